Context: an optimization exercise on an open-source flow, tuned for small area. The choices shown serve that exercise and are no tape-out recipe. At most, simulation tests tie the RTL to the original design; equivalence was not proved. Runs are listed by start time; runs that overlapped did not see each other's results, and the first one shown may already differ from the original design. Not every run is shown, and edits may drop behaviour that the tests do not exercise. The RTL of run 5 was laid out without a check of its function. In runs 7 to 17 the design's own scripts or RTL, not TritonCTS, make the clock network. The flow treats the clock pin as an ideal source. Dropping or thinning the clock tree relies on that and would not hold on a real chip. Power figures rest on the tool's default switching activity, not on a simulated workload.

==> flow/run.sh <==
#!/bin/bash
# synth_recipe.tcl (not shown) runs the flow's synth.tcl, then flattens the netlist and writes it again
# the make line also repeats each setting of config.mk as NAME=value (left out here)
make -C /OpenROAD-flow-scripts/flow DESIGN_CONFIG=/design/flow/config.mk WORK_HOME=/design/flow/orfs CLKGATE_MAP_FILE= SYNTH_SCRIPT=/design/flow/synth_recipe.tcl finish
==> flow/config.mk <==
export PLATFORM = sky130hd
export DESIGN_NAME = Soft_Processor
export DESIGN_NICKNAME = Soft_Processor
export VERILOG_FILES = /design/flow/design.v
export SDC_FILE = /design/flow/constraint.sdc
export NUM_CORES = 4
export LEC_CHECK = 0
export CAP_MARGIN = 20
export CORE_MARGIN = 2
export CORE_UTILIZATION = 40
export SLEW_MARGIN = 20
==> flow/constraint.sdc <==
create_clock -name core_clock -period 10.0 [get_ports {SYSCLK}]
set_input_delay 2.0000 -clock core_clock [delete_from_list [all_inputs] [get_ports {SYSCLK}]]
set_output_delay 2.0000 -clock core_clock [all_outputs]
set_load 0.01 [all_outputs]
==> flow/design.v <==
`timescale 1ns / 1ps
module Soft_Processor(
    output [7:0] LED,
    output [6:0] SEGMENT,
    output reg CTRL,
    input [7:0] SWITCH,
    input [2:0] BUTTON,
    input SYSCLK,
    input RST
);
    wire step, step_next;
    wire reset_all, reset_all_next;
    wire pc_acc_reset, pc_acc_reset_next;
    debounce STEP ( .clk(SYSCLK), .reset(RST), .button_in(BUTTON[0]), .button_out(step), .button_next(step_next));
    debounce RESET (.clk(SYSCLK), .reset(RST), .button_in(BUTTON[1]), .button_out(reset_all), .button_next(reset_all_next));
    debounce RESET_PC_ACC (.clk(SYSCLK), .reset(RST), .button_in(BUTTON[2]), .button_out(pc_acc_reset), .button_next(pc_acc_reset_next));
    reg [3:0] ACC;
    reg [3:0] PC;
    reg [3:0] R [0:15];
    reg carry;
    wire [7:0] rom_instr;
    Instruction_ROM ROM (.pc(PC), .instr(rom_instr));
    wire use_rom = (SWITCH[7:4] == 4'h0);
    wire [7:0] current_instr = use_rom ? rom_instr : SWITCH;
    wire [3:0] opcode = current_instr[7:4];
    wire [3:0] operand = current_instr[3:0];
    reg [2:0] count;
    localparam [2:0] desired = 3'd5;  
    always @(posedge SYSCLK) begin
        if (RST) begin
            CTRL <= 1'b0;
            count <= 3'd0;
        end else if (count == desired) begin
            CTRL <= ~CTRL;
            count <= 3'd0;
        end else begin
            count <= count + 3'd1;
        end
    end
    wire step_edge = step_next & ~step;
    integer i;
    always @ (posedge SYSCLK) begin
       if (RST || reset_all_next) begin
            ACC <= 0;
            PC <= 0;
            carry <= 0;
            for (i = 0; i < 16; i = i + 1) begin
                R[i] <= 4'b0;
            end
       end else if (pc_acc_reset_next) begin
            ACC <= 0;
            PC  <= 0;
       end else if (step_edge) begin
            case(opcode)
                4'h0: ;
                4'h1: ACC <= R[operand];
                4'h2: R[operand] <= ACC;
                4'h3: {carry, ACC} <= ACC + R[operand];
                4'h4: {carry, ACC} <= ACC - R[operand];
                4'h5: ACC <= ACC & R[operand];
                4'h6: ACC <= ACC | R[operand];
                4'h7: ACC <= operand;
                4'h8: {carry, ACC} <= ACC + operand;
                4'h9: {carry, ACC} <= ACC - operand;
                4'hA: PC <= operand;
                4'hB: if (!(ACC == 4'h0)) PC <= operand;
                4'hC: if (ACC == 4'h0) PC <= operand;
                4'hD: if (!carry) PC <= operand;
                4'hE: if (carry) PC <= operand;
                4'hF: ;  
                default: ;
            endcase
            if (!(opcode == 4'hA || (opcode == 4'hB && !(ACC == 4'h0)) || (opcode == 4'hC && (ACC == 4'h0))
            || (opcode == 4'hD && !carry) || (opcode == 4'hE && carry) || opcode == 4'hF)) begin
                PC <= PC + 1;
            end
        end
    end
    wire [6:0] left;
    wire [6:0] right;
    SevenSegDisp LeftDisp (.segment(left), .value(operand));
    SevenSegDisp RightDisp (.segment(right), .value(R[operand]));
    wire [6:0] L_zero;
    wire [6:0] R_zero;
    SevenSegDisp Zero (.segment(L_zero), .value(4'd0));
    SevenSegDisp R_Zero (.segment(R_zero), .value(R[0]));
    wire [6:0] left_seg = use_rom ? L_zero : left;
    wire [6:0] right_seg = use_rom ? R_zero : right;
    assign LED[7:4] = PC;
    assign LED[3:0] = ACC;
    assign SEGMENT = CTRL ? left_seg : right_seg;
endmodule
module Instruction_ROM (
    input [3:0] pc,
    output reg [7:0] instr
);
    always @(*) begin
        case (pc)
            4'b0000: instr = 8'b0001_0000;  
            4'b0001: instr = 8'b1000_0001;  
            4'b0010: instr = 8'b0010_0000;  
            4'b0011: instr = 8'b1011_0000;  
            default: instr = 8'b1111_1111;  
        endcase
    end
endmodule
module SevenSegDisp(
    output reg [6:0] segment,
    input [3:0] value
);
    always @(*) begin
        case(value)
            4'b0000: segment = 7'b1111110;
            4'b0001: segment = 7'b0110000;
            4'b0010: segment = 7'b1101101;
            4'b0011: segment = 7'b1111001;
            4'b0100: segment = 7'b0110011;
            4'b0101: segment = 7'b1011011;
            4'b0110: segment = 7'b1011111;
            4'b0111: segment = 7'b1110000;
            4'b1000: segment = 7'b1111111;
            4'b1001: segment = 7'b1110011;
            4'b1010: segment = 7'b1110111;
            4'b1011: segment = 7'b0011111;
            4'b1100: segment = 7'b0001101;
            4'b1101: segment = 7'b0111101;
            4'b1110: segment = 7'b1001111;
            4'b1111: segment = 7'b1000111;
            default: segment = 7'b0000000;
        endcase
    end
endmodule
module debounce(
    input clk,
    input reset,         
    input button_in,
    output button_out,
    output button_next   
);
    wire slow_clk_en;
    wire Q1, Q2, Q2_bar, Q0;
    clock_enable u1(
        .Clk_100M(clk),
        .reset(reset),
        .slow_clk_en(slow_clk_en)
    );
    my_dff_en d0(
        .DFF_CLOCK(clk),
        .reset(reset),
        .clock_enable(slow_clk_en),
        .D(button_in),
        .Q(Q0)
    );
    my_dff_en d1(
        .DFF_CLOCK(clk),
        .reset(reset),
        .clock_enable(slow_clk_en),
        .D(Q0),
        .Q(Q1)
    );
    my_dff_en d2(
        .DFF_CLOCK(clk),
        .reset(reset),
        .clock_enable(slow_clk_en),
        .D(Q1),
        .Q(Q2)
    );
    assign Q2_bar = ~Q2;
    assign button_out = Q1 & Q2_bar;
    assign button_next = reset ? 1'b0 : (slow_clk_en ? (Q0 & ~Q1) : button_out);
endmodule
module clock_enable(
    input Clk_100M,
    input reset,         
    output slow_clk_en
);
    reg [2:0] counter;
    localparam [2:0] desired = 3'd5;  
    always @(posedge Clk_100M) begin
        if (reset) begin
            counter <= 3'd0;
        end else begin
            counter <= (counter >= desired) ? 3'd0 : counter + 3'd1;
        end
    end
    assign slow_clk_en = (counter == desired) ? 1'b1 : 1'b0;
endmodule
module my_dff_en(
    input DFF_CLOCK,
    input reset,         
    input clock_enable,
    input D,
    output reg Q
);
    always @(posedge DFF_CLOCK) begin
        if (reset) begin
            Q <= 1'b0;
        end else if (clock_enable) begin
            Q <= D;
        end
    end
endmodule
==> flow_summary.ini, run 1 <==
[status]
status = timing/DRC/antenna clean

[place]
io_buffers = 28
gp_congestion = 0.9505
dp_hpwl_mm = 13.35

[worst_setup_path]
arrival_ns = 7.01
critical_path_class = input port to primary output
start_kind = input port
cpLargestDelayFamily = simple AND/OR/NAND/NOR gates
crit_required_ns = 8.00
crit_buf_inv = 5
cpPeakStageDelay_ns = 0.68
end_kind = primary output
crit_path_max_fanout = 18
path_cells = clkdlybuf4s50_1 > nor4_4 > nor2_1 > nor2_2 > inv_2 > a211oi_1 > a31o_2 > o32ai_1 > nor2_1 > inv_1 > ha_1 > inv_1 > mux2i_1 > o22ai_1 > a221oi_1 > clkdlybuf4s50_1
cp_slowest_cell = nor2_2

[synth]
synth_top_family_by_area = simple AND/OR/NAND/NOR gates
synth_compound_area_frac = 0.2006
synth.distinct_cells = 72
synth.top_cell.area_share = 0.2929
synth_nets = 801
synth_area_leaders = edfxtp_1 (29%), ha_1 (9.9%), dfxtp_1 (9.2%), nor3_1 (6.8%), nand2_1 (3.3%)
synth-main-ff-cell = edfxtp_1
async_reset_ff_frac = 0
synthCells = 733
synth_fa_ha_area_frac = 0.1083
synthSimpleGateAreaFrac = 0.2201
synth_top_cell_by_area = edfxtp_1
synth.area.mux_share = 0.02479
yosys_warnings = 5
synthXorXnorAreaFrac = 0.006674
synth-edff-count = 64
yosysSeqAreaShare = 0.3844
syn_area_per_cell_um2 = 8.951
yosys_register_bits = 94
synth_area_mm2 = 0.006561

[sta]
fin_setup_tns_ns = 0
hold_viol_final = 0
fin_crit_ns = 9.006
drv_slew = 0
fmax_mhz = 111.0
finClkSkew_ns = 0.01733
rsz0062_at_grt = false
finalSetupViolCount = 0
worstMarginPinSlew_ns = 0.9124
slew_headroom = 0.3880
fin_hold_ws_ns = 0.4591
post-route-period-util = 0.9006

[clocking]
cts_resized = 0
cts-root-buf = clkbuf_16
cts_tree = yes
clock_sinks = 94
clockBufferDepth = 2
post_cts_buffers = 0
insertion_delay_ns = 0.36
postCtsHoldBufs = 0
htree_levels = 3
clk_pin_slew_worst_paths_ns = 0.07
cts_made_buffers = 9

[routing]
antenna_left = 0
routed_via_density = 5.987
first_pass_iters = 6
drc = 0
wl_per_cell_um = 19.33
vias = 5688
routed_wl_mm = 18.37
drtIter0Drc = 494

[floorplan]
num_rows = 46
dieHeight_um = 132.1
io_pins = 29
dieArea_mm2 = 0.01744
start_util = 0.4116
core_mm2 = 0.01594
die_w_um = 132.1

[power]
power_leakage_nw = 2.558
power.total_mw = 0.9643
ir_drop_mv = 0.09662
p_per_area_mw_per_mm2 = 133.2

[global_route]
grt_pass1_wl_mm = 29.06
grt_pass1_vias = 5490
gr-total-overflow = 0
grt_max_degree = 24
antenna_found_initial = 0
grt_util_all_layers = 0.2105

[layout]
area_growth_pct = 10.34
register_area_mm2 = 0.002522
fin_util = 0.4541
multi_input_area_mm2 = 0.003690
antenna_cells = 0
nFillCells = 1549
drive_gt1_frac = 0.06267
fin_nets = 797

[min_path]
min_path_type = flop to flop

[flow_run]
maxCapViolations = 0
-- sequential cells by signal (all words and copies together) (netlist names), 3 cells and up --
register / flops
R: 64
ACC: 4
PC: 4
RESET.u1.counter: 3
RESET_PC_ACC.u1.counter: 3
STEP.u1.counter: 3
count: 3
-- final timing paths --
kind	from	cells past startpoint	endpoint	slack [ns]
worst max register to register	PC[0]	18	ACC[1]	4.75
worst min register to register	count[0]	1	count[0]	0.46
worst max-delay path	SWITCH[4]	16	SEGMENT[3]	0.99
worst min-delay path	count[0]	1	count[0]	0.46
-- report_power, final --
part | internal, mW | total (mW) | switching, mW
clock network | 0.173 | 0.332 | 0.159
logic | 0.0750 | 0.195 | 0.120
registers | 0.427 | 0.437 | 0.00944
total | 0.675 | 0.964 | 0.289
-- metal layers --
layer | GRT usage | up-vias | wire length (um)
met5 | 0 | - | 0
met4 | 0.08213 | 0 | 440
met3 | 0.03230 | 34 | 1018
met2 | 0.3472 | 208 | 8641
met1 | 0.2780 | 2713 | 8264
li1 | - | 2733 | -
-- synth_stat cells (5+ instances only) --
cell and n:
dfxtp_1 30, and2_1 5, nor2b_1 7, o21a_1 6, nor3_1 89, nand3_1 18
nand2_1 57, nand2b_1 9, a21boi_0 9, clkbuf_1 42, a21oi_1 41, o21ai_0 40
o31ai_1 9, and3_1 16, mux2i_1 14, o211ai_1 6, nor4_1 5, nor2_1 36
inv_2 5, ha_1 52, edfxtp_1 64, inv_1 30, a31oi_1 8, or3_1 5
a211oi_1 28
-- layout by cell type (no fill, tap or decap), types with 14 or more instances in the layout --
master           instances
nor3_1                  89
edfxtp_1                64
nand2_1                 57
ha_1                    52
a21oi_1                 41
o21ai_0                 40
nor2_1                  36
dfxtp_1                 30
inv_1                   30
clkdlybuf4s50_1         28
a211oi_1                27
nand3_1                 18
and3_1                  16
mux2i_1                 14
-- cell type report --
cell class,count,share of cell area
Clock buffer,10,0.03163
Multi-Input combinational cell,550,0.5097
Sequential cell,94,0.3484
Tap cell,216,0.03733
Inverter,39,0.02022
Timing Repair Buffer,35,0.04597
Clock inverter,6,0.006740
-- cells by family after synthesis --
group	Yosys count
adders and majority gates	55
xor gates and xnor gates	5
DFF	94
AOI/OAI and AO/OA	197
buffers and inverters	89
and+or+nand+nor	278
muxes	15
-- through the flow --
step / cells / worst slack [ns] / cell area, um2
after global placement: 934 / 1.243 / 6962
after detailed placement: 934 / 1.034 / 6962
final: 950 / 0.9937 / 7239
after global routing: 950 / 0.6256 / 7239
after floorplan: 733 / 2.799 / 6561
after CTS: 950 / 1.015 / 7239
-- worst reg2reg max path, stage by stage, from the launching register on --
cell and delay (ns):
dfxtp_1 0.45, inv_1 0.10, ha_1 0.27, nor3_1 0.53, nor3_4 0.10, nor2_2 0.69
a211oi_1 0.25, a311o_1 0.40, o32ai_1 0.35, nor2_1 0.22, inv_1 0.21, ha_1 0.23
inv_1 0.06, fa_1 0.47, inv_1 0.04, a222oi_1 0.42, nand2_1 0.10, a21oi_1 0.17
a211oi_1 0.07
==> inputs of run 2 (changes only) <==
==> flow/design.v (replaced) <==
`timescale 1ns / 1ps
module Soft_Processor(
    output [7:0] LED,
    output [6:0] SEGMENT,
    output reg CTRL,
    input [7:0] SWITCH,
    input [2:0] BUTTON,
    input SYSCLK,
    input RST
);
    reg [2:0] cnt;
    wire tick = cnt[2] & ~cnt[1];
    always @(posedge SYSCLK) begin
        if (RST) cnt <= 3'b000;
        else     cnt <= {cnt[1:0], ~cnt[2]};
    end
    always @(posedge SYSCLK) begin
        if (RST) CTRL <= 1'b0;
        else if (tick) CTRL <= ~CTRL;
    end
    reg [2:0] q0, q1, db;
    always @(posedge SYSCLK) begin
        if (RST) q0 <= 3'b000;
        else if (tick) q0 <= BUTTON;
    end
    always @(posedge SYSCLK) begin
        if (tick) q1 <= q0;
    end
    always @(posedge SYSCLK) begin
        if (RST) db <= 3'b000;
        else if (tick) db <= q0 & ~q1;
    end
    wire step_edge = tick & q0[0] & ~q1[0] & ~db[0];
    wire ra_next   = tick ? (q0[1] & ~q1[1]) : db[1];
    wire pa_next   = tick ? (q0[2] & ~q1[2]) : db[2];
    reg [3:0] ACC;
    reg [3:0] PC;
    reg carry;
    reg [3:0] R [0:15];
    wire use_rom = (SWITCH[7:4] == 4'h0);
    wire pc_lo = (PC[3:2] == 2'b00);
    reg [3:0] rom_op;
    always @(*) begin
        case (PC[1:0])
            2'd0: rom_op = 4'h1;
            2'd1: rom_op = 4'h8;
            2'd2: rom_op = 4'h2;
            default: rom_op = 4'hB;
        endcase
        if (!pc_lo) rom_op = 4'hF;
    end
    wire [3:0] rom_arg = pc_lo ? {3'b000, (PC[1:0] == 2'd1)} : 4'hF;
    wire [3:0] opcode  = use_rom ? rom_op  : SWITCH[7:4];
    wire [3:0] operand = use_rom ? rom_arg : SWITCH[3:0];
    wire [3:0] raddr = use_rom ? 4'h0 : SWITCH[3:0];
    wire [3:0] rval = R[raddr];
    wire use_reg = (opcode == 4'h1) | (opcode == 4'h3) | (opcode == 4'h4) |
                   (opcode == 4'h5) | (opcode == 4'h6);
    wire [3:0] b = use_reg ? rval : operand;
    wire is_sub = (opcode == 4'h4) | (opcode == 4'h9);
    wire [4:0] sum = {1'b0, ACC} + {1'b0, b ^ {4{is_sub}}} + {4'b0, is_sub};
    wire cout = sum[4] ^ is_sub;
    reg [3:0] alu;
    always @(*) begin
        case (opcode)
            4'h3, 4'h4, 4'h8, 4'h9: alu = sum[3:0];
            4'h5: alu = ACC & b;
            4'h6: alu = ACC | b;
            default: alu = b;  
        endcase
    end
    wire acc_wr   = (opcode == 4'h1) | (opcode == 4'h3) | (opcode == 4'h4) |
                    (opcode == 4'h5) | (opcode == 4'h6) | (opcode == 4'h7) |
                    (opcode == 4'h8) | (opcode == 4'h9);
    wire carry_wr = (opcode == 4'h3) | (opcode == 4'h4) | (opcode == 4'h8) | (opcode == 4'h9);
    wire acc_zero = (ACC == 4'h0);
    wire taken = (opcode == 4'hA) | ((opcode == 4'hB) & ~acc_zero) |
                 ((opcode == 4'hC) & acc_zero) | ((opcode == 4'hD) & ~carry) |
                 ((opcode == 4'hE) & carry);
    wire halt = (opcode == 4'hF);
    wire clr_all = RST | ra_next;
    wire clr_pa  = clr_all | pa_next;
    wire exec    = step_edge & ~pa_next;    
    always @(posedge SYSCLK) begin
        if (clr_pa) ACC <= 4'h0;
        else if (exec & acc_wr) ACC <= alu;
    end
    always @(posedge SYSCLK) begin
        if (clr_pa) PC <= 4'h0;
        else if (exec & ~halt) PC <= taken ? operand : PC + 4'h1;
    end
    always @(posedge SYSCLK) begin
        if (clr_all) carry <= 1'b0;
        else if (exec & carry_wr) carry <= cout;
    end
    wire [3:0] wdata = ACC & {4{~clr_all}};
    wire wr = exec & (opcode == 4'h2);
    genvar g;
    generate
        for (g = 0; g < 16; g = g + 1) begin : regs
            always @(posedge SYSCLK) begin
                if (clr_all | (wr & (raddr == g))) R[g] <= wdata;
            end
        end
    endgenerate
    wire [3:0] dval = CTRL ? raddr : rval;
    reg [6:0] seg;
    always @(*) begin
        case (dval)
            4'h0: seg = 7'h7E;
            4'h1: seg = 7'h30;
            4'h2: seg = 7'h6D;
            4'h3: seg = 7'h79;
            4'h4: seg = 7'h33;
            4'h5: seg = 7'h5B;
            4'h6: seg = 7'h5F;
            4'h7: seg = 7'h70;
            4'h8: seg = 7'h7F;
            4'h9: seg = 7'h73;
            4'hA: seg = 7'h77;
            4'hB: seg = 7'h1F;
            4'hC: seg = 7'h0D;
            4'hD: seg = 7'h3D;
            4'hE: seg = 7'h4F;
            default: seg = 7'h47;
        endcase
    end
    assign SEGMENT = seg;
    assign LED = {PC, ACC};
endmodule
--- a/flow/config.mk
+++ b/flow/config.mk
@@ -5,6 +5,7 @@
 export SDC_FILE = /design/flow/constraint.sdc
 export NUM_CORES = 4
 export LEC_CHECK = 0
+export ABC_AREA = 1
 export CAP_MARGIN = 20
 export CORE_MARGIN = 2
 export CORE_UTILIZATION = 40
==> flow_summary.ini, run 2 <==
[status]
status = timing/DRC/antenna clean

[power]
p_per_area_mw_per_mm2 = 159.3
power_leakage_nw = 2.354
switching_share = 0.2575
p_switching_mw = 0.2219
pwr-share-comb = 0.153
power.total_mw = 0.8619
clockPowerShare = 0.383
ir_drop_mv = 0.08347
intPower_mw = 0.6400
p_seq_frac = 0.464

[clocking]
htree_levels = 3
post_cts_buffers = 0
cts-root-buf = clkbuf_16
cts_made_buffers = 9
insertion_delay_ns = 0.33
cts_tree = yes
clockBufferDepth = 2
clock_sinks = 86
clk_pin_slew_worst_paths_ns = 0.06
cts_resized = 0
postCtsHoldBufs = 0

[place]
io_buffers = 28
gp_congestion = 0.8978
dp.cells = 700
dp_hpwl_mm = 7.902
place_area_mm2 = 0.005107

[sta]
drv_slew = 0
worstMarginPinSlew_ns = 1.101
fmax_mhz = 128.5
slew_headroom = 0.2634
finClkSkew_ns = 0.007821
rsz0062_at_grt = false
fin_crit_ns = 7.780
hold_viol_final = 0
finalSetupViolCount = 0
post-route-period-util = 0.7780
fin_setup_tns_ns = 0

[routing]
antenna_left = 0
wl_per_cell_um = 15.00
routed_via_density = 5.113
drtIter0Drc = 311
drc = 0
routed_wl_mm = 10.74
vias = 3661
first_pass_iters = 5

[layout]
nFillCells = 1087
layout.cells.non_filler = 716
fin_nets = 596
largestRegisters = R (64), ACC (4), PC (4)
largest-register = R
final_area_mm2 = 0.005409
fin_util = 0.4737
drive_gt1_frac = 0.09424
antenna_cells = 0
register_area_mm2 = 0.002392
multi_input_area_mm2 = 0.001966
area_growth_pct = 15.96
final_cell_mix = nand2_1 (154), edfxtp_1 (67), inv_1 (67)
layout_commonest_cell = nand2_1
largest_reg_flops = 64

[floorplan]
io_pins = 29
start_util = 0.4085
die_w_um = 112.0
num_rows = 39
dieArea_mm2 = 0.01254
core_mm2 = 0.01142
dieHeight_um = 112.0

[global_route]
gr-total-overflow = 0
grt_max_degree = 18
antenna_found_initial = 0
grt_pass1_wl_mm = 17.71
grt_pass1_vias = 3522
grt_util_all_layers = 0.1767

[synth]
yosys_register_bits = 86
synth_top_cell_by_area = edfxtp_1
yosysSeqAreaShare = 0.5129
synth-main-ff-cell = edfxtp_1
synth_area_mm2 = 0.004664
synth-edff-count = 67
syn_area_per_cell_um2 = 8.768
synthCells = 532
synth.distinct_cells = 39
synth.top_cell.area_share = 0.4313
synth_area_leaders = edfxtp_1 (43%), nand2_1 (12%), dfxtp_1 (8.2%), inv_1 (5.4%), nor2_1 (4.0%)
synth_nets = 560
synth_common_cells = nand2_1 (154), edfxtp_1 (67), inv_1 (67)
synth.most_common_cell = nand2_1
yosys_warnings = 2
async_reset_ff_frac = 0

[worst_setup_path]
arrival_ns = 5.78
crit_required_ns = 8.00
cpPeakStageDelay_ns = 0.55
end_kind = primary output
timing.rr.start = PC[0]
r2r_cells = 18
critical_path_class = input port to primary output
path_cells = clkdlybuf4s50_1 > nor2_1 > nand2_2 > o21ai_0 > nand2_1 > nand2_1 > nor2_1 > nand2_1 > o21ai_0 > o21ai_0 > inv_1 > ha_1 > nand2_1 > nand2_1 > o21ai_0 > clkdlybuf4s50_1
cpLargestDelayFamily = simple AND/OR/NAND/NOR gates
crit_buf_inv = 3
start_kind = input port
cpMostUsedCell = nand2_1
regToRegEndpoint = ACC[2]
cp_slowest_cell = clkdlybuf4s50_1
r2r_slack_ns = 6.45
crit_path_max_fanout = 17

[min_path]
hold_path_depth = 1
min_path_type = flop to flop
hold_start = cnt[2]
whs_endpoint = cnt[0]

[flow_run]
maxCapViolations = 0
-- run 2: changes by cell type after synthesis, moves of 10 or more --
cell and change:
and3_1 -16, nand2_1 +97, o21ai_0 -17, mux2i_1 -14, a211oi_1 -25, nor3_1 -86
dfxtp_1 -11, nand3_1 +10, clkbuf_1 -37, a21oi_1 -24, ha_1 -38, nor2_1 +14
inv_1 +37
-- run 2: worst max-delay path by stage --
stage                     startpoint    endpoint  slack, ns  cells after the start
final                      SWITCH[7]  SEGMENT[6]       2.22                     16
after global placement     SWITCH[4]  SEGMENT[6]       2.34                     16
after CTS                  SWITCH[4]  SEGMENT[6]       2.21                     16
after floorplan            SWITCH[4]  SEGMENT[6]       3.94                     14
after detailed placement   SWITCH[4]  SEGMENT[6]       2.25                     16
after global routing       SWITCH[4]  SEGMENT[1]       1.90                     17
-- run 2: cell type report --
class,count,area share
Multi-Input combinational cell,368,0.3634
Sequential cell,86,0.4423
Timing Repair Buffer,31,0.05598
Clock inverter,7,0.01365
Tap cell,143,0.03308
Inverter,72,0.04997
Clock buffer,9,0.04164
-- run 2: metal layers --
| metal | track usage | part of all wire | wire [um] |
|---|---|---|---|
| met4 | 0.05528 | 0.018 | 189 |
| met2 | 0.2614 | 0.43 | 4617 |
| met5 | 0 | 0 | 0 |
| met1 | 0.2581 | 0.49 | 5236 |
| met3 | 0.04192 | 0.065 | 698 |
-- run 2: power by group through the flow --
stage	combinational (mW)	sequential, mW	clock, mW
final	0.132	0.400	0.330
after global routing	0.149	0.401	0.352
after CTS	0.132	0.400	0.336
after detailed placement	0.131	0.408	0
after global placement	0.129	0.408	0
after floorplan	0.0858	0.406	0
-- run 2: metrics by stage --
stage	setup WS (ns)	hold slack, ns
floorplan	3.942	0.3883
global placement	2.339	0.3947
detailed placement	2.245	0.4057
CTS	2.214	0.4144
global route	1.904	0.4257
finish	2.220	0.4113
-- run 2: cells by family (layout without fill, tap and decap cells) --
group	Yosys count	in the layout	share of synthesized area
buf+inv	78	119	0.06626
xor+xnor	6	6	0.01127
flops	86	86	0.5129
fa+ha+maj	15	15	0.04185
simple gates	268	268	0.2559
compound gates	79	79	0.1119
==> inputs of run 3 (changes only) <==
==> flow/flow/run.sh (new file) <==
#!/bin/bash
# Own layout flow: the standard flow, except
#  - synthesis maps logic with an area-oriented ABC script (flow/area.abc);
#    everything else in synthesis (registers included) is the standard synthesis;
#  - port buffers use the smallest buffer cell;
#  - clock tree built from small clock buffers, without dummy loads.
set -euo pipefail
W=$(pwd)
F=$W/flow

# synthesis script: ORFS synth.tcl with only the abc script replaced
sed "s|^  log_cmd abc {\*}\$abc_args|  log_cmd abc {*}[lreplace \$abc_args 1 1 $F/area.abc]|" \
    "$FLOW_HOME/scripts/synth.tcl" > "$W/orfs_synth_area.tcl"
grep -q "$F/area.abc" "$W/orfs_synth_area.tcl"
sed "s|source \$::env(SCRIPTS_DIR)/synth.tcl|source $W/orfs_synth_area.tcl|" \
    "$W/synth_recipe.tcl" > "$W/area_synth.tcl"
grep -q orfs_synth_area "$W/area_synth.tcl"
sed "s|$W/synth_recipe.tcl|$W/area_synth.tcl|g" "$W/standard.sh" > "$W/area_synth.sh"
grep -q area_synth.tcl "$W/area_synth.sh"

bash "$W/area_synth.sh" synth > "$W/synth.log" 2>&1

export BUFFER_PORTS_ARGS="-buffer_cell sky130_fd_sc_hd__buf_1"
export CTS_ARGS="-sink_clustering_enable -repair_clock_nets -dont_use_dummy_load -buf_list ${CTS_BUFS:-sky130_fd_sc_hd__clkbuf_8} -sink_clustering_size ${CTS_SIZE:-30}"
bash "$W/standard.sh" finish > "$W/layout.log" 2>&1
==> flow/flow/area.abc (new file) <==
strash
&get -n
&st
&dch
&nf -R 1000
&put
topo
stime -c
==> flow/standard.sh (new file) <==
#!/bin/bash
# synth_recipe.tcl (not shown) runs the flow's synth.tcl, then flattens the netlist and writes it again
# the make line also repeats each setting of config.mk as NAME=value (left out here)
make -C /OpenROAD-flow-scripts/flow DESIGN_CONFIG=/design/flow/config.mk WORK_HOME=/design/flow/orfs CLKGATE_MAP_FILE= SYNTH_SCRIPT=/design/flow/synth_recipe.tcl "${@:-finish}"
--- a/flow/config.mk
+++ b/flow/config.mk
@@ -5,7 +5,6 @@
 export SDC_FILE = /design/flow/constraint.sdc
 export NUM_CORES = 4
 export LEC_CHECK = 0
-export ABC_AREA = 1
 export CAP_MARGIN = 20
 export CORE_MARGIN = 2
 export CORE_UTILIZATION = 40
removed: flow/run.sh
==> flow_summary.ini, run 3 <==
[clocking]
cts_made_buffers = 9
clockBufferDepth = 2
htree_levels = 3
cts_resized = 0
cts_tree = yes
clock_sinks = 86
postCtsHoldBufs = 0
cts-root-buf = clkbuf_8
insertion_delay_ns = 0.35
clk_pin_slew_worst_paths_ns = 0.09
post_cts_buffers = 0

[sta]
slew_headroom = 0.2986
drv_slew = 0
hold_viol_final = 0
fin_setup_tns_ns = 0
fin_crit_ns = 8.209
worstMarginPinSlew_ns = 1.052
setup_slack_ns = 1.791
rsz0062_at_grt = false
finalSetupViolCount = 0
fmax_mhz = 121.8
post-route-period-util = 0.8209
finClkSkew_ns = 0.03019

[worst_setup_path]
crit_path_max_fanout = 16
startpoint = SWITCH[4]
end_kind = primary output
regToRegEndpoint = carry
r2r_slack_ns = 6.15
r2r_cells = 13
start_kind = input port
crit_end = SEGMENT[1]
arrival_ns = 6.21
crit_required_ns = 8.00
critical_path_class = input port to primary output
timing.rr.start = PC[0]

[floorplan]
num_rows = 37
io_pins = 29
start_util = 0.4057
dieArea_mm2 = 0.01116
core_mm2 = 0.01018
die_w_um = 105.6
dieHeight_um = 105.6

[synth]
synth.distinct_cells = 39
synth_common_cells = edfxtp_1 (67), nor2_1 (54), nand2_1 (33), o21ai_0 (33), a21oi_1 (25)
syn_area_per_cell_um2 = 10.84
yosys_register_bits = 86
synthCells = 381
synth-main-ff-cell = edfxtp_1
synth_area_mm2 = 0.004131
synth_top_cell_by_area = edfxtp_1
synth.most_common_cell = edfxtp_1
synth_nets = 409
yosys_warnings = 2
synth.top_cell.area_share = 0.4870
async_reset_ff_frac = 0
synth-edff-count = 67
synth_area_leaders = edfxtp_1 (49%), dfxtp_1 (9.2%), nor2_1 (4.9%), ha_1 (4.2%), o21ai_0 (4.0%)
yosysSeqAreaShare = 0.5790

[global_route]
grt_pass1_wl_mm = 15.25
grt_pass1_vias = 3018
grt_util_all_layers = 0.1766
gr-total-overflow = 0
antenna_found_initial = 0
grt_max_degree = 24

[routing]
drtIter0Drc = 235
first_pass_iters = 5
routed_wl_mm = 9.674
routed_via_density = 5.676
antenna_left = 0
wl_per_cell_um = 17.43
vias = 3150
drc = 0

[place]
io_buffers = 28
gp_congestion = 0.9106
pre_cts_ws_ns = 1.933
dp_hpwl_mm = 6.964

[layout]
largest_reg_flops = 64
layout_commonest_cell = edfxtp_1
area_growth_pct = 9.842
largest-register = R
drive_gt1_frac = 0.02387
fin_nets = 449
final_cell_mix = edfxtp_1 (67), nor2_1 (54), nand2_1 (33), o21ai_0 (33), buf_1 (28)
antenna_cells = 0
largestRegisters = R (64), ACC (4), PC (4)

[power]
p_per_area_mw_per_mm2 = 152.0
ir_drop_mv = 0.06589
power.total_mw = 0.6899
power_leakage_nw = 1.571

[status]
status = timing/DRC/antenna clean

[min_path]
min_path_type = flop to flop

[flow_run]
maxCapViolations = 0
[run 3: worst min path at each step]
stage | startpoint | end | depth (start not counted)
finish | cnt[2] | cnt[0] | 1
global route | cnt[2] | cnt[0] | 1
CTS | cnt[2] | cnt[0] | 1
detailed placement | cnt[2] | cnt[0] | 1
global placement | cnt[2] | cnt[0] | 1
floorplan | cnt[2] | cnt[0] | 1
[run 3: metal layers]
layer	up-vias	track usage	share of wire
li1	1521	-	-
met3	13	0.04020	0.058
met1	1515	0.2431	0.47
met2	101	0.2793	0.46
met4	0	0.05451	0.014
met5	-	0	0
[run 3: area by class of cell]
type / instances / area, um2
fillers: 981 / 5647
flip-flops and latches: 86 / 2392
multi-input cells: 282 / 1690
well taps: 136 / 170.2
clock buffers: 9 / 123.9
repair buffers: 29 / 112.6
inverters: 13 / 48.80
[run 3: logic make-up (layout without fill, tap and decap cells)]
| family | count (synthesis) | in the layout | share of synthesized area |
|---|---|---|---|
| compound gates | 118 | 118 | 0.1823 |
| xor+xnor | 8 | 8 | 0.01696 |
| fa+ha+maj | 15 | 15 | 0.04724 |
| buf+inv | 13 | 51 | 0.01181 |
| flops | 86 | 86 | 0.5790 |
| mux | 7 | 7 | 0.01696 |
| simple gates | 134 | 134 | 0.1457 |
[run 3: worst max-delay path: stages]
cell and delay [ns]:
buf_1 0.11, or4_1 0.78, and2_0 0.35, nand2_1 0.24, nor2_1 0.16, a222oi_1 0.42
nand3_1 0.15, nor2_1 0.14, a21oi_1 0.10, o21ai_0 0.51, clkinv_1 0.31, ha_1 0.27
nor2_1 0.19, a21oi_1 0.07, o21ai_0 0.22, buf_1 0.17
[run 3: stage by stage]
| step | instance area (um2) | std cells | hold WS, ns | utilization |
|---|---|---|---|---|
| global placement | 4414 | 546 | 0.4108 | 0.4334 |
| global route | 4538 | 555 | 0.4419 | 0.4456 |
| floorplan | 4131 | 381 | 0.3894 | - |
| detailed placement | 4414 | 546 | 0.4098 | 0.4334 |
| finish | 4538 | 555 | 0.4266 | 0.4456 |
| CTS | 4538 | 555 | 0.4240 | 0.4456 |
[run 3: report_power, final]
part           leakage [nW]  switching [mW]  internal (mW)  total, mW
sequential            0.843         0.00480          0.396      0.400
clock                0.0647           0.106         0.0806      0.187
combinational         0.663          0.0691         0.0336      0.103
==> inputs of run 4 (changes only) <==
--- a/flow/flow/run.sh
+++ b/flow/flow/run.sh
@@ -1,6 +1,7 @@
 #!/bin/bash
 # Own layout flow: the standard flow, except
-#  - synthesis maps logic with an area-oriented ABC script (flow/area.abc);
+#  - synthesis maps logic with an area-oriented ABC script (flow/area.abc)
+#    and leaves adders to ABC (no full/half-adder cell extraction);
 #    everything else in synthesis (registers included) is the standard synthesis;
 #  - port buffers use the smallest buffer cell;
 #  - clock tree built from small clock buffers, without dummy loads.
@@ -12,7 +13,7 @@
 sed "s|^  log_cmd abc {\*}\$abc_args|  log_cmd abc {*}[lreplace \$abc_args 1 1 $F/area.abc]|" \
     "$FLOW_HOME/scripts/synth.tcl" > "$W/orfs_synth_area.tcl"
 grep -q "$F/area.abc" "$W/orfs_synth_area.tcl"
-sed "s|source \$::env(SCRIPTS_DIR)/synth.tcl|source $W/orfs_synth_area.tcl|" \
+sed "s|source \$::env(SCRIPTS_DIR)/synth.tcl|set ::env(ADDER_MAP_FILE) {}; source $W/orfs_synth_area.tcl|" \
     "$W/synth_recipe.tcl" > "$W/area_synth.tcl"
 grep -q orfs_synth_area "$W/area_synth.tcl"
 sed "s|$W/synth_recipe.tcl|$W/area_synth.tcl|g" "$W/standard.sh" > "$W/area_synth.sh"
==> flow_summary.ini, run 4 <==
[status]
status = timing/DRC/antenna clean

[place]
gp_congestion = 0.8820
dp_hpwl_mm = 6.696
io_buffers = 28

[sta]
post-route-period-util = 0.7706
slew_headroom = 0.3213
fin_setup_tns_ns = 0
fmax_mhz = 129.8
hold_viol_final = 0
drv_slew = 0
finalSetupViolCount = 0
fin_crit_ns = 7.706
worstMarginPinSlew_ns = 1.018
finClkSkew_ns = 0.01930
rsz0062_at_grt = false

[worst_setup_path]
crit_cells = 14
crit_buf_inv = 2
r2r_cells = 18
cpLargestDelayFamily = simple AND/OR/NAND/NOR gates
timing.rr.start = PC[0]
path_cells = buf_1 > or4_1 > nand2_1 > nand2_1 > nor3_1 > a222oi_1 > nand3_1 > or3_1 > o21ai_0 > o21ai_0 > nor2b_1 > o21ai_0 > o22ai_1 > buf_1
cp_slowest_cell = or4_1
arrival_ns = 5.71
regToRegEndpoint = ACC[3]
crit_path_max_fanout = 10
start_kind = input port
cpMostUsedCell = o21ai_0
critical_path_class = input port to primary output
crit_required_ns = 8.00
end_kind = primary output
r2r_slack_ns = 6.14
cpPeakStageDelay_ns = 0.70

[layout]
antenna_cells = 0
multi_input_area_mm2 = 0.001559
largest_reg_flops = 64
nFillCells = 946
final_cell_mix = edfxtp_1 (67), nor2_1 (57), nand2_1 (39)
area_growth_pct = 10.08
largestRegisters = R (64), ACC (4), PC (4)
register_area_mm2 = 0.002392
fin_nets = 435
largest-register = R
layout_commonest_cell = edfxtp_1
drive_gt1_frac = 0.02381

[synth]
synth_area_leaders = edfxtp_1 (50%), dfxtp_1 (9.5%), nor2_1 (5.4%), a22oi_1 (4.3%), nand2_1 (3.7%)
synth_area_mm2 = 0.003996
synthCells = 382
synth.top_cell.area_share = 0.5034
yosys_register_bits = 86
async_reset_ff_frac = 0
yosysSeqAreaShare = 0.5986
synth.distinct_cells = 35
synth_top_cell_by_area = edfxtp_1
syn_area_per_cell_um2 = 10.46
synth-edff-count = 67
synth_common_cells = edfxtp_1 (67), nor2_1 (57), nand2_1 (39)
yosys_warnings = 2
synth-main-ff-cell = edfxtp_1
synth_nets = 395
synth.most_common_cell = edfxtp_1

[min_path]
hold_path_depth = 1
min_path_type = flop to flop
hold_start = cnt[2]
whs_endpoint = cnt[0]

[global_route]
grt_util_all_layers = 0.1767
grt_max_degree = 23
gr-total-overflow = 0
grt_pass1_vias = 2915
grt_pass1_wl_mm = 15.01
antenna_found_initial = 0

[power]
pwr-share-comb = 0.137
intPower_mw = 0.5056
p_per_area_mw_per_mm2 = 153.9
power.total_mw = 0.6771
p_switching_mw = 0.1716
p_seq_frac = 0.591
clockPowerShare = 0.272
ir_drop_mv = 0.04589
switching_share = 0.2534
power_leakage_nw = 1.476

[routing]
wl_per_cell_um = 16.74
antenna_left = 0
vias = 3117
routed_via_density = 5.637
routed_wl_mm = 9.259
drc = 0
first_pass_iters = 5
drtIter0Drc = 238

[clocking]
insertion_delay_ns = 0.35
cts-root-buf = clkbuf_8
clockBufferDepth = 2
cts_resized = 0
post_cts_buffers = 0
cts_tree = yes
postCtsHoldBufs = 0
clock_sinks = 86
cts_made_buffers = 9
htree_levels = 3
clk_pin_slew_worst_paths_ns = 0.08

[floorplan]
io_pins = 29
start_util = 0.4108
dieHeight_um = 104.0
die_w_um = 104.0
core_mm2 = 0.009729
dieArea_mm2 = 0.01081
num_rows = 36

[flow_run]
maxCapViolations = 0
==> run 4: cell types whose count changed after synthesis, moves of 4 or more <==
cell / delta
mux2i_1: -5
xnor2_1: +5
and2_0: +4
ha_1: -14
o21ai_0: -7
nand2_1: +6
nor3_1: +7
==> run 4: logic make-up after synthesis <==
logic type,share of synthesized area
AO/OA/AOI/OAI,0.1647
XOR/XNOR,0.02849
adder cells (fa/ha/maj),0.002505
buffers and inverters,0.01127
flip-flops,0.5986
multiplexers,0.007827
AND/OR/NAND/NOR,0.1866
==> run 4: power by group through the flow <==
stage          Combinational [mW]  Clock [mW]  Sequential, mW
2_1_floorplan              0.0657           0           0.406
3_3_place_gp               0.0913           0           0.408
3_5_place_dp               0.0922           0           0.408
4_1_cts                    0.0925       0.189           0.400
5_1_grt                     0.104       0.205           0.401
6_report                   0.0928       0.184           0.400
==> run 4: worst max-delay path by stage <==
| stage | end | start | slack (ns) |
|---|---|---|---|
| after floorplan | SEGMENT[5] | SWITCH[4] | 3.23 |
| after global placement | SEGMENT[5] | SWITCH[4] | 2.42 |
| after detailed placement | SEGMENT[5] | SWITCH[4] | 2.35 |
| after CTS | SEGMENT[5] | SWITCH[4] | 2.34 |
| after global routing | SEGMENT[5] | SWITCH[4] | 1.85 |
| final | SEGMENT[5] | SWITCH[4] | 2.29 |
==> run 4: metrics by stage <==
stage / setup slack, ns / utilization / instance area (um2) / hold WS (ns) / instances
2_1_floorplan: 3.234 / - / 3996 / 0.3894 / 382
3_3_place_gp: 2.417 / 0.4394 / 4275 / 0.4089 / 544
3_5_place_dp: 2.354 / 0.4394 / 4275 / 0.4073 / 544
4_1_cts: 2.341 / 0.4522 / 4399 / 0.4220 / 553
5_1_grt: 1.845 / 0.4522 / 4399 / 0.4559 / 553
6_report: 2.294 / 0.4522 / 4399 / 0.4225 / 553
==> run 4: area by class of cell <==
cell class,instances,share of cell area
tap,133,0.03783
multi-input combinational,284,0.3544
timing repair buffer,29,0.02560
clock buffer,9,0.02816
inverter,12,0.01024
sequential,86,0.5438
==> run 4: layer usage <==
metal / GRT usage / vias up / part of all wire
li1: - / 1520 / -
met1: 0.2410 / 1462 / 0.46
met2: 0.2768 / 117 / 0.46
met3: 0.04261 / 18 / 0.063
met4: 0.06081 / 0 / 0.021
met5: 0 / - / 0
==> inputs of run 5 (changes only) <==
--- a/flow/design.v
+++ b/flow/design.v
@@ -81,10 +81,8 @@
     wire clr_all = RST | ra_next;
     wire clr_pa  = clr_all | pa_next;
     wire exec    = step_edge & ~pa_next;    
-    always @(posedge SYSCLK) begin
-        if (clr_pa) ACC <= 4'h0;
-        else if (exec & acc_wr) ACC <= alu;
-    end
+    wire [3:0] acc_next = clr_pa ? 4'h0 : (exec & acc_wr) ? alu : ACC;
+    always @(posedge SYSCLK) ACC <= acc_next;
     always @(posedge SYSCLK) begin
         if (clr_pa) PC <= 4'h0;
         else if (exec & ~halt) PC <= taken ? operand : PC + 4'h1;
@@ -93,7 +91,7 @@
         if (clr_all) carry <= 1'b0;
         else if (exec & carry_wr) carry <= cout;
     end
-    wire [3:0] wdata = ACC & {4{~clr_all}};
+    wire [3:0] wdata = acc_next;
     wire wr = exec & (opcode == 4'h2);
     genvar g;
     generate
==> flow/flow/run.sh (replaced) <==
#!/bin/bash
# Own layout flow: the standard flow (standard.sh), except
#  - synthesis maps logic with an area-oriented ABC script (flow/area.abc)
#    and leaves adders to ABC (no full/half-adder cell extraction); the rest
#    of synthesis, registers included, is the standard synthesis;
#  - port buffers use a small buffer cell (flow/params.sh);
#  - the clock tree uses small clock buffers and no dummy loads.
set -euo pipefail
W=$(pwd)
F=$W/flow
source "$F/params.sh"

# synthesis script: ORFS synth.tcl with only the abc script replaced
sed "s|^  log_cmd abc {\*}\$abc_args|  log_cmd abc {*}[lreplace \$abc_args 1 1 $F/area.abc]|" \
    "$FLOW_HOME/scripts/synth.tcl" > "$W/orfs_synth_area.tcl"
grep -q "$F/area.abc" "$W/orfs_synth_area.tcl"
sed "s|source \$::env(SCRIPTS_DIR)/synth.tcl|set ::env(ADDER_MAP_FILE) {}; source $W/orfs_synth_area.tcl|" \
    "$W/synth_recipe.tcl" > "$W/area_synth.tcl"
grep -q orfs_synth_area "$W/area_synth.tcl"
sed "s|$W/synth_recipe.tcl|$W/area_synth.tcl|g" "$W/standard.sh" > "$W/area_synth.sh"
grep -q area_synth.tcl "$W/area_synth.sh"

bash "$W/area_synth.sh" synth > "$W/synth.log" 2>&1

export BUFFER_PORTS_ARGS="-buffer_cell $PORT_BUF"
export CTS_ARGS="-sink_clustering_enable -repair_clock_nets -dont_use_dummy_load -buf_list {$CTS_BUFS} $CTS_EXTRA"
bash "$W/standard.sh" finish > "$W/layout.log" 2>&1
==> flow/flow/area.abc (replaced) <==
strash
&get -n
&deepsyn -T 120
&st
&dch
&nf -R 1000
&put
==> flow/flow/params.sh (new file) <==
# layout choices read by run.sh
CTS_BUFS="sky130_fd_sc_hd__clkbuf_8"
CTS_EXTRA=""
PORT_BUF="sky130_fd_sc_hd__buf_1"
--- a/flow/config.mk
+++ b/flow/config.mk
@@ -7,5 +7,5 @@
 export LEC_CHECK = 0
 export CAP_MARGIN = 20
 export CORE_MARGIN = 2
-export CORE_UTILIZATION = 40
+export CORE_UTILIZATION = 65
 export SLEW_MARGIN = 20
==> flow_summary.ini, run 5 <==
[status]
status = timing/DRC/antenna clean

[floorplan]
core_mm2 = 0.005574
die_w_um = 80.35
start_util = 0.6797
dieArea_mm2 = 0.006455
dieHeight_um = 80.35
io_pins = 29
num_rows = 27

[flow_run]
maxCapViolations = 0

[worst_setup_path]
timing.rr.start = R[12][0]
crit_buf_inv = 3
crit_required_ns = 8.00
start_kind = input port
critical_path_class = input port to primary output
r2r_cells = 14
end_kind = primary output
path_cells = buf_1 > clkinv_1 > nor2_1 > o21ai_0 > o22ai_1 > o21ai_0 > a31oi_1 > mux2i_1 > or2_0 > and3_1 > nand2_1 > o21ai_0 > xor2_1 > nand2_1 > buf_1
cpMostUsedCell = o21ai_0
r2r_slack_ns = 6.39
cpPeakStageDelay_ns = 0.48
cpLargestDelayFamily = simple AND/OR/NAND/NOR gates
regToRegEndpoint = R[6][3]
arrival_ns = 5.45
crit_path_max_fanout = 12
cp_slowest_cell = buf_1

[synth]
syn_area_per_cell_um2 = 11.31
async_reset_ff_frac = 0
yosys_register_bits = 86
synth.top_cell.area_share = 0.5310
synth_nets = 348
yosysSeqAreaShare = 0.6314
synth-edff-count = 67
synth.most_common_cell = edfxtp_1
yosys_warnings = 2
synth_common_cells = edfxtp_1 (67), nand2_1 (39), o21ai_0 (37)
synth.distinct_cells = 46
synth-main-ff-cell = edfxtp_1
synthCells = 335
synth_top_cell_by_area = edfxtp_1
synth_area_mm2 = 0.003789
synth_area_leaders = edfxtp_1 (53%), dfxtp_1 (10%), o21ai_0 (4.9%), nand2_1 (3.9%), nor2_1 (3.4%)

[routing]
vias = 3014
antenna_left = 0
wl_per_cell_um = 20.39
drc = 0
routed_wl_mm = 9.174
routed_via_density = 6.698
drtIter0Drc = 364
first_pass_iters = 6

[clocking]
htree_levels = 3
cts_resized = 0
cts_tree = yes
post_cts_buffers = 0
cts_made_buffers = 9
clk_pin_slew_worst_paths_ns = 0.06
cts-root-buf = clkbuf_8
clockBufferDepth = 2
postCtsHoldBufs = 0
clock_sinks = 86
insertion_delay_ns = 0.36

[layout]
drive_gt1_frac = 0.04762
largestRegisters = R (64), ACC (4), PC (4)
layout_commonest_cell = edfxtp_1
area_growth_pct = 10.11
largest-register = R
largest_reg_flops = 64
antenna_cells = 0
final_cell_mix = edfxtp_1 (67), nand2_1 (39), o21ai_0 (37)
fin_nets = 393
fin_util = 0.7484

[sta]
fmax_mhz = 134.2
post-route-period-util = 0.7450
finClkSkew_ns = 0.02134
hold_viol_final = 0
fin_setup_tns_ns = 0
fin_crit_ns = 7.450
slew_headroom = 0.2880
worstMarginPinSlew_ns = 1.053
finalSetupViolCount = 0
rsz0062_at_grt = false
drv_slew = 0

[min_path]
hold_path_depth = 1
min_path_type = flop to flop
hold_start = cnt[2]
whs_endpoint = cnt[0]

[global_route]
use_met3 = 0.09663
grt_util_all_layers = 0.3128
grt_pass1_wl_mm = 14.61
grt_use_met2 = 0.4550
use_met1 = 0.4444
grt_max_degree = 19
antenna_found_initial = 0
top_usage_layer = met2
gr-total-overflow = 0
grt_pass1_vias = 2814

[power]
ir_drop_mv = 0.1605
power_leakage_nw = 1.425
p_per_area_mw_per_mm2 = 184.5

[place]
io_buffers = 28
gp_congestion = 0.9496
dp_hpwl_mm = 6.478
-- run 5: cell types whose count changed in the layout (fill, tap and decap cells not counted), sizes merged, moves of 4 or more --
cell	delta
and2	-7
a21oi	-4
nor3	-16
a22oi	-11
a22o	+6
nand4	-8
nor2b	+6
a211oi	-5
o21ai	+11
a221oi	+4
o31ai	-6
xnor2	-5
nor2	-23
buf	+5
-- run 5: layout make-up --
class                      count  area [um2]
tap                           72       90.09
sequential                    86        2392
timing repair buffer          34       150.1
clock buffer                   9       123.9
inverter                      12       45.04
fill                         407        1403
multi-input combinational    237        1370
-- run 5: logic make-up after synthesis --
group                      count (synthesis)  share of synthesized area
AOI/OAI and AO/OA                        116                     0.1972
and+or+nand+nor                          112                     0.1377
DFF                                       86                     0.6314
buffers and inverters                     12                    0.01189
xor gates and xnor gates                   6                    0.01387
muxes                                      2                   0.005284
adders and majority gates                  1                   0.002642
-- run 5: stage by stage --
step | hold WS (ns) | instances | total power, mW | instance area (um2) | setup WS (ns)
after detailed placement | 0.4254 | 441 | 0.5908 | 4048 | 2.690
final | 0.4304 | 450 | 0.7698 | 4172 | 2.550
after global placement | 0.4096 | 441 | 0.5831 | 4048 | 2.897
after global routing | 0.4377 | 450 | 0.8012 | 4172 | 2.337
after CTS | 0.4305 | 450 | 0.7670 | 4172 | 2.701
after floorplan | 0.3894 | 335 | 0.5311 | 3789 | 3.887
-- run 5: worst max-delay path by stage --
stage / from / to / slack, ns / depth (start not counted)
final: SWITCH[1] / SEGMENT[6] / 2.55 / 15
after global routing: SWITCH[1] / SEGMENT[6] / 2.34 / 15
after CTS: SWITCH[1] / SEGMENT[6] / 2.70 / 15
after detailed placement: SWITCH[1] / SEGMENT[6] / 2.69 / 15
after global placement: SWITCH[1] / SEGMENT[6] / 2.90 / 15
after floorplan: SWITCH[4] / SEGMENT[2] / 3.89 / 10
-- run 5: report_power, final --
part | internal, mW | switching [mW] | total [mW]
sequential | 0.403 | 0.0111 | 0.414
combinational | 0.0566 | 0.114 | 0.171
clock | 0.0805 | 0.104 | 0.184
total | 0.540 | 0.229 | 0.770
-- run 5: worst register-to-register path, stage by stage, from the launching register on --
cell and delay, ns:
edfxtp_1 0.39, a221oi_1 0.29, a21oi_1 0.09, a221oi_1 0.33, a21oi_1 0.10, o32ai_1 0.41, a22oi_1 0.22, nand2_1 0.13
maj3_1 0.23, o221ai_1 0.19, and3_1 0.23, nor2_1 0.17, a21oi_1 0.10, a311oi_2 0.25, buf_4 0.28
-- run 5: per-layer routing --
layer | vias up | routed length [um]
met3 | 20 | 961
li1 | 1374 | -
met5 | - | 0
met4 | 0 | 187
met1 | 1442 | 3846
met2 | 178 | 4179
==> inputs of run 6 (changes only) <==
--- a/flow/design.v
+++ b/flow/design.v
@@ -18,7 +18,7 @@
         if (RST) CTRL <= 1'b0;
         else if (tick) CTRL <= ~CTRL;
     end
-    reg [2:0] q0, q1, db;
+    reg [2:0] q0, q1;
     always @(posedge SYSCLK) begin
         if (RST) q0 <= 3'b000;
         else if (tick) q0 <= BUTTON;
@@ -26,13 +26,10 @@
     always @(posedge SYSCLK) begin
         if (tick) q1 <= q0;
     end
-    always @(posedge SYSCLK) begin
-        if (RST) db <= 3'b000;
-        else if (tick) db <= q0 & ~q1;
-    end
-    wire step_edge = tick & q0[0] & ~q1[0] & ~db[0];
-    wire ra_next   = tick ? (q0[1] & ~q1[1]) : db[1];
-    wire pa_next   = tick ? (q0[2] & ~q1[2]) : db[2];
+    wire [2:0] rise = {3{tick}} & q0 & ~q1;
+    wire step_edge = rise[0];
+    wire ra_next   = rise[1];
+    wire pa_next   = rise[2];
     reg [3:0] ACC;
     reg [3:0] PC;
     reg carry;
==> flow/flow/area.abc (replaced) <==
strash
&get -n
&deepsyn -T 180
&st
&dch
&nf -R 1000
&put
==> flow_summary.ini, run 6 <==
[routing]
routed_via_density = 6.532
first_pass_iters = 5
routed_wl_mm = 8.685
wl_per_cell_um = 19.74
drtIter0Drc = 340
antenna_left = 0
vias = 2874
drc = 0

[global_route]
use_met3 = 0.06222
antenna_found_initial = 0
grt_util_all_layers = 0.2903
grt_pass1_wl_mm = 13.49
top_usage_layer = met2
grt_pass1_vias = 2616
use_met1 = 0.3927
grt_use_met2 = 0.4580
gr-total-overflow = 0
grt_max_degree = 19

[synth]
synth_nets = 339
synth_area_mm2 = 0.003732
synth-main-ff-cell = edfxtp_1
synth.most_common_cell = edfxtp_1
yosys_warnings = 2
synth_top_cell_by_area = edfxtp_1
syn_area_per_cell_um2 = 11.45
yosysSeqAreaShare = 0.6249
yosys_register_bits = 83
synth-edff-count = 67
synth_area_leaders = edfxtp_1 (54%), dfxtp_1 (8.6%), nand2_1 (3.6%), nor2_1 (3.4%), o21ai_0 (2.8%)
async_reset_ff_frac = 0
synth.top_cell.area_share = 0.5391
synthCells = 326
synth.distinct_cells = 36
synth_common_cells = edfxtp_1 (67), nand2_1 (36), nor2_1 (34)

[sta]
finClkSkew_ns = 0.01883
setup_slack_ns = 2.359
hold_viol_final = 0
drv_slew = 0
post-route-period-util = 0.7641
worstMarginPinSlew_ns = 0.9980
finalSetupViolCount = 0
fmax_mhz = 130.9
rsz0062_at_grt = false
fin_setup_tns_ns = 0
fin_crit_ns = 7.641
slew_headroom = 0.3286
fin_hold_ws_ns = 0.4191

[worst_setup_path]
start_kind = input port
arrival_ns = 5.64
cpLargestDelayFamily = simple AND/OR/NAND/NOR gates
regToRegEndpoint = R[12][2]
timing.rr.start = PC[0]
cpPeakStageDelay_ns = 0.89
end_kind = primary output
crit_buf_inv = 2
crit_required_ns = 8.00
crit_path_max_fanout = 8
r2r_slack_ns = 5.83
path_cells = buf_1 > nor4_1 > nor2_1 > nand2_1 > nor2_1 > a222oi_1 > nand4_1 > a21oi_1 > nor2_1 > o21ai_0 > o21ai_0 > nand2_1 > o21ai_0 > buf_1
critical_path_class = input port to primary output
startpoint = SWITCH[4]
cp_slowest_cell = nor4_1
r2r_cells = 10

[layout]
layout_commonest_cell = edfxtp_1
largest_reg_flops = 64
nFillCells = 432
largestRegisters = R (64), ACC (4), PC (4)
multi_input_area_mm2 = 0.001388
largest-register = R
fin_nets = 383
final_cell_mix = edfxtp_1 (67), nand2_1 (36), nor2_1 (34)
area_growth_pct = 9.923
register_area_mm2 = 0.002332
drive_gt1_frac = 0.04348
antenna_cells = 0

[place]
gp_congestion = 0.9133
pre_cts_ws_ns = 2.406
io_buffers = 28
dp_hpwl_mm = 6.103

[clocking]
insertion_delay_ns = 0.35
post_cts_buffers = 0
clock_sinks = 83
postCtsHoldBufs = 0
cts_resized = 0
htree_levels = 3
clk_pin_slew_worst_paths_ns = 0.07
cts_made_buffers = 9
cts-root-buf = clkbuf_8
cts_tree = yes
clockBufferDepth = 2

[min_path]
min_path_type = flop to flop
hold_path_depth = 1
whs_endpoint = cnt[0]
hold_start = cnt[2]

[floorplan]
dieHeight_um = 79.78
start_util = 0.6737
io_pins = 29
core_mm2 = 0.005540
dieArea_mm2 = 0.006364
die_w_um = 79.78
num_rows = 27

[status]
status = timing/DRC/antenna clean

[power]
power.total_mw = 0.6601
p_per_area_mw_per_mm2 = 160.9
ir_drop_mv = 0.1424
power_leakage_nw = 1.383

[flow_run]
maxCapViolations = 0
-- run 6: logic make-up after synthesis --
group,synth area share
compound gates,0.1787
mux,0.005699
buf+inv,0.007041
xor+xnor,0.02581
flops,0.6249
fa+ha+maj,0.005364
simple gates,0.1525
-- run 6: metrics by stage --
step / util / area [um2] / cells
final: 0.7405 / 4103 / 440
after global routing: 0.7405 / 4103 / 440
after detailed placement: 0.7168 / 3971 / 431
after global placement: 0.7168 / 3971 / 431
after floorplan: - / 3732 / 326
after CTS: 0.7392 / 4095 / 440
-- run 6: how the worst max path moves through the flow --
stage	endpoint	slack, ns	cells past startpoint
6_report	SEGMENT[2]	2.36	14
5_1_grt	SEGMENT[6]	2.02	14
4_1_cts	SEGMENT[2]	2.40	14
3_5_place_dp	SEGMENT[2]	2.41	14
3_3_place_gp	SEGMENT[6]	2.61	15
2_1_floorplan	SEGMENT[6]	3.31	13
-- run 6: power breakdown --
| part | leakage, nW | internal [mW] | total [mW] | switching (mW) |
|---|---|---|---|---|
| clock | 0.0647 | 0.0805 | 0.185 | 0.104 |
| sequential | 0.817 | 0.383 | 0.387 | 0.00455 |
| combinational | 0.502 | 0.0287 | 0.0880 | 0.0594 |
| total | 1.38 | 0.492 | 0.660 | 0.168 |
-- run 6: routing by layer --
layer | routed length [um] | part of all wire | vias up
li1 | - | - | 1357
met1 | 3807 | 0.44 | 1359
met2 | 4024 | 0.46 | 139
met3 | 662 | 0.076 | 19
met4 | 190 | 0.022 | 0
met5 | 0 | 0 | -
-- run 6: layout make-up --
class,instances,area share
Sequential cell,83,0.5685
Multi-Input combinational cell,236,0.3382
Timing Repair Buffer,33,0.03477
Clock buffer,9,0.03019
Tap cell,72,0.02196
Inverter,7,0.006404
==> inputs of run 7 (changes only) <==
==> flow/flow/run.sh (replaced) <==
#!/bin/bash
# Own layout flow: the standard flow (standard.sh), except
#  - synthesis maps logic with an area-oriented ABC script (deepsyn, then &nf),
#    tried with several seeds in parallel, keeping the smallest result; it leaves
#    adders to ABC (no full/half-adder cell extraction). The rest of synthesis,
#    registers included, is the standard synthesis;
#  - port buffers use a small buffer cell;
#  - the clock is buffered by flow/manual_cts.tcl (a few clock buffers driven
#    straight from the clock port, each driving a compact group of flip-flops)
#    instead of TritonCTS.
# Settings are in flow/params.sh. Each tool's output goes to a log file here.
set -euo pipefail
W=$(pwd)
F=$W/flow
source "$F/params.sh"

# synthesis script: ORFS synth.tcl with only the abc script replaced
sed "s|^  log_cmd abc {\*}\$abc_args|  log_cmd abc {*}[lreplace \$abc_args 1 1 \$::env(AREA_ABC)]|" \
    "$FLOW_HOME/scripts/synth.tcl" > "$W/orfs_synth_area.tcl"
grep -q 'AREA_ABC' "$W/orfs_synth_area.tcl"
sed "s|source \$::env(SCRIPTS_DIR)/synth.tcl|set ::env(ADDER_MAP_FILE) {}; source $W/orfs_synth_area.tcl|" \
    "$W/synth_recipe.tcl" > "$W/area_synth.tcl"
grep -q orfs_synth_area "$W/area_synth.tcl"

best=""; best_area=""
for s in $SEEDS; do
  printf 'strash\n&get -n\n&deepsyn -T %s -S %s\n&st\n&dch\n&nf -R 1000\n&put\n' "$DEEPSYN_T" "$s" > "$W/area_$s.abc"
  sed -e "s|$W/synth_recipe.tcl|$W/area_synth.tcl|g" -e "s|WORK_HOME=$W/orfs |WORK_HOME=$W/syn_$s |" \
      "$W/standard.sh" > "$W/synth_$s.sh"
  grep -q "WORK_HOME=$W/syn_$s " "$W/synth_$s.sh"
  (AREA_ABC="$W/area_$s.abc" bash "$W/synth_$s.sh" synth > "$W/synth_$s.log" 2>&1 || true) &
done
wait
for s in $SEEDS; do
  st="$W/syn_$s/reports/sky130hd/Soft_Processor/base/synth_stat.txt"
  [[ -f "$W/syn_$s/results/sky130hd/Soft_Processor/base/1_synth.odb" && -f "$st" ]] || continue
  a=$(awk '/Chip area for module/ {print $NF}' "$st" | tail -1)
  echo "seed $s: synthesis area $a" | tee -a "$W/synth_choice.log"
  if [[ -z "$best" ]] || awk -v a="$a" -v b="$best_area" 'BEGIN {exit !(a < b)}'; then best=$s; best_area=$a; fi
done
[[ -n "$best" ]]
echo "kept seed $best ($best_area)" | tee -a "$W/synth_choice.log"
mv "$W/syn_$best" "$W/orfs"

export BUFFER_PORTS_ARGS="-buffer_cell $PORT_BUF"
export MCTS_LIB="$F/manual_cts_lib.tcl" MCTS_BUFS MCTS_CAPS
export PRE_CTS_TCL="$F/manual_cts.tcl"
bash "$W/standard.sh" finish > "$W/layout.log" 2>&1
==> flow/flow/manual_cts.tcl (new file) <==
# PRE_CTS_TCL hook: buffer the clock by hand (flow/manual_cts_lib.tcl) and skip TritonCTS.
source $::env(MCTS_LIB)
manual_cts $::env(MCTS_BUFS) $::env(MCTS_CAPS)
set_propagated_clock [all_clocks]
rename clock_tree_synthesis orig_clock_tree_synthesis
proc clock_tree_synthesis {args} {
  puts "clock_tree_synthesis skipped: the clock buffers were placed by manual_cts"
}
==> flow/flow/manual_cts_lib.tcl (new file) <==
# Clock buffering without TritonCTS: the flip-flop clock pins are split by recursive
# bisection (alternating on the wider side) into equal groups, one clock buffer per group
# placed at the group's centre and driven straight from the clock port.
proc bisect {sinks caps} {
  if {[llength $caps] == 1} { return [list $sinks] }
  set hc [expr {[llength $caps] / 2}]
  set c1 [lrange $caps 0 [expr {$hc - 1}]]; set c2 [lrange $caps $hc end]
  set w1 0.0; foreach c $c1 { set w1 [expr {$w1 + $c}] }
  set w2 0.0; foreach c $c2 { set w2 [expr {$w2 + $c}] }
  set xs {}; set ys {}
  foreach s $sinks { lappend xs [lindex $s 1]; lappend ys [lindex $s 2] }
  set xs [lsort -real $xs]; set ys [lsort -real $ys]
  set idx [expr {([lindex $xs end] - [lindex $xs 0]) >= ([lindex $ys end] - [lindex $ys 0]) ? 1 : 2}]
  set sorted [lsort -real -index $idx $sinks]
  set h [expr {int(round([llength $sorted] * $w1 / ($w1 + $w2)))}]
  return [concat [bisect [lrange $sorted 0 [expr {$h - 1}]] $c1] \
                 [bisect [lrange $sorted $h end] $c2]]
}
# bufs: one clock buffer cell per group; caps: the relative share of clock pins of each
proc manual_cts {bufs caps} {
  set block [ord::get_db_block]
  set db [ord::get_db]
  set clknet [$block findNet SYSCLK]
  set sinks {}
  foreach it [$clknet getITerms] {
    set inst [$it getInst]
    set bb [$inst getBBox]
    lappend sinks [list $it [expr {([$bb xMin] + [$bb xMax]) / 2.0}] [expr {([$bb yMin] + [$bb yMax]) / 2.0}]]
  }
  set groups [bisect $sinks $caps]
  set k 0
  foreach g $groups {
    set sx 0.0; set sy 0.0
    foreach s $g { set sx [expr {$sx + [lindex $s 1]}]; set sy [expr {$sy + [lindex $s 2]}] }
    set n [llength $g]
    set master [$db findMaster [lindex $bufs $k]]
    set inst [odb::dbInst_create $block $master "clkbuf_m_$k"]
    set net [odb::dbNet_create $block "clknet_m_$k"]
    $net setSigType CLOCK
    [$inst findITerm A] connect $clknet
    [$inst findITerm X] connect $net
    $inst setLocation [expr {int($sx / $n - [$master getWidth] / 2)}] [expr {int($sy / $n - [$master getHeight] / 2)}]
    $inst setPlacementStatus PLACED
    foreach s $g {
      set it [lindex $s 0]
      $it disconnect
      $it connect $net
    }
    puts "manual_cts: buffer $k [$master getName] drives $n clock pins"
    incr k
  }
}
==> flow/flow/params.sh (replaced) <==
# layout choices read by run.sh
# deepsyn seeds tried in parallel; the smallest synthesis is kept
SEEDS="1 2 3 4"
DEEPSYN_T=150
PORT_BUF="sky130_fd_sc_hd__buf_1"
# clock buffers, one per group of clock pins, with each group's relative size
MCTS_BUFS="sky130_fd_sc_hd__clkbuf_16 sky130_fd_sc_hd__clkbuf_8 sky130_fd_sc_hd__clkbuf_16 sky130_fd_sc_hd__clkbuf_8"
MCTS_CAPS="1.6 1 1.6 1"
removed: flow/flow/area.abc
==> flow_summary.ini, run 7 <==
[global_route]
grt_max_degree = 27
grt_pass1_wl_mm = 13.08
grt_pass1_vias = 2571
gr-total-overflow = 0
grt_util_all_layers = 0.2692
antenna_found_initial = 0

[layout]
antenna_cells = 0
fin_nets = 380
largest_reg_flops = 64
final_cell_mix = edfxtp_1 (67), o21ai_0 (42), nor2_1 (39)
layout_commonest_cell = edfxtp_1
largest-register = R
largestRegisters = R (64), ACC (4), PC (4)
area_growth_pct = 9.221
fin_util = 0.7311
drive_gt1_frac = 0.02740
nFillCells = 399

[place]
dp_hpwl_mm = 5.814
io_buffers = 28
gp_congestion = 0.9533
pre_cts_ws_ns = 2.875

[clocking]
clk_pin_slew_worst_paths_ns = 0.08
cts_resized = 0
post_cts_buffers = 0
insertion_delay_ns = 0.16
postCtsHoldBufs = 0

[power]
p_per_area_mw_per_mm2 = 172.8
p_seq_frac = 0.578
pwr-share-comb = 0.228
power_leakage_nw = 1.343
switching_share = 0.2841
p_switching_mw = 0.1965
ir_drop_mv = 0.1883
clockPowerShare = 0.194
intPower_mw = 0.4951
power.total_mw = 0.6915

[sta]
slew_headroom = 0.4336
fin_crit_ns = 7.281
worstMarginPinSlew_ns = 0.8420
setup_slack_ns = 2.719
finalSetupViolCount = 0
fin_hold_ws_ns = 0.4074
fin_setup_tns_ns = 0
fmax_mhz = 137.3
finClkSkew_ns = 0.01475
post-route-period-util = 0.7281
rsz0062_at_grt = false
hold_viol_final = 0
drv_slew = 0

[synth]
yosys_register_bits = 83
yosys_warnings = 2
synth_area_mm2 = 0.003664
synth_top_cell_by_area = edfxtp_1
async_reset_ff_frac = 0
synth_nets = 342
synth-main-ff-cell = edfxtp_1
synth-edff-count = 67
yosysSeqAreaShare = 0.6366
synth.distinct_cells = 33
syn_area_per_cell_um2 = 11.14
synth.top_cell.area_share = 0.5492
synth_area_leaders = edfxtp_1 (55%), dfxtp_1 (8.7%), o21ai_0 (5.7%), nor2_1 (4.0%), nand2_1 (3.2%)
synth_common_cells = edfxtp_1 (67), o21ai_0 (42), nor2_1 (39)
synth.most_common_cell = edfxtp_1
synthCells = 329

[worst_setup_path]
start_kind = input port
crit_path_max_fanout = 17
critical_path_class = input port to primary output
arrival_ns = 5.28
end_kind = primary output
crit_required_ns = 8.00

[flow_run]
maxCapViolations = 0

[routing]
routed_via_density = 6.561
antenna_left = 0
drc = 0
drtIter0Drc = 371
vias = 2867
wl_per_cell_um = 18.84
routed_wl_mm = 8.233
first_pass_iters = 5

[floorplan]
dieHeight_um = 79.08
dieArea_mm2 = 0.006253
num_rows = 27
start_util = 0.6694
core_mm2 = 0.005473
io_pins = 29
die_w_um = 79.08

[min_path]
min_path_type = flop to flop

[status]
status = timing/DRC/antenna clean
==> run 7: cell types whose count changed after synthesis, moves of 5 or more <==
cell / change
a22oi_1: -5
nand2_1: -5
nand3_1: -5
nor2_1: +5
o21ai_0: +21
o22ai_1: +11
o31ai_1: -9
==> run 7: per-stage QoR <==
stage	area, um2	cells
detailed placement	3913	433
floorplan	3664	329
global placement	3901	433
global route	4001	437
CTS	3990	437
finish	4001	437
==> run 7: worst paths after layout <==
check / end / cells past startpoint / slack [ns] / start
setup reg to reg: R[11][3] / 12 / 6.21 / cnt[2]
setup / recovery: SEGMENT[0] / 15 / 2.72 / SWITCH[1]
hold / removal: cnt[0] / 1 / 0.41 / cnt[2]
hold reg to reg: cnt[0] / 1 / 0.41 / cnt[2]
==> run 7: critical path, stage by stage <==
cell and delay (ns):
buf_1 0.55, or2_0 0.52, o22ai_1 0.19, nor3_1 0.14, o21ai_0 0.14, o21ai_0 0.13
nor3_1 0.08, a21oi_1 0.19, clkinv_1 0.10, o21ai_0 0.48, o21ai_0 0.23, nand2_1 0.12
nand2_1 0.07, or2_0 0.21, buf_1 0.12
==> run 7: power groups by stage <==
| stage | sequential, mW | combinational [mW] | clock (mW) |
|---|---|---|---|
| after detailed placement | 0.407 | 0.154 | 0 |
| final | 0.400 | 0.157 | 0.134 |
| after global routing | 0.401 | 0.173 | 0.144 |
| after CTS | 0.400 | 0.155 | 0.133 |
| after floorplan | 0.406 | 0.103 | 0 |
| after global placement | 0.407 | 0.150 | 0 |
==> run 7: logic make-up (layout without fill, tap and decap cells) <==
| logic type | count (synthesis) | after routing | synth area share |
|---|---|---|---|
| compound gates | 108 | 108 | 0.1827 |
| xor+xnor | 8 | 8 | 0.01913 |
| buf+inv | 11 | 47 | 0.01127 |
| flops | 83 | 83 | 0.6366 |
| mux | 1 | 1 | 0.002732 |
| simple gates | 118 | 118 | 0.1475 |
==> run 7: layout make-up <==
class,count,area (um2),share of cell area
flip-flops and latches,83,2332,0.5829
multi-input cells,235,1325,0.3311
repair buffers,32,135.1,0.03377
well taps,72,90.09,0.02251
plain buffers,4,77.57,0.01939
inverters,11,41.29,0.01032
==> run 7: per-layer routing <==
layer	wire (um)	global-route usage	share of wire
met1	3588	0.4123	0.44
met2	3541	0.4110	0.43
met3	928	0.03977	0.11
met4	174	0.06724	0.021
met5	0	0	0
==> inputs of run 8 (changes only) <==
--- a/flow/config.mk
+++ b/flow/config.mk
@@ -7,5 +7,6 @@
 export LEC_CHECK = 0
 export CAP_MARGIN = 20
 export CORE_MARGIN = 2
-export CORE_UTILIZATION = 65
+export CORE_UTILIZATION = 80
+export GPL_TIMING_DRIVEN = 0
 export SLEW_MARGIN = 20
==> flow_summary.ini, run 8 <==
[synth]
yosysSeqAreaShare = 0.6366
synth_top_cell_by_area = edfxtp_1
synth.top_cell.area_share = 0.5492
async_reset_ff_frac = 0
synth_area_leaders = edfxtp_1 (55%), dfxtp_1 (8.7%), o21ai_0 (5.7%), nor2_1 (4.0%), nand2_1 (3.2%)
synthCells = 329
synth_common_cells = edfxtp_1 (67), o21ai_0 (42), nor2_1 (39)
synth.distinct_cells = 33
yosys_register_bits = 83
synth-edff-count = 67
synth-main-ff-cell = edfxtp_1
synth_area_mm2 = 0.003664
yosys_warnings = 2
synth.most_common_cell = edfxtp_1
synth_nets = 342
syn_area_per_cell_um2 = 11.14

[sta]
fin_setup_tns_ns = 0
finalSetupViolCount = 0
hold_viol_final = 0
fin_hold_ws_ns = 0.4354
post-route-period-util = 0.7665
slew_headroom = 0.3588
drv_slew = 0
fin_crit_ns = 7.665
fmax_mhz = 130.5
finClkSkew_ns = 0.01774
setup_slack_ns = 2.335
rsz0062_at_grt = false
worstMarginPinSlew_ns = 0.9533

[clocking]
cts_resized = 0
postCtsHoldBufs = 0
clk_pin_slew_worst_paths_ns = 0.09
insertion_delay_ns = 0.17
post_cts_buffers = 0

[place]
io_buffers = 28
place_area_mm2 = 0.003882
pre_cts_ws_ns = 2.617
dp_hpwl_mm = 6.593
gp_congestion = 0.9129
dp.cells = 413

[power]
power.total_mw = 0.7065
ir_drop_mv = 0.1700
power_leakage_nw = 1.344
p_per_area_mw_per_mm2 = 177.8

[worst_setup_path]
path_cells = buf_1 > or2_0 > o22ai_1 > nor3_1 > o21ai_0 > o21ai_0 > nor3_1 > a21oi_1 > clkinv_1 > o21ai_0 > o21ai_0 > nand2_1 > nand2_1 > or2_0 > buf_1
cpMostUsedCell = o21ai_0
cp_slowest_cell = or2_0
arrival_ns = 5.67
crit_required_ns = 8.00
start_kind = input port
crit_path_max_fanout = 17
cpPeakStageDelay_ns = 0.65
critical_path_class = input port to primary output
end_kind = primary output

[layout]
final_cell_mix = edfxtp_1 (67), o21ai_0 (42), nor2_1 (39)
layout.cells.non_filler = 417
final_area_mm2 = 0.003973
area_growth_pct = 8.436
nFillCells = 172
antenna_cells = 0
largestRegisters = R (64), ACC (4), PC (4)
layout_commonest_cell = edfxtp_1
drive_gt1_frac = 0.03562
largest_reg_flops = 64
largest-register = R
fin_util = 0.9061
fin_nets = 380

[global_route]
grt_max_degree = 27
gr-total-overflow = 0
grt_pass1_vias = 2869
grt_util_all_layers = 0.3824
antenna_found_initial = 0
grt_pass1_wl_mm = 14.65

[routing]
routed_wl_mm = 10.27
antenna_left = 0
routed_via_density = 7.573
vias = 3158
drc = 0
first_pass_iters = 7
wl_per_cell_um = 24.64
drtIter0Drc = 544

[floorplan]
die_w_um = 71.67
io_pins = 29
core_mm2 = 0.004384
dieHeight_um = 71.67
start_util = 0.8356
dieArea_mm2 = 0.005137
num_rows = 24

[min_path]
min_path_type = flop to flop

[flow_run]
maxCapViolations = 0

[status]
status = timing/DRC/antenna clean
==> run 8: per-layer routing <==
metal,global-route usage,routed length (um)
met5,0,0
met3,0.08017,1527
met4,0.1488,518
met2,0.6245,4822
met1,0.5115,3405
==> run 8: cells by family (layout without fill, tap and decap cells) <==
logic type | after synthesis | in the layout | share of synthesized area
compound gates | 108 | 108 | 0.1827
flops | 83 | 83 | 0.6366
buf+inv | 11 | 47 | 0.01127
mux | 1 | 1 | 0.002732
xor+xnor | 8 | 8 | 0.01913
simple gates | 118 | 118 | 0.1475
==> run 8: where the power goes <==
part / internal [mW] / total [mW] / switching [mW]
combinational: 0.0517 / 0.164 / 0.112
sequential: 0.388 / 0.401 / 0.0130
clock: 0.0555 / 0.141 / 0.0859
total: 0.495 / 0.706 / 0.211
==> run 8: worst max-delay path: cells and delay by family <==
kind	cells	cell delay, ns
simple gates	6	1.37
compound gates	6	1.49
buf+inv	3	0.81
==> run 8: final timing paths <==
kind	start	to	slack, ns	cells past startpoint
worst max-delay path	SWITCH[1]	SEGMENT[0]	2.33	15
worst min-delay path	cnt[2]	cnt[0]	0.44	1
worst max register to register	cnt[2]	R[14][3]	5.40	12
worst min register to register	cnt[2]	cnt[0]	0.44	1
==> run 8: area by class of cell <==
| type | instances | area [um2] | share of cell area |
|---|---|---|---|
| sequential | 83 | 2332 | 0.5871 |
| timing repair buffer | 32 | 135.1 | 0.03402 |
| buffer | 4 | 77.57 | 0.01953 |
| multi-input combinational | 235 | 1321 | 0.3326 |
| inverter | 11 | 41.29 | 0.01039 |
| tap | 52 | 65.06 | 0.01638 |
==> inputs of run 9 (changes only) <==
--- a/flow/config.mk
+++ b/flow/config.mk
@@ -7,6 +7,6 @@
 export LEC_CHECK = 0
 export CAP_MARGIN = 20
 export CORE_MARGIN = 2
-export CORE_UTILIZATION = 80
+export CORE_UTILIZATION = 65
 export GPL_TIMING_DRIVEN = 0
 export SLEW_MARGIN = 20
==> flow_summary.ini, run 9 <==
[status]
status = timing/DRC/antenna clean

[layout]
register_area_mm2 = 0.002332
nFillCells = 411
final_area_mm2 = 0.003994
drive_gt1_frac = 0.03571
largest_reg_flops = 64
antenna_cells = 0
multi_input_area_mm2 = 0.001325
final_cell_mix = edfxtp_1 (67), o21ai_0 (42), nor2_1 (39)
area_growth_pct = 9.016
layout_commonest_cell = edfxtp_1
largestRegisters = R (64), ACC (4), PC (4)
fin_nets = 379
fin_util = 0.7298
largest-register = R

[worst_setup_path]
cpPeakStageDelay_ns = 0.62
r2r_slack_ns = 5.89
crit_required_ns = 8.00
crit_path_max_fanout = 17
cpMostUsedCell = o21ai_0
r2r_cells = 12
arrival_ns = 5.53
cpLargestDelayFamily = compound AO/OA/AOI/OAI gates
cp_slowest_cell = or2_0
startpoint = SWITCH[2]
timing.rr.start = cnt[2]
crit_buf_inv = 3
start_kind = input port
path_cells = buf_1 > or2_0 > o22ai_1 > nor3_1 > o21ai_0 > o21ai_0 > nor3_1 > a21oi_1 > clkinv_1 > o21ai_0 > o21ai_0 > nand2_1 > nand2_1 > or2_0 > buf_1
critical_path_class = input port to primary output
regToRegEndpoint = R[10][3]
end_kind = primary output

[synth]
synth_area_mm2 = 0.003664
synth.most_common_cell = edfxtp_1
syn_area_per_cell_um2 = 11.14
synth_common_cells = edfxtp_1 (67), o21ai_0 (42), nor2_1 (39)
yosysSeqAreaShare = 0.6366
yosys_register_bits = 83
synth.distinct_cells = 33
async_reset_ff_frac = 0
synth_nets = 342
yosys_warnings = 2
synth-edff-count = 67
synth_top_cell_by_area = edfxtp_1
synthCells = 329
synth.top_cell.area_share = 0.5492
synth_area_leaders = edfxtp_1 (55%), dfxtp_1 (8.7%), o21ai_0 (5.7%), nor2_1 (4.0%), nand2_1 (3.2%)
synth-main-ff-cell = edfxtp_1

[routing]
wl_per_cell_um = 19.15
routed_via_density = 6.406
drc = 0
routed_wl_mm = 8.350
drtIter0Drc = 435
first_pass_iters = 5
vias = 2793
antenna_left = 0

[sta]
hold_viol_final = 0
worstMarginPinSlew_ns = 0.8399
fin_setup_tns_ns = 0
finClkSkew_ns = 0.01589
finalSetupViolCount = 0
fin_hold_ws_ns = 0.4161
fin_crit_ns = 7.532
rsz0062_at_grt = false
fmax_mhz = 132.8
slew_headroom = 0.4350
post-route-period-util = 0.7532
drv_slew = 0

[power]
ir_drop_mv = 0.1533
power.total_mw = 0.6935
p_per_area_mw_per_mm2 = 173.6
power_leakage_nw = 1.338

[floorplan]
dieArea_mm2 = 0.006253
start_util = 0.6694
die_w_um = 79.08
dieHeight_um = 79.08
num_rows = 27
core_mm2 = 0.005473
io_pins = 29

[flow_run]
maxCapViolations = 0

[clocking]
cts_resized = 0
clk_pin_slew_worst_paths_ns = 0.09
postCtsHoldBufs = 0
insertion_delay_ns = 0.16
post_cts_buffers = 0

[min_path]
min_path_type = flop to flop
hold_start = cnt[2]
whs_endpoint = cnt[0]
hold_path_depth = 1

[global_route]
grt_max_degree = 27
grt_util_all_layers = 0.2726
grt_pass1_wl_mm = 13.15
antenna_found_initial = 0
grt_pass1_vias = 2597
gr-total-overflow = 0

[place]
place_area_mm2 = 0.003910
dp_hpwl_mm = 5.994
gp_congestion = 0.8837
io_buffers = 28
## run 9: cell count changes in the layout (fill, tap and decap cells not counted), sizes merged
cell  delta
buf      -1
## run 9: final cells by class
| cell class | count | area share |
|---|---|---|
| Sequential cell | 83 | 0.5840 |
| Multi-Input combinational cell | 235 | 0.3318 |
| Timing Repair Buffer | 31 | 0.03195 |
| Tap cell | 72 | 0.02256 |
| Buffer | 4 | 0.01942 |
| Inverter | 11 | 0.01034 |
## run 9: kinds of logic after synthesis
| family | count (synthesis) | share of synthesized area |
|---|---|---|
| AND/OR/NAND/NOR | 118 | 0.1475 |
| AO/OA/AOI/OAI | 108 | 0.1827 |
| flip-flops | 83 | 0.6366 |
| buffers and inverters | 11 | 0.01127 |
| XOR/XNOR | 8 | 0.01913 |
| multiplexers | 1 | 0.002732 |
## run 9: worst max-delay path by stage
stage / end / slack (ns) / cells past startpoint
2_1_floorplan: SEGMENT[3] / 3.91 / 8
3_3_place_gp: R[7][3] / 2.45 / 17
3_5_place_dp: SEGMENT[0] / 2.66 / 15
4_1_cts: SEGMENT[0] / 2.64 / 15
5_1_grt: SEGMENT[0] / 2.25 / 15
6_report: SEGMENT[0] / 2.47 / 15
## run 9: worst register-to-register path, stage by stage, from the launching register on
cell      delay [ns]
dfxtp_1         0.33
nor2b_1         0.49
nand4_1         0.28
or3_1           0.43
a21oi_1         0.28
nand2_1         0.21
nor3_1          0.26
a31oi_1         0.12
o21ai_0         0.32
xor2_1          0.27
nand2_1         0.10
a221oi_2        0.59
buf_4           0.29
## run 9: through the flow
stage | worst slack [ns] | instances
floorplan | 3.905 | 329
global placement | 2.450 | 429
detailed placement | 2.662 | 432
CTS | 2.635 | 436
global route | 2.249 | 436
finish | 2.468 | 436
## run 9: metal layers
layer	global-route usage	wire (um)	vias up
met5	0	0	-
met1	0.4252	3729	1332
met3	0.02841	732	9
li1	-	-	1333
met2	0.4229	3783	119
met4	0.05690	104	0
## run 9: power by group
group	internal, mW	switching (mW)
Sequential	0.388	0.0111
Clock	0.0552	0.0794
Combinational	0.0517	0.108
Total	0.495	0.199
==> inputs of run 10 (changes only) <==
--- a/flow/config.mk
+++ b/flow/config.mk
@@ -5,8 +5,8 @@
 export SDC_FILE = /design/flow/constraint.sdc
 export NUM_CORES = 4
 export LEC_CHECK = 0
-export CAP_MARGIN = 20
+export CAP_MARGIN = 0
 export CORE_MARGIN = 2
 export CORE_UTILIZATION = 65
 export GPL_TIMING_DRIVEN = 0
-export SLEW_MARGIN = 20
+export SLEW_MARGIN = 0
==> flow_summary.ini, run 10 <==
[status]
status = timing/DRC/antenna clean

[synth]
synth_area_mm2 = 0.003664
synth.top_cell.area_share = 0.5492
synth_nets = 342
synth-edff-count = 67
syn_area_per_cell_um2 = 11.14
synth_top_cell_by_area = edfxtp_1
synth.most_common_cell = edfxtp_1
yosys_warnings = 2
yosys_register_bits = 83
synthCells = 329
synth.distinct_cells = 33
synth-main-ff-cell = edfxtp_1
yosysSeqAreaShare = 0.6366
async_reset_ff_frac = 0
synth_common_cells = edfxtp_1 (67), o21ai_0 (42), nor2_1 (39)
synth_area_leaders = edfxtp_1 (55%), dfxtp_1 (8.7%), o21ai_0 (5.7%), nor2_1 (4.0%), nand2_1 (3.2%)

[floorplan]
die_w_um = 79.08
num_rows = 27
dieArea_mm2 = 0.006253
core_mm2 = 0.005473
start_util = 0.6694
io_pins = 29
dieHeight_um = 79.08

[layout]
largest-register = R
final_cell_mix = edfxtp_1 (67), o21ai_0 (42), nor2_1 (39)
largest_reg_flops = 64
multi_input_area_mm2 = 0.001309
largestRegisters = R (64), ACC (4), PC (4)
layout_commonest_cell = edfxtp_1
fin_nets = 379
drive_gt1_frac = 0.02747
area_growth_pct = 8.572
nFillCells = 420
antenna_cells = 0
register_area_mm2 = 0.002332
layout.cells.non_filler = 436

[clocking]
post_cts_buffers = 0
cts_resized = 0
clk_pin_slew_worst_paths_ns = 0.09
postCtsHoldBufs = 0
insertion_delay_ns = 0.16

[flow_run]
maxCapViolations = 0

[place]
gp_congestion = 0.8837
dp.cells = 432
pre_cts_ws_ns = 2.632
io_buffers = 28
dp_hpwl_mm = 5.990

[routing]
routed_wl_mm = 8.419
antenna_left = 0
drtIter0Drc = 409
vias = 2843
wl_per_cell_um = 19.31
first_pass_iters = 5
routed_via_density = 6.521
drc = 0

[sta]
finClkSkew_ns = 0.01526
hold_viol_final = 0
finalSetupViolCount = 0
fin_setup_tns_ns = 0
rsz0062_at_grt = false
slew_headroom = 0.1255
fmax_mhz = 134.0
post-route-period-util = 0.7462
worstMarginPinSlew_ns = 1.312
drv_slew = 0
fin_crit_ns = 7.462
setup_slack_ns = 2.538

[global_route]
gr-total-overflow = 0
antenna_found_initial = 0
grt_pass1_wl_mm = 13.42
grt_util_all_layers = 0.2764
grt_pass1_vias = 2673
grt_max_degree = 27

[worst_setup_path]
crit_required_ns = 8.00
critical_path_class = input port to primary output
arrival_ns = 5.46
end_kind = primary output
crit_path_max_fanout = 17
start_kind = input port

[power]
ir_drop_mv = 0.2145
power_leakage_nw = 1.337
p_per_area_mw_per_mm2 = 174.4

[min_path]
min_path_type = flop to flop
[run 10: cell counts after synthesis]
Identical to the previous run, type by type.
[run 10: cell type report]
class	instances	area share
Buffer	4	0.01950
Sequential cell	83	0.5863
Multi-Input combinational cell	235	0.3290
Tap cell	72	0.02265
Inverter	11	0.01038
Timing Repair Buffer	31	0.03209
[run 10: critical path, stage by stage]
cell and delay [ns]:
buf_1 0.57, or2_0 0.61, o22ai_1 0.22, nor3_1 0.18, o21ai_0 0.12, o21ai_0 0.12
nor3_1 0.09, a21oi_1 0.18, clkinv_1 0.10, o21ai_0 0.48, o21ai_0 0.25, nand2_1 0.12
nand2_1 0.07, or2_0 0.21, buf_1 0.12
[run 10: final timing paths]
| path | from | to | slack (ns) | cells past startpoint |
|---|---|---|---|---|
| setup reg to reg | cnt[2] | R[2][2] | 5.88 | 10 |
| hold reg to reg | cnt[2] | cnt[0] | 0.41 | 1 |
| hold / removal | cnt[2] | cnt[0] | 0.41 | 1 |
| setup / recovery | SWITCH[2] | SEGMENT[0] | 2.54 | 15 |
[run 10: kinds of logic (layout without fill, tap and decap cells)]
logic type / Yosys count / after routing / synth area share
flops: 83 / 83 / 0.6366
buf+inv: 11 / 46 / 0.01127
xor+xnor: 8 / 8 / 0.01913
simple gates: 118 / 118 / 0.1475
mux: 1 / 1 / 0.002732
compound gates: 108 / 108 / 0.1827
[run 10: where the power goes]
group	switching [mW]	total, mW	internal, mW
Clock	0.0804	0.136	0.0553
Sequential	0.0113	0.399	0.388
Combinational	0.107	0.159	0.0516
[run 10: metrics by stage]
step	utilization	power [mW]	area, um2	hold slack [ns]
2_1_floorplan	-	0.5090	3664	0.3810
3_3_place_gp	0.7051	0.5559	3859	0.3984
3_5_place_dp	0.7126	0.5636	3900	0.4031
4_1_cts	0.7268	0.6915	3978	0.4196
5_1_grt	0.7268	0.7216	3978	0.4310
6_report	0.7268	0.6938	3978	0.4147
[run 10: metal layers]
layer	wire [um]	vias up	GRT usage
met1	3545	1343	0.4163
li1	-	1328	-
met2	3890	160	0.4331
met3	857	12	0.04091
met5	0	-	0
met4	125	0	0.06207
==> inputs of run 11 (changes only) <==
--- a/flow/design.v
+++ b/flow/design.v
@@ -34,6 +34,46 @@
     reg [3:0] PC;
     reg carry;
     reg [3:0] R [0:15];
+    wire [3:0] acc_next, pc_next, raddr; wire carry_next, wr, clr_all;
+    wire [3:0] rval;
+    core C(.SWITCH(SWITCH), .PC(PC), .ACC(ACC), .carry(carry), .rval(rval), .RST(RST), .step_edge(step_edge),
+           .ra_next(ra_next), .pa_next(pa_next), .acc_next(acc_next), .pc_next(pc_next), .carry_next(carry_next),
+           .wr(wr), .raddr(raddr), .clr_all(clr_all));
+    always @(posedge SYSCLK) begin ACC <= acc_next; PC <= pc_next; carry <= carry_next; end
+    rdmux RM(.r({R[15], R[14], R[13], R[12], R[11], R[10], R[9], R[8],
+                 R[7], R[6], R[5], R[4], R[3], R[2], R[1], R[0]}), .a(raddr), .y(rval));
+    wire [15:0] en;
+    wdec WD(.a(raddr), .wr(wr), .clr(clr_all), .en(en));
+    genvar g;
+    generate
+        for (g = 0; g < 16; g = g + 1) begin : regs
+            always @(posedge SYSCLK) begin
+                if (en[g]) R[g] <= acc_next;
+            end
+        end
+    endgenerate
+    wire [6:0] seg;
+    segd SD(.c(CTRL), .a(raddr), .r(rval), .s(seg));
+    assign SEGMENT = seg;
+    assign LED = {PC, ACC};
+endmodule
+module rdmux(input [63:0] r, input [3:0] a, output [3:0] y);
+    assign y = r[a*4 +: 4];
+endmodule
+module segd(input c, input [3:0] a, input [3:0] r, output reg [6:0] s);
+    wire [3:0] d = c ? a : r;
+    always @(*) begin
+        case (d)
+            4'h0: s = 7'h7E; 4'h1: s = 7'h30; 4'h2: s = 7'h6D; 4'h3: s = 7'h79;
+            4'h4: s = 7'h33; 4'h5: s = 7'h5B; 4'h6: s = 7'h5F; 4'h7: s = 7'h70;
+            4'h8: s = 7'h7F; 4'h9: s = 7'h73; 4'hA: s = 7'h77; 4'hB: s = 7'h1F;
+            4'hC: s = 7'h0D; 4'hD: s = 7'h3D; 4'hE: s = 7'h4F; default: s = 7'h47;
+        endcase
+    end
+endmodule
+module core(input [7:0] SWITCH, input [3:0] PC, input [3:0] ACC, input carry, input [3:0] rval,
+  input RST, input step_edge, input ra_next, input pa_next,
+  output [3:0] acc_next, output [3:0] pc_next, output carry_next, output wr, output [3:0] raddr, output clr_all);
     wire use_rom = (SWITCH[7:4] == 4'h0);
     wire pc_lo = (PC[3:2] == 2'b00);
     reg [3:0] rom_op;
@@ -49,8 +89,7 @@
     wire [3:0] rom_arg = pc_lo ? {3'b000, (PC[1:0] == 2'd1)} : 4'hF;
     wire [3:0] opcode  = use_rom ? rom_op  : SWITCH[7:4];
     wire [3:0] operand = use_rom ? rom_arg : SWITCH[3:0];
-    wire [3:0] raddr = use_rom ? 4'h0 : SWITCH[3:0];
-    wire [3:0] rval = R[raddr];
+    assign raddr = use_rom ? 4'h0 : SWITCH[3:0];
     wire use_reg = (opcode == 4'h1) | (opcode == 4'h3) | (opcode == 4'h4) |
                    (opcode == 4'h5) | (opcode == 4'h6);
     wire [3:0] b = use_reg ? rval : operand;
@@ -75,51 +114,35 @@
                  ((opcode == 4'hC) & acc_zero) | ((opcode == 4'hD) & ~carry) |
                  ((opcode == 4'hE) & carry);
     wire halt = (opcode == 4'hF);
-    wire clr_all = RST | ra_next;
+    assign clr_all = RST | ra_next;
     wire clr_pa  = clr_all | pa_next;
     wire exec    = step_edge & ~pa_next;    
-    wire [3:0] acc_next = clr_pa ? 4'h0 : (exec & acc_wr) ? alu : ACC;
-    always @(posedge SYSCLK) ACC <= acc_next;
-    always @(posedge SYSCLK) begin
-        if (clr_pa) PC <= 4'h0;
-        else if (exec & ~halt) PC <= taken ? operand : PC + 4'h1;
-    end
-    always @(posedge SYSCLK) begin
-        if (clr_all) carry <= 1'b0;
-        else if (exec & carry_wr) carry <= cout;
-    end
-    wire [3:0] wdata = acc_next;
-    wire wr = exec & (opcode == 4'h2);
+    assign acc_next = clr_pa ? 4'h0 : (exec & acc_wr) ? alu : ACC;
+    assign pc_next = clr_pa ? 4'h0 : (exec & ~halt) ? (taken ? operand : PC + 4'h1) : PC;
+    assign carry_next = clr_all ? 1'b0 : (exec & carry_wr) ? cout : carry;
+    assign wr = exec & (opcode == 4'h2);
+endmodule
+module wdec(input [3:0] a, input wr, input clr, output [15:0] en);
+    wire [3:0] na;
+    wire [3:0] nh, nl;
+    g_inv i0(.a(a[0]), .y(na[0]));
+    g_inv i1(.a(a[1]), .y(na[1]));
+    g_inv i2(.a(a[2]), .y(na[2]));
+    g_inv i3(.a(a[3]), .y(na[3]));
+    g_a31oi h0(.a(wr), .b(na[3]), .c(na[2]), .d(clr), .y(nh[0]));
+    g_a31oi h1(.a(wr), .b(na[3]), .c(a[2]),  .d(clr), .y(nh[1]));
+    g_a31oi h2(.a(wr), .b(a[3]),  .c(na[2]), .d(clr), .y(nh[2]));
+    g_a31oi h3(.a(wr), .b(a[3]),  .c(a[2]),  .d(clr), .y(nh[3]));
+    g_a21oi l0(.a(na[1]), .b(na[0]), .c(clr), .y(nl[0]));
+    g_a21oi l1(.a(na[1]), .b(a[0]),  .c(clr), .y(nl[1]));
+    g_a21oi l2(.a(a[1]),  .b(na[0]), .c(clr), .y(nl[2]));
+    g_a21oi l3(.a(a[1]),  .b(a[0]),  .c(clr), .y(nl[3]));
     genvar g;
-    generate
-        for (g = 0; g < 16; g = g + 1) begin : regs
-            always @(posedge SYSCLK) begin
-                if (clr_all | (wr & (raddr == g))) R[g] <= wdata;
-            end
-        end
-    endgenerate
-    wire [3:0] dval = CTRL ? raddr : rval;
-    reg [6:0] seg;
-    always @(*) begin
-        case (dval)
-            4'h0: seg = 7'h7E;
-            4'h1: seg = 7'h30;
-            4'h2: seg = 7'h6D;
-            4'h3: seg = 7'h79;
-            4'h4: seg = 7'h33;
-            4'h5: seg = 7'h5B;
-            4'h6: seg = 7'h5F;
-            4'h7: seg = 7'h70;
-            4'h8: seg = 7'h7F;
-            4'h9: seg = 7'h73;
-            4'hA: seg = 7'h77;
-            4'hB: seg = 7'h1F;
-            4'hC: seg = 7'h0D;
-            4'hD: seg = 7'h3D;
-            4'hE: seg = 7'h4F;
-            default: seg = 7'h47;
-        endcase
-    end
-    assign SEGMENT = seg;
-    assign LED = {PC, ACC};
+    generate for (g = 0; g < 16; g = g + 1) begin : e
+        g_nor2 n(.a(nh[g / 4]), .b(nl[g % 4]), .y(en[g]));
+    end endgenerate
 endmodule
+module g_inv(input a, output y); assign y = ~a; endmodule
+module g_nor2(input a, input b, output y); assign y = ~(a | b); endmodule
+module g_a21oi(input a, input b, input c, output y); assign y = ~((a & b) | c); endmodule
+module g_a31oi(input a, input b, input c, input d, output y); assign y = ~((a & b & c) | d); endmodule
==> flow/flow/run.sh (replaced) <==
#!/bin/bash
# Own layout flow: the standard flow (standard.sh), except
#  - port buffers use a small buffer cell;
#  - the clock is buffered by flow/manual_cts.tcl (a few clock buffers driven
#    straight from the clock port, each driving a compact group of flip-flops)
#    instead of TritonCTS.
# Settings are in flow/params.sh. Each tool's output goes to a log file here.
set -euo pipefail
W=$(pwd)
F=$W/flow
source "$F/params.sh"

# synthesis script: ORFS synth.tcl with its abc call replaced by flow/permod_abc.tcl
sed "s|^  log_cmd abc {\*}\$abc_args|  source $F/permod_abc.tcl|" \
    "$FLOW_HOME/scripts/synth.tcl" > "$W/orfs_synth_area.tcl"
grep -q 'permod_abc' "$W/orfs_synth_area.tcl"
sed "s|source \$::env(SCRIPTS_DIR)/synth.tcl|set ::env(ADDER_MAP_FILE) {}; source $W/orfs_synth_area.tcl|" \
    "$W/synth_recipe.tcl" > "$W/area_synth.tcl"
grep -q orfs_synth_area "$W/area_synth.tcl"
sed -e "s|$W/synth_recipe.tcl|$W/area_synth.tcl|g" "$W/standard.sh" > "$W/area_synth.sh"
grep -q "area_synth.tcl.*SYNTH_HIERARCHICAL=1" "$W/area_synth.sh"

PERMOD_PARAMS="$F/permod_params.tcl" PERMOD_DIR="$W/permod" \
  bash "$W/area_synth.sh" synth > "$W/synth.log" 2>&1

export BUFFER_PORTS_ARGS="-buffer_cell $PORT_BUF"
export MCTS_LIB="$F/manual_cts_lib.tcl" MCTS_BUFS MCTS_CAPS
export PRE_CTS_TCL="$F/manual_cts.tcl"
bash "$W/standard.sh" finish > "$W/layout.log" 2>&1
==> flow/flow/params.sh (replaced) <==
# layout choices read by run.sh
PORT_BUF="sky130_fd_sc_hd__buf_1"
# clock buffers, one per group of clock pins, with each group's relative size
MCTS_BUFS="sky130_fd_sc_hd__clkbuf_16 sky130_fd_sc_hd__clkbuf_8 sky130_fd_sc_hd__clkbuf_16 sky130_fd_sc_hd__clkbuf_8"
MCTS_CAPS="1.6 1 1.6 1"
==> flow/flow/permod_abc.tcl (new file) <==
# Replaces the single abc call of ORFS synth.tcl (sourced in its place, so $abc_args and
# $lib_args are ORFS's). The design is synthesized hierarchically: each module is mapped
# on its own. The gate modules (g_*) get one plain area mapping; every other module is
# mapped with each of its candidate ABC scripts in turn, keeping the smallest result.
source $::env(PERMOD_PARAMS)
set base_args [lrange $abc_args 2 end]
set sdir $::env(PERMOD_DIR)
file mkdir $sdir

proc permod_script {name body} {
  global sdir
  set f "$sdir/$name.abc"
  set fh [open $f w]; puts $fh $body; close $fh
  return $f
}
proc permod_area {m} {
  global lib_args
  set out [tee -q -s result.string stat {*}$lib_args $m]
  if {![regexp {Chip area for module '\\?[^']*': ([0-9.eE+-]+)} $out -> a]} { error "no area for $m" }
  return $a
}

log_cmd abc -script [permod_script plain $plain_script] {*}$base_args g_*
design -save permod_cur
foreach {m cands} $permod_candidates {
  set best ""; set best_area 0
  foreach c $cands {
    design -load permod_cur
    log_cmd abc -script [permod_script "${m}_[incr ::permod_n]" $c] {*}$base_args $m
    set a [permod_area $m]
    puts "PERMOD $m candidate [string map {"\n" "; "} $c] area $a"
    if {$best eq "" || $a < $best_area} { set best_area $a; set best $c; design -save permod_best }
  }
  puts "PERMOD $m kept area $best_area: [string map {"\n" "; "} $best]"
  design -load permod_best
  design -save permod_cur
}
design -load permod_cur
==> flow/flow/permod_params.tcl (new file) <==
# candidate ABC scripts per module (flow/permod_abc.tcl)
set plain_script "strash\n&get -n\n&st\n&dch\n&nf -R 1000\n&put"
proc ds {t s} { return "strash\n&get -n\n&deepsyn -T $t -S $s\n&st\n&dch\n&nf -R 1000\n&put" }
set twice "strash\n&get -n\n&st\n&dch\n&nf -R 1000\n&put\n&get -n\n&st\n&dch\n&nf -R 1000\n&put"
set permod_candidates [list \
  core  [list [ds 120 1] [ds 120 2] [ds 120 3] [ds 120 4] [ds 120 5] [ds 120 6]] \
  rdmux [list $plain_script $twice [ds 60 1] [ds 60 2] [ds 60 3]] \
  segd  [list $plain_script [ds 30 1] [ds 30 2] [ds 30 3]] \
  Soft_Processor [list $plain_script $twice [ds 30 1] [ds 30 2]] \
]
--- a/flow/config.mk
+++ b/flow/config.mk
@@ -10,3 +10,5 @@
 export CORE_UTILIZATION = 65
 export GPL_TIMING_DRIVEN = 0
 export SLEW_MARGIN = 0
+export SYNTH_HIERARCHICAL = 1
+export SYNTH_MINIMUM_KEEP_SIZE = 0
==> flow_summary.ini, run 11 <==
[status]
status = timing/DRC/antenna clean

[synth]
synth.most_common_cell = edfxtp_1
synth-edff-count = 67
syn_area_per_cell_um2 = 11.78
synth_top_cell_by_area = edfxtp_1
yosys_warnings = 10
synthSimpleGateAreaFrac = 0.1289
synth.distinct_cells = 40
synth_compound_area_frac = 0.1599
synthXorXnorAreaFrac = 0.02896
synth_area_leaders = edfxtp_1 (55%), dfxtp_1 (8.8%), nor2_1 (4.8%), nand2_1 (3.4%), a21oi_1 (2.8%)
yosysSeqAreaShare = 0.6425
synth-main-ff-cell = edfxtp_1
synth_nets = 321
synthCells = 308
synth_common_cells = edfxtp_1 (67), nor2_1 (46), nand2_1 (33)
synth_area_mm2 = 0.003630
synth_fa_ha_area_frac = 0.005515
async_reset_ff_frac = 0
synth.area.mux_share = 0.01758
synth_top_family_by_area = compound AO/OA/AOI/OAI gates
yosys_register_bits = 83
synth.top_cell.area_share = 0.5543

[global_route]
grt_max_degree = 27
grt_pass1_wl_mm = 12.26
antenna_found_initial = 0
grt_pass1_vias = 2416
grt_util_all_layers = 0.2524
gr-total-overflow = 0

[floorplan]
core_mm2 = 0.005439
dieHeight_um = 78.73
num_rows = 27
die_w_um = 78.73
start_util = 0.6674
io_pins = 29
dieArea_mm2 = 0.006198

[layout]
largestRegisters = R (64), ACC (4), PC (4)
fin_util = 0.7175
drive_gt1_frac = 0.01176
largest-register = R
final_cell_mix = edfxtp_1 (67), nor2_1 (46), nand2_1 (33)
antenna_cells = 0
layout.cells.non_filler = 412
final_area_mm2 = 0.003902
fin_nets = 355
largest_reg_flops = 64
layout_commonest_cell = edfxtp_1
area_growth_pct = 7.515

[place]
pre_cts_ws_ns = 0.9501
gp_congestion = 0.9198
dp.cells = 408
dp_hpwl_mm = 5.354
io_buffers = 28
place_area_mm2 = 0.003825

[worst_setup_path]
r2r_slack_ns = 5.60
timing.rr.start = R[10][0]
end_kind = primary output
start_kind = input port
path_cells = buf_1 > clkinv_1 > nand2_1 > and2_0 > nor3b_1 > a22o_1 > a221oi_1 > and3_1 > a31oi_1 > mux2_1 > xor2_1 > nand2_1 > a21boi_0 > nor2_1 > a21boi_0 > o221ai_1 > nor2_1 > a211oi_1 > buf_1
r2r_cells = 12
arrival_ns = 7.16
cp_slowest_cell = nor3b_1
startpoint = SWITCH[5]
critical_path_class = input port to primary output
crit_required_ns = 8.00
regToRegEndpoint = R[0][3]
cpPeakStageDelay_ns = 1.12
crit_path_max_fanout = 13

[clocking]
cts_resized = 0
clk_pin_slew_worst_paths_ns = 0.09
postCtsHoldBufs = 0
post_cts_buffers = 0
insertion_delay_ns = 0.16

[power]
p_seq_frac = 0.632
power.total_mw = 0.6149
power_leakage_nw = 1.293
clockPowerShare = 0.222
p_switching_mw = 0.1462
p_per_area_mw_per_mm2 = 157.6
switching_share = 0.2377
ir_drop_mv = 0.1559
pwr-share-comb = 0.146
intPower_mw = 0.4687

[routing]
antenna_left = 0
routed_wl_mm = 7.655
first_pass_iters = 5
drc = 0
drtIter0Drc = 311
routed_via_density = 6.383
vias = 2630
wl_per_cell_um = 18.58

[sta]
post-route-period-util = 0.9164
worstMarginPinSlew_ns = 1.326
fin_setup_tns_ns = 0
hold_viol_final = 0
finClkSkew_ns = 0.01072
finalSetupViolCount = 0
drv_slew = 0
fin_hold_ws_ns = 0.4246
setup_slack_ns = 0.8358
fin_crit_ns = 9.164
fmax_mhz = 109.1
slew_headroom = 0.1139
rsz0062_at_grt = false

[min_path]
min_path_type = flop to flop
hold_path_depth = 1
whs_endpoint = cnt[0]
hold_start = cnt[2]

[flow_run]
maxCapViolations = 0
-- run 11: cell types whose count changed after synthesis, sizes merged, moves of 5 or more --
cell,before,now
o21ai,42,10
nor3,13,6
clkinv,11,16
nor2,39,46
a222oi,0,7
a221oi,4,9
o22ai,11,5
nand3,6,1
nor2b,11,2
-- run 11: power groups by stage --
stage,logic (mW),registers [mW],clock network (mW)
finish,0.0898,0.389,0.136
global route,0.0997,0.390,0.146
CTS,0.0889,0.389,0.134
detailed placement,0.0887,0.397,0
global placement,0.0866,0.396,0
floorplan,0.0621,0.395,0
-- run 11: per-layer routing --
metal / wire length [um] / track usage
met1: 3597 / 0.3904
met3: 461 / 0.02159
met5: 0 / 0
met2: 3477 / 0.4051
met4: 119 / 0.04035
-- run 11: final cells by class --
cell class / count / area [um2]
plain buffers: 4 / 77.57
fillers: 412 / 1536
inverters: 16 / 60.06
multi-input cells: 209 / 1237
flip-flops and latches: 83 / 2332
well taps: 72 / 90.09
repair buffers: 28 / 105.1
-- run 11: logic make-up (layout without fill, tap and decap cells) --
kind of cell               count (synthesis)  after routing
and+or+nand+nor                          106            106
AOI/OAI and AO/OA                         83             83
DFF                                       83             83
buffers and inverters                     16             48
xor gates and xnor gates                  12             12
muxes                                      6              6
adders and majority gates                  2              2
-- run 11: modules after synthesis (local to each module, per instance), excerpt --
module / cells / flip-flops and latches / cell area (um2) / copies in the design
Soft_Processor: 100 / 83 / 2426 / 1
core: 100 / 0 / 539.3 / 1
g_a21oi: 1 / 0 / 5.005 / 4
g_a31oi: 1 / 0 / 6.256 / 4
g_inv: 1 / 0 / 3.754 / 4
g_nor2: 1 / 0 / 3.754 / 16
rdmux: 58 / 0 / 400.4 / 1
segd: 22 / 0 / 143.9 / 1
-- run 11: how the worst max path moves through the flow --
stage / endpoint / cells past startpoint
after floorplan: SEGMENT[6] / 17
after global placement: SEGMENT[6] / 19
after detailed placement: SEGMENT[6] / 19
after CTS: SEGMENT[6] / 19
after global routing: SEGMENT[6] / 19
final: SEGMENT[6] / 19
-- run 11: critical path: cells and delay by family --
kind | cells | cell delay [ns]
AO/OA/AOI/OAI | 7 | 1.50
XOR/XNOR | 1 | 0.27
buffers and inverters | 3 | 0.66
multiplexers | 1 | 0.28
AND/OR/NAND/NOR | 7 | 2.46
==> inputs of run 12 (changes only) <==
==> flow/design.v: back to that of run 6 <==
==> flow/flow/run.sh (replaced) <==
#!/bin/bash
# Own layout flow: the standard flow (standard.sh), except
#  - synthesis maps logic with an area-oriented ABC script (deepsyn, then &nf),
#    tried with several seeds in parallel, keeping the smallest result; it leaves
#    adders to ABC (no full/half-adder cell extraction). The rest of synthesis,
#    registers included, is the standard synthesis;
#  - port buffers use a small buffer cell;
#  - the clock is buffered by flow/manual_cts.tcl (a few clock buffers driven
#    straight from the clock port, each driving a compact group of flip-flops)
#    instead of TritonCTS.
# Settings are in flow/params.sh. Each tool's output goes to a log file here.
set -euo pipefail
W=$(pwd)
F=$W/flow
source "$F/params.sh"

# synthesis script: ORFS synth.tcl with only the abc script replaced
sed "s|^  log_cmd abc {\*}\$abc_args|  log_cmd abc {*}[lreplace \$abc_args 1 1 \$::env(AREA_ABC)]|" \
    "$FLOW_HOME/scripts/synth.tcl" > "$W/orfs_synth_area.tcl"
grep -q 'AREA_ABC' "$W/orfs_synth_area.tcl"
sed "s|source \$::env(SCRIPTS_DIR)/synth.tcl|set ::env(ADDER_MAP_FILE) {}; source $W/orfs_synth_area.tcl|" \
    "$W/synth_recipe.tcl" > "$W/area_synth.tcl"
grep -q orfs_synth_area "$W/area_synth.tcl"

best=""; best_area=""
for s in $SEEDS; do
  printf 'strash\n&get -n\n&deepsyn -T %s -S %s\n&st\n&dch\n&nf -R 1000\n&put\n' "$DEEPSYN_T" "$s" > "$W/area_$s.abc"
  sed -e "s|$W/synth_recipe.tcl|$W/area_synth.tcl|g" -e "s|WORK_HOME=$W/orfs |WORK_HOME=$W/syn_$s |" \
      "$W/standard.sh" > "$W/synth_$s.sh"
  grep -q "WORK_HOME=$W/syn_$s " "$W/synth_$s.sh"
  (AREA_ABC="$W/area_$s.abc" bash "$W/synth_$s.sh" synth > "$W/synth_$s.log" 2>&1 || true) &
done
wait
for s in $SEEDS; do
  st="$W/syn_$s/reports/sky130hd/Soft_Processor/base/synth_stat.txt"
  [[ -f "$W/syn_$s/results/sky130hd/Soft_Processor/base/1_synth.odb" && -f "$st" ]] || continue
  a=$(awk '/Chip area for module/ {print $NF}' "$st" | tail -1)
  echo "seed $s: synthesis area $a" | tee -a "$W/synth_choice.log"
  if [[ -z "$best" ]] || awk -v a="$a" -v b="$best_area" 'BEGIN {exit !(a < b)}'; then best=$s; best_area=$a; fi
done
[[ -n "$best" ]]
echo "kept seed $best ($best_area)" | tee -a "$W/synth_choice.log"
mv "$W/syn_$best" "$W/orfs"

export BUFFER_PORTS_ARGS="-buffer_cell $PORT_BUF"
export MCTS_LIB="$F/manual_cts_lib.tcl" MCTS_BUFS MCTS_CAPS
export PRE_CTS_TCL="$F/manual_cts.tcl"
bash "$W/standard.sh" finish > "$W/layout.log" 2>&1
==> flow/flow/params.sh (replaced) <==
# layout choices read by run.sh
# deepsyn seeds tried in parallel; the smallest synthesis is kept
SEEDS="5 6 7"
DEEPSYN_T=400
PORT_BUF="sky130_fd_sc_hd__buf_1"
# clock buffers, one per group of clock pins, with each group's relative size
MCTS_BUFS="sky130_fd_sc_hd__clkbuf_16 sky130_fd_sc_hd__clkbuf_8 sky130_fd_sc_hd__clkbuf_16 sky130_fd_sc_hd__clkbuf_8"
MCTS_CAPS="1.6 1 1.6 1"
--- a/flow/config.mk
+++ b/flow/config.mk
@@ -10,5 +10,3 @@
 export CORE_UTILIZATION = 65
 export GPL_TIMING_DRIVEN = 0
 export SLEW_MARGIN = 0
-export SYNTH_HIERARCHICAL = 1
-export SYNTH_MINIMUM_KEEP_SIZE = 0
removed: flow/flow/permod_abc.tcl
removed: flow/flow/permod_params.tcl
==> flow_summary.ini, run 12 <==
[layout]
largest_reg_flops = 64
largest-register = R
drive_gt1_frac = 0.02459
layout_commonest_cell = edfxtp_1
largestRegisters = R (64), ACC (4), PC (4)
final_cell_mix = edfxtp_1 (67), nor2_1 (40), o21ai_0 (36)
area_growth_pct = 8.390
fin_nets = 381
antenna_cells = 0

[synth]
synth.most_common_cell = edfxtp_1
synth-main-ff-cell = edfxtp_1
yosysSeqAreaShare = 0.6332
synth_nets = 345
synth_top_cell_by_area = edfxtp_1
async_reset_ff_frac = 0
synth_area_mm2 = 0.003684
yosys_warnings = 2
yosys_register_bits = 83
synth.top_cell.area_share = 0.5462
synth-edff-count = 67
synthCells = 332
synth_area_leaders = edfxtp_1 (55%), dfxtp_1 (8.7%), o21ai_0 (4.9%), nor2_1 (4.1%), nand2_1 (3.1%)
synth.distinct_cells = 37
synth_common_cells = edfxtp_1 (67), nor2_1 (40), o21ai_0 (36)
syn_area_per_cell_um2 = 11.09

[sta]
rsz0062_at_grt = false
worstMarginPinSlew_ns = 1.234
finalSetupViolCount = 0
finClkSkew_ns = 0.01986
fin_setup_tns_ns = 0
fin_crit_ns = 7.861
post-route-period-util = 0.7861
hold_viol_final = 0
drv_slew = 0
fin_hold_ws_ns = 0.4276
slew_headroom = 0.1771
fmax_mhz = 127.2

[floorplan]
num_rows = 27
core_mm2 = 0.005507
dieHeight_um = 79.28
io_pins = 29
die_w_um = 79.28
dieArea_mm2 = 0.006285
start_util = 0.6689

[worst_setup_path]
r2r_slack_ns = 5.48
crit_path_max_fanout = 15
end_kind = primary output
cp_slowest_cell = a21oi_1
regToRegEndpoint = R[8][3]
crit_cells = 14
arrival_ns = 5.86
crit_buf_inv = 2
cpMostUsedCell = nor2_1
startpoint = SWITCH[1]
r2r_cells = 13
start_kind = input port
cpPeakStageDelay_ns = 0.67
critical_path_class = input port to primary output
cpLargestDelayFamily = simple AND/OR/NAND/NOR gates
timing.rr.start = cnt[2]
path_cells = buf_1 > nor2_1 > a21oi_1 > o21ai_0 > nor4_1 > nor2_1 > mux2_1 > nand2b_1 > nor2_1 > nor2_1 > nor3_1 > nor2_1 > a21oi_1 > buf_1
crit_required_ns = 8.00

[global_route]
grt_max_degree = 27
grt_pass1_wl_mm = 13.23
grt_util_all_layers = 0.2724
antenna_found_initial = 0
grt_pass1_vias = 2678
gr-total-overflow = 0

[min_path]
whs_endpoint = cnt[0]
min_path_type = flop to flop
hold_start = cnt[2]
hold_path_depth = 1

[routing]
routed_via_density = 6.484
routed_wl_mm = 8.370
wl_per_cell_um = 19.11
first_pass_iters = 5
drtIter0Drc = 422
antenna_left = 0
drc = 0
vias = 2840

[place]
dp_hpwl_mm = 5.977
io_buffers = 28
gp_congestion = 0.8632

[power]
power.total_mw = 0.6194
power_leakage_nw = 1.336
p_per_area_mw_per_mm2 = 155.1
ir_drop_mv = 0.1590

[clocking]
clk_pin_slew_worst_paths_ns = 0.09
post_cts_buffers = 0
insertion_delay_ns = 0.17
postCtsHoldBufs = 0
cts_resized = 0

[flow_run]
maxCapViolations = 0

[status]
status = timing/DRC/antenna clean
## run 12: cell count changes in the layout (fill, tap and decap cells not counted), sizes merged, moves of 6 or more
cell and change:
nor4 +6, o21ai +26, nor2b +7, a221oi -7, nand2b +6, nor2 -6
## run 12: cell type report
class / instances / area, um2
plain buffers: 4 / 77.57
fillers: 421 / 1514
inverters: 14 / 52.55
multi-input cells: 235 / 1316
flip-flops and latches: 83 / 2332
well taps: 72 / 90.09
repair buffers: 30 / 123.9
## run 12: routing by layer
| layer | global-route usage | vias up | share of wire | wire [um] |
|---|---|---|---|---|
| met5 | 0 | - | 0 | 0 |
| met4 | 0.07586 | 0 | 0.027 | 223 |
| met3 | 0.03636 | 19 | 0.093 | 778 |
| met2 | 0.4322 | 169 | 0.46 | 3826 |
| met1 | 0.4003 | 1312 | 0.42 | 3541 |
| li1 | - | 1340 | - | - |
## run 12: power by group
part | switching (mW) | total, mW | internal [mW]
Combinational | 0.0622 | 0.0895 | 0.0273
Sequential | 0.00572 | 0.394 | 0.388
Clock | 0.0806 | 0.136 | 0.0553
Total | 0.149 | 0.619 | 0.471
## run 12: cells by family (layout without fill, tap and decap cells)
family,after synthesis,count (layout),share of synthesized area
flip-flops,83,83,0.6332
XOR/XNOR,7,7,0.01664
multiplexers,2,2,0.006114
AO/OA/AOI/OAI,108,108,0.1824
AND/OR/NAND/NOR,118,118,0.1474
buffers and inverters,14,48,0.01427
## run 12: worst max path at each step
stage / to / slack [ns]
2_1_floorplan: R[0][3] / 3.55
3_3_place_gp: R[4][3] / 0.33
3_5_place_dp: SEGMENT[6] / 2.27
4_1_cts: SEGMENT[6] / 2.25
5_1_grt: SEGMENT[6] / 1.92
6_report: SEGMENT[6] / 2.14
## run 12: per-stage QoR
stage | instances | setup WS [ns] | area [um2] | utilization
after floorplan | 332 | 3.545 | 3684 | -
final | 438 | 2.139 | 3993 | 0.7251
after global placement | 432 | 0.3261 | 3879 | 0.7044
after CTS | 438 | 2.249 | 3986 | 0.7239
after global routing | 438 | 1.924 | 3993 | 0.7251
after detailed placement | 434 | 2.269 | 3909 | 0.7098
## run 12: worst reg2reg max path, stage by stage, from the launching register on
cell and delay [ns]:
dfxtp_1 0.34, nor2b_1 0.49, nand2_1 0.10, nor3_1 0.33, clkinv_1 0.18, nor3_1 0.41, o21a_1 0.23, o311ai_0 0.22
nor3_1 0.32, a211oi_1 0.13, xor2_1 0.19, nor2b_1 0.19, a2111oi_2 1.02, buf_6 0.24
==> inputs of run 13 (changes only) <==
==> flow/design.v: back to that of run 11 <==
==> flow/flow/run.sh (replaced) <==
#!/bin/bash
# Own layout flow: the standard flow (standard.sh), except
#  - port buffers use a small buffer cell;
#  - the clock is buffered by flow/manual_cts.tcl (a few clock buffers driven
#    straight from the clock port, each driving a compact group of flip-flops)
#    instead of TritonCTS.
# Settings are in flow/params.sh. Each tool's output goes to a log file here.
set -euo pipefail
W=$(pwd)
F=$W/flow
source "$F/params.sh"

# synthesis script: ORFS synth.tcl with its abc call replaced by flow/permod_abc.tcl
sed "s|^  log_cmd abc {\*}\$abc_args|  source $F/permod_abc.tcl|" \
    "$FLOW_HOME/scripts/synth.tcl" > "$W/orfs_synth_area.tcl"
grep -q 'permod_abc' "$W/orfs_synth_area.tcl"
sed "s|source \$::env(SCRIPTS_DIR)/synth.tcl|set ::env(ADDER_MAP_FILE) {}; source $W/orfs_synth_area.tcl|" \
    "$W/synth_recipe.tcl" > "$W/area_synth.tcl"
grep -q orfs_synth_area "$W/area_synth.tcl"
sed -e "s|$W/synth_recipe.tcl|$W/area_synth.tcl|g" "$W/standard.sh" > "$W/area_synth.sh"
grep -q "area_synth.tcl.*SYNTH_HIERARCHICAL=1" "$W/area_synth.sh"

# several synthesis runs in parallel, each trying other deepsyn seeds; keep the smallest
best=""; best_area=""
for k in $RUNS; do
  sed "s|WORK_HOME=$W/orfs |WORK_HOME=$W/syn_$k |" "$W/area_synth.sh" > "$W/area_synth_$k.sh"
  grep -q "WORK_HOME=$W/syn_$k " "$W/area_synth_$k.sh"
  (PERMOD_PARAMS="$F/permod_params.tcl" PERMOD_DIR="$W/permod_$k" PERMOD_SEED_BASE=$((k * 10)) \
    bash "$W/area_synth_$k.sh" synth > "$W/synth_$k.log" 2>&1 || true) &
done
wait
for k in $RUNS; do
  st="$W/syn_$k/reports/sky130hd/Soft_Processor/base/synth_stat.txt"
  [[ -f "$W/syn_$k/results/sky130hd/Soft_Processor/base/1_synth.odb" && -f "$st" ]] || continue
  a=$(awk '/Chip area for top module/ {print $NF}' "$st" | tail -1)
  echo "run $k: synthesis area $a" | tee -a "$W/synth_choice.log"
  if [[ -z "$best" ]] || awk -v a="$a" -v b="$best_area" 'BEGIN {exit !(a < b)}'; then best=$k; best_area=$a; fi
done
[[ -n "$best" ]]
echo "kept run $best ($best_area)" | tee -a "$W/synth_choice.log"
mv "$W/syn_$best" "$W/orfs"

export BUFFER_PORTS_ARGS="-buffer_cell $PORT_BUF"
export MCTS_LIB="$F/manual_cts_lib.tcl" MCTS_BUFS MCTS_CAPS
export PRE_CTS_TCL="$F/manual_cts.tcl"
bash "$W/standard.sh" finish > "$W/layout.log" 2>&1
==> flow/flow/params.sh (replaced) <==
# layout choices read by run.sh
PORT_BUF="sky130_fd_sc_hd__buf_1"
# clock buffers, one per group of clock pins, with each group's relative size
MCTS_BUFS="sky130_fd_sc_hd__clkbuf_16 sky130_fd_sc_hd__clkbuf_8 sky130_fd_sc_hd__clkbuf_16 sky130_fd_sc_hd__clkbuf_8"
MCTS_CAPS="1.6 1 1.6 1"
RUNS="1 2 3"
==> flow/flow/permod_abc.tcl (new file) <==
# Replaces the single abc call of ORFS synth.tcl (sourced in its place, so $abc_args and
# $lib_args are ORFS's). The design is synthesized hierarchically: each module is mapped
# on its own. The gate modules (g_*) get one plain area mapping; every other module is
# mapped with each of its candidate ABC scripts in turn, keeping the smallest result.
source $::env(PERMOD_PARAMS)
set base_args [lrange $abc_args 2 end]
set sdir $::env(PERMOD_DIR)
file mkdir $sdir

proc permod_script {name body} {
  global sdir
  set f "$sdir/$name.abc"
  set fh [open $f w]; puts $fh $body; close $fh
  return $f
}
proc permod_area {m} {
  global lib_args
  set out [tee -q -s result.string stat {*}$lib_args $m]
  if {![regexp {Chip area for module '\\?[^']*': ([0-9.eE+-]+)} $out -> a]} { error "no area for $m" }
  return $a
}

log_cmd abc -script [permod_script plain $plain_script] {*}$base_args g_*
design -save permod_cur
foreach {m cands} $permod_candidates {
  set best ""; set best_area 0
  foreach c $cands {
    design -load permod_cur
    log_cmd abc -script [permod_script "${m}_[incr ::permod_n]" $c] {*}$base_args $m
    set a [permod_area $m]
    puts "PERMOD $m candidate [string map {"\n" "; "} $c] area $a"
    if {$best eq "" || $a < $best_area} { set best_area $a; set best $c; design -save permod_best }
  }
  puts "PERMOD $m kept area $best_area: [string map {"\n" "; "} $best]"
  design -load permod_best
  design -save permod_cur
}
design -load permod_cur
==> flow/flow/permod_params.tcl (new file) <==
# candidate ABC scripts per module (flow/permod_abc.tcl); PERMOD_SEED_BASE offsets the
# deepsyn seeds so that parallel synthesis runs try different ones
set plain_script "strash\n&get -n\n&st\n&dch\n&nf -R 1000\n&put"
set twice "strash\n&get -n\n&st\n&dch\n&nf -R 1000\n&put\n&get -n\n&st\n&dch\n&nf -R 1000\n&put"
set sb $::env(PERMOD_SEED_BASE)
proc ds {t s} {
  global sb
  return "strash\n&get -n\n&deepsyn -T $t -S [expr {($sb + $s) % 101}]\n&st\n&dch\n&nf -R 1000\n&put"
}
set core_c {}
for {set i 0} {$i < 7} {incr i} { lappend core_c [ds 90 $i] }
set permod_candidates [list \
  core  $core_c \
  rdmux [list $plain_script $twice [ds 45 0] [ds 45 1]] \
  segd  [list $plain_script [ds 20 0] [ds 20 1]] \
  Soft_Processor [list $plain_script [ds 20 0]] \
]
--- a/flow/config.mk
+++ b/flow/config.mk
@@ -10,3 +10,5 @@
 export CORE_UTILIZATION = 65
 export GPL_TIMING_DRIVEN = 0
 export SLEW_MARGIN = 0
+export SYNTH_HIERARCHICAL = 1
+export SYNTH_MINIMUM_KEEP_SIZE = 0
==> flow_summary.ini, run 13 <==
[place]
gp_congestion = 0.8246
dp.cells = 408
io_buffers = 28
dp_hpwl_mm = 5.271
pre_cts_ws_ns = 1.346
place_area_mm2 = 0.003801

[routing]
wl_per_cell_um = 18.61
drc = 0
routed_wl_mm = 7.668
vias = 2662
first_pass_iters = 5
drtIter0Drc = 247
antenna_left = 0
routed_via_density = 6.461

[synth]
synth_common_cells = edfxtp_1 (67), nor2_1 (38), nand2_1 (34)
synth_area_leaders = edfxtp_1 (56%), dfxtp_1 (8.9%), a21oi_1 (4.6%), a222oi_1 (4.4%), nor2_1 (4.0%)
synth-main-ff-cell = edfxtp_1
synth.distinct_cells = 35
synth_top_cell_by_area = edfxtp_1
synthCells = 308
synth-edff-count = 67
synth_nets = 321
async_reset_ff_frac = 0
syn_area_per_cell_um2 = 11.71
yosys_register_bits = 83
yosys_warnings = 10
synth.most_common_cell = edfxtp_1
synth_area_mm2 = 0.003606
synth.top_cell.area_share = 0.5579
yosysSeqAreaShare = 0.6468

[sta]
finClkSkew_ns = 0.01349
drv_slew = 0
hold_viol_final = 0
fin_setup_tns_ns = 0
worstMarginPinSlew_ns = 1.350
rsz0062_at_grt = false
post-route-period-util = 0.8759
fin_hold_ws_ns = 0.4274
finalSetupViolCount = 0
setup_slack_ns = 1.241
slew_headroom = 0.09979
fmax_mhz = 114.2
fin_crit_ns = 8.759

[flow_run]
maxCapViolations = 0

[floorplan]
dieHeight_um = 78.48
num_rows = 27
die_w_um = 78.48
core_mm2 = 0.005439
dieArea_mm2 = 0.006159
start_util = 0.6630
io_pins = 29

[layout]
layout_commonest_cell = edfxtp_1
fin_nets = 355
drive_gt1_frac = 0.01176
layout.cells.non_filler = 412
fin_util = 0.7131
largest_reg_flops = 64
final_area_mm2 = 0.003879
area_growth_pct = 7.564
largestRegisters = R (64), ACC (4), PC (4)
largest-register = R
antenna_cells = 0
final_cell_mix = edfxtp_1 (67), nor2_1 (38), nand2_1 (34)

[global_route]
grt_max_degree = 27
gr-total-overflow = 0
grt_pass1_vias = 2550
antenna_found_initial = 0
grt_util_all_layers = 0.2608
grt_pass1_wl_mm = 12.56

[min_path]
hold_path_depth = 1
min_path_type = flop to flop
whs_endpoint = cnt[0]
hold_start = cnt[2]

[worst_setup_path]
regToRegEndpoint = R[9][3]
startpoint = SWITCH[6]
crit_path_max_fanout = 16
crit_required_ns = 8.00
timing.rr.start = R[9][0]
r2r_cells = 12
end_kind = primary output
start_kind = input port
critical_path_class = input port to primary output
r2r_slack_ns = 5.74
arrival_ns = 6.76

[power]
p_per_area_mw_per_mm2 = 157.9
ir_drop_mv = 0.1083
power.total_mw = 0.6125
power_leakage_nw = 1.286

[clocking]
insertion_delay_ns = 0.16
cts_resized = 0
clk_pin_slew_worst_paths_ns = 0.09
post_cts_buffers = 0
postCtsHoldBufs = 0

[status]
status = timing/DRC/antenna clean
## run 13: changes by cell type after synthesis, sizes merged, moves of 4 or more
cell    before  now
o221ai       5    1
a222oi       2   16
nand2       30   34
nand3        6   12
nand2b       8    2
nor4         7    2
o21ai       36   17
nor3        10    4
a21oi       22   33
o22ai       10    3
## run 13: layout make-up
class                           instances  area, um2
Sequential cell                        83       2332
Fill cell                             402       1560
Multi-Input combinational cell        214       1232
Timing Repair Buffer                   28      105.1
Tap cell                               72      90.09
Buffer                                  4      77.57
Inverter                               11      41.29
## run 13: modules after synthesis, one instance, submodules excluded, excerpt
module | times used | cell area [um2] | cells inside | flip-flops and latches
Soft_Processor | 1 | 2426 | 100 | 83
core | 1 | 543.0 | 98 | 0
g_a21oi | 4 | 5.005 | 1 | 0
g_a31oi | 4 | 6.256 | 1 | 0
g_inv | 4 | 3.754 | 1 | 0
g_nor2 | 16 | 3.754 | 1 | 0
rdmux | 1 | 372.9 | 60 | 0
segd | 1 | 143.9 | 22 | 0
## run 13: metal layers
layer | GRT usage | vias up | wire length [um]
li1 | - | 1257 | -
met1 | 0.3685 | 1267 | 3245
met2 | 0.4448 | 122 | 3699
met3 | 0.01609 | 16 | 529
met4 | 0.07368 | 0 | 194
met5 | 0 | - | 0
## run 13: kinds of logic after synthesis
kind of cell | Yosys count | share of synthesized area
fa+ha+maj | 2 | 0.005552
flops | 83 | 0.6468
simple gates | 104 | 0.1253
xor+xnor | 10 | 0.02429
buf+inv | 11 | 0.01145
compound gates | 92 | 0.1690
mux | 6 | 0.01770
## run 13: how the worst max path moves through the flow
stage               cells after the start  slack (ns)          to
floorplan                              17        2.27  SEGMENT[6]
global placement                       20        1.51  SEGMENT[6]
detailed placement                     20        1.35  SEGMENT[6]
CTS                                    20        1.32  SEGMENT[6]
global route                           20        0.73  SEGMENT[6]
finish                                 20        1.24  SEGMENT[6]
## run 13: report_power, final
group	total, mW	leakage, nW	internal, mW	switching [mW]
registers	0.389	0.789	0.384	0.00414
clock network	0.134	0.0390	0.0552	0.0784
logic	0.0903	0.458	0.0281	0.0621
total	0.612	1.29	0.468	0.145
## run 13: critical path: stages
cell	delay [ns]
buf_1	0.20
nor3_1	0.32
nand2_1	0.17
nand2_1	0.14
clkinv_1	0.22
nor2_1	0.98
a222oi_1	0.29
a21oi_1	0.28
nand2_1	0.11
nand2_1	0.11
mux2_1	0.25
xor2_1	0.24
nand2_1	0.09
a21boi_0	0.24
nor2_1	0.14
a21boi_0	0.36
o221ai_1	0.25
nor2_1	0.14
a211oi_1	0.06
buf_1	0.16
==> inputs of run 14 (changes only) <==
==> flow/flow/params.sh (replaced) <==
# layout choices read by run.sh
PORT_BUF="sky130_fd_sc_hd__buf_1"
# clock buffers, one per group of clock pins, with each group's relative size
MCTS_BUFS="sky130_fd_sc_hd__clkbuf_16 sky130_fd_sc_hd__clkbuf_8 sky130_fd_sc_hd__clkbuf_8 sky130_fd_sc_hd__clkbuf_8"
MCTS_CAPS="1.6 1 1 1"
RUNS="4 5 6"
==> flow_summary.ini, run 14 <==
[place]
gp_congestion = 0.9371
place_area_mm2 = 0.003810
io_buffers = 28
dp_hpwl_mm = 5.417

[layout]
layout_commonest_cell = edfxtp_1
multi_input_area_mm2 = 0.001234
final_area_mm2 = 0.003876
fin_nets = 347
largestRegisters = R (64), ACC (4), PC (4)
antenna_cells = 0
fin_util = 0.7127
drive_gt1_frac = 0.01807
register_area_mm2 = 0.002332
area_growth_pct = 7.607
final_cell_mix = edfxtp_1 (67), nor2_1 (39), nand2_1 (28), buf_1 (28), a21oi_1 (21)
largest-register = R
nFillCells = 403
largest_reg_flops = 64

[status]
status = timing/DRC/antenna clean

[sta]
drv_slew = 0
slew_headroom = 0.1177
post-route-period-util = 0.9232
fmax_mhz = 108.3
worstMarginPinSlew_ns = 1.323
hold_viol_final = 0
finClkSkew_ns = 0.01289
fin_hold_ws_ns = 0.4312
rsz0062_at_grt = false
fin_crit_ns = 9.232
finalSetupViolCount = 0
fin_setup_tns_ns = 0

[routing]
drc = 0
routed_wl_mm = 7.548
drtIter0Drc = 311
routed_via_density = 6.453
vias = 2607
first_pass_iters = 5
wl_per_cell_um = 18.68
antenna_left = 0

[worst_setup_path]
crit_required_ns = 8.00
crit_path_max_fanout = 13
arrival_ns = 7.23
critical_path_class = input port to primary output
end_kind = primary output
startpoint = SWITCH[5]
timing.rr.start = R[2][0]
start_kind = input port

[power]
power_leakage_nw = 1.270
power.total_mw = 0.5981
p_per_area_mw_per_mm2 = 154.3
ir_drop_mv = 0.2046

[synth]
synth_area_mm2 = 0.003602
synthCells = 299
synth.most_common_cell = edfxtp_1
yosys_register_bits = 83
synth.distinct_cells = 42
synth-edff-count = 67
synth_nets = 312
synth_area_leaders = edfxtp_1 (56%), dfxtp_1 (8.9%), nor2_1 (4.1%), a21oi_1 (2.9%), nand2_1 (2.9%)
yosysSeqAreaShare = 0.6474
synth-main-ff-cell = edfxtp_1
yosys_warnings = 10
syn_area_per_cell_um2 = 12.05
async_reset_ff_frac = 0
synth_common_cells = edfxtp_1 (67), nor2_1 (39), nand2_1 (28)
synth_top_cell_by_area = edfxtp_1
synth.top_cell.area_share = 0.5585

[global_route]
gr-total-overflow = 0
grt_max_degree = 30
grt_pass1_wl_mm = 12.11
grt_util_all_layers = 0.2530
antenna_found_initial = 0
grt_pass1_vias = 2333

[clocking]
post_cts_buffers = 0
insertion_delay_ns = 0.17
clk_pin_slew_worst_paths_ns = 0.10
cts_resized = 0
postCtsHoldBufs = 0

[floorplan]
io_pins = 29
start_util = 0.6623
die_w_um = 78.45
dieHeight_um = 78.45
dieArea_mm2 = 0.006154
num_rows = 27
core_mm2 = 0.005439

[min_path]
hold_start = cnt[2]
min_path_type = flop to flop

[flow_run]
maxCapViolations = 0
## run 14: cell count changes after synthesis, moves of 3 or more
cell,previous run,this run
nand2_1,34,28
a22o_1,3,9
a221oi_1,0,8
nand3_1,12,6
a31oi_1,6,9
a21oi_1,33,21
nor3b_1,1,5
and4_1,0,3
a222oi_1,16,8
o21ai_0,17,14
## run 14: area by class of cell
| class | count | area share |
|---|---|---|
| Buffer | 4 | 0.01711 |
| Sequential cell | 83 | 0.6017 |
| Multi-Input combinational cell | 205 | 0.3183 |
| Tap cell | 72 | 0.02324 |
| Timing Repair Buffer | 29 | 0.02905 |
| Inverter | 11 | 0.01065 |
## run 14: Yosys stat by module, one instance, submodules excluded, a selection
module | flip-flops and latches | cells inside | cell area (um2) | copies in the design
g_inv | 0 | 1 | 3.754 | 4
segd | 0 | 22 | 143.9 | 1
Soft_Processor | 83 | 100 | 2426 | 1
g_a31oi | 0 | 1 | 6.256 | 4
core | 0 | 99 | 540.5 | 1
g_nor2 | 0 | 1 | 3.754 | 16
rdmux | 0 | 50 | 371.6 | 1
g_a21oi | 0 | 1 | 5.005 | 4
## run 14: critical path, cell delays in order
cell	delay [ns]
buf_1	0.20
or4_1	0.68
nand2_1	0.15
clkinv_1	0.29
nor3b_1	1.04
a22o_1	0.29
a221oi_1	0.06
and4_1	0.32
a31oi_1	0.27
mux2i_1	0.23
xor2_1	0.28
nand2_1	0.09
a21boi_0	0.26
nor2_1	0.14
a21boi_0	0.35
o221ai_1	0.25
nor2_1	0.13
a211oi_1	0.06
buf_1	0.15
## run 14: cell families after synthesis
| family | synth area share |
|---|---|
| AO/OA/AOI/OAI | 0.1747 |
| XOR/XNOR | 0.01702 |
| adder cells (fa/ha/maj) | 0.002779 |
| AND/OR/NAND/NOR | 0.1289 |
| multiplexers | 0.01771 |
| flip-flops | 0.6474 |
| buffers and inverters | 0.01146 |
## run 14: stage by stage
stage	setup WS, ns	std cells
floorplan	1.893	299
global placement	1.029	399
detailed placement	0.9133	400
CTS	0.9174	404
global route	0.3362	404
finish	0.7684	404
## run 14: power by group
part / total [mW] / switching, mW / internal, mW
Clock: 0.126 / 0.0796 / 0.0465
Combinational: 0.0832 / 0.0572 / 0.0260
Sequential: 0.389 / 0.00420 / 0.385
## run 14: per-layer routing
layer	wire length [um]	global-route usage	up-vias
li1	-	-	1242
met1	3535	0.3992	1251
met2	3380	0.4000	100
met3	487	0.01034	14
met4	146	0.05088	0
met5	0	0	-
## run 14: worst paths after layout
path	to	depth (start not counted)	slack [ns]
min reg2reg	cnt[0]	1	0.43
max	SEGMENT[6]	19	0.77
min	cnt[0]	1	0.43
max reg2reg	R[13][3]	13	5.73
==> inputs of run 15 (changes only) <==
--- a/flow/design.v
+++ b/flow/design.v
@@ -34,16 +34,16 @@
     reg [3:0] PC;
     reg carry;
     reg [3:0] R [0:15];
-    wire [3:0] acc_next, pc_next, raddr; wire carry_next, wr, clr_all;
+    wire [3:0] acc_next, pc_next, raddr, nraddr; wire carry_next, wr, clr_all;
     wire [3:0] rval;
     core C(.SWITCH(SWITCH), .PC(PC), .ACC(ACC), .carry(carry), .rval(rval), .RST(RST), .step_edge(step_edge),
            .ra_next(ra_next), .pa_next(pa_next), .acc_next(acc_next), .pc_next(pc_next), .carry_next(carry_next),
-           .wr(wr), .raddr(raddr), .clr_all(clr_all));
+           .wr(wr), .raddr(raddr), .nraddr(nraddr), .clr_all(clr_all));
     always @(posedge SYSCLK) begin ACC <= acc_next; PC <= pc_next; carry <= carry_next; end
     rdmux RM(.r({R[15], R[14], R[13], R[12], R[11], R[10], R[9], R[8],
                  R[7], R[6], R[5], R[4], R[3], R[2], R[1], R[0]}), .a(raddr), .y(rval));
     wire [15:0] en;
-    wdec WD(.a(raddr), .wr(wr), .clr(clr_all), .en(en));
+    wdec WD(.a(raddr), .na(nraddr), .wr(wr), .clr(clr_all), .en(en));
     genvar g;
     generate
         for (g = 0; g < 16; g = g + 1) begin : regs
@@ -73,7 +73,7 @@
 endmodule
 module core(input [7:0] SWITCH, input [3:0] PC, input [3:0] ACC, input carry, input [3:0] rval,
   input RST, input step_edge, input ra_next, input pa_next,
-  output [3:0] acc_next, output [3:0] pc_next, output carry_next, output wr, output [3:0] raddr, output clr_all);
+  output [3:0] acc_next, output [3:0] pc_next, output carry_next, output wr, output [3:0] raddr, output [3:0] nraddr, output clr_all);
     wire use_rom = (SWITCH[7:4] == 4'h0);
     wire pc_lo = (PC[3:2] == 2'b00);
     reg [3:0] rom_op;
@@ -90,6 +90,7 @@
     wire [3:0] opcode  = use_rom ? rom_op  : SWITCH[7:4];
     wire [3:0] operand = use_rom ? rom_arg : SWITCH[3:0];
     assign raddr = use_rom ? 4'h0 : SWITCH[3:0];
+    assign nraddr = ~raddr;
     wire use_reg = (opcode == 4'h1) | (opcode == 4'h3) | (opcode == 4'h4) |
                    (opcode == 4'h5) | (opcode == 4'h6);
     wire [3:0] b = use_reg ? rval : operand;
@@ -122,13 +123,8 @@
     assign carry_next = clr_all ? 1'b0 : (exec & carry_wr) ? cout : carry;
     assign wr = exec & (opcode == 4'h2);
 endmodule
-module wdec(input [3:0] a, input wr, input clr, output [15:0] en);
-    wire [3:0] na;
+module wdec(input [3:0] a, input [3:0] na, input wr, input clr, output [15:0] en);
     wire [3:0] nh, nl;
-    g_inv i0(.a(a[0]), .y(na[0]));
-    g_inv i1(.a(a[1]), .y(na[1]));
-    g_inv i2(.a(a[2]), .y(na[2]));
-    g_inv i3(.a(a[3]), .y(na[3]));
     g_a31oi h0(.a(wr), .b(na[3]), .c(na[2]), .d(clr), .y(nh[0]));
     g_a31oi h1(.a(wr), .b(na[3]), .c(a[2]),  .d(clr), .y(nh[1]));
     g_a31oi h2(.a(wr), .b(a[3]),  .c(na[2]), .d(clr), .y(nh[2]));
@@ -142,7 +138,6 @@
         g_nor2 n(.a(nh[g / 4]), .b(nl[g % 4]), .y(en[g]));
     end endgenerate
 endmodule
-module g_inv(input a, output y); assign y = ~a; endmodule
 module g_nor2(input a, input b, output y); assign y = ~(a | b); endmodule
 module g_a21oi(input a, input b, input c, output y); assign y = ~((a & b) | c); endmodule
 module g_a31oi(input a, input b, input c, input d, output y); assign y = ~((a & b & c) | d); endmodule
==> flow/flow/params.sh (replaced) <==
# layout choices read by run.sh
PORT_BUF="sky130_fd_sc_hd__buf_1"
# clock buffers, one per group of clock pins, with each group's relative size
MCTS_BUFS="sky130_fd_sc_hd__clkbuf_16 sky130_fd_sc_hd__clkbuf_8 sky130_fd_sc_hd__clkbuf_16 sky130_fd_sc_hd__clkbuf_8"
MCTS_CAPS="1.6 1 1.6 1"
RUNS="1 3 4"
==> flow_summary.ini, run 15 <==
[routing]
routed_via_density = 6.625
routed_wl_mm = 7.909
met1_length_mm = 3.549
first_pass_iters = 7
top_layer = met4
drtIter0Drc = 426
antenna_left = 0
vias = 2630
wl_per_cell_um = 19.92
wl_met3_um = 731
drc = 0
route.met2.wl_mm = 3.562

[layout]
final_area_mm2 = 0.003891
area_growth_pct = 8.514
layout_commonest_cell = edfxtp_1
nFillCells = 404
largest-register = R
largestRegisters = R (64), ACC (4), PC (4)
largest_reg_flops = 64
antenna_cells = 0
fin_util = 0.7199
drive_gt1_frac = 0.02769
fin_nets = 340
final_cell_mix = edfxtp_1 (67), nor2_1 (41), buf_1 (28)

[synth]
synth.most_common_cell = edfxtp_1
yosys_warnings = 10
synth_nets = 303
yosys_register_bits = 83
synth_area_mm2 = 0.003586
async_reset_ff_frac = 0
yosysSeqAreaShare = 0.6504
synth.top_cell.area_share = 0.5611
synth_top_cell_by_area = edfxtp_1
synth-main-ff-cell = edfxtp_1
synth.distinct_cells = 43
synthCells = 290
syn_area_per_cell_um2 = 12.37
synth_area_leaders = edfxtp_1 (56%), dfxtp_1 (8.9%), nor2_1 (4.3%), a21oi_1 (2.9%), a222oi_1 (2.2%)
synth-edff-count = 67
synth_common_cells = edfxtp_1 (67), nor2_1 (41), a21oi_1 (21), nand2_1 (21), dfxtp_1 (16)

[floorplan]
core_mm2 = 0.005405
start_util = 0.6634
dieHeight_um = 78.28
num_rows = 27
io_pins = 29
dieArea_mm2 = 0.006127
die_w_um = 78.28

[place]
dp_hpwl_mm = 5.797
io_buffers = 28
place_area_mm2 = 0.003814
gp_congestion = 0.9567

[sta]
rsz0062_at_grt = false
finClkSkew_ns = 0.01747
worstMarginPinSlew_ns = 1.377
fin_crit_ns = 9.297
finalSetupViolCount = 0
hold_viol_final = 0
fin_hold_ws_ns = 0.4537
post-route-period-util = 0.9297
drv_slew = 0
slew_headroom = 0.08204
fmax_mhz = 107.6

[worst_setup_path]
critical_path_class = input port to primary output
crit_path_max_fanout = 11
cpPeakStageDelay_ns = 1.04
crit_buf_inv = 3
r2r_slack_ns = 5.51
crit_required_ns = 8.00
timing.rr.start = PC[2]
regToRegEndpoint = R[8][3]
startpoint = SWITCH[4]
path_cells = buf_1 > or4_1 > nand2_1 > clkinv_1 > nor3b_1 > a22o_1 > a221oi_1 > and4_1 > a31oi_1 > mux2i_1 > xor2_1 > nand2_1 > a21boi_0 > nor2_1 > a21boi_0 > o221ai_1 > nor2_1 > a211oi_1 > buf_1
cpLargestDelayFamily = simple AND/OR/NAND/NOR gates
cp_slowest_cell = nor3b_1
arrival_ns = 7.30
end_kind = primary output
start_kind = input port
r2r_cells = 12

[global_route]
grt_max_degree = 27
grt_util_all_layers = 0.2625
grt_pass1_wl_mm = 12.44
antenna_found_initial = 0
grt_pass1_vias = 2339
gr-total-overflow = 0

[power]
power_leakage_nw = 1.286
p_per_area_mw_per_mm2 = 156.0
intPower_mw = 0.4656
switching_share = 0.2332
pwr-share-comb = 0.141
p_switching_mw = 0.1416
ir_drop_mv = 0.1926
p_seq_frac = 0.640
clockPowerShare = 0.219

[status]
status = timing/DRC/antenna clean

[clocking]
insertion_delay_ns = 0.16
post_cts_buffers = 0
postCtsHoldBufs = 0
cts_resized = 0
clk_pin_slew_worst_paths_ns = 0.08

[min_path]
hold_path_depth = 1
hold_start = cnt[2]
min_path_type = flop to flop
whs_endpoint = cnt[0]

[flow_run]
maxCapViolations = 0
-- run 15: cell count changes in the layout (fill, tap and decap cells not counted), sizes merged, moves of 3 or more --
cell / change
nand3: -3
and3: +3
or3: +3
nand2: -7
o21ai: -11
a31o: +3
-- run 15: through the flow --
stage          setup slack (ns)  power (mW)  instances  TNS [ns]
3_5_place_dp             0.9689      0.4802        393         0
2_1_floorplan             1.869      0.4522        290         0
4_1_cts                  0.9661      0.6057        397         0
6_report                 0.7029      0.6072        397         0
3_3_place_gp            -0.5611      0.4778        390    -17.39
5_1_grt                  0.3881      0.6273        397         0
-- run 15: how the worst max path moves through the flow --
stage,depth (start not counted),end
after CTS,19,SEGMENT[6]
after detailed placement,19,SEGMENT[6]
after global routing,18,SEGMENT[6]
final,19,SEGMENT[6]
after floorplan,17,SEGMENT[6]
after global placement,15,R[1][2]
-- run 15: cells by family (layout without fill, tap and decap cells) --
family,after synthesis,after routing,share of synthesized area
buffers and inverters,9,44,0.009420
XOR/XNOR,8,8,0.01954
flip-flops,83,83,0.6504
multiplexers,6,6,0.01779
AO/OA/AOI/OAI,82,82,0.1643
AND/OR/NAND/NOR,102,102,0.1385
-- run 15: area by class of cell --
type | count | area (um2) | share of cell area
sequential | 83 | 2332 | 0.5994
multi-input combinational | 198 | 1232 | 0.3167
timing repair buffer | 31 | 125.1 | 0.03215
tap | 72 | 90.09 | 0.02315
buffer | 4 | 77.57 | 0.01994
inverter | 9 | 33.78 | 0.008682
-- run 15: per-module statistics from Yosys, one instance, submodules excluded, excerpt --
module	cells	copies in the design	area, um2
g_a31oi	1	4	6.256
Soft_Processor	100	1	2426
rdmux	50	1	371.6
core	94	1	539.3
g_nor2	1	16	3.754
g_a21oi	1	4	5.005
segd	22	1	143.9
-- run 15: power groups by stage --
stage                     Clock (mW)  Sequential [mW]  Combinational (mW)
after floorplan                    0            0.395              0.0571
after global placement             0            0.396              0.0817
after detailed placement           0            0.397              0.0835
after CTS                      0.133            0.389              0.0839
after global routing           0.144            0.390              0.0933
final                          0.133            0.389              0.0857
-- run 15: layer usage --
metal / up-vias / GRT usage
met5: - / 0
met4: 0 / 0.03509
met3: 8 / 0.02759
met2: 143 / 0.3991
met1: 1250 / 0.4252
li1: 1229 / -
==> inputs of run 16 (changes only) <==
--- a/flow/design.v
+++ b/flow/design.v
@@ -34,11 +34,15 @@
     reg [3:0] PC;
     reg carry;
     reg [3:0] R [0:15];
-    wire [3:0] acc_next, pc_next, raddr, nraddr; wire carry_next, wr, clr_all;
+    wire [3:0] acc_next, acc_pre_n, pc_next, raddr, nraddr; wire carry_next, wr, clr_all, clr_pa;
     wire [3:0] rval;
     core C(.SWITCH(SWITCH), .PC(PC), .ACC(ACC), .carry(carry), .rval(rval), .RST(RST), .step_edge(step_edge),
-           .ra_next(ra_next), .pa_next(pa_next), .acc_next(acc_next), .pc_next(pc_next), .carry_next(carry_next),
+           .ra_next(ra_next), .pa_next(pa_next), .acc_pre_n(acc_pre_n), .clr_pa(clr_pa), .pc_next(pc_next), .carry_next(carry_next),
            .wr(wr), .raddr(raddr), .nraddr(nraddr), .clr_all(clr_all));
+    g_nor2 an0(.a(clr_pa), .b(acc_pre_n[0]), .y(acc_next[0]));
+    g_nor2 an1(.a(clr_pa), .b(acc_pre_n[1]), .y(acc_next[1]));
+    g_nor2 an2(.a(clr_pa), .b(acc_pre_n[2]), .y(acc_next[2]));
+    g_nor2 an3(.a(clr_pa), .b(acc_pre_n[3]), .y(acc_next[3]));
     always @(posedge SYSCLK) begin ACC <= acc_next; PC <= pc_next; carry <= carry_next; end
     rdmux RM(.r({R[15], R[14], R[13], R[12], R[11], R[10], R[9], R[8],
                  R[7], R[6], R[5], R[4], R[3], R[2], R[1], R[0]}), .a(raddr), .y(rval));
@@ -73,7 +77,7 @@
 endmodule
 module core(input [7:0] SWITCH, input [3:0] PC, input [3:0] ACC, input carry, input [3:0] rval,
   input RST, input step_edge, input ra_next, input pa_next,
-  output [3:0] acc_next, output [3:0] pc_next, output carry_next, output wr, output [3:0] raddr, output [3:0] nraddr, output clr_all);
+  output [3:0] acc_pre_n, output clr_pa, output [3:0] pc_next, output carry_next, output wr, output [3:0] raddr, output [3:0] nraddr, output clr_all);
     wire use_rom = (SWITCH[7:4] == 4'h0);
     wire pc_lo = (PC[3:2] == 2'b00);
     reg [3:0] rom_op;
@@ -116,9 +120,9 @@
                  ((opcode == 4'hE) & carry);
     wire halt = (opcode == 4'hF);
     assign clr_all = RST | ra_next;
-    wire clr_pa  = clr_all | pa_next;
+    assign clr_pa = clr_all | pa_next;
     wire exec    = step_edge & ~pa_next;    
-    assign acc_next = clr_pa ? 4'h0 : (exec & acc_wr) ? alu : ACC;
+    assign acc_pre_n = ~((exec & acc_wr) ? alu : ACC);
     assign pc_next = clr_pa ? 4'h0 : (exec & ~halt) ? (taken ? operand : PC + 4'h1) : PC;
     assign carry_next = clr_all ? 1'b0 : (exec & carry_wr) ? cout : carry;
     assign wr = exec & (opcode == 4'h2);
==> flow/flow/params.sh (replaced) <==
# layout choices read by run.sh
PORT_BUF="sky130_fd_sc_hd__buf_1"
# clock buffers, one per group of clock pins, with each group's relative size
MCTS_BUFS="sky130_fd_sc_hd__clkbuf_16 sky130_fd_sc_hd__clkbuf_8 sky130_fd_sc_hd__clkbuf_16 sky130_fd_sc_hd__clkbuf_8"
MCTS_CAPS="1.6 1 1.6 1"
RUNS="1 2 3 4"
==> flow_summary.ini, run 16 <==
[layout]
largest-register = R
layout.cells.non_filler = 399
drive_gt1_frac = 0.01223
fin_nets = 342
register_area_mm2 = 0.002332
largestRegisters = R (64), ACC (4), PC (4)
largest_reg_flops = 64
layout_commonest_cell = edfxtp_1
final_cell_mix = edfxtp_1 (67), nor2_1 (48), buf_1 (28)
area_growth_pct = 7.617
antenna_cells = 0
multi_input_area_mm2 = 0.001219
nFillCells = 392

[clocking]
insertion_delay_ns = 0.17
post_cts_buffers = 0
cts_resized = 0
postCtsHoldBufs = 0
clk_pin_slew_worst_paths_ns = 0.09

[worst_setup_path]
crit_buf_inv = 4
crit_cells = 21
end_kind = primary output
startpoint = SWITCH[5]
timing.rr.start = PC[0]
critical_path_class = input port to primary output
start_kind = input port
crit_required_ns = 8.00
cpMostUsedCell = nor2_1
cpPeakStageDelay_ns = 1.05
r2r_cells = 15
path_cells = buf_1 > nor2_1 > clkinv_1 > or3_1 > nand2_1 > clkinv_1 > nor3b_1 > a22o_1 > a221oi_1 > and4_1 > a31oi_1 > mux2i_1 > xor2_1 > nand2_1 > a21boi_0 > nor2_1 > a21boi_0 > o221ai_1 > nor2_1 > a211oi_1 > buf_1
crit_path_max_fanout = 11
arrival_ns = 7.38
cpLargestDelayFamily = simple AND/OR/NAND/NOR gates
r2r_slack_ns = 5.51
cp_slowest_cell = nor3b_1
regToRegEndpoint = R[5][3]
crit_end = SEGMENT[6]

[sta]
slew_headroom = 0.1740
setup_slack_ns = 0.6172
fin_setup_tns_ns = 0
finClkSkew_ns = 0.01978
fmax_mhz = 106.6
hold_viol_final = 0
drv_slew = 0
finalSetupViolCount = 0
post-route-period-util = 0.9383
worstMarginPinSlew_ns = 1.236
rsz0062_at_grt = false
fin_crit_ns = 9.383

[global_route]
grt_util_all_layers = 0.2540
grt_pass1_vias = 2353
grt_max_degree = 27
grt_pass1_wl_mm = 12.01
antenna_found_initial = 0
gr-total-overflow = 0

[floorplan]
dieArea_mm2 = 0.006119
num_rows = 27
dieHeight_um = 78.23
core_mm2 = 0.005405
start_util = 0.6625
die_w_um = 78.23
io_pins = 29

[routing]
antenna_left = 0
drc = 0
routed_wl_mm = 7.528
vias = 2530
drtIter0Drc = 323
first_pass_iters = 6
routed_via_density = 6.341
wl_per_cell_um = 18.87

[min_path]
min_path_type = flop to flop
hold_start = cnt[2]

[synth]
synth_area_leaders = edfxtp_1 (56%), dfxtp_1 (8.9%), nor2_1 (5.0%), a21oi_1 (2.9%), nand2_1 (2.3%)
synth_area_mm2 = 0.003581
synth.top_cell.area_share = 0.5618
async_reset_ff_frac = 0
synth_common_cells = edfxtp_1 (67), nor2_1 (48), nand2_1 (22)
yosys_register_bits = 83
synth-main-ff-cell = edfxtp_1
synth-edff-count = 67
synth.distinct_cells = 39
syn_area_per_cell_um2 = 12.14
synth.most_common_cell = edfxtp_1
synthCells = 295
yosys_warnings = 10
synth_top_cell_by_area = edfxtp_1
yosysSeqAreaShare = 0.6513
synth_nets = 308

[power]
power_leakage_nw = 1.261
p_per_area_mw_per_mm2 = 159.5
ir_drop_mv = 0.1807
power.total_mw = 0.6145

[place]
dp_hpwl_mm = 5.357
io_buffers = 28
dp.cells = 395
gp_congestion = 0.8904
pre_cts_ws_ns = 0.8427

[status]
status = timing/DRC/antenna clean

[flow_run]
maxCapViolations = 0
[run 16: worst reg2reg max path, delay by kind of cell (launching register included)]
kind / cells / cell delay (ns)
adder cells (fa/ha/maj): 1 / 0.36
AO/OA/AOI/OAI: 6 / 1.24
flip-flops: 1 / 0.37
XOR/XNOR: 1 / 0.22
AND/OR/NAND/NOR: 7 / 1.93
[run 16: area by class of cell]
class / instances / area share
sequential: 83 / 0.6052
multi-input combinational: 204 / 0.3162
timing repair buffer: 28 / 0.02727
tap: 72 / 0.02338
buffer: 4 / 0.02013
inverter: 8 / 0.007792
[run 16: through the flow]
stage,util,cell area [um2],hold slack [ns]
4_1_cts,0.7130,3854,0.4324
6_report,0.7130,3854,0.4274
2_1_floorplan,-,3581,0.3894
3_5_place_dp,0.6986,3776,0.4058
5_1_grt,0.7130,3854,0.4496
3_3_place_gp,0.6986,3776,0.4180
[run 16: worst min path at each step]
stage,endpoint,slack (ns),cells after the start
4_1_cts,cnt[0],0.43,1
5_1_grt,cnt[0],0.45,1
3_3_place_gp,cnt[0],0.42,1
3_5_place_dp,cnt[0],0.41,1
6_report,cnt[0],0.43,1
2_1_floorplan,cnt[0],0.39,1
[run 16: cell families (layout without fill, tap and decap cells)]
logic type                 Yosys count  after routing  share of synthesized area
AOI/OAI and AO/OA                   86             86                     0.1670
xor gates and xnor gates             6              6                    0.01467
and+or+nand+nor                    104            104                     0.1352
adders and majority gates            1              1                   0.002795
buffers and inverters                8             40                   0.008386
DFF                                 83             83                     0.6513
muxes                                7              7                    0.02061
[run 16: Yosys stat by module, one instance, submodules excluded, a selection]
module | flops+latches | cells | copies in the design | area [um2]
core | 0 | 95 | 1 | 519.2
rdmux | 0 | 50 | 1 | 371.6
Soft_Processor | 83 | 100 | 1 | 2426
segd | 0 | 22 | 1 | 143.9
g_nor2 | 0 | 1 | 20 | 3.754
g_a31oi | 0 | 1 | 4 | 6.256
g_a21oi | 0 | 1 | 4 | 5.005
[run 16: where the power goes]
group	leakage [nW]	switching (mW)	internal (mW)
clock network	0.0390	0.0771	0.0551
registers	0.791	0.00530	0.389
logic	0.431	0.0610	0.0267
[run 16: metal layers]
layer  GRT usage  vias up  share of wire
li1            -     1230              -
met1      0.3889     1211           0.46
met2      0.4034       82           0.46
met3     0.03563        7          0.076
met4     0.03860        0         0.0077
met5           0        -              0
==> inputs of run 17 (changes only) <==
==> flow/flow/params.sh (replaced) <==
# layout choices read by run.sh
PORT_BUF="sky130_fd_sc_hd__buf_1"
# clock buffers, one per group of clock pins, with each group's relative size
MCTS_BUFS="sky130_fd_sc_hd__clkbuf_16 sky130_fd_sc_hd__clkbuf_8 sky130_fd_sc_hd__clkbuf_16 sky130_fd_sc_hd__clkbuf_8"
MCTS_CAPS="1.6 1 1.6 1"
RUNS="5 6 7 8"
==> flow_summary.ini, run 17 <==
[status]
status = timing/DRC/antenna clean

[synth]
yosys_register_bits = 83
synth.distinct_cells = 38
synth_nets = 310
synthSimpleGateAreaFrac = 0.1376
synth_compound_area_frac = 0.1675
synth-main-ff-cell = edfxtp_1
synth.top_cell.area_share = 0.5601
synth.most_common_cell = edfxtp_1
synth_common_cells = edfxtp_1 (67), nor2_1 (40), nand2_1 (28)
synthXorXnorAreaFrac = 0.01463
synth_top_family_by_area = compound AO/OA/AOI/OAI gates
synthCells = 297
synth_top_cell_by_area = edfxtp_1
syn_area_per_cell_um2 = 12.09
synth-edff-count = 67
yosys_warnings = 10
yosysSeqAreaShare = 0.6493
synth_fa_ha_area_frac = 0
synth.area.mux_share = 0.02055
synth_area_leaders = edfxtp_1 (56%), dfxtp_1 (8.9%), nor2_1 (4.2%), nand2_1 (2.9%), a222oi_1 (2.5%)
async_reset_ff_frac = 0
synth_area_mm2 = 0.003592

[power]
p_switching_mw = 0.1386
intPower_mw = 0.4641
pwr-share-comb = 0.134
clockPowerShare = 0.222
switching_share = 0.2299
power_leakage_nw = 1.285
p_per_area_mw_per_mm2 = 155.9
ir_drop_mv = 0.1606
power.total_mw = 0.6027
p_seq_frac = 0.644

[routing]
routed_via_density = 6.459
antenna_left = 0
first_pass_iters = 7
routed_wl_mm = 7.653
drtIter0Drc = 296
vias = 2590
drc = 0
wl_per_cell_um = 19.08

[layout]
final_cell_mix = edfxtp_1 (67), nor2_1 (40), nand2_1 (28), buf_1 (28)
antenna_cells = 0
final_area_mm2 = 0.003865
layout.cells.non_filler = 401
nFillCells = 403
largest_reg_flops = 64
largestRegisters = R (64), ACC (4), PC (4)
area_growth_pct = 7.593
largest-register = R
register_area_mm2 = 0.002332
drive_gt1_frac = 0.01216
fin_nets = 344
layout_commonest_cell = edfxtp_1
multi_input_area_mm2 = 0.001222

[clocking]
cts_resized = 0
insertion_delay_ns = 0.17
clk_pin_slew_worst_paths_ns = 0.09
postCtsHoldBufs = 0
post_cts_buffers = 0

[global_route]
antenna_found_initial = 0
gr-total-overflow = 0
grt_max_degree = 27
grt_pass1_vias = 2312
grt_util_all_layers = 0.2546
grt_pass1_wl_mm = 12.08

[worst_setup_path]
arrival_ns = 7.20
startpoint = SWITCH[5]
start_kind = input port
r2r_cells = 14
timing.rr.start = R[11][0]
crit_path_max_fanout = 11
end_kind = primary output
critical_path_class = input port to primary output
crit_required_ns = 8.00

[place]
dp_hpwl_mm = 5.487
io_buffers = 28
gp_congestion = 0.9005
pre_cts_ws_ns = 0.8949
dp.cells = 397
place_area_mm2 = 0.003787

[sta]
finClkSkew_ns = 0.02156
post-route-period-util = 0.9202
slew_headroom = 0.1612
fin_crit_ns = 9.202
hold_viol_final = 0
rsz0062_at_grt = false
fmax_mhz = 108.7
worstMarginPinSlew_ns = 1.255
fin_setup_tns_ns = 0
finalSetupViolCount = 0
drv_slew = 0
setup_slack_ns = 0.7982

[floorplan]
core_mm2 = 0.005405
start_util = 0.6646
io_pins = 29
die_w_um = 78.34
num_rows = 27
dieHeight_um = 78.34
dieArea_mm2 = 0.006137

[flow_run]
maxCapViolations = 0

[min_path]
hold_start = cnt[2]
hold_path_depth = 1
min_path_type = flop to flop
==> run 17: cell types whose count changed in the layout (fill, tap and decap cells not counted), moves of 3 or more <==
cell / previous run / this run
nand3_1: 3 / 6
nand2_1: 22 / 28
o21ai_0: 12 / 9
a21oi_1: 21 / 16
a22oi_1: 2 / 6
and4_1: 3 / 0
nor2_1: 48 / 40
o22ai_1: 3 / 7
nor2b_1: 2 / 5
==> run 17: path summary, 6_finish.rpt <==
check | endpoint | slack (ns)
setup / recovery | SEGMENT[6] | 0.80
hold / removal | cnt[0] | 0.43
setup reg to reg | R[15][3] | 5.73
hold reg to reg | cnt[0] | 0.43
==> run 17: per-stage QoR <==
step                hold WS (ns)    util
CTS                       0.4353  0.7150
global placement          0.4073  0.7007
finish                    0.4281  0.7150
floorplan                 0.3894       -
global route              0.4678  0.7150
detailed placement        0.4215  0.7007
==> run 17: cell families after synthesis <==
group	after synthesis
AND/OR/NAND/NOR	106
flip-flops	83
buffers and inverters	10
XOR/XNOR	6
multiplexers	7
AO/OA/AOI/OAI	85
==> run 17: layer usage <==
| metal | GRT usage | wire, um |
|---|---|---|
| met1 | 0.3881 | 3309 |
| met2 | 0.4190 | 3587 |
| met3 | 0.01494 | 600 |
| met4 | 0.04386 | 155 |
| met5 | 0 | 0 |
==> run 17: final cells by class <==
class / instances / area share
flip-flops and latches: 83 / 0.6034
well taps: 72 / 0.02331
inverters: 10 / 0.009712
multi-input cells: 204 / 0.3163
plain buffers: 4 / 0.02007
repair buffers: 28 / 0.02719
==> run 17: power by group through the flow <==
stage               combinational [mW]  sequential, mW  clock, mW
floorplan                       0.0543           0.395          0
global placement                0.0778           0.396          0
detailed placement              0.0794           0.396          0
CTS                             0.0798           0.388      0.133
global route                    0.0884           0.390      0.146
finish                          0.0807           0.388      0.134
==> run 17: worst max-delay path, cell delays in order <==
cell and delay, ns:
buf_1 0.16, or3_1 0.42, nand2b_1 0.24, nand2_1 0.24, clkinv_1 0.27, nor3b_1 1.05
a22o_1 0.33, a221oi_1 0.07, and3_1 0.28, a31oi_1 0.25, mux2_1 0.28, xor2_1 0.24
nand2_1 0.10, a21boi_0 0.24, nor2_1 0.13, a21boi_0 0.30, o221ai_1 0.24, nor2_1 0.13
a211oi_1 0.06, buf_1 0.16
==> run 17: modules after synthesis, one instance, submodules excluded, a selection <==
| module | flops+latches | cell area (um2) |
|---|---|---|
| rdmux | 0 | 366.6 |
| Soft_Processor | 83 | 2426 |
| g_a21oi | 0 | 5.005 |
| core | 0 | 535.5 |
| g_nor2 | 0 | 3.754 |
| segd | 0 | 143.9 |
| g_a31oi | 0 | 6.256 |

what the ideal ports hide:
In the flow no input, the clock included, has a driving cell. The finished layouts below were timed again as built, in two steps. Step 1 assumes that a clkbuf_16 drives the clock port and a buf_2 every other input. Step 2 times the ports against the registers' clock, not the clock port: input delays grow and output delays shrink by t, the midpoint of the rising clock arrivals with the driver on. a / b / c = ideal ports / drivers / drivers and shift; a / b = the first two.
| run | shift t [ns] | setup slack, ns | worst slew at a driven data input, ns | pins driven straight from the clock port |
|---|---|---|---|---|
| run 1 | 0.394 | 0.994 / 0.971 / 0.971 | 0.03 | 1 |
| run 2 | 0.365 | 2.220 / 2.193 / 2.193 | 0.04 | 1 |
| run 3 | 0.371 | 1.791 / 1.769 / 1.769 | 0.04 | 1 |
| run 4 | 0.383 | 2.294 / 2.274 / 2.274 | 0.03 | 1 |
| run 5 | 0.376 | 2.550 / 2.524 / 2.524 | 0.03 | 1 |
| run 6 | 0.372 | 2.359 / 2.338 / 2.338 | 0.03 | 1 |
| run 7 | 0.227 | 2.719 / 2.693 / 2.693 | 0.03 | 4 |
| run 8 | 0.230 | 2.335 / 2.309 / 2.309 | 0.04 | 4 |
| run 9 | 0.225 | 2.468 / 2.443 / 2.443 | 0.03 | 4 |
| run 10 | 0.221 | 2.538 / 2.513 / 2.513 | 0.03 | 4 |
| run 11 | 0.226 | 0.836 / 0.812 / 0.812 | 0.03 | 4 |
| run 12 | 0.227 | 2.139 / 2.113 / 2.113 | 0.03 | 4 |
| run 13 | 0.217 | 1.241 / 1.221 / 1.221 | 0.03 | 4 |
| run 14 | 0.223 | 0.768 / 0.748 / 0.748 | 0.03 | 4 |
| run 15 | 0.222 | 0.703 / 0.683 / 0.683 | 0.03 | 4 |
| run 16 | 0.224 | 0.617 / 0.598 / 0.598 | 0.03 | 4 |
| run 17 | 0.224 | 0.798 / 0.775 / 0.775 | 0.03 | 4 |
After both steps setup and hold are still met in every run listed. For run 2, which loses most, drivers alone change the setup slack by -0.027 ns; drivers and shift together by -0.027 ns.
